Context: an optimization exercise on an open-source flow, tuned for small area. The choices shown serve that exercise and are no tape-out recipe. At most, simulation tests tie the RTL to the original design; equivalence was not proved. The runs stand in the order in which they began. Some may have run side by side, so a run need not build on the results above it, and the first need not be the original design. The series may have gaps, and a smaller design here may also do less where the tests do not look. Only the layout flow was run in runs 3, 4 and 9; the RTL was not checked for function there. Power is estimated from default activity; no workload was simulated.

**design/flow/run.sh**
```bash
#!/bin/bash
# synth_recipe.tcl (not shown) runs the flow's synth.tcl, then flattens the netlist and writes it again
# the make line also repeats each setting of config.mk as NAME=value (left out here)
make -C /OpenROAD-flow-scripts/flow DESIGN_CONFIG=/design/flow/config.mk WORK_HOME=/design/flow/orfs CLKGATE_MAP_FILE= SYNTH_SCRIPT=/design/flow/synth_recipe.tcl finish
```
**design/flow/config.mk**
```make
export PLATFORM = sky130hd
export DESIGN_NAME = uart_string_loopback
export DESIGN_NICKNAME = uart_string_loopback
export VERILOG_FILES = /design/flow/design.v
export SDC_FILE = /design/flow/constraint.sdc
export NUM_CORES = 4
export LEC_CHECK = 0
export CAP_MARGIN = 20
export CORE_MARGIN = 2
export CORE_UTILIZATION = 40
export SLEW_MARGIN = 20
```
**design/flow/constraint.sdc**
```tcl
create_clock -name core_clock -period 20.0 [get_ports {clk}]
set_input_delay 4.0000 -clock core_clock [delete_from_list [all_inputs] [get_ports {clk}]]
set_output_delay 4.0000 -clock core_clock [all_outputs]
set_load 0.01 [all_outputs]
```
**design/flow/design.v**
```verilog
module uart_rx (
    input clk,                
    input rst_n,              
    input rx,                 
    output reg [7:0] data_out,  
    output reg valid           
);
    parameter BAUD_DIV = 434;   
    parameter TICK_DIV = 27;  
    localparam STATE_IDLE  = 2'd0, STATE_START = 2'd1, STATE_DATA  = 2'd2, STATE_STOP  = 2'd3;
    reg [1:0] state;
    reg [12:0] clk_counter;
    reg [3:0] tick_counter;
    reg [3:0] bit_index;
    reg [7:0] rx_shift;
    reg rx_sync1, rx_sync2;  
    always @(posedge clk or negedge rst_n) begin
        if (!rst_n) begin
            rx_sync1 <= 1'b1;
            rx_sync2 <= 1'b1;
        end else begin
            rx_sync1 <= rx;
            rx_sync2 <= rx_sync1;
        end
    end
    always @(posedge clk or negedge rst_n) begin
        if (!rst_n) begin
            state       <= STATE_IDLE;
            clk_counter <= 13'd0;
            tick_counter <= 4'd0;
            bit_index   <= 4'd0;
            rx_shift    <= 8'd0;
            data_out    <= 8'd0;
            valid       <= 1'b0;
        end else begin
            case (state)
                STATE_IDLE: begin
                    valid       <= 0;
                    clk_counter <= 13'd0;
                    tick_counter <= 4'd0;
                    bit_index   <= 4'd0;
                    if (rx_sync2 == 1'b0) begin
                        state <= STATE_START;
                    end
                end
                STATE_START: begin
                    if (clk_counter < TICK_DIV - 1'b1) begin
                        clk_counter <= clk_counter + 13'd1;
                    end else begin
                        clk_counter <= 13'd0;
                        tick_counter <= tick_counter + 4'd1;
                        if (tick_counter == 4'd8) begin
                            if (rx_sync2 == 1'b0) begin
                                state <= STATE_DATA;
                            end else begin
                                state <= STATE_IDLE;
                            end
                        end
                    end
                end
                STATE_DATA: begin
                    if (clk_counter < TICK_DIV - 1'b1) begin
                        clk_counter <= clk_counter + 13'd1;
                    end else begin
                        clk_counter <= 13'd0;
                        tick_counter <= tick_counter + 4'd1;
                        if (tick_counter == 4'd8) begin
                            rx_shift[bit_index] <= rx_sync2;
                            if (bit_index < 4'd7) begin
                                bit_index <= bit_index + 4'd1;
                            end else begin
                                bit_index <= 4'd0;
                                state <= STATE_STOP;
                            end
                        end
                    end
                end
                STATE_STOP: begin
                    if (clk_counter < TICK_DIV - 1'b1) begin
                        clk_counter <= clk_counter + 13'd1;
                    end else begin
                        clk_counter <= 13'd0;
                        tick_counter <= tick_counter + 4'd1;
                        if (tick_counter == 4'd8) begin
                            if (rx_sync2 == 1'b1) begin
                                data_out <= rx_shift;
                                valid <= 1'b1;
                            end
                            state <= STATE_IDLE;
                        end
                    end
                end
                default: state <= STATE_IDLE;
            endcase
        end
    end
endmodule
module uart_tx (
    input clk,
    input rst_n,
    input trigger,
    input [7:0] data_in,
    output reg tx,
    output reg busy
);
    parameter BAUD_DIV = 434;   
    parameter TICK_DIV = 27;  
    localparam STATE_IDLE  = 2'd0, STATE_START = 2'd1, STATE_DATA  = 2'd2, STATE_STOP  = 2'd3;
    reg [1:0] state;
    reg [12:0] clk_counter;
    reg [3:0] tick_counter;
    reg [3:0] bit_index;
    reg [7:0] tx_shift;
    always @(posedge clk or negedge rst_n) begin
        if (!rst_n) begin
            state        <= STATE_IDLE;
            tx           <= 1'b1;
            clk_counter  <= 13'd0;
            tick_counter <= 4'd0;
            bit_index    <= 4'd0;
            busy         <= 1'b0;
            tx_shift     <= 8'd0;
        end else begin
            case (state)
                STATE_IDLE: begin
                    tx           <= 1'b1;
                    clk_counter  <= 13'd0;
                    tick_counter <= 4'd0;
                    bit_index    <= 4'd0;
                    busy         <= 1'b0;
                    if (trigger) begin
                        busy      <= 1'b1;
                        tx_shift  <= data_in;
                        state     <= STATE_START;
                    end
                end
                STATE_START: begin
                    tx <= 1'b0;
                    if (clk_counter < TICK_DIV - 1'b1) begin
                        clk_counter <= clk_counter + 1'b1;
                    end else begin
                        clk_counter <= 13'd0;
                        if (tick_counter < 4'd15) begin
                            tick_counter <= tick_counter + 1'b1;
                        end else begin
                            tick_counter <= 4'd0;
                            state <= STATE_DATA;
                        end
                    end
                end
                STATE_DATA: begin
                    tx <= tx_shift[0];
                    if (clk_counter < TICK_DIV - 1'b1) begin
                        clk_counter <= clk_counter + 1'b1;
                    end else begin
                        clk_counter <= 13'd0;
                        if (tick_counter < 4'd15) begin
                            tick_counter <= tick_counter + 1'b1;
                        end else begin
                            tick_counter <= 4'd0;
                            tx_shift <= {1'b0, tx_shift[7:1]};
                            if (bit_index < 4'd7) begin
                                bit_index <= bit_index + 1'b1;
                            end else begin
                                bit_index <= 4'd0;
                                state <= STATE_STOP;
                            end
                        end
                    end
                end
                STATE_STOP: begin
                    tx <= 1'b1;
                    if (clk_counter < TICK_DIV - 1'b1) begin
                        clk_counter <= clk_counter + 1'b1;
                    end else begin
                        clk_counter <= 13'd0;
                        if (tick_counter < 4'd15) begin
                            tick_counter <= tick_counter + 1'b1;
                        end else begin
                            tick_counter <= 4'd0;
                            state <= STATE_IDLE;
                        end
                    end
                end
                default: state <= STATE_IDLE;
            endcase
        end
    end
endmodule
module uart_string_loopback (
    input  wire clk,
    input  wire rst_n,
    input  wire rx,
    output wire tx
);
parameter BUFFER_SIZE = 32;  
parameter DATA_WIDTH = 8;      
reg [DATA_WIDTH-1:0] buffer [0:BUFFER_SIZE-1];  
reg [$clog2(BUFFER_SIZE)-1:0] write_ptr;        
reg [$clog2(BUFFER_SIZE)-1:0] read_ptr;         
wire [DATA_WIDTH-1:0] rx_data;                  
wire rx_valid;                                  
reg [DATA_WIDTH-1:0] tx_data;                   
reg trigger;                                    
wire tx_busy;                                   
reg full, empty;                                
wire buffer_full  = (write_ptr == read_ptr - 1) || (write_ptr == (BUFFER_SIZE-1) && read_ptr == 0);
wire buffer_empty = (write_ptr == read_ptr);
uart_rx uart_rx_inst (
    .clk(clk),
    .rst_n(rst_n),
    .rx(rx),
    .data_out(rx_data),
    .valid(rx_valid)
);
uart_tx uart_tx_inst (
    .clk(clk),
    .rst_n(rst_n),
    .trigger(trigger),
    .data_in(tx_data),
    .tx(tx),
    .busy(tx_busy)
);
always @(posedge clk or negedge rst_n) begin
    if (!rst_n) begin
        write_ptr <= 1'b0;
        read_ptr  <= 1'b0;
        trigger   <= 1'b0;
    end else begin
        if (rx_valid && !buffer_full) begin
            buffer[write_ptr] <= rx_data;
            write_ptr <= (write_ptr == BUFFER_SIZE-1) ? 0 : write_ptr + 1'b1;
        end
        if (!tx_busy && !buffer_empty && !trigger) begin
            tx_data <= buffer[read_ptr];
            trigger <= 1'b1;
            read_ptr <= (read_ptr == BUFFER_SIZE-1) ? 0 : read_ptr + 1'b1;
        end 
		  else begin
            trigger <= 1'b0;
        end
    end
end
endmodule
```
==> results.json, run 1 <==
{
  "status": "complete, no violations",
  "setup_violations": 0,
  "dieArea_sq_um": 38300,
  "synthesis.area_sq_um": 14700,
  "synth_flop_cell": "edfxtp_1",
  "num_rows": 70,
  "via_per_inst": 6.08,
  "gp_congestion": 1.04,
  "ys_types": 80,
  "r2r_setup_slack_ns": 15.95,
  "cp_max_fo": 34,
  "design.core.area_sq_um": 36300,
  "grt_usage_pct": 21.6,
  "wl_mm": 41.0,
  "r2r_end": "buffer[4][2]$_DFFE_PP_",
  "synth-edff-count": 264,
  "final_core_util_pct": 45.3,
  "clk_root_buffer_cell": "clkbuf_16",
  "grt_busiest_layer": "met2",
  "leakage_nw": 6.06,
  "cts_resized": 0,
  "start_util_pct": 40.4,
  "clock-sinks": 350,
  "synth-seq-cells": 350,
  "vias": 9444,
  "drt_pass1_iterations": 8,
  "startpoint": "rst_n",
  "startpoint_type": "primary input",
  "groute.layer.met3.usage_pct": 5.66,
  "htree_levels": 2,
  "period_needed_ns": 6.07,
  "nets": 1087,
  "antenna_found_initial": 2,
  "routedWlPerCell_um": 26.4,
  "ant_nets": 0,
  "cap_violations": 0,
  "hold_viol_final": 0,
  "layout_common_cells": "edfxtp_1, dfrtp_1, nand2_1",
  "grt_pass1_vias": 8862,
  "grt_pass1_wl_mm": 60.1,
  "cts-buffers-inserted": 37,
  "rsz0062_at_grt": "no",
  "slew_headroom_pct": 23.0,
  "cts_tree": "done",
  "cts_buffer_depth": 3,
  "die_width_um": 196,
  "overflow": 0,
  "crit_path_end_kind": "flip-flop",
  "period_share_pct": 30.3,
  "grt_max_degree": 59,
  "clock_latency_ns": 0.54,
  "skew_ns": 0.0288,
  "fmax_mhz": 165,
  "cts_hold_repair.buffers": 0,
  "worst_slew_pin_slew_ns": 1.15,
  "drv_slew": 0,
  "path_clk_slew_ns": 0.06,
  "met1_usage_pct": 29.6,
  "hold_class": "flip-flop to flip-flop",
  "portBuffers": 3,
  "power.total_w": 0.00208,
  "dpl.hpwl_mm": 26.6,
  "post-cts-setup-buffers": 0,
  "ys.warnings.count": 4,
  "cp.required_ns": 20.13,
  "syn_to_final_growth_pct": 12.3,
  "drt-initial-drc-count": 1391,
  "final_common_cell": "edfxtp_1",
  "path_class": "primary input to flip-flop",
  "io_pins": 4,
  "grt_use_met2_pct": 32.5,
  "avgSynthCellArea_sq_um": 14.1,
  "async_flop_share_pct": 24.6,
  "critPathCapture": "buffer[4][2]$_DFFE_PP_",
  "die_height_um": 196,
  "drive_gt1_share_pct": 13.6,
  "route.detailed.drc": 0,
  "critPathArrivalTime_ns": 6.20,
  "tns_ns": 0,
  "synthCells": 1044,
  "n_fill_cell": 3124,
  "rr_startpoint": "read_ptr[4]$_DFFE_PN0P_",
  "ys_seq_area_share_pct": 68.7,
  "vdd_ir_drop_max_uv": 66.7,
  "power_density_nw_per_um2": 126,
  "rr_worst_depth": 7
}
## routing by layer
metal,wire (um),share of wire (%)
met5,0,0
met4,1830,4.5
met3,4710,11
met2,18300,45
met1,16200,39
## through the flow
step | std cells | hold slack (ns) | area, sq um | worst slack, ns
global placement | 1483 | 0.349 | 15200 | 13.57
global route | 1551 | 0.364 | 16500 | 13.86
detailed placement | 1483 | 0.349 | 15200 | 13.50
floorplan | 1059 | 0.345 | 14700 | 14.63
CTS | 1550 | 0.358 | 16400 | 14.04
finish | 1553 | 0.356 | 16500 | 13.93
## area by class of cell
| type | count | area (sq um) | area share, % |
|---|---|---|---|
| Sequential cell | 350 | 10100 | 61.2 |
| Multi-Input combinational cell | 619 | 4340 | 26.3 |
| Clock buffer | 46 | 1020 | 6.16 |
| Tap cell | 468 | 586 | 3.55 |
| Clock inverter | 21 | 196 | 1.19 |
| Timing Repair Buffer | 19 | 145 | 0.881 |
| Inverter | 28 | 105 | 0.638 |
| Antenna cell | 2 | 5.00 | 0.0304 |
## kinds of logic (layout without fill, tap and decap cells)
kind of cell	Yosys count	in the layout	share of synthesized area, %
muxes	53	53	4.23
xor gates and xnor gates	20	20	1.19
adders and majority gates	29	29	2.47
buffers and inverters	90	114	2.68
other	1	18	0.0255
AOI/OAI and AO/OA	223	223	11.0
and+or+nand+nor	278	278	9.74
DFF	350	350	68.7
## registers in the layout, summed over array words and instances (netlist names), 2 cells and up, named ones only
register / flops
buffer: 256
uart_rx_inst.clk_counter: 13
uart_tx_inst.clk_counter: 13
tx_data: 8
uart_rx_inst.data_out: 8
uart_rx_inst.rx_shift: 8
uart_tx_inst.tx_shift: 8
read_ptr: 5
write_ptr: 5
uart_rx_inst.bit_index: 4
uart_rx_inst.tick_counter: 4
uart_tx_inst.bit_index: 4
uart_tx_inst.tick_counter: 4
uart_tx_inst.state: 2
## worst max-delay path, cell delays in order
cell,delay (ns)
buf_4,0.40
inv_1,0.21
nor2_1,0.34
nand2_1,0.28
nor3_1,0.93
## how the worst min path moves through the flow
stage,from,to,slack (ns),depth (start not counted)
2_1_floorplan,uart_rx_inst.rx_sync1$_DFF_PN1_,uart_rx_inst.rx_sync2$_DFF_PN1_,0.35,0
3_3_place_gp,uart_rx_inst.rx_sync1$_DFF_PN1_,uart_rx_inst.rx_sync2$_DFF_PN1_,0.35,0
3_5_place_dp,uart_rx_inst.rx_sync1$_DFF_PN1_,uart_rx_inst.rx_sync2$_DFF_PN1_,0.35,0
4_1_cts,uart_rx_inst.rx_sync1$_DFF_PN1_,uart_rx_inst.rx_sync2$_DFF_PN1_,0.36,0
5_1_grt,uart_rx_inst.rx_sync1$_DFF_PN1_,uart_rx_inst.rx_sync2$_DFF_PN1_,0.36,0
6_report,uart_rx_inst.rx_sync1$_DFF_PN1_,uart_rx_inst.rx_sync2$_DFF_PN1_,0.36,0
## Yosys cell counts, drive strengths merged (7+ instances only)
cell type / number / area [sq um]
clkbuf: 32 / 120
nand2: 64 / 240
inv: 28 / 105
a21oi: 13 / 65.1
a22oi: 45 / 338
xor2: 12 / 105
mux2: 32 / 360
o21ai: 53 / 265
xnor2: 8 / 70.1
nor2: 34 / 133
nand3: 44 / 220
buf: 30 / 169
o22ai: 12 / 75.1
ha: 29 / 363
a32oi: 15 / 131
dfrtp: 83 / 2080
edfxtp: 264 / 7930
nand4: 12 / 75.1
a31oi: 7 / 43.8
nand2b: 10 / 62.6
nor3: 53 / 265
nor2b: 12 / 75.1
mux2i: 17 / 170
a222oi: 8 / 80.1
## report_power, final
group          internal (W)  leakage, nW  switching (W)
clock network      0.000402        0.584       0.000281
registers          0.000830         3.91      0.0000426
logic              0.000167         1.57       0.000358
total               0.00140         6.06       0.000682
==> inputs of run 2 (changes only) <==
==> design/flow/design.v (replaced) <==
module uart_rx (
    input clk,
    input rst_n,
    input rx,
    output reg bit_out,      
    output reg [2:0] bit_idx,  
    output wire bit_ok,      
    output reg valid         
);
    localparam STATE_IDLE  = 2'd0, STATE_START = 2'd1, STATE_DATA  = 2'd2, STATE_STOP  = 2'd3;
    reg [1:0] state;
    reg [4:0] clk_counter;
    reg [3:0] tick_counter;
    reg rx_sync1, rx_sync2;
    always @(posedge clk or negedge rst_n) begin
        if (!rst_n) begin
            rx_sync1 <= 1'b1;
            rx_sync2 <= 1'b1;
        end else begin
            rx_sync1 <= rx;
            rx_sync2 <= rx_sync1;
        end
    end
    wire sample = (clk_counter == 5'd26) && (tick_counter == 4'd8);
    assign bit_ok = (state == STATE_STOP) || (state == STATE_DATA && bit_idx != 3'd7);
    always @(posedge clk or negedge rst_n) begin
        if (!rst_n) begin
            state <= STATE_IDLE;
            valid <= 1'b0;
        end else begin
            case (state)
                STATE_IDLE: begin
                    valid <= 1'b0;
                    if (!rx_sync2) state <= STATE_START;
                end
                STATE_START: if (sample) state <= rx_sync2 ? STATE_IDLE : STATE_DATA;
                STATE_DATA:  if (sample && bit_idx == 3'd6) state <= STATE_STOP;
                STATE_STOP: if (sample) begin
                    valid <= rx_sync2;
                    state <= STATE_IDLE;
                end
            endcase
        end
    end
    always @(posedge clk) begin
        if (state == STATE_IDLE) begin
            clk_counter  <= 5'd0;
            tick_counter <= 4'd0;
            bit_idx      <= 3'd7;
        end else begin
            if (clk_counter == 5'd26) begin
                clk_counter  <= 5'd0;
                tick_counter <= tick_counter + 4'd1;
            end else begin
                clk_counter <= clk_counter + 5'd1;
            end
            if (sample && state == STATE_DATA) begin
                bit_out <= rx_sync2;
                bit_idx <= bit_idx + 3'd1;
            end
        end
    end
endmodule
module uart_tx (
    input clk,
    input rst_n,
    input trigger,
    input bit_in,
    input bit_load,
    output reg [2:0] bit_idx,
    output reg tx,
    output wire busy
);
    localparam STATE_IDLE  = 2'd0, STATE_START = 2'd1, STATE_DATA  = 2'd2, STATE_STOP  = 2'd3;
    reg [1:0] state;
    reg [4:0] clk_counter;
    reg [3:0] tick_counter;
    reg next_bit;
    wire bit_end = (clk_counter == 5'd26) && (tick_counter == 4'd15);
    wire bit_begin = (clk_counter == 5'd0) && (tick_counter == 4'd0);
    assign busy = (state != STATE_IDLE);
    always @(posedge clk or negedge rst_n) begin
        if (!rst_n) begin
            state <= STATE_IDLE;
            tx    <= 1'b1;
        end else begin
            case (state)
                STATE_IDLE: begin
                    tx <= 1'b1;
                    if (trigger) state <= STATE_START;
                end
                STATE_START: begin
                    tx <= 1'b0;
                    if (bit_end) state <= STATE_DATA;
                end
                STATE_DATA: begin
                    if (bit_begin) tx <= next_bit;
                    if (bit_end && bit_idx == 3'd0) state <= STATE_STOP;
                end
                STATE_STOP: begin
                    tx <= 1'b1;
                    if (bit_idx == 3'd2) state <= STATE_IDLE;
                end
            endcase
        end
    end
    always @(posedge clk) begin
        if (bit_load) next_bit <= bit_in;
        if (state == STATE_IDLE) begin
            clk_counter  <= 5'd0;
            tick_counter <= 4'd0;
            bit_idx      <= 3'd0;
        end else if (clk_counter == 5'd26) begin
            clk_counter  <= 5'd0;
            tick_counter <= tick_counter + 4'd1;
            if (tick_counter == 4'd15) bit_idx <= bit_idx + 3'd1;
        end else begin
            clk_counter <= clk_counter + 5'd1;
        end
    end
endmodule
module uart_string_loopback (
    input  wire clk,
    input  wire rst_n,
    input  wire rx,
    output wire tx
);
reg [255:0] ring;
reg [7:0] addr;
reg [4:0] write_ptr;
reg [4:0] read_ptr;
reg trigger;
wire rx_bit, rx_bit_ok, rx_valid;
wire [2:0] rx_idx, tx_idx;
wire tx_busy;
wire buffer_full  = (write_ptr + 5'd1 == read_ptr);
wire buffer_empty = (write_ptr == read_ptr);
wire write_en = rx_bit_ok && (addr == {write_ptr, rx_idx});
wire read_en  = (addr == {read_ptr, tx_idx});
uart_rx uart_rx_inst (
    .clk(clk),
    .rst_n(rst_n),
    .rx(rx),
    .bit_out(rx_bit),
    .bit_idx(rx_idx),
    .bit_ok(rx_bit_ok),
    .valid(rx_valid)
);
uart_tx uart_tx_inst (
    .clk(clk),
    .rst_n(rst_n),
    .trigger(trigger),
    .bit_in(ring[7]),
    .bit_load(read_en),
    .bit_idx(tx_idx),
    .tx(tx),
    .busy(tx_busy)
);
always @(posedge clk)
    ring <= {ring[254:0], write_en ? rx_bit : ring[255]};
always @(posedge clk or negedge rst_n) begin
    if (!rst_n) begin
        addr      <= 8'd0;
        write_ptr <= 5'd0;
        read_ptr  <= 5'd0;
        trigger   <= 1'b0;
    end else begin
        addr <= addr + 8'd1;
        if (rx_valid && !buffer_full)
            write_ptr <= write_ptr + 5'd1;
        if (!tx_busy && !buffer_empty && !trigger) begin
            trigger  <= 1'b1;
            read_ptr <= read_ptr + 5'd1;
        end else begin
            trigger <= 1'b0;
        end
    end
end
endmodule
==> run 2 against run 1 <==
  * Die area is 45% lower
  * Wire length is 76% lower
  * First-iteration DRC count fell by 91%
  * Global-route usage fell by 12 points
  * Final area down 44%
  * Via count fell by 63%
  * Utilization is 2.4 points higher
  * Fmax is 8.6% higher
  * Register-to-register slack improved by 1.9 ns
==> results.json, run 2 <==
{
  "gp_congestion": 0.700,
  "synthCells": 529,
  "worst_slew_pin_slew_ns": 0.532,
  "hold_depth": 0,
  "cp.buffers_inverters": 1,
  "layout_common_cells": "dfxtp_1, nor2_1, clkbuf_16",
  "die_height_um": 145,
  "worstPathCellList": "clkdlybuf4s50_1",
  "grt_pass1_vias": 3620,
  "drv_slew": 0,
  "r2r_setup_slack_ns": 17.83,
  "yosysTopAreaCell": "dfxtp_1",
  "skew_ns": 0.0115,
  "synth-seq-cells": 309,
  "antenna_found_initial": 0,
  "synth.area.top_cells": "dfxtp_1, dfrtp_1, ha_1",
  "placed_area_sq_um": 8250,
  "dieArea_sq_um": 21000,
  "reg_top3": "ring: 256 flops, addr: 8 flops",
  "routedWlPerCell_um": 11.8,
  "crit_path_end_kind": "output port",
  "clock-sinks": 309,
  "drt-initial-drc-count": 124,
  "cp.required_ns": 16.00,
  "cap_violations": 0,
  "yosys-top-cells-count": "dfxtp_1, nor2_1, xnor2_1",
  "r2r_end": "read_ptr[1]$_DFFE_PN0P_",
  "grt_max_degree": 28,
  "pre_cts_slack_ns": 14.96,
  "ys_types": 53,
  "slew_headroom_pct": 63.6,
  "synth_fa_ha_area_share_pct": 3.78,
  "hold_class": "flip-flop to flip-flop",
  "portBuffers": 3,
  "grt_pass1_wl_mm": 17.7,
  "drt_pass1_iterations": 4,
  "start_util_pct": 40.8,
  "yosysMostFrequentCell": "dfxtp_1",
  "io_pins": 4,
  "ys.warnings.count": 3,
  "synth.top_cell.area_share_pct": 70.6,
  "synth-edff-count": 2,
  "final_common_cell": "dfxtp_1",
  "cts_tree": "done",
  "rr_startpoint": "uart_tx_inst.state[0]$_DFFE_PN0P_",
  "status": "complete, no violations",
  "path_clk_slew_ns": 0.07,
  "period_needed_ns": 5.59,
  "ant_nets": 0,
  "critPathTopFamily": "flip-flops",
  "grt_usage_pct": 9.96,
  "timing.final.ws_setup_ns": 14.41,
  "hold_viol_final": 0,
  "cts_hold_repair.buffers": 0,
  "crit_slowest_cell": "dfstp_2",
  "rsz0062_at_grt": "no",
  "htree_levels": 1,
  "synth_flop_cell": "dfxtp_1",
  "synth_xor_area_share_pct": 5.40,
  "n_fill_cell": 1658,
  "synth_top_family_by_area": "simple AND/OR/NAND/NOR gates",
  "min_to": "ring[29]$_DFF_P_",
  "num_rows": 51,
  "path_class": "flip-flop to output port",
  "period_share_pct": 27.9,
  "syn_to_final_growth_pct": 17.0,
  "die_width_um": 145,
  "largest_register_ffs": 256,
  "cts-buffers-inserted": 27,
  "route.detailed.drc": 0,
  "holdWs_ns": 0.321,
  "rr_worst_depth": 5,
  "async_flop_share_pct": 8.74,
  "fin_area_sq_um": 9300,
  "synthMuxAreaShare_pct": 0.929,
  "cp_max_fo": 2,
  "wl_mm": 9.85,
  "drive_gt1_share_pct": 11.7,
  "synth_compound_area_share_pct": 2.99,
  "post-cts-setup-buffers": 0,
  "nets": 579,
  "tns_ns": 0,
  "vias": 3481,
  "synth_simple_gate_area_share_pct": 5.42,
  "clk_root_buffer_cell": "clkbuf_16",
  "setup_violations": 0,
  "cts_resized": 0,
  "fmax_mhz": 179,
  "critPathMaxStageDelay_ns": 0.53,
  "cts_buffer_depth": 3,
  "critPathArrivalTime_ns": 1.59,
  "avgSynthCellArea_sq_um": 15.0,
  "design.core.area_sq_um": 19500,
  "diodes": 0,
  "synthesis.area_sq_um": 7940,
  "dpl.hpwl_mm": 5.61,
  "ys_seq_area_share_pct": 79.9,
  "startpoint_type": "flip-flop",
  "overflow": 0,
  "clock_latency_ns": 0.53,
  "top_register": "ring",
  "via_per_inst": 4.15,
  "hold_path.startpoint": "ring[28]$_DFF_P_"
}
[run 2: cell types whose count changed in the layout (fill, tap and decap cells not counted), moves of 18 or more]
cell	change
a22oi_1	-45
edfxtp_1	-262
xnor2_1	+18
dfrtp_1	-51
nand2_1	-50
nor3_1	-39
dfxtp_1	+280
mux2_2	-28
nand3_1	-33
o21ai_0	-47
[run 2: cell type report]
| class | count | area, sq um | area share [%] |
|---|---|---|---|
| clock buffers | 34 | 763 | 8.21 |
| clock inverters | 16 | 280 | 3.01 |
| inverters | 18 | 67.6 | 0.727 |
| multi-input cells | 192 | 1470 | 15.8 |
| flip-flops and latches | 309 | 6340 | 68.3 |
| well taps | 265 | 332 | 3.57 |
| repair buffers | 4 | 37.5 | 0.404 |
[run 2: how the worst max path moves through the flow]
stage,start,to,slack [ns],depth (start not counted)
after floorplan,uart_tx_inst.tx$_DFFE_PN1P_,tx,15.47,0
after global placement,uart_tx_inst.tx$_DFFE_PN1P_,tx,14.97,1
after detailed placement,uart_tx_inst.tx$_DFFE_PN1P_,tx,14.96,1
after CTS,uart_tx_inst.tx$_DFFE_PN1P_,tx,14.37,1
after global routing,uart_tx_inst.tx$_DFFE_PN1P_,tx,14.35,1
final,uart_tx_inst.tx$_DFFE_PN1P_,tx,14.41,1
[run 2: metrics by stage]
step | util (%) | std cells
floorplan | - | 529
global placement | 42.4 | 788
detailed placement | 42.4 | 788
CTS | 47.8 | 838
global route | 47.8 | 838
finish | 47.8 | 838
[run 2: per-layer routing]
layer | up-vias | part of all wire [%] | wire, um | track usage (%)
met3 | 20 | 4.3 | 422 | 2.64
met1 | 1656 | 50 | 4970 | 13.9
met5 | - | 0 | 0 | 0
met2 | 43 | 43 | 4210 | 14.6
met4 | 0 | 2.5 | 248 | 4.26
li1 | 1762 | - | - | -
[run 2: logic make-up (layout without fill, tap and decap cells)]
logic type	Yosys count	count (layout)
compound gates	31	31
xor+xnor	49	49
fa+ha+maj	24	24
buf+inv	28	72
flops	309	309
mux	6	6
simple gates	82	82
Power of run 2 is not shown: the default activity estimate is doubtful for this run.
==> inputs of run 3 (changes only) <==
--- a/design/flow/design.v
+++ b/design/flow/design.v
@@ -4,6 +4,6 @@
     input rx,
-    output reg bit_out,      
+    output reg bit_out,        
     output reg [2:0] bit_idx,  
-    output wire bit_ok,      
-    output reg valid         
+    output wire bit_ok,        
+    output wire valid          
 );
@@ -11,5 +11,7 @@
     reg [1:0] state;
-    reg [4:0] clk_counter;
+    reg cnt_lsb;            
+    reg [3:0] cnt_hi;       
     reg [3:0] tick_counter;
     reg rx_sync1, rx_sync2;
+    wire [4:0] clk_counter = {cnt_hi, cnt_lsb};
     always @(posedge clk or negedge rst_n) begin
@@ -23,21 +25,23 @@
     end
-    wire sample = (clk_counter == 5'd26) && (tick_counter == 4'd8);
+    wire tick_end = (clk_counter == 5'd26);
+    wire sample = tick_end && (tick_counter == 4'd8);
     assign bit_ok = (state == STATE_STOP) || (state == STATE_DATA && bit_idx != 3'd7);
+    assign valid = (state == STATE_IDLE) && cnt_lsb;
     always @(posedge clk or negedge rst_n) begin
         if (!rst_n) begin
-            state <= STATE_IDLE;
-            valid <= 1'b0;
+            state   <= STATE_IDLE;
+            cnt_lsb <= 1'b0;
         end else begin
             case (state)
-                STATE_IDLE: begin
-                    valid <= 1'b0;
-                    if (!rx_sync2) state <= STATE_START;
-                end
+                STATE_IDLE:  if (!rx_sync2) state <= STATE_START;
                 STATE_START: if (sample) state <= rx_sync2 ? STATE_IDLE : STATE_DATA;
                 STATE_DATA:  if (sample && bit_idx == 3'd6) state <= STATE_STOP;
-                STATE_STOP: if (sample) begin
-                    valid <= rx_sync2;
-                    state <= STATE_IDLE;
-                end
+                STATE_STOP:  if (sample) state <= STATE_IDLE;
             endcase
+            if (state == STATE_IDLE)
+                cnt_lsb <= 1'b0;
+            else if (tick_end)
+                cnt_lsb <= (state == STATE_STOP) && sample && rx_sync2;
+            else
+                cnt_lsb <= ~cnt_lsb;
         end
@@ -46,3 +50,3 @@
         if (state == STATE_IDLE) begin
-            clk_counter  <= 5'd0;
+            cnt_hi       <= 4'd0;
             tick_counter <= 4'd0;
@@ -50,7 +54,7 @@
         end else begin
-            if (clk_counter == 5'd26) begin
-                clk_counter  <= 5'd0;
+            if (tick_end) begin
+                cnt_hi       <= 4'd0;
                 tick_counter <= tick_counter + 4'd1;
             end else begin
-                clk_counter <= clk_counter + 5'd1;
+                cnt_hi <= cnt_hi + {3'd0, cnt_lsb};
             end
@@ -66,3 +70,3 @@
     input rst_n,
-    input trigger,
+    input trigger,           
     input bit_in,
@@ -92,3 +96,3 @@
                 STATE_START: begin
-                    tx <= 1'b0;
+                    tx <= (clk_counter == 5'd31);
                     if (bit_end) state <= STATE_DATA;
@@ -109,3 +113,3 @@
         if (state == STATE_IDLE) begin
-            clk_counter  <= 5'd0;
+            clk_counter  <= 5'd31;
             tick_counter <= 4'd0;
@@ -131,3 +135,2 @@
 reg [4:0] read_ptr;
-reg trigger;
 wire rx_bit, rx_bit_ok, rx_valid;
@@ -137,2 +140,3 @@
 wire buffer_empty = (write_ptr == read_ptr);
+wire trigger      = !tx_busy && !buffer_empty;
 wire write_en = rx_bit_ok && (addr == {write_ptr, rx_idx});
@@ -165,3 +169,2 @@
         read_ptr  <= 5'd0;
-        trigger   <= 1'b0;
     end else begin
@@ -170,8 +173,4 @@
             write_ptr <= write_ptr + 5'd1;
-        if (!tx_busy && !buffer_empty && !trigger) begin
-            trigger  <= 1'b1;
+        if (trigger)
             read_ptr <= read_ptr + 5'd1;
-        end else begin
-            trigger <= 1'b0;
-        end
     end
--- a/design/flow/config.mk
+++ b/design/flow/config.mk
@@ -9,3 +9,6 @@
 export CORE_MARGIN = 2
-export CORE_UTILIZATION = 40
+export CORE_UTILIZATION = 60
+export CTS_BUF_LIST = sky130_fd_sc_hd__clkbuf_4
+export CTS_CLUSTER_DIAMETER = 50
+export CTS_CLUSTER_SIZE = 10
 export SLEW_MARGIN = 20
==> run 3 against run 2 <==
  * Critical endpoint unchanged
  * Non-clock buffer count stayed put
  * Clock skew is 0.020 ns higher
  * Sequential cell count is 2 lower
  * Sequential share of layout area is 6.7 points higher
  * Die area is 33% lower
  * Highest routed layer unchanged
  * Largest cell class unchanged
  * Final cell count is 14% lower
==> results.json, run 3 <==
{
  "final_common_cell": "dfxtp_1",
  "cts_buffer_depth": 3,
  "grt_max_degree": 27,
  "rr_worst_depth": 7,
  "routedWlPerCell_um": 12.7,
  "portBuffers": 3,
  "grt_pass1_vias": 3411,
  "grt_pass1_wl_mm": 16.4,
  "drive_gt1_share_pct": 11.2,
  "fmax_mhz": 176,
  "overflow": 0,
  "async_flop_share_pct": 8.47,
  "yosysMostFrequentCell": "dfxtp_1",
  "top_register": "ring",
  "cts_hold_repair.buffers": 0,
  "yosysTopAreaCell": "dfxtp_1",
  "critPathCapture": "tx",
  "antenna_found_initial": 0,
  "hold_class": "flip-flop to flip-flop",
  "cp_max_fo": 2,
  "startpoint_type": "flip-flop",
  "gp_congestion": 0.752,
  "via_per_inst": 4.65,
  "yosys-top-cells-count": "dfxtp_1, xnor2_1, ha_1",
  "clock_latency_ns": 0.61,
  "grt_usage_pct": 14.6,
  "period_needed_ns": 5.67,
  "path_clk_slew_ns": 0.11,
  "cts-buffers-inserted": 37,
  "slew_headroom_pct": 61.7,
  "rr_startpoint": "uart_tx_inst.clk_counter[0]$_SDFF_PP1_",
  "start_util_pct": 61.7,
  "crit_slowest_cell": "dfstp_2",
  "die_height_um": 118,
  "syn_to_final_growth_pct": 7.14,
  "ys.warnings.count": 3,
  "design.core.area_sq_um": 12700,
  "drt-initial-drc-count": 125,
  "cp.buffers_inverters": 1,
  "synth-seq-cells": 307,
  "reg_top3": "ring: 256 flops, addr: 8 flops",
  "drv_slew": 0,
  "clk_root_buffer_cell": "clkbuf_4",
  "synth_flop_cell": "dfxtp_1",
  "cap_violations": 0,
  "num_rows": 41,
  "synthCells": 511,
  "clock-sinks": 307,
  "htree_levels": 2,
  "path_class": "flip-flop to output port",
  "layout_common_cells": "dfxtp_1, clkbuf_4, xnor2_1",
  "hold_viol_final": 0,
  "critPathTopFamily": "flip-flops",
  "r2r_end": "uart_tx_inst.state[1]$_DFFE_PN0P_",
  "startpoint": "uart_tx_inst.tx$_DFFE_PN1P_",
  "drt_pass1_iterations": 4,
  "dpl.hpwl_mm": 5.36,
  "route.detailed.drc": 0,
  "setup_violations": 0,
  "worstPathCellList": "clkdlybuf4s50_1",
  "wl_mm": 9.22,
  "post-cts-setup-buffers": 0,
  "rsz0062_at_grt": "no",
  "synth.area.top_cells": "dfxtp_1, dfrtp_1, ha_1",
  "ys_seq_area_share_pct": 80.3,
  "critPathArrivalTime_ns": 1.67,
  "ys_types": 43,
  "critPathMaxStageDelay_ns": 0.54,
  "dieArea_sq_um": 14000,
  "tns_ns": 0,
  "ant_nets": 0,
  "nets": 572,
  "cts_resized": 0,
  "cts_tree": "done",
  "r2r_setup_slack_ns": 17.93,
  "synth.top_cell.area_share_pct": 71.2,
  "skew_ns": 0.0317,
  "synth-edff-count": 2,
  "die_width_um": 118,
  "cp.depth": 1,
  "largest_register_ffs": 256,
  "status": "complete, no violations",
  "avgSynthCellArea_sq_um": 15.4,
  "vias": 3365,
  "period_share_pct": 28.4,
  "io_pins": 4,
  "cp.required_ns": 16.00,
  "worst_slew_pin_slew_ns": 0.568,
  "synthesis.area_sq_um": 7850,
  "diodes": 0,
  "crit_path_end_kind": "output port"
}
## run 3: cell types whose count changed in the layout (fill, tap and decap cells not counted), moves of 3 or more
cell	delta
nand3_1	-3
clkbuf_4	+45
a21oi_1	-3
clkbuf_16	-28
nor2_1	-12
clkinv_2	-5
bufinv_16	-7
clkbuf_8	-4
nand2_1	+4
a21o_1	+4
## run 3: cell families after synthesis
logic type	Yosys count	synth area share, %
adder cells (fa/ha/maj)	25	3.98
flip-flops	307	80.3
buffers and inverters	26	1.35
AND/OR/NAND/NOR	71	5.16
AO/OA/AOI/OAI	23	2.18
multiplexers	9	1.31
XOR/XNOR	50	5.75
## run 3: final cells by class
cell class,count,area (sq um)
repair buffers,4,37.5
flip-flops and latches,307,6300
clock inverters,2,16.3
clock buffers,45,338
multi-input cells,178,1440
inverters,16,60.1
fillers,972,4310
well taps,172,215
## run 3: worst min-delay path by stage
stage,slack [ns],start,cells after the start,to
after global placement,0.31,ring[36]$_DFF_P_,0,ring[37]$_DFF_P_
final,0.31,ring[232]$_DFF_P_,0,ring[233]$_DFF_P_
after CTS,0.32,ring[232]$_DFF_P_,0,ring[233]$_DFF_P_
after detailed placement,0.31,ring[175]$_DFF_P_,0,ring[176]$_DFF_P_
after floorplan,0.31,ring[99]$_DFF_P_,0,ring[100]$_DFF_P_
after global routing,0.32,ring[176]$_DFF_P_,0,ring[177]$_DFF_P_
## run 3: routing by layer
metal	GRT usage [%]	vias to the layer above	part of all wire (%)
met5	0	-	0
li1	-	1719	-
met4	6.18	0	2.7
met1	20.9	1574	52
met3	5.26	20	4.4
met2	20.0	52	41
## run 3: through the flow
step | std cells | util (%) | setup WS, ns | hold WS, ns | instance area, sq um
2_1_floorplan | 511 | - | 15.47 | 0.310 | 7850
3_3_place_gp | 677 | 63.3 | 14.97 | 0.312 | 8060
3_5_place_dp | 677 | 63.3 | 14.97 | 0.312 | 8060
4_1_cts | 724 | 66.1 | 14.28 | 0.318 | 8410
5_1_grt | 724 | 66.1 | 14.24 | 0.321 | 8410
6_report | 724 | 66.1 | 14.33 | 0.312 | 8410
Power of run 3 is not shown: the default activity estimate is doubtful for this run.
==> inputs of run 4 (changes only) <==
--- a/design/flow/config.mk
+++ b/design/flow/config.mk
@@ -10,5 +10,5 @@
 export CORE_UTILIZATION = 60
-export CTS_BUF_LIST = sky130_fd_sc_hd__clkbuf_4
+export CTS_BUF_LIST = sky130_fd_sc_hd__clkbuf_8
 export CTS_CLUSTER_DIAMETER = 50
-export CTS_CLUSTER_SIZE = 10
+export CTS_CLUSTER_SIZE = 16
 export SLEW_MARGIN = 20
==> run 4 against run 3 <==
  * Global-route usage shrank 0.39 points
  * Sequential cell count is the same
  * Clock-buffer cell count shrank 20
  * Fmax grew 1.5%
  * Via count shrank 2.5%
  * Still clean
  * Non-clock buffer count is the same
  * Worst setup slack gained 0.085 ns
  * Critical path type unchanged
==> results.json, run 4 <==
{
  "worstPathCellList": "clkdlybuf4s50_1",
  "placed_area_sq_um": 8060,
  "crit_path_end_kind": "output port",
  "vias": 3282,
  "grt_pass1_wl_mm": 16.3,
  "path_clk_slew_ns": 0.09,
  "dp_cells": 677,
  "drt-initial-drc-count": 140,
  "portBuffers": 3,
  "cts_tree": "done",
  "grt_pass1_vias": 3300,
  "crit_slowest_cell": "dfstp_2",
  "critPathTopFamily": "flip-flops",
  "seq_area_sq_um": 6300,
  "grt_max_degree": 27,
  "critPathMaxStageDelay_ns": 0.54,
  "route.detailed.drc": 0,
  "synth.top_cell.area_share_pct": 71.2,
  "layout_common_cells": "dfxtp_1, xnor2_1, ha_1, clkbuf_8, dfrtp_1",
  "cp_max_fo": 2,
  "yosysMostFrequentCell": "dfxtp_1",
  "hold_path.startpoint": "ring[81]$_DFF_P_",
  "io_pins": 4,
  "cp.required_ns": 16.00,
  "synth.area.top_cells": "dfxtp_1, dfrtp_1, ha_1",
  "skew_ns": 0.0198,
  "ys_seq_area_share_pct": 80.3,
  "layout.cells.non_filler": 713,
  "fmax_mhz": 179,
  "design.core.area_sq_um": 12700,
  "gp_congestion": 0.752,
  "die_width_um": 118,
  "cts-buffers-inserted": 25,
  "async_flop_share_pct": 8.47,
  "dpl.hpwl_mm": 5.36,
  "diodes": 0,
  "critPathArrivalTime_ns": 1.59,
  "rr_startpoint": "uart_tx_inst.clk_counter[0]$_SDFF_PP1_",
  "synth-seq-cells": 307,
  "hold_depth": 0,
  "reg_top3": "ring: 256 flops, addr: 8 flops",
  "htree_levels": 1,
  "yosysTopAreaCell": "dfxtp_1",
  "drv_slew": 0,
  "grt_usage_pct": 14.2,
  "ys.warnings.count": 3,
  "r2r_setup_slack_ns": 17.93,
  "r2r_end": "uart_tx_inst.state[1]$_DFFE_PN0P_",
  "num_rows": 41,
  "cap_violations": 0,
  "drive_gt1_share_pct": 8.32,
  "hold_class": "flip-flop to flip-flop",
  "synthesis.area_sq_um": 7850,
  "avgSynthCellArea_sq_um": 15.4,
  "synth_flop_cell": "dfxtp_1",
  "tns_ns": 0,
  "routedWlPerCell_um": 12.9,
  "fin_area_sq_um": 8480,
  "hold_viol_final": 0,
  "cp.buffers_inverters": 1,
  "startpoint_type": "flip-flop",
  "top_register": "ring",
  "rr_worst_depth": 7,
  "start_util_pct": 61.7,
  "largest_register_ffs": 256,
  "syn_to_final_growth_pct": 8.07,
  "rsz0062_at_grt": "no",
  "n_fill_cell": 969,
  "period_needed_ns": 5.59,
  "via_per_inst": 4.60,
  "wl_mm": 9.18,
  "overflow": 0,
  "cts_resized": 0,
  "clock_latency_ns": 0.53,
  "drt_pass1_iterations": 4,
  "final_common_cell": "dfxtp_1",
  "setup_violations": 0,
  "nets": 560,
  "cts_buffer_depth": 3,
  "synth-edff-count": 2,
  "ys_types": 43,
  "cts_hold_repair.buffers": 0,
  "period_share_pct": 27.9,
  "dieArea_sq_um": 14000,
  "min_to": "ring[82]$_DFF_P_",
  "status": "complete, no violations",
  "synthCells": 511,
  "multiInputGateArea_sq_um": 1440,
  "antenna_found_initial": 0,
  "post-cts-setup-buffers": 0,
  "clock-sinks": 307,
  "path_class": "flip-flop to output port",
  "clk_root_buffer_cell": "clkbuf_8",
  "die_height_um": 118,
  "yosys-top-cells-count": "dfxtp_1, xnor2_1, ha_1",
  "worst_slew_pin_slew_ns": 0.592,
  "slew_headroom_pct": 60.1,
  "ant_nets": 0
}
[run 4: cell counts after synthesis]
No cell type changed its count.
[run 4: layer usage]
metal / share of wire [%] / routed length [um] / up-vias / track usage, %
li1: - / - / 1675 / -
met3: 3.2 / 294 / 25 / 3.33
met5: 0 / 0 / - / 0
met4: 3.1 / 282 / 0 / 5.51
met1: 53 / 4880 / 1541 / 21.7
met2: 41 / 3720 / 41 / 19.5
[run 4: stage by stage]
step	hold slack, ns	utilization [%]	setup slack [ns]
floorplan	0.310	-	15.47
finish	0.308	66.7	14.41
global placement	0.312	63.3	14.97
global route	0.313	66.7	14.35
detailed placement	0.312	63.3	14.97
CTS	0.310	66.7	14.38
[run 4: cell families after synthesis]
group | synth area share, %
buffers and inverters | 1.35
and+or+nand+nor | 5.16
AOI/OAI and AO/OA | 2.18
muxes | 1.31
xor gates and xnor gates | 5.75
DFF | 80.3
adders and majority gates | 3.98
[run 4: how the worst max path moves through the flow]
stage,startpoint,end,slack [ns],cells after the start
6_report,uart_tx_inst.tx$_DFFE_PN1P_,tx,14.41,1
5_1_grt,uart_tx_inst.tx$_DFFE_PN1P_,tx,14.35,1
4_1_cts,uart_tx_inst.tx$_DFFE_PN1P_,tx,14.38,1
3_5_place_dp,uart_tx_inst.tx$_DFFE_PN1P_,tx,14.97,1
3_3_place_gp,uart_tx_inst.tx$_DFFE_PN1P_,tx,14.97,1
2_1_floorplan,uart_tx_inst.tx$_DFFE_PN1P_,tx,15.47,0
[run 4: cell type report]
| class | count | area share, % |
|---|---|---|
| clock buffer | 25 | 4.06 |
| clock inverter | 11 | 0.973 |
| inverter | 16 | 0.708 |
| multi-input combinational | 178 | 17.0 |
| sequential | 307 | 74.3 |
| tap | 172 | 2.54 |
| timing repair buffer | 4 | 0.442 |
Power of run 4 is not shown: the default activity estimate is doubtful for this run.
==> inputs of run 5 (changes only) <==
--- a/design/flow/design.v
+++ b/design/flow/design.v
@@ -7,11 +7,10 @@
     output wire bit_ok,        
-    output wire valid          
+    output reg valid           
 );
     localparam STATE_IDLE  = 2'd0, STATE_START = 2'd1, STATE_DATA  = 2'd2, STATE_STOP  = 2'd3;
+    localparam [8:0] LFSR_END  = 9'h1ee;
+    localparam [8:0] LFSR_IDLE = 9'h11c;     
     reg [1:0] state;
-    reg cnt_lsb;            
-    reg [3:0] cnt_hi;       
-    reg [3:0] tick_counter;
+    reg [8:0] lfsr;
     reg rx_sync1, rx_sync2;
-    wire [4:0] clk_counter = {cnt_hi, cnt_lsb};
     always @(posedge clk or negedge rst_n) begin
@@ -25,11 +24,10 @@
     end
-    wire tick_end = (clk_counter == 5'd26);
-    wire sample = tick_end && (tick_counter == 4'd8);
+    wire sample = (lfsr == LFSR_END);
     assign bit_ok = (state == STATE_STOP) || (state == STATE_DATA && bit_idx != 3'd7);
-    assign valid = (state == STATE_IDLE) && cnt_lsb;
     always @(posedge clk or negedge rst_n) begin
         if (!rst_n) begin
-            state   <= STATE_IDLE;
-            cnt_lsb <= 1'b0;
+            state <= STATE_IDLE;
+            valid <= 1'b0;
         end else begin
+            valid <= 1'b0;
             case (state)
@@ -38,10 +36,7 @@
                 STATE_DATA:  if (sample && bit_idx == 3'd6) state <= STATE_STOP;
-                STATE_STOP:  if (sample) state <= STATE_IDLE;
+                STATE_STOP:  if (sample) begin
+                    valid <= rx_sync2;
+                    state <= STATE_IDLE;
+                end
             endcase
-            if (state == STATE_IDLE)
-                cnt_lsb <= 1'b0;
-            else if (tick_end)
-                cnt_lsb <= (state == STATE_STOP) && sample && rx_sync2;
-            else
-                cnt_lsb <= ~cnt_lsb;
         end
@@ -50,12 +45,6 @@
         if (state == STATE_IDLE) begin
-            cnt_hi       <= 4'd0;
-            tick_counter <= 4'd0;
-            bit_idx      <= 3'd7;
+            lfsr    <= LFSR_IDLE;
+            bit_idx <= 3'd7;
         end else begin
-            if (tick_end) begin
-                cnt_hi       <= 4'd0;
-                tick_counter <= tick_counter + 4'd1;
-            end else begin
-                cnt_hi <= cnt_hi + {3'd0, cnt_lsb};
-            end
+            lfsr <= {lfsr[7:0], lfsr[8] ^ lfsr[4] ^ sample};
             if (sample && state == STATE_DATA) begin
@@ -78,8 +67,8 @@
     localparam STATE_IDLE  = 2'd0, STATE_START = 2'd1, STATE_DATA  = 2'd2, STATE_STOP  = 2'd3;
+    localparam [8:0] LFSR_END  = 9'h1ee;
+    localparam [8:0] LFSR_IDLE = 9'h1f7;     
     reg [1:0] state;
-    reg [4:0] clk_counter;
-    reg [3:0] tick_counter;
+    reg [8:0] lfsr;
     reg next_bit;
-    wire bit_end = (clk_counter == 5'd26) && (tick_counter == 4'd15);
-    wire bit_begin = (clk_counter == 5'd0) && (tick_counter == 4'd0);
+    wire hit = (lfsr == LFSR_END);
     assign busy = (state != STATE_IDLE);
@@ -95,13 +84,13 @@
                 end
-                STATE_START: begin
-                    tx <= (clk_counter == 5'd31);
-                    if (bit_end) state <= STATE_DATA;
+                STATE_START: if (hit) begin
+                    tx    <= 1'b0;
+                    state <= STATE_DATA;
                 end
-                STATE_DATA: begin
-                    if (bit_begin) tx <= next_bit;
-                    if (bit_end && bit_idx == 3'd0) state <= STATE_STOP;
+                STATE_DATA: if (hit) begin
+                    tx <= next_bit;
+                    if (bit_idx == 3'd7) state <= STATE_STOP;
                 end
-                STATE_STOP: begin
+                STATE_STOP: if (hit) begin
                     tx <= 1'b1;
-                    if (bit_idx == 3'd2) state <= STATE_IDLE;
+                    if (bit_idx == 3'd1) state <= STATE_IDLE;
                 end
@@ -113,11 +102,7 @@
         if (state == STATE_IDLE) begin
-            clk_counter  <= 5'd31;
-            tick_counter <= 4'd0;
-            bit_idx      <= 3'd0;
-        end else if (clk_counter == 5'd26) begin
-            clk_counter  <= 5'd0;
-            tick_counter <= tick_counter + 4'd1;
-            if (tick_counter == 4'd15) bit_idx <= bit_idx + 3'd1;
+            lfsr    <= LFSR_IDLE;
+            bit_idx <= 3'd7;
         end else begin
-            clk_counter <= clk_counter + 5'd1;
+            lfsr <= {lfsr[7:0], lfsr[8] ^ lfsr[4] ^ hit};
+            if (hit) bit_idx <= bit_idx + 3'd1;
         end
==> design/flow/flow/run.sh (new file) <==
#!/bin/bash
# The standard layout, with clock tree synthesis told not to add dummy loads
export CTS_ARGS="-sink_clustering_enable -repair_clock_nets -buf_list sky130_fd_sc_hd__clkbuf_4 -sink_clustering_size 10 -sink_clustering_max_diameter 50 -dont_use_dummy_load"
bash standard.sh > standard.log 2>&1
==> design/flow/standard.sh (new file) <==
#!/bin/bash
# synth_recipe.tcl (not shown) runs the flow's synth.tcl, then flattens the netlist and writes it again
# the make line also repeats each setting of config.mk as NAME=value (left out here)
make -C /OpenROAD-flow-scripts/flow DESIGN_CONFIG=/design/flow/config.mk WORK_HOME=/design/flow/orfs CLKGATE_MAP_FILE= SYNTH_SCRIPT=/design/flow/synth_recipe.tcl "${@:-finish}"
--- a/design/flow/config.mk
+++ b/design/flow/config.mk
@@ -10,5 +10,5 @@
 export CORE_UTILIZATION = 60
-export CTS_BUF_LIST = sky130_fd_sc_hd__clkbuf_8
+export CTS_BUF_LIST = sky130_fd_sc_hd__clkbuf_4
 export CTS_CLUSTER_DIAMETER = 50
-export CTS_CLUSTER_SIZE = 16
+export CTS_CLUSTER_SIZE = 10
 export SLEW_MARGIN = 20
removed: design/flow/run.sh
==> run 5 against run 4 <==
  * Sequential share of layout area rose by 3.8 points
  * Still clean
  * Worst setup slack worse by 0.036 ns
  * Clock-buffer cell count grew 12
  * Utilization is 2.0 points lower
  * Final area is 4.5% lower
  * Critical path type unchanged
  * Fmax is 0.64% lower
==> results.json, run 5 <==
{
  "r2r_setup_slack_ns": 17.95,
  "hold_viol_final": 0,
  "crit_slowest_cell": "dfstp_2",
  "crit_path_end_kind": "output port",
  "worstPathCellList": "clkdlybuf4s50_1",
  "cts_buffer_depth": 3,
  "drv_slew": 0,
  "dpl.hpwl_mm": 4.83,
  "grt_pass1_wl_mm": 14.9,
  "drt-initial-drc-count": 111,
  "ys_types": 47,
  "drt_pass1_iterations": 4,
  "grt_max_degree": 27,
  "grt_usage_pct": 14.2,
  "antenna_found_initial": 0,
  "start_util_pct": 60.9,
  "cts_resized": 0,
  "critPathTopFamily": "flip-flops",
  "dieArea_sq_um": 13600,
  "setup_violations": 0,
  "synth-seq-cells": 308,
  "fmax_mhz": 178,
  "startpoint": "uart_tx_inst.tx$_DFFE_PN1P_",
  "synth.top_cell.area_share_pct": 73.5,
  "yosysMostFrequentCell": "dfxtp_1",
  "final_common_cell": "dfxtp_1",
  "yosys-top-cells-count": "dfxtp_1, dfrtp_1, xnor2_1",
  "cts_hold_repair.buffers": 0,
  "n_fill_cell": 965,
  "layout_common_cells": "dfxtp_1, clkbuf_4, dfrtp_1",
  "cts-buffers-inserted": 37,
  "clock-sinks": 308,
  "yosysTopAreaCell": "dfxtp_1",
  "critPathArrivalTime_ns": 1.62,
  "tns_ns": 0,
  "path_class": "flip-flop to output port",
  "reg_top3": "ring: 256 flops, uart_rx_inst.lfsr: 9 flops, uart_tx_inst.lfsr: 9 flops",
  "overflow": 0,
  "cp.buffers_inverters": 1,
  "drive_gt1_share_pct": 11.5,
  "cp.required_ns": 16.00,
  "diodes": 0,
  "worst_slew_pin_slew_ns": 0.538,
  "ys_seq_area_share_pct": 82.9,
  "htree_levels": 2,
  "routedWlPerCell_um": 12.5,
  "async_flop_share_pct": 8.44,
  "die_height_um": 117,
  "wl_mm": 8.65,
  "synth-edff-count": 2,
  "die_width_um": 117,
  "clock_latency_ns": 0.59,
  "portBuffers": 3,
  "synthCells": 491,
  "gp_congestion": 0.790,
  "nets": 540,
  "ant_nets": 0,
  "synthesis.area_sq_um": 7630,
  "rr_startpoint": "write_ptr[0]$_DFFE_PN0P_",
  "hold_class": "flip-flop to flip-flop",
  "largest_register_ffs": 256,
  "io_pins": 4,
  "status": "complete, no violations",
  "synth_flop_cell": "dfxtp_1",
  "path_clk_slew_ns": 0.10,
  "synth.area.top_cells": "dfxtp_1, dfrtp_1, xnor2_1",
  "cap_violations": 0,
  "post-cts-setup-buffers": 0,
  "skew_ns": 0.0415,
  "route.detailed.drc": 0,
  "syn_to_final_growth_pct": 6.20,
  "period_share_pct": 28.1,
  "rsz0062_at_grt": "no",
  "hold_path.startpoint": "ring[89]$_DFF_P_",
  "startpoint_type": "flip-flop",
  "top_register": "ring",
  "num_rows": 41,
  "period_needed_ns": 5.62,
  "cp_max_fo": 2,
  "via_per_inst": 4.66,
  "ys.warnings.count": 3,
  "critPathMaxStageDelay_ns": 0.54,
  "clk_root_buffer_cell": "clkbuf_4",
  "avgSynthCellArea_sq_um": 15.5,
  "slew_headroom_pct": 64.1,
  "cts_tree": "done",
  "vias": 3237,
  "grt_pass1_vias": 3129,
  "design.core.area_sq_um": 12500
}
## run 5: cell count changes in the layout (fill, tap and decap cells not counted), sizes merged, moves of 4 or more
cell    before  now
a211o        0    4
nand2       18   13
clkbuf      25   37
xor2        21   16
inv         24   11
nand4        9    5
nor2b        0    7
xnor2       28   21
a21o         5    1
nand4b       2    6
or2          0   13
ha          25   13
## run 5: kinds of logic (layout without fill, tap and decap cells)
logic type	count (synthesis)	in the layout	share of synthesized area (%)
AOI/OAI and AO/OA	26	26	2.36
xor gates and xnor gates	37	37	4.45
adders and majority gates	13	13	2.13
buffers and inverters	21	52	1.30
DFF	308	308	82.9
muxes	7	7	1.07
and+or+nand+nor	79	79	5.84
## run 5: cell type report
| class | count | area [sq um] | share of cell area (%) |
|---|---|---|---|
| well taps | 172 | 215 | 2.66 |
| repair buffers | 4 | 37.5 | 0.463 |
| flip-flops and latches | 308 | 6320 | 78.0 |
| multi-input cells | 162 | 1210 | 14.9 |
| inverters | 11 | 41.3 | 0.510 |
| clock buffers | 37 | 278 | 3.43 |
## run 5: through the flow
stage	utilization [%]	cell area (sq um)	hold WS, ns	cells	worst slack [ns]
2_1_floorplan	-	7630	0.310	491	15.47
3_3_place_gp	62.5	7820	0.312	657	14.97
3_5_place_dp	62.5	7820	0.312	657	14.97
4_1_cts	64.7	8100	0.299	694	14.32
5_1_grt	64.7	8100	0.296	694	14.29
6_report	64.7	8100	0.295	694	14.38
## run 5: path summary, 6_finish.rpt
path,endpoint,depth (start not counted)
max reg2reg,write_ptr[1]$_DFFE_PN0P_,6
min,ring[90]$_DFF_P_,0
max in group asynchronous,uart_rx_inst.rx_sync1$_DFF_PN1_,2
min in group asynchronous,addr[4]$_DFF_PN0_,2
min reg2reg,ring[90]$_DFF_P_,0
max,tx,1
## run 5: per-layer routing
layer / wire length, um / GRT usage [%] / vias up / share of wire (%)
met1: 4660 / 20.8 / 1527 / 54
met5: 0 / 0 / - / 0
li1: - / - / 1646 / -
met3: 344 / 4.62 / 19 / 4.0
met2: 3390 / 18.4 / 45 / 39
met4: 255 / 8.24 / 0 / 2.9
Power of run 5 is not shown: the default activity estimate is doubtful for this run.
==> inputs of run 6 (changes only) <==
==> design/flow/run.sh (new file) <==
#!/bin/bash
# synth_recipe.tcl (not shown) runs the flow's synth.tcl, then flattens the netlist and writes it again
# the make line also repeats each setting of config.mk as NAME=value (left out here)
make -C /OpenROAD-flow-scripts/flow DESIGN_CONFIG=/design/flow/config.mk WORK_HOME=/design/flow/orfs CLKGATE_MAP_FILE= SYNTH_SCRIPT=/design/flow/synth_recipe.tcl finish
removed: design/flow/flow/run.sh
removed: design/flow/standard.sh
==> run 6 against run 5 <==
  * Still clean on timing, DRC and antenna
  * Synthesized area did not move
  * Clock-buffer cell count is 4 higher
  * Global-route usage grew 0.11 points
  * First-iteration DRC count shrank 5.4%
  * Via count up 0.59%
  * Critical path depth stayed put
  * Final cell count increased by 1.3%
  * Register-to-register slack is essentially flat
  * Clock skew is 0.020 ns lower
  * Sequential share of layout area shrank 0.80 points
  * Critical endpoint unchanged
  * Highest routed layer unchanged
==> results.json, run 6 <==
{
  "status": "complete, no violations",
  "diodes": 0,
  "overflow": 0,
  "cts_tree": "done",
  "top_register": "ring",
  "reg_top3": "ring: 256 flops, uart_rx_inst.lfsr: 9 flops, uart_tx_inst.lfsr: 9 flops",
  "cts_buffer_depth": 3,
  "grt_max_degree": 27,
  "rsz0062_at_grt": "no",
  "hold_path.startpoint": "ring[235]$_DFF_P_",
  "r2r_setup_slack_ns": 17.94,
  "worstPathCellList": "clkdlybuf4s50_1",
  "drv_slew": 0,
  "post-cts-setup-buffers": 0,
  "tns_ns": 0,
  "synth.top_cell.area_share_pct": 73.5,
  "setup_violations": 0,
  "crit_path_end_kind": "output port",
  "start_util_pct": 60.9,
  "layout.cells.non_filler": 703,
  "crit_slowest_cell": "dfstp_2",
  "num_rows": 41,
  "ys_seq_area_share_pct": 82.9,
  "cts_hold_repair.buffers": 0,
  "grt_use_met2_pct": 18.5,
  "nets": 540,
  "critPathMaxStageDelay_ns": 0.54,
  "ys_types": 47,
  "cp.buffers_inverters": 1,
  "vias": 3256,
  "critPathTopFamily": "flip-flops",
  "yosysTopAreaCell": "dfxtp_1",
  "syn_to_final_growth_pct": 7.30,
  "die_width_um": 117,
  "cts-buffers-inserted": 37,
  "dp_cells": 657,
  "clock-sinks": 308,
  "drt-initial-drc-count": 105,
  "cap_violations": 0,
  "min_to": "ring[236]$_DFF_P_",
  "dpl.hpwl_mm": 4.83,
  "n_fill_cell": 955,
  "ys.warnings.count": 3,
  "grt_pass1_vias": 3172,
  "synth_flop_cell": "dfxtp_1",
  "gp_congestion": 0.790,
  "final_common_cell": "dfxtp_1",
  "cp.required_ns": 16.00,
  "slew_headroom_pct": 65.0,
  "path_class": "flip-flop to output port",
  "hold_class": "flip-flop to flip-flop",
  "antenna_found_initial": 0,
  "skew_ns": 0.0210,
  "synth.area.top_cells": "dfxtp_1, dfrtp_1, xnor2_1",
  "rr_worst_depth": 5,
  "critPathArrivalTime_ns": 1.67,
  "grt_pass1_wl_mm": 15.0,
  "avgSynthCellArea_sq_um": 15.5,
  "grt_busiest_layer": "met1",
  "cts_resized": 0,
  "ant_nets": 0,
  "pre_cts_slack_ns": 14.97,
  "clock_latency_ns": 0.61,
  "grt_usage_pct": 14.3,
  "synth-edff-count": 2,
  "route.detailed.drc": 0,
  "path_clk_slew_ns": 0.11,
  "synth-seq-cells": 308,
  "io_pins": 4,
  "cp_max_fo": 2,
  "yosys-top-cells-count": "dfxtp_1, dfrtp_1, xnor2_1",
  "startpoint_type": "flip-flop",
  "yosysMostFrequentCell": "dfxtp_1",
  "layout_common_cells": "dfxtp_1, clkbuf_4, dfrtp_1",
  "synthesis.area_sq_um": 7630,
  "dieArea_sq_um": 13600,
  "largest_register_ffs": 256,
  "synthCells": 491,
  "hold_viol_final": 0,
  "fmax_mhz": 176,
  "clk_root_buffer_cell": "clkbuf_4",
  "groute.layer.met3.usage_pct": 4.62,
  "routedWlPerCell_um": 12.3,
  "hold_depth": 0,
  "design.core.area_sq_um": 12500,
  "timing.final.ws_setup_ns": 14.33,
  "wl_mm": 8.67,
  "rr_startpoint": "write_ptr[2]$_DFFE_PN0P_",
  "period_share_pct": 28.3,
  "portBuffers": 3,
  "async_flop_share_pct": 8.44,
  "drive_gt1_share_pct": 12.8,
  "htree_levels": 2,
  "drt_pass1_iterations": 4,
  "period_needed_ns": 5.67,
  "via_per_inst": 4.63,
  "die_height_um": 117,
  "r2r_end": "uart_tx_inst.state[1]$_DFFE_PN0P_",
  "worst_slew_pin_slew_ns": 0.521,
  "met1_usage_pct": 20.8
}
-- run 6: cell count changes in the layout (fill, tap and decap cells not counted) --
cell / previous run / this run
bufinv_16: 0 / 1
clkbuf_4: 37 / 41
clkinv_1: 0 / 1
clkinv_4: 0 / 1
clkinvlp_4: 0 / 1
inv_2: 0 / 1
-- run 6: worst max path at each step --
stage                                start  endpoint  cells after the start
2_1_floorplan  uart_tx_inst.tx$_DFFE_PN1P_        tx                      0
3_3_place_gp   uart_tx_inst.tx$_DFFE_PN1P_        tx                      1
3_5_place_dp   uart_tx_inst.tx$_DFFE_PN1P_        tx                      1
4_1_cts        uart_tx_inst.tx$_DFFE_PN1P_        tx                      1
5_1_grt        uart_tx_inst.tx$_DFFE_PN1P_        tx                      1
6_report       uart_tx_inst.tx$_DFFE_PN1P_        tx                      1
-- run 6: layout make-up --
type                    instances  area (sq um)  area share [%]
multi-input cells             162          1210            14.8
clock inverters                 5          53.8           0.657
repair buffers                  4          37.5           0.459
well taps                     172           215            2.63
flip-flops and latches        308          6320            77.2
clock buffers                  41           308            3.76
inverters                      11          41.3           0.505
-- run 6: metrics by stage --
stage,hold slack [ns],area (sq um),utilization [%]
finish,0.318,8180,65.4
global route,0.328,8180,65.4
CTS,0.325,8180,65.4
detailed placement,0.312,7820,62.5
global placement,0.312,7820,62.5
floorplan,0.310,7630,-
-- run 6: logic make-up after synthesis --
family	synth area share [%]
buf+inv	1.30
simple gates	5.84
flops	82.9
xor+xnor	4.45
compound gates	2.36
fa+ha+maj	2.13
mux	1.07
-- run 6: metal layers --
layer | wire length, um | part of all wire, %
met4 | 324 | 3.7
met1 | 4690 | 54
met3 | 302 | 3.5
met5 | 0 | 0
met2 | 3360 | 39
Power of run 6 is not shown: the default activity estimate is doubtful for this run.
==> inputs of run 7 (changes only) <==
==> design/flow/flow/run.sh (new file) <==
#!/bin/bash
# The standard layout; clock tree without dummy loads, port buffers of the
# smallest buffer, and downsizing of gates off the critical paths
export CTS_ARGS="-sink_clustering_enable -repair_clock_nets -buf_list sky130_fd_sc_hd__clkbuf_4 -sink_clustering_size 10 -sink_clustering_max_diameter 50 -dont_use_dummy_load"
export BUFFER_PORTS_ARGS="-buffer_cell sky130_fd_sc_hd__buf_1"
export RECOVER_POWER=100
bash standard.sh > standard.log 2>&1
==> design/flow/standard.sh (new file) <==
#!/bin/bash
# synth_recipe.tcl (not shown) runs the flow's synth.tcl, then flattens the netlist and writes it again
# the make line also repeats each setting of config.mk as NAME=value (left out here)
make -C /OpenROAD-flow-scripts/flow DESIGN_CONFIG=/design/flow/config.mk WORK_HOME=/design/flow/orfs CLKGATE_MAP_FILE= SYNTH_SCRIPT=/design/flow/synth_recipe.tcl "${@:-finish}"
--- a/design/flow/config.mk
+++ b/design/flow/config.mk
@@ -9,3 +9,3 @@
 export CORE_MARGIN = 2
-export CORE_UTILIZATION = 60
+export CORE_UTILIZATION = 70
 export CTS_BUF_LIST = sky130_fd_sc_hd__clkbuf_4
removed: design/flow/run.sh
==> run 7 against run 6 <==
  * Register-to-register slack lost 0.16 ns
  * Fmax up 8.6%
  * Synthesized cell count did not move
  * Via count fell by 1.9%
  * Sequential share of layout area rose by 1.6 points
  * Critical path type unchanged
  * Largest cell class unchanged
==> results.json, run 7 <==
{
  "async_flop_share_pct": 8.44,
  "antenna_found_initial": 1,
  "portBuffers": 3,
  "dp_cells": 625,
  "hold_viol_final": 0,
  "drv_slew": 0,
  "largest_register_ffs": 256,
  "synthCells": 491,
  "tns_ns": 0,
  "clk_root_buffer_cell": "clkbuf_4",
  "synth-edff-count": 2,
  "status": "complete, no violations",
  "grt_usage_pct": 17.5,
  "synth.area.top_cells": "dfxtp_1, dfrtp_1, xnor2_1",
  "n_fill_cell": 664,
  "die_width_um": 108,
  "slew_headroom_pct": 8.24,
  "avgSynthCellArea_sq_um": 15.5,
  "startpoint_type": "flip-flop",
  "dpl.hpwl_mm": 5.61,
  "die_height_um": 108,
  "fmax_mhz": 192,
  "hold_class": "flip-flop to flip-flop",
  "yosysTopAreaCell": "dfxtp_1",
  "pre_cts_slack_ns": 15.35,
  "grt_pass1_vias": 3298,
  "crit_slowest_cell": "dfstp_2",
  "ant_nets": 0,
  "cp.buffers_inverters": 1,
  "io_pins": 4,
  "gp_congestion": 0.729,
  "htree_levels": 2,
  "route.detailed.drc": 0,
  "routedWlPerCell_um": 14.2,
  "drive_gt1_share_pct": 10.4,
  "crit_path_end_kind": "output port",
  "wl_mm": 9.43,
  "critPathMaxStageDelay_ns": 0.54,
  "ys_types": 47,
  "via_per_inst": 4.82,
  "syn_to_final_growth_pct": 5.13,
  "layout.cells.non_filler": 662,
  "clock_latency_ns": 0.56,
  "cts_resized": 0,
  "nets": 539,
  "overflow": 0,
  "vias": 3193,
  "design.core.area_sq_um": 10700,
  "grt_pass1_wl_mm": 16.0,
  "drt-initial-drc-count": 135,
  "synth.top_cell.area_share_pct": 73.5,
  "path_class": "flip-flop to output port",
  "setup_violations": 0,
  "critPathTopFamily": "flip-flops",
  "ys.warnings.count": 3,
  "grt_max_degree": 27,
  "start_util_pct": 71.0,
  "holdWs_ns": 0.310,
  "path_clk_slew_ns": 0.11,
  "layout_common_cells": "dfxtp_1, clkbuf_4, dfrtp_1",
  "cts_tree": "done",
  "worstPathCellList": "buf_1",
  "clock-sinks": 308,
  "top_register": "ring",
  "synthesis.area_sq_um": 7630,
  "dieArea_sq_um": 11700,
  "synth-seq-cells": 308,
  "final_common_cell": "dfxtp_1",
  "critPathArrivalTime_ns": 1.22,
  "period_share_pct": 26.1,
  "post-cts-setup-buffers": 0,
  "cap_violations": 0,
  "cp_max_fo": 2,
  "timing.final.ws_setup_ns": 14.78,
  "synth_flop_cell": "dfxtp_1",
  "cts_hold_repair.buffers": 0,
  "ys_seq_area_share_pct": 82.9,
  "yosys-top-cells-count": "dfxtp_1, dfrtp_1, xnor2_1",
  "rsz0062_at_grt": "no",
  "yosysMostFrequentCell": "dfxtp_1",
  "num_rows": 38,
  "cts_buffer_depth": 3,
  "period_needed_ns": 5.22,
  "worst_slew_pin_slew_ns": 1.38,
  "cp.required_ns": 16.00,
  "cts-buffers-inserted": 36,
  "drt_pass1_iterations": 4,
  "reg_top3": "ring: 256 flops, uart_rx_inst.lfsr: 9 flops, uart_tx_inst.lfsr: 9 flops",
  "skew_ns": 0.0352
}
[run 7: per-stage QoR]
stage | cell area, sq um | utilization [%]
2_1_floorplan | 7630 | -
3_3_place_gp | 7760 | 72.3
3_5_place_dp | 7760 | 72.3
4_1_cts | 8030 | 74.8
5_1_grt | 8020 | 74.6
6_report | 8020 | 74.6
[run 7: cells by family (layout without fill, tap and decap cells)]
group	Yosys count	after routing	share of synthesized area, %
flip-flops	308	308	82.9
AND/OR/NAND/NOR	79	79	5.84
XOR/XNOR	37	37	4.45
AO/OA/AOI/OAI	26	26	2.36
buffers and inverters	21	51	1.30
adder cells (fa/ha/maj)	13	13	2.13
multiplexers	7	7	1.07
other	0	1	0
[run 7: worst paths after layout]
| check | depth (start not counted) | to | startpoint | slack (ns) |
|---|---|---|---|---|
| setup / recovery | 1 | tx | uart_tx_inst.tx$_DFFE_PN1P_ | 14.78 |
| hold / removal | 0 | ring[65]$_DFF_P_ | ring[64]$_DFF_P_ | 0.31 |
| setup reg to reg | 6 | write_ptr[1]$_DFFE_PN0P_ | write_ptr[0]$_DFFE_PN0P_ | 17.78 |
| hold reg to reg | 0 | ring[65]$_DFF_P_ | ring[64]$_DFF_P_ | 0.31 |
| max in group asynchronous | 2 | addr[0]$_DFF_PN0_ | rst_n | 15.34 |
| min in group asynchronous | 2 | addr[7]$_DFF_PN0_ | rst_n | 3.84 |
[run 7: final cells by class]
cell class / instances / area (sq um) / share of cell area [%]
Inverter: 11 / 41.3 / 0.515
Tap cell: 140 / 175 / 2.18
Sequential cell: 308 / 6320 / 78.8
Timing Repair Buffer: 4 / 15.0 / 0.187
Antenna cell: 1 / 2.50 / 0.0312
Multi-Input combinational cell: 162 / 1190 / 14.9
Clock buffer: 36 / 270 / 3.37
[run 7: routing by layer]
metal,share of wire (%),vias to the layer above,track usage (%)
met1,50,1487,25.4
li1,-,1643,-
met5,0,-,0
met4,2.0,0,7.33
met3,3.4,18,4.22
met2,44,45,25.7
Power of run 7 is not shown: the default activity estimate is doubtful for this run.
==> inputs of run 8 (changes only) <==
==> design/flow/flow/run.sh (replaced) <==
#!/bin/bash
# The standard layout; clock tree without dummy loads, port buffers of the
# smallest buffer, and downsizing of gates off the critical paths
export CTS_ARGS="-sink_clustering_enable -repair_clock_nets -buf_list sky130_fd_sc_hd__clkbuf_8 -sink_clustering_size 18 -sink_clustering_max_diameter 60 -dont_use_dummy_load"
export BUFFER_PORTS_ARGS="-buffer_cell sky130_fd_sc_hd__buf_1"
export RECOVER_POWER=100
bash standard.sh > standard.log 2>&1
==> run 8 against run 7 <==
  * Utilization up 0.15 points
  * Final area is 0.20% higher
  * Critical path depth did not move
  * Critical path type unchanged
  * Critical endpoint unchanged
==> results.json, run 8 <==
{
  "status": "complete, no violations",
  "ys_seq_area_share_pct": 82.9,
  "avgSynthCellArea_sq_um": 15.5,
  "drt_pass1_iterations": 4,
  "skew_ns": 0.0428,
  "cts_resized": 0,
  "n_fill_cell": 659,
  "diodes": 0,
  "critPathTopFamily": "flip-flops",
  "clock_latency_ns": 0.51,
  "critPathArrivalTime_ns": 1.16,
  "yosys-top-cells-count": "dfxtp_1, dfrtp_1, xnor2_1",
  "cp_max_fo": 2,
  "worst_slew_pin_slew_ns": 1.39,
  "startpoint_type": "flip-flop",
  "path_clk_slew_ns": 0.09,
  "cts_tree": "done",
  "fmax_mhz": 194,
  "rsz0062_at_grt": "no",
  "io_pins": 4,
  "slew_headroom_pct": 7.35,
  "critPathMaxStageDelay_ns": 0.54,
  "cap_violations": 0,
  "portBuffers": 3,
  "clk_root_buffer_cell": "clkbuf_8",
  "path_class": "flip-flop to output port",
  "grt_pass1_vias": 3171,
  "ant_nets": 0,
  "wl_mm": 9.35,
  "hold_class": "flip-flop to flip-flop",
  "reg_top3": "ring: 256 flops, uart_rx_inst.lfsr: 9 flops, uart_tx_inst.lfsr: 9 flops",
  "drive_gt1_share_pct": 7.71,
  "tns_ns": 0,
  "grt_pass1_wl_mm": 15.6,
  "design.core.area_sq_um": 10700,
  "crit_slowest_cell": "dfstp_2",
  "yosysTopAreaCell": "dfxtp_1",
  "route.detailed.drc": 0,
  "post-cts-setup-buffers": 0,
  "cts_hold_repair.buffers": 0,
  "setup_violations": 0,
  "layout_common_cells": "dfxtp_1, dfrtp_1, xnor2_1, clkbuf_8",
  "period_needed_ns": 5.16,
  "die_height_um": 108,
  "yosysMostFrequentCell": "dfxtp_1",
  "hold_viol_final": 0,
  "synth.area.top_cells": "dfxtp_1, dfrtp_1, xnor2_1",
  "clock-sinks": 308,
  "synth-seq-cells": 308,
  "crit_path_end_kind": "output port",
  "start_util_pct": 71.0,
  "dpl.hpwl_mm": 5.61,
  "cp.required_ns": 16.00,
  "cp.buffers_inverters": 1,
  "worstPathCellList": "buf_1",
  "synth.top_cell.area_share_pct": 73.5,
  "drv_slew": 0,
  "synth_flop_cell": "dfxtp_1",
  "largest_register_ffs": 256,
  "synthCells": 491,
  "top_register": "ring",
  "overflow": 0,
  "ys_types": 47,
  "final_common_cell": "dfxtp_1",
  "dieArea_sq_um": 11700,
  "synth-edff-count": 2,
  "antenna_found_initial": 0,
  "grt_max_degree": 27,
  "cts-buffers-inserted": 21,
  "ys.warnings.count": 3,
  "async_flop_share_pct": 8.44,
  "die_width_um": 108,
  "grt_usage_pct": 17.0,
  "syn_to_final_growth_pct": 5.35,
  "drt-initial-drc-count": 144,
  "htree_levels": 1,
  "via_per_inst": 4.85,
  "vias": 3133,
  "cts_buffer_depth": 3,
  "nets": 524,
  "period_share_pct": 25.8,
  "routedWlPerCell_um": 14.5,
  "synthesis.area_sq_um": 7630,
  "gp_congestion": 0.729,
  "num_rows": 38
}
run 8: cell counts after synthesis:
Identical to the previous run, type by type.
run 8: kinds of logic (layout without fill, tap and decap cells):
logic type	after synthesis	in the layout	synth area share, %
mux	7	7	1.07
xor+xnor	37	37	4.45
fa+ha+maj	13	13	2.13
flops	308	308	82.9
compound gates	26	26	2.36
simple gates	79	79	5.84
buf+inv	21	36	1.30
run 8: final cells by class:
| type | instances | area, sq um | share of cell area [%] |
|---|---|---|---|
| clock buffer | 21 | 289 | 3.60 |
| inverter | 11 | 41.3 | 0.514 |
| multi-input combinational | 162 | 1190 | 14.9 |
| sequential | 308 | 6320 | 78.7 |
| tap | 140 | 175 | 2.18 |
| timing repair buffer | 4 | 15.0 | 0.187 |
run 8: final timing paths:
| path | slack (ns) | depth (start not counted) | endpoint | from |
|---|---|---|---|---|
| setup / recovery | 14.84 | 1 | tx | uart_tx_inst.tx$_DFFE_PN1P_ |
| hold / removal | 0.31 | 0 | ring[144]$_DFF_P_ | ring[143]$_DFF_P_ |
| setup reg to reg | 17.75 | 6 | write_ptr[1]$_DFFE_PN0P_ | write_ptr[0]$_DFFE_PN0P_ |
| hold reg to reg | 0.31 | 0 | ring[144]$_DFF_P_ | ring[143]$_DFF_P_ |
| max in group asynchronous | 15.27 | 2 | write_ptr[3]$_DFFE_PN0P_ | rst_n |
| min in group asynchronous | 3.87 | 2 | addr[0]$_DFF_PN0_ | rst_n |
run 8: routing by layer:
metal,global-route usage (%),wire length [um],vias up
li1,-,-,1595
met1,25.0,4680,1483
met2,26.0,4150,34
met3,3.01,271,21
met4,5.49,251,0
met5,0,0,-
run 8: metrics by stage:
| step | util [%] | cells | cell area [sq um] | setup WS (ns) | hold WS [ns] |
|---|---|---|---|---|---|
| 2_1_floorplan | - | 491 | 7630 | 15.47 | 0.310 |
| 3_3_place_gp | 72.3 | 625 | 7760 | 15.35 | 0.313 |
| 3_5_place_dp | 72.3 | 625 | 7760 | 15.35 | 0.312 |
| 4_1_cts | 74.9 | 646 | 8050 | 14.81 | 0.311 |
| 5_1_grt | 74.8 | 646 | 8040 | 14.77 | 0.322 |
| 6_report | 74.8 | 646 | 8040 | 14.84 | 0.311 |
Power of run 8 is not shown: the default activity estimate is doubtful for this run.
==> inputs of run 9 (changes only) <==
==> design/flow/design.v (replaced) <==
module uart_rx (
    input clk,
    input rst_n,
    input rx,
    output reg bit_out,        
    output wire [2:0] bit_idx,
    output wire bit_ok,        
    output reg valid           
);
    localparam [3:0] PHASE_IDLE = 4'b0000, PHASE_START = 4'b0110;
    localparam [8:0] LFSR_END  = 9'h1ee;
    localparam [8:0] LFSR_IDLE = 9'h11c;     
    reg [3:0] phase;
    reg [8:0] lfsr;
    reg rx_sync1, rx_sync2;
    always @(posedge clk or negedge rst_n) begin
        if (!rst_n) begin
            rx_sync1 <= 1'b1;
            rx_sync2 <= 1'b1;
        end else begin
            rx_sync1 <= rx;
            rx_sync2 <= rx_sync1;
        end
    end
    wire sample = (lfsr == LFSR_END);
    wire idle   = (phase == PHASE_IDLE);
    assign bit_ok  = phase[3];
    assign bit_idx = phase[2:0];
    always @(posedge clk or negedge rst_n) begin
        if (!rst_n) begin
            phase <= PHASE_IDLE;
            valid <= 1'b0;
        end else begin
            valid <= sample && (phase == 4'b1111) && rx_sync2;
            if (idle) begin
                if (!rx_sync2) phase <= PHASE_START;
            end else if (sample) begin
                if (phase == PHASE_START && rx_sync2)
                    phase <= PHASE_IDLE;
                else
                    phase <= phase + 4'd1;
            end
        end
    end
    always @(posedge clk) begin
        if (sample) bit_out <= rx_sync2;
        if (idle)
            lfsr <= LFSR_IDLE;
        else
            lfsr <= {lfsr[7:0], lfsr[8] ^ lfsr[4] ^ sample};
    end
endmodule
module uart_tx (
    input clk,
    input rst_n,
    input trigger,           
    input bit_in,
    input bit_load,
    output wire [2:0] bit_idx,
    output reg tx,
    output wire busy
);
    localparam [3:0] PHASE_IDLE = 4'b0010, PHASE_START = 4'b0111;
    localparam [8:0] LFSR_END  = 9'h1ee;
    localparam [8:0] LFSR_IDLE = 9'h1f7;     
    reg [3:0] phase;
    reg [8:0] lfsr;
    reg next_bit;
    wire hit  = (lfsr == LFSR_END);
    wire idle = (phase == PHASE_IDLE);
    assign busy    = !idle;
    assign bit_idx = phase[2:0];
    always @(posedge clk or negedge rst_n) begin
        if (!rst_n) begin
            phase <= PHASE_IDLE;
            tx    <= 1'b1;
        end else begin
            if (idle) begin
                if (trigger) phase <= PHASE_START;
            end else if (hit) begin
                phase <= phase + 4'd1;
                tx <= phase[3] ? next_bit : !phase[2];
            end
        end
    end
    always @(posedge clk) begin
        if (bit_load) next_bit <= bit_in;
        if (idle)
            lfsr <= LFSR_IDLE;
        else
            lfsr <= {lfsr[7:0], lfsr[8] ^ lfsr[4] ^ hit};
    end
endmodule
module uart_string_loopback (
    input  wire clk,
    input  wire rst_n,
    input  wire rx,
    output wire tx
);
reg [255:0] ring;
reg [7:0] addr;
reg [4:0] write_ptr;
reg [4:0] read_ptr;
wire rx_bit, rx_bit_ok, rx_valid;
wire [2:0] rx_idx, tx_idx;
wire tx_busy;
wire at_w = (addr[7:3] == write_ptr);
wire at_r = (addr[7:3] == read_ptr);
reg  at_w_d;
reg buffer_nonempty;
reg buffer_full;
wire push    = rx_valid && !buffer_full;
wire trigger = !tx_busy && buffer_nonempty;
wire write_en = rx_bit_ok && at_w && (addr[2:0] == rx_idx);
wire read_en  = at_r && (addr[2:0] == tx_idx);
uart_rx uart_rx_inst (
    .clk(clk),
    .rst_n(rst_n),
    .rx(rx),
    .bit_out(rx_bit),
    .bit_idx(rx_idx),
    .bit_ok(rx_bit_ok),
    .valid(rx_valid)
);
uart_tx uart_tx_inst (
    .clk(clk),
    .rst_n(rst_n),
    .trigger(trigger),
    .bit_in(ring[7]),
    .bit_load(read_en),
    .bit_idx(tx_idx),
    .tx(tx),
    .busy(tx_busy)
);
always @(posedge clk)
    at_w_d <= at_w;
always @(posedge clk)
    ring <= {ring[254:0], write_en ? rx_bit : ring[255]};
always @(posedge clk or negedge rst_n) begin
    if (!rst_n) begin
        addr         <= 8'd0;
        write_ptr    <= 5'd0;
        read_ptr     <= 5'd0;
        buffer_nonempty <= 1'b0;
        buffer_full     <= 1'b0;
    end else begin
        addr <= addr + 8'd1;
        if (push) begin
            write_ptr       <= write_ptr + 5'd1;
            buffer_nonempty <= 1'b1;
        end else if (at_w) begin
            buffer_nonempty <= !at_r;
        end
        if (trigger) begin
            read_ptr    <= read_ptr + 5'd1;
            buffer_full <= 1'b0;
        end else if (at_w_d && !at_w) begin
            buffer_full <= at_r;
        end
    end
end
endmodule
==> design/flow/flow/run.sh (replaced) <==
#!/bin/bash
# The standard layout; clock tree without dummy loads, port buffers of the
# smallest buffer, and downsizing of gates off the critical paths
export CTS_ARGS="-sink_clustering_enable -repair_clock_nets -buf_list sky130_fd_sc_hd__clkbuf_4 -sink_clustering_size 10 -sink_clustering_max_diameter 50 -dont_use_dummy_load"
export BUFFER_PORTS_ARGS="-buffer_cell sky130_fd_sc_hd__buf_1"
export RECOVER_POWER=100
bash standard.sh > standard.log 2>&1
==> run 9 against run 8 <==
  * Now fails the layout checks on capacitance limit, slew limit
  * First-iteration DRC count is 2.1% lower
  * Worst setup slack got worse by 0.055 ns
  * Die area shrank 2.2%
  * Clock skew is 0.012 ns higher
  * Utilization increased by 1.3 points
==> results.json, run 9 <==
{
  "critPathTopFamily": "flip-flops",
  "synthCells": 470,
  "die_height_um": 107,
  "crit_slowest_cell": "dfstp_2",
  "groute.layer.met3.usage_pct": 4.26,
  "yosys-top-cells-count": "dfxtp_1, dfrtp_1, xnor2_1",
  "die_width_um": 107,
  "routedWlPerCell_um": 13.8,
  "critPathMaxStageDelay_ns": 0.54,
  "drt_pass1_iterations": 4,
  "cp.required_ns": 16.00,
  "grt_max_degree": 33,
  "synth-seq-cells": 309,
  "crit_path_end_kind": "output port",
  "overflow": 0,
  "grt_pass1_vias": 3235,
  "synth_flop_cell": "dfxtp_1",
  "synth.area.top_cells": "dfxtp_1, dfrtp_1, xnor2_1",
  "rsz0062_at_grt": "no",
  "hold_path.startpoint": "ring[164]$_DFF_P_",
  "status": "complete, but fails checks",
  "cts-buffers-inserted": 37,
  "holdWs_ns": 0.258,
  "final_common_cell": "dfxtp_1",
  "antenna_found_initial": 0,
  "startpoint_type": "flip-flop",
  "r2r_setup_slack_ns": 17.41,
  "dieArea_sq_um": 11500,
  "hold_viol_final": 0,
  "post-cts-setup-buffers": 0,
  "wl_mm": 8.78,
  "ys_seq_area_share_pct": 85.5,
  "pre_cts_slack_ns": 15.34,
  "clock-sinks": 309,
  "ys_types": 40,
  "nets": 514,
  "drt-initial-drc-count": 141,
  "num_rows": 37,
  "worstPathCellList": "buf_1",
  "yosysTopAreaCell": "dfxtp_1",
  "grt_usage_pct": 16.9,
  "clock_latency_ns": 0.58,
  "period_share_pct": 26.1,
  "design.core.area_sq_um": 10300,
  "cp.buffers_inverters": 1,
  "yosysMostFrequentCell": "dfxtp_1",
  "diodes": 0,
  "synth_simple_gate_area_share_pct": 6.65,
  "period_needed_ns": 5.22,
  "n_fill_cell": 592,
  "largest_register_ffs": 256,
  "fmax_mhz": 192,
  "r2r_end": "uart_tx_inst.phase[2]$_DFFE_PN0P_",
  "vias": 3125,
  "ys.warnings.count": 3,
  "synthMuxAreaShare_pct": 0.705,
  "gp_congestion": 0.745,
  "violations": "capacitance limit, slew limit",
  "cp_max_fo": 2,
  "synth_top_family_by_area": "simple AND/OR/NAND/NOR gates",
  "worst_slew_pin_slew_ns": 1.66,
  "path_class": "flip-flop to output port",
  "layout_common_cells": "dfxtp_1, clkbuf_4, dfrtp_1",
  "met1_usage_pct": 23.7,
  "cts_buffer_depth": 3,
  "cap_violations": 1,
  "critPathArrivalTime_ns": 1.22,
  "synth_fa_ha_area_share_pct": 1.34,
  "start_util_pct": 72.2,
  "path_clk_slew_ns": 0.10,
  "cts_resized": 0,
  "tns_ns": 0,
  "slew_headroom_pct": -11.0,
  "skew_ns": 0.0552,
  "rr_startpoint": "uart_tx_inst.phase[1]$_DFFE_PN1P_",
  "synth-edff-count": 2,
  "ant_nets": 0,
  "portBuffers": 3,
  "avgSynthCellArea_sq_um": 15.9,
  "via_per_inst": 4.91,
  "htree_levels": 2,
  "startpoint": "uart_tx_inst.tx$_DFFE_PN1P_",
  "setup_violations": 0,
  "dpl.hpwl_mm": 5.08,
  "synthesis.area_sq_um": 7460,
  "final_core_util_pct": 76.0,
  "syn_to_final_growth_pct": 5.29,
  "io_pins": 4,
  "grt_use_met2_pct": 25.3,
  "async_flop_share_pct": 10.4,
  "synth.top_cell.area_share_pct": 73.8,
  "rr_worst_depth": 5,
  "clk_root_buffer_cell": "clkbuf_4",
  "reg_top3": "ring: 256 flops, uart_rx_inst.lfsr: 9 flops, uart_tx_inst.lfsr: 9 flops",
  "hold_depth": 0,
  "route.detailed.drc": 0,
  "drive_gt1_share_pct": 10.8,
  "cts_hold_repair.buffers": 0,
  "synth_compound_area_share_pct": 1.24,
  "cts_tree": "done",
  "timing.final.ws_setup_ns": 14.78,
  "top_register": "ring",
  "hold_class": "flip-flop to flip-flop",
  "drv_slew": 33,
  "grt_busiest_layer": "met2",
  "synth_xor_area_share_pct": 3.52,
  "grt_pass1_wl_mm": 15.2,
  "min_to": "ring[165]$_DFF_P_"
}
==> run 9: cell types whose count changed in the layout (fill, tap and decap cells not counted), sizes merged, moves of 5 or more <==
cell	change
nor2	-6
clkbuf	+16
ha	-5
dfxtp	-5
xor2	-8
dfrtp	+5
==> run 9: worst register-to-register path, stage by stage (launching register included) <==
cell and delay (ns):
dfstp_1 0.64, ha_1 0.18, nor3b_1 0.95, and4b_1 0.39, and3_1 0.21, o21ai_0 0.14
==> run 9: layout make-up <==
class	instances	area, sq um	share of cell area [%]
repair buffers	3	11.3	0.143
multi-input cells	143	986	12.6
clock buffers	37	278	3.54
well taps	136	170	2.17
flip-flops and latches	309	6370	81.2
inverters	9	33.8	0.430
==> run 9: metal layers <==
layer / routed length, um / part of all wire (%)
met1: 4350 / 50
met2: 3900 / 44
met3: 348 / 4.0
met4: 185 / 2.1
met5: 0 / 0
==> run 9: per-stage QoR <==
stage / area (sq um) / instances
final: 7850 / 637
after floorplan: 7460 / 470
after CTS: 7870 / 637
after global placement: 7590 / 600
after detailed placement: 7590 / 600
after global routing: 7850 / 637
==> run 9: how the worst max path moves through the flow <==
stage	end	slack, ns	cells after the start
floorplan	tx	15.47	0
global placement	tx	15.35	1
detailed placement	tx	15.34	1
CTS	tx	14.74	1
global route	tx	14.71	1
finish	tx	14.78	1
==> run 9: kinds of logic (layout without fill, tap and decap cells) <==
group                      Yosys count  count (layout)
buffers and inverters               18              49
muxes                                5               5
AOI/OAI and AO/OA                   16              16
xor gates and xnor gates            30              30
DFF                                309             309
adders and majority gates            8               8
and+or+nand+nor                     84              84
Power of run 9 is not shown: the default activity estimate is doubtful for this run.
==> inputs of run 10 (changes only) <==
--- a/design/flow/design.v
+++ b/design/flow/design.v
@@ -7,5 +7,5 @@
     output wire bit_ok,        
-    output reg valid           
+    output wire valid          
 );
-    localparam [3:0] PHASE_IDLE = 4'b0000, PHASE_START = 4'b0110;
+    localparam [3:0] PHASE_IDLE = 4'b0001, PHASE_VALID = 4'b0000, PHASE_START = 4'b0110;
     localparam [8:0] LFSR_END  = 9'h1ee;
@@ -25,5 +25,6 @@
     wire sample = (lfsr == LFSR_END);
-    wire idle   = (phase == PHASE_IDLE);
+    wire idle   = (phase[3:1] == 3'b000);    
     assign bit_ok  = phase[3];
     assign bit_idx = phase[2:0];
+    assign valid   = (phase == PHASE_VALID);
     always @(posedge clk or negedge rst_n) begin
@@ -31,9 +32,7 @@
             phase <= PHASE_IDLE;
-            valid <= 1'b0;
         end else begin
-            valid <= sample && (phase == 4'b1111) && rx_sync2;
             if (idle) begin
-                if (!rx_sync2) phase <= PHASE_START;
+                phase <= rx_sync2 ? PHASE_IDLE : PHASE_START;
             end else if (sample) begin
-                if (phase == PHASE_START && rx_sync2)
+                if ((phase == PHASE_START || phase == 4'b1111) && (rx_sync2 ^ phase[3]))
                     phase <= PHASE_IDLE;
==> run 10 against run 9 <==
  * Still fails the layout checks on capacitance limit, slew limit
  * Non-clock buffer count is 1 higher
  * Hold slack better by 0.061 ns
  * Via count is 4.3% lower
  * Final cell count is 1.3% lower
  * Synthesized area is 0.76% lower
  * Critical path type unchanged
  * Sequential share of layout area is 0.099 points higher
  * Sequential cell count is 1 lower
==> results.json, run 10 <==
{
  "status": "complete, but fails checks",
  "violations": "capacitance limit, slew limit",
  "synth_fa_ha_area_share_pct": 1.35,
  "grt_pass1_wl_mm": 14.6,
  "path_class": "flip-flop to output port",
  "synthCells": 461,
  "largest_register_ffs": 256,
  "drv_slew": 32,
  "ys.warnings.count": 3,
  "cts_hold_repair.buffers": 0,
  "htree_levels": 2,
  "avgSynthCellArea_sq_um": 16.1,
  "nets": 506,
  "cts_resized": 0,
  "yosysTopAreaCell": "dfxtp_1",
  "synth_top_family_by_area": "simple AND/OR/NAND/NOR gates",
  "top_register": "ring",
  "cts_tree": "done",
  "antenna_found_initial": 0,
  "cts-buffers-inserted": 36,
  "rr_startpoint": "uart_tx_inst.phase[1]$_DFFE_PN1P_",
  "ant_nets": 0,
  "synth.top_cell.area_share_pct": 74.4,
  "fin_area_sq_um": 7810,
  "drive_gt1_share_pct": 9.33,
  "synth-seq-cells": 308,
  "crit_slowest_cell": "dfstp_2",
  "grt_max_degree": 32,
  "critPathMaxStageDelay_ns": 0.54,
  "gp_congestion": 0.726,
  "rsz0062_at_grt": "no",
  "diodes": 0,
  "critPathArrivalTime_ns": 1.24,
  "async_flop_share_pct": 10.1,
  "cp.buffers_inverters": 1,
  "path_clk_slew_ns": 0.10,
  "routedWlPerCell_um": 13.4,
  "cts_buffer_depth": 3,
  "final_core_util_pct": 76.0,
  "reg_top3": "ring: 256 flops, uart_rx_inst.lfsr: 9 flops, uart_tx_inst.lfsr: 9 flops",
  "r2r_end": "uart_tx_inst.tx$_DFFE_PN1P_",
  "placed_area_sq_um": 7560,
  "ys_seq_area_share_pct": 85.8,
  "slew_headroom_pct": -9.34,
  "grt_usage_pct": 16.2,
  "setup_violations": 0,
  "overflow": 0,
  "cp_max_fo": 2,
  "rr_worst_depth": 5,
  "vias": 2991,
  "start_util_pct": 72.0,
  "portBuffers": 3,
  "drt_pass1_iterations": 4,
  "synth_compound_area_share_pct": 1.78,
  "startpoint": "uart_tx_inst.tx$_DFFE_PN1P_",
  "period_share_pct": 26.2,
  "pre_cts_slack_ns": 15.35,
  "synthMuxAreaShare_pct": 0.998,
  "yosysMostFrequentCell": "dfxtp_1",
  "syn_to_final_growth_pct": 5.56,
  "synth_xor_area_share_pct": 3.67,
  "post-cts-setup-buffers": 0,
  "n_fill_cell": 614,
  "dieArea_sq_um": 11400,
  "r2r_setup_slack_ns": 17.59,
  "critPathTopFamily": "flip-flops",
  "dpl.hpwl_mm": 4.92,
  "design.core.area_sq_um": 10300,
  "tns_ns": 0,
  "layout_common_cells": "dfxtp_1, clkbuf_4, dfrtp_1",
  "fmax_mhz": 191,
  "period_needed_ns": 5.24,
  "die_width_um": 107,
  "yosys-top-cells-count": "dfxtp_1, dfrtp_1, xnor2_1",
  "drt-initial-drc-count": 107,
  "clock-sinks": 308,
  "synth-edff-count": 2,
  "timing.final.ws_setup_ns": 14.76,
  "cp.depth": 1,
  "clk_root_buffer_cell": "clkbuf_4",
  "grt_pass1_vias": 3169,
  "crit_path_end_kind": "output port",
  "die_height_um": 107,
  "num_rows": 37,
  "startpoint_type": "flip-flop",
  "hold_class": "flip-flop to flip-flop",
  "cp.required_ns": 16.00,
  "wl_mm": 8.46,
  "route.detailed.drc": 0,
  "synth_flop_cell": "dfxtp_1",
  "hold_viol_final": 0,
  "worst_slew_pin_slew_ns": 1.64,
  "critPathCapture": "tx",
  "io_pins": 4,
  "ys_types": 42,
  "skew_ns": 0.0377,
  "synthesis.area_sq_um": 7400,
  "worstPathCellList": "buf_1",
  "final_common_cell": "dfxtp_1",
  "clock_latency_ns": 0.56,
  "synth.area.top_cells": "dfxtp_1, dfrtp_1, xnor2_1",
  "via_per_inst": 4.76,
  "synth_simple_gate_area_share_pct": 5.58,
  "cap_violations": 1
}
[run 10: changes by cell type in the layout (fill, tap and decap cells not counted), sizes merged, moves of 4 or more]
cell and delta:
and2 +4, o31ai +4, nand2b +4, or2 -5, a21oi -4, nand3 -4, nor2b -7
[run 10: worst min-delay path by stage]
| stage | start | end | slack [ns] | cells past startpoint |
|---|---|---|---|---|
| floorplan | ring[99]$_DFF_P_ | ring[100]$_DFF_P_ | 0.31 | 0 |
| global placement | ring[177]$_DFF_P_ | ring[178]$_DFF_P_ | 0.31 | 0 |
| detailed placement | ring[13]$_DFF_P_ | ring[14]$_DFF_P_ | 0.31 | 0 |
| CTS | ring[121]$_DFF_P_ | ring[122]$_DFF_P_ | 0.31 | 0 |
| global route | ring[2]$_DFF_P_ | ring[3]$_DFF_P_ | 0.32 | 0 |
| finish | ring[121]$_DFF_P_ | ring[122]$_DFF_P_ | 0.32 | 0 |
[run 10: stage by stage]
stage	hold WS, ns	instances
2_1_floorplan	0.310	461
5_1_grt	0.318	629
3_3_place_gp	0.312	593
4_1_cts	0.314	629
6_report	0.319	629
3_5_place_dp	0.312	593
[run 10: layout make-up]
cell class                 instances  area [sq um]  area share [%]
inverter                           8          30.0           0.384
multi-input combinational        137           978            12.5
sequential                       308          6350            81.3
timing repair buffer               4          15.0           0.192
tap                              136           170            2.18
clock buffer                      36           270            3.46
[run 10: cell families after synthesis]
group,Yosys count
AO/OA/AOI/OAI,19
XOR/XNOR,31
adder cells (fa/ha/maj),8
buffers and inverters,16
flip-flops,308
multiplexers,7
AND/OR/NAND/NOR,72
[run 10: routing by layer]
metal  global-route usage [%]  part of all wire (%)
met1                     24.6                    53
met2                     22.7                    42
met3                     4.74                   3.3
met4                     5.29                   1.3
met5                        0                     0
Power of run 10 is not shown: the default activity estimate is doubtful for this run.
==> inputs of run 11 (changes only) <==
==> design/flow/flow/run.sh (replaced) <==
#!/bin/bash
# The standard layout; clock tree without dummy loads, port buffers of the
# smallest buffer, and downsizing of gates off the critical paths
export CTS_ARGS="-sink_clustering_enable -repair_clock_nets -buf_list sky130_fd_sc_hd__clkbuf_4 -sink_clustering_size 12 -sink_clustering_max_diameter 40 -dont_use_dummy_load"
export BUFFER_PORTS_ARGS="-buffer_cell sky130_fd_sc_hd__buf_1"
export RECOVER_POWER=100
bash standard.sh > standard.log 2>&1
--- a/design/flow/config.mk
+++ b/design/flow/config.mk
@@ -9,6 +9,3 @@
 export CORE_MARGIN = 2
-export CORE_UTILIZATION = 70
-export CTS_BUF_LIST = sky130_fd_sc_hd__clkbuf_4
-export CTS_CLUSTER_DIAMETER = 50
-export CTS_CLUSTER_SIZE = 10
+export CORE_UTILIZATION = 75
 export SLEW_MARGIN = 20
==> run 11 against run 10 <==
  * The layout still fails its checks (capacitance limit, slew limit)
  * Sequential cell count did not move
  * Clock-buffer cell count down 5
  * Via count grew 1.6%
  * Synthesized area unchanged
  * Synthesized cell count unchanged
  * Clock skew rose by 0.024 ns
  * Non-clock buffer count did not move
  * Hold slack worse by 0.049 ns
  * Wire length up 5.3%
  * Critical path depth unchanged
  * Final area is 0.50% lower
  * Worst setup slack worse by 0.085 ns
  * Critical endpoint unchanged
==> results.json, run 11 <==
{
  "htree_levels": 1,
  "critPathArrivalTime_ns": 1.33,
  "critPathMaxStageDelay_ns": 0.54,
  "yosys-top-cells-count": "dfxtp_1, dfrtp_1, xnor2_1",
  "die_width_um": 103,
  "synth_flop_cell": "dfxtp_1",
  "synth_xor_area_share_pct": 3.67,
  "cp.required_ns": 16.00,
  "min_to": "ring[37]$_DFF_P_",
  "synthMuxAreaShare_pct": 0.998,
  "rr_worst_depth": 5,
  "gp_congestion": 0.761,
  "worstPathCellList": "buf_1",
  "syn_to_final_growth_pct": 5.04,
  "grt_max_degree": 32,
  "cts-buffers-inserted": 31,
  "design.core.area_sq_um": 9680,
  "num_rows": 36,
  "dpl.hpwl_mm": 5.31,
  "setup_violations": 0,
  "startpoint_type": "flip-flop",
  "timing.final.ws_setup_ns": 14.67,
  "layout_common_cells": "dfxtp_1, clkbuf_4, dfrtp_1",
  "synth_compound_area_share_pct": 1.78,
  "placed_area_sq_um": 7550,
  "critPathTopFamily": "flip-flops",
  "r2r_end": "uart_tx_inst.tx$_DFFE_PN1P_",
  "grt_pass1_vias": 2997,
  "ys.warnings.count": 3,
  "route.detailed.drc": 0,
  "overflow": 0,
  "start_util_pct": 76.4,
  "antenna_found_initial": 1,
  "final_core_util_pct": 80.3,
  "period_share_pct": 26.6,
  "post-cts-setup-buffers": 0,
  "reg_top3": "ring: 256 flops, uart_rx_inst.lfsr: 9 flops, uart_tx_inst.lfsr: 9 flops",
  "drv_slew": 32,
  "ys_types": 42,
  "hold_viol_final": 0,
  "slew_headroom_pct": -7.65,
  "yosysTopAreaCell": "dfxtp_1",
  "die_height_um": 103,
  "wl_mm": 8.91,
  "rsz0062_at_grt": "no",
  "cts_tree": "done",
  "clock-sinks": 308,
  "grt_usage_pct": 17.7,
  "skew_ns": 0.0613,
  "drt-initial-drc-count": 110,
  "cap_violations": 1,
  "drive_gt1_share_pct": 8.20,
  "dieArea_sq_um": 10700,
  "synthesis.area_sq_um": 7400,
  "violations": "capacitance limit, slew limit",
  "clock_latency_ns": 0.62,
  "synthCells": 461,
  "tns_ns": 0,
  "cp.buffers_inverters": 1,
  "portBuffers": 3,
  "status": "complete, but fails checks",
  "top_register": "ring",
  "avgSynthCellArea_sq_um": 16.1,
  "hold_depth": 0,
  "r2r_setup_slack_ns": 17.37,
  "yosysMostFrequentCell": "dfxtp_1",
  "hold_path.startpoint": "ring[36]$_DFF_P_",
  "ant_nets": 0,
  "vias": 3038,
  "largest_register_ffs": 256,
  "cts_resized": 0,
  "path_clk_slew_ns": 0.11,
  "crit_slowest_cell": "dfstp_1",
  "cp_max_fo": 2,
  "fin_area_sq_um": 7770,
  "period_needed_ns": 5.33,
  "cts_buffer_depth": 3,
  "worst_slew_pin_slew_ns": 1.61,
  "via_per_inst": 4.88,
  "synth_simple_gate_area_share_pct": 5.58,
  "ys_seq_area_share_pct": 85.8,
  "hold_class": "flip-flop to flip-flop",
  "async_flop_share_pct": 10.1,
  "nets": 501,
  "synth.top_cell.area_share_pct": 74.4,
  "clk_root_buffer_cell": "clkbuf_4",
  "io_pins": 4,
  "rr_startpoint": "uart_tx_inst.phase[1]$_DFFE_PN1P_",
  "final_common_cell": "dfxtp_1",
  "routedWlPerCell_um": 14.3,
  "path_class": "flip-flop to output port",
  "synth-edff-count": 2,
  "cts_hold_repair.buffers": 0,
  "drt_pass1_iterations": 4,
  "grt_pass1_wl_mm": 14.3,
  "pre_cts_slack_ns": 15.33,
  "fmax_mhz": 188,
  "crit_path_end_kind": "output port",
  "synth_top_family_by_area": "simple AND/OR/NAND/NOR gates",
  "synth_fa_ha_area_share_pct": 1.35,
  "synth-seq-cells": 308,
  "synth.area.top_cells": "dfxtp_1, dfrtp_1, xnor2_1"
}
==> run 11: cell counts after synthesis <==
No cell type changed its count.
==> run 11: area by class of cell <==
| cell class | count | area, sq um |
|---|---|---|
| tap | 133 | 166 |
| clock buffer | 31 | 233 |
| inverter | 8 | 30.0 |
| timing repair buffer | 4 | 15.0 |
| multi-input combinational | 137 | 978 |
| sequential | 308 | 6350 |
| antenna | 1 | 2.50 |
| fill | 504 | 1910 |
==> run 11: cells by family after synthesis <==
logic type      Yosys count
buf+inv                  16
mux                       7
xor+xnor                 31
flops                   308
simple gates             72
compound gates           19
fa+ha+maj                 8
==> run 11: layer usage <==
metal  global-route usage (%)  up-vias  part of all wire (%)
met3                     3.97       19                   4.1
met2                     26.1       65                    44
met5                        0        -                     0
met4                     7.69        0                   2.4
met1                     25.6     1421                    50
li1                         -     1533                     -
==> run 11: worst max path at each step <==
stage | startpoint | end | slack, ns | depth (start not counted)
floorplan | uart_tx_inst.tx$_DFFE_PN1P_ | tx | 15.47 | 0
CTS | uart_tx_inst.tx$_DFFE_PN1P_ | tx | 14.60 | 1
global route | uart_tx_inst.tx$_DFFE_PN1P_ | tx | 14.56 | 1
detailed placement | uart_tx_inst.tx$_DFFE_PN1P_ | tx | 15.33 | 1
finish | uart_tx_inst.tx$_DFFE_PN1P_ | tx | 14.67 | 1
global placement | uart_tx_inst.tx$_DFFE_PN1P_ | tx | 15.35 | 1
==> run 11: metrics by stage <==
stage	instances	hold WS, ns
after floorplan	461	0.310
after CTS	621	0.275
after global placement	590	0.312
after global routing	622	0.279
after detailed placement	590	0.312
final	622	0.270
Power of run 11 is not shown: the default activity estimate is doubtful for this run.
==> inputs of run 12 (changes only) <==
==> design/flow/flow/run.sh (replaced) <==
#!/bin/bash
# The standard layout, with three changes:
# - after the standard synthesis, its combinational gates are re-mapped for
#   area (flow/resynth.ys); the flip-flops stay exactly as synthesised;
# - clock tree synthesis adds no dummy loads and uses clkbuf_4;
# - port buffers are buf_2.
set -euo pipefail
export CTS_ARGS="-sink_clustering_enable -repair_clock_nets -buf_list sky130_fd_sc_hd__clkbuf_4 -sink_clustering_size 10 -sink_clustering_max_diameter 50 -dont_use_dummy_load"
export BUFFER_PORTS_ARGS="-buffer_cell sky130_fd_sc_hd__buf_2"
R=orfs/results/$FLOW_PLATFORM/uart_string_loopback/base
LIB=$FLOW_HOME/platforms/sky130hd/lib/sky130_fd_sc_hd__tt_025C_1v80.lib

bash standard.sh synth > standard_synth.log 2>&1
cp $R/1_2_yosys.v standard_synth_netlist.v
sed -e "s#LIB_FILE#$LIB#g" -e "s#NETLIST_IN#standard_synth_netlist.v#" \
    -e "s#NETLIST_OUT#$R/1_2_yosys.v#" -e "s#TOP_NAME#$FLOW_TOP#" flow/resynth.ys > resynth.ys
yosys -c resynth.ys > resynth.log 2>&1 || yosys -s resynth.ys > resynth.log 2>&1
rm -f $R/1_synth.odb $R/1_synth.sdc
bash standard.sh synth > standard_synth_odb.log 2>&1
bash standard.sh > standard.log 2>&1
==> design/flow/flow/area.abc (new file) <==
strash; dch -f; amap; strash; dch -f; amap
==> design/flow/flow/resynth.ys (new file) <==
# Re-map the combinational logic of the standard synthesis for area.
# Every flip-flop instance is kept as it is (a black box here), with its name
# and cell type; only the gates between them are rebuilt.
read_liberty -ignore_miss_func LIB_FILE
blackbox =sky130_fd_sc_hd__df* =sky130_fd_sc_hd__edf* =sky130_fd_sc_hd__sdf* =sky130_fd_sc_hd__sedf* =sky130_fd_sc_hd__dl*
read_verilog NETLIST_IN
hierarchy -top TOP_NAME
stat -liberty LIB_FILE
flatten
opt -purge
abc -liberty LIB_FILE -dont_use *lpflow* -dont_use *probe* -script flow/area.abc
opt_clean -purge
hilomap -singleton -hicell sky130_fd_sc_hd__conb_1 HI -locell sky130_fd_sc_hd__conb_1 LO
insbuf -buf sky130_fd_sc_hd__buf_4 A X
splitnets
opt_clean -purge
stat -liberty LIB_FILE
write_verilog -noattr -noexpr -nohex -nodec NETLIST_OUT
--- a/design/flow/config.mk
+++ b/design/flow/config.mk
@@ -9,3 +9,3 @@
 export CORE_MARGIN = 2
-export CORE_UTILIZATION = 75
+export CORE_UTILIZATION = 70
 export SLEW_MARGIN = 20
==> run 12 against run 11 <==
  * Synthesized area is 3.4% lower
  * Clock-buffer cell count is 5 higher
  * Wire length is 6.2% lower
  * Hold slack better by 0.045 ns
  * Register-to-register slack hardly changed
  * Final cell count is 2.7% higher
  * Sequential cell count stayed put
  * Now clean on timing, DRC and antenna
==> results.json, run 12 <==
{
  "clk_root_buffer_cell": "clkbuf_4",
  "diodes": 0,
  "design.core.area_sq_um": 9860,
  "final_common_cell": "dfxtp_1",
  "period_share_pct": 25.9,
  "grt_max_degree": 32,
  "cts_buffer_depth": 3,
  "min_to": "ring[31]$_DFF_P_",
  "grt_usage_pct": 16.5,
  "skew_ns": 0.0393,
  "synthesis.area_sq_um": 7150,
  "cts_resized": 0,
  "post-cts-setup-buffers": 0,
  "dpl.hpwl_mm": 4.58,
  "drive_gt1_share_pct": 9.09,
  "gp_congestion": 0.742,
  "die_width_um": 105,
  "path_clk_slew_ns": 0.11,
  "vias": 3122,
  "synthCells": 467,
  "crit_path_end_kind": "output port",
  "nets": 511,
  "grt_pass1_vias": 3166,
  "drt_pass1_iterations": 4,
  "dieArea_sq_um": 11000,
  "clock_latency_ns": 0.56,
  "critPathMaxStageDelay_ns": 0.54,
  "layout_common_cells": "dfxtp_1, clkinv_1, clkbuf_4",
  "num_rows": 36,
  "route.detailed.drc": 0,
  "rr_worst_depth": 9,
  "routedWlPerCell_um": 13.1,
  "startpoint_type": "flip-flop",
  "io_pins": 4,
  "hold_path.startpoint": "ring[30]$_DFF_P_",
  "cts-buffers-inserted": 36,
  "hold_class": "flip-flop to flip-flop",
  "portBuffers": 3,
  "reg_top3": "ring: 256 flops, uart_rx_inst.lfsr: 9 flops, uart_tx_inst.lfsr: 9 flops",
  "crit_slowest_cell": "dfstp_2",
  "cap_violations": 0,
  "path_class": "flip-flop to output port",
  "rr_startpoint": "uart_rx_inst.phase[1]$_DFFE_PN0P_",
  "cp.buffers_inverters": 1,
  "drt-initial-drc-count": 93,
  "avgSynthCellArea_sq_um": 15.3,
  "cp.required_ns": 16.00,
  "hold_depth": 0,
  "cts_hold_repair.buffers": 0,
  "grt_pass1_wl_mm": 14.6,
  "die_height_um": 105,
  "status": "complete, no violations",
  "drv_slew": 0,
  "wl_mm": 8.36,
  "critPathArrivalTime_ns": 1.19,
  "r2r_setup_slack_ns": 17.38,
  "syn_to_final_growth_pct": 6.48,
  "ant_nets": 0,
  "htree_levels": 2,
  "rsz0062_at_grt": "no",
  "start_util_pct": 72.5,
  "cts_tree": "done",
  "antenna_found_initial": 0,
  "largest_register_ffs": 256,
  "worstPathCellList": "buf_2",
  "period_needed_ns": 5.19,
  "clock-sinks": 308,
  "tns_ns": 0,
  "overflow": 0,
  "r2r_end": "write_ptr[4]$_DFFE_PN0P_",
  "via_per_inst": 4.89,
  "fmax_mhz": 193,
  "multiInputGateArea_sq_um": 673,
  "hold_viol_final": 0,
  "slew_headroom_pct": 47.9,
  "seq_area_sq_um": 6350,
  "cp_max_fo": 2,
  "setup_violations": 0,
  "ys.warnings.count": 3,
  "top_register": "ring",
  "n_fill_cell": 585,
  "critPathTopFamily": "flip-flops",
  "worst_slew_pin_slew_ns": 0.775
}
==> run 12: metal layers <==
metal	up-vias	routed length (um)	track usage (%)
li1	1592	-	-
met3	13	326	4.74
met2	57	3580	24.1
met1	1460	4330	23.7
met5	-	0	0
met4	0	123	6.00
==> run 12: area by class of cell <==
type,instances,share of cell area (%)
clock buffer,36,3.55
inverter,37,1.82
timing repair buffer,3,0.197
tap,133,2.19
sequential,308,83.4
multi-input combinational,122,8.84
==> run 12: stage by stage <==
step	hold WS, ns	worst slack, ns	instances	util [%]	cell area, sq um
after floorplan	0.310	15.47	467	-	7150
after global placement	0.310	15.38	603	74.3	7330
after detailed placement	0.312	15.38	603	74.4	7340
after CTS	0.295	14.77	639	77.1	7610
after global routing	0.298	14.74	639	77.2	7610
final	0.314	14.81	639	77.2	7610
==> run 12: worst max path at each step <==
stage,startpoint,endpoint,slack [ns],depth (start not counted)
after floorplan,uart_tx_inst.tx$_DFFE_PN1P_,tx,15.47,0
after global placement,uart_tx_inst.tx$_DFFE_PN1P_,tx,15.38,1
after detailed placement,uart_tx_inst.tx$_DFFE_PN1P_,tx,15.38,1
after CTS,uart_tx_inst.tx$_DFFE_PN1P_,tx,14.77,1
after global routing,uart_tx_inst.tx$_DFFE_PN1P_,tx,14.74,1
final,uart_tx_inst.tx$_DFFE_PN1P_,tx,14.81,1
Power of run 12 is not shown: the default activity estimate is doubtful for this run.
==> inputs of run 13 (changes only) <==
--- a/design/flow/flow/run.sh
+++ b/design/flow/flow/run.sh
@@ -16,3 +16,3 @@
     -e "s#NETLIST_OUT#$R/1_2_yosys.v#" -e "s#TOP_NAME#$FLOW_TOP#" flow/resynth.ys > resynth.ys
-yosys -c resynth.ys > resynth.log 2>&1 || yosys -s resynth.ys > resynth.log 2>&1
+yosys -s resynth.ys > resynth.log 2>&1
 rm -f $R/1_synth.odb $R/1_synth.sdc
==> run 13 against run 12 <==
  * Largest cell class unchanged
  * Critical path type unchanged
  * Sequential cell count is the same
  * Die area unchanged
  * Still clean
  * Clock skew is the same
  * Global-route usage unchanged
==> results.json, run 13 <==
{
  "top_register": "ring",
  "final_common_cell": "dfxtp_1",
  "groute.layer.met3.usage_pct": 4.74,
  "clock-sinks": 308,
  "fin_area_sq_um": 7610,
  "crit_path_end_kind": "output port",
  "synthesis.area_sq_um": 7150,
  "route.detailed.drc": 0,
  "cts_buffer_depth": 3,
  "io_pins": 4,
  "n_fill_cell": 585,
  "reg_top3": "ring: 256 flops, uart_rx_inst.lfsr: 9 flops, uart_tx_inst.lfsr: 9 flops",
  "met1_usage_pct": 23.7,
  "path_class": "flip-flop to output port",
  "fmax_mhz": 193,
  "startpoint_type": "flip-flop",
  "setup_violations": 0,
  "critPathArrivalTime_ns": 1.19,
  "status": "complete, no violations",
  "routedWlPerCell_um": 13.1,
  "cp_max_fo": 2,
  "pre_cts_slack_ns": 15.38,
  "hold_class": "flip-flop to flip-flop",
  "design.core.area_sq_um": 9860,
  "nets": 511,
  "cts-buffers-inserted": 36,
  "clock_latency_ns": 0.56,
  "ys.warnings.count": 3,
  "synthCells": 467,
  "multiInputGateArea_sq_um": 673,
  "drt-initial-drc-count": 93,
  "cts_hold_repair.buffers": 0,
  "period_needed_ns": 5.19,
  "seq_area_sq_um": 6350,
  "skew_ns": 0.0393,
  "grt_pass1_vias": 3166,
  "crit_slowest_cell": "dfstp_2",
  "cp.required_ns": 16.00,
  "slew_headroom_pct": 47.9,
  "hold_viol_final": 0,
  "grt_use_met2_pct": 24.1,
  "worst_slew_pin_slew_ns": 0.775,
  "worstPathCellList": "buf_2",
  "diodes": 0,
  "critPathMaxStageDelay_ns": 0.54,
  "cts_resized": 0,
  "cap_violations": 0,
  "placed_area_sq_um": 7340,
  "gp_congestion": 0.742,
  "drive_gt1_share_pct": 9.09,
  "grt_busiest_layer": "met2",
  "drv_slew": 0,
  "portBuffers": 3,
  "tns_ns": 0,
  "period_share_pct": 25.9,
  "largest_register_ffs": 256,
  "wl_mm": 8.36,
  "holdWs_ns": 0.314,
  "dpl.hpwl_mm": 4.58,
  "clk_root_buffer_cell": "clkbuf_4",
  "die_width_um": 105,
  "grt_pass1_wl_mm": 14.6,
  "ant_nets": 0,
  "rsz0062_at_grt": "no",
  "layout_common_cells": "dfxtp_1, clkinv_1, clkbuf_4",
  "start_util_pct": 72.5,
  "dieArea_sq_um": 11000,
  "post-cts-setup-buffers": 0,
  "path_clk_slew_ns": 0.11,
  "num_rows": 36,
  "die_height_um": 105,
  "overflow": 0,
  "syn_to_final_growth_pct": 6.48,
  "timing.final.ws_setup_ns": 14.81,
  "htree_levels": 2,
  "cp.buffers_inverters": 1,
  "grt_max_degree": 32,
  "critPathTopFamily": "flip-flops",
  "cts_tree": "done",
  "avgSynthCellArea_sq_um": 15.3,
  "via_per_inst": 4.89,
  "grt_usage_pct": 16.5,
  "vias": 3122,
  "drt_pass1_iterations": 4,
  "antenna_found_initial": 0
}
-- run 13: worst paths after layout --
check / to / startpoint / depth (start not counted) / slack (ns)
worst max-delay path: tx / uart_tx_inst.tx$_DFFE_PN1P_ / 1 / 14.81
worst min-delay path: ring[31]$_DFF_P_ / ring[30]$_DFF_P_ / 0 / 0.31
worst max register to register: write_ptr[4]$_DFFE_PN0P_ / uart_rx_inst.phase[1]$_DFFE_PN0P_ / 9 / 17.38
worst min register to register: ring[31]$_DFF_P_ / ring[30]$_DFF_P_ / 0 / 0.31
max in group asynchronous: uart_rx_inst.phase[2]$_DFFE_PN0P_ / rst_n / 1 / 16.07
min in group asynchronous: uart_tx_inst.phase[3]$_DFFE_PN0P_ / rst_n / 1 / 3.50
-- run 13: cell type report --
type,instances,area share [%]
Sequential cell,308,83.4
Multi-Input combinational cell,122,8.84
Clock buffer,36,3.55
Tap cell,133,2.19
Inverter,37,1.82
Timing Repair Buffer,3,0.197
-- run 13: per-stage QoR --
step	std cells	utilization, %
4_1_cts	639	77.1
5_1_grt	639	77.2
6_report	639	77.2
3_3_place_gp	603	74.3
2_1_floorplan	467	-
3_5_place_dp	603	74.4
-- run 13: metal layers --
layer	routed length, um	up-vias	part of all wire, %
li1	-	1592	-
met5	0	-	0
met3	326	13	3.9
met4	123	0	1.5
met1	4330	1460	52
met2	3580	57	43
Power of run 13 is not shown: the default activity estimate is doubtful for this run.
==> inputs of run 14 (changes only) <==
--- a/design/flow/design.v
+++ b/design/flow/design.v
@@ -99,5 +99,5 @@
 reg [255:0] ring;
-reg [7:0] addr;
-reg [4:0] write_ptr;
-reg [4:0] read_ptr;
+reg [2:0] bit_pos;
+reg [4:0] write_rel;     
+reg [4:0] read_rel;      
 wire rx_bit, rx_bit_ok, rx_valid;
@@ -105,5 +105,6 @@
 wire tx_busy;
-wire at_w = (addr[7:3] == write_ptr);
-wire at_r = (addr[7:3] == read_ptr);
-reg  at_w_d;
+wire slot_end = (bit_pos == 3'd7);
+wire at_w = (write_rel == 5'd0);
+wire at_r = (read_rel == 5'd0);
+wire after_w = (write_rel == 5'd31);
 reg buffer_nonempty;
@@ -112,4 +113,4 @@
 wire trigger = !tx_busy && buffer_nonempty;
-wire write_en = rx_bit_ok && at_w && (addr[2:0] == rx_idx);
-wire read_en  = at_r && (addr[2:0] == tx_idx);
+wire write_en = rx_bit_ok && at_w && (bit_pos == rx_idx);
+wire read_en  = at_r && (bit_pos == tx_idx);
 uart_rx uart_rx_inst (
@@ -134,4 +135,2 @@
 always @(posedge clk)
-    at_w_d <= at_w;
-always @(posedge clk)
     ring <= {ring[254:0], write_en ? rx_bit : ring[255]};
@@ -139,5 +138,5 @@
     if (!rst_n) begin
-        addr         <= 8'd0;
-        write_ptr    <= 5'd0;
-        read_ptr     <= 5'd0;
+        bit_pos         <= 3'd0;
+        write_rel       <= 5'd0;
+        read_rel        <= 5'd0;
         buffer_nonempty <= 1'b0;
@@ -145,15 +144,19 @@
     end else begin
-        addr <= addr + 8'd1;
-        if (push) begin
-            write_ptr       <= write_ptr + 5'd1;
+        bit_pos <= bit_pos + 3'd1;
+        if (push && !slot_end)
+            write_rel <= write_rel + 5'd1;
+        else if (!push && slot_end)
+            write_rel <= write_rel - 5'd1;
+        if (trigger && !slot_end)
+            read_rel <= read_rel + 5'd1;
+        else if (!trigger && slot_end)
+            read_rel <= read_rel - 5'd1;
+        if (push)
             buffer_nonempty <= 1'b1;
-        end else if (at_w) begin
+        else if (at_w)
             buffer_nonempty <= !at_r;
-        end
-        if (trigger) begin
-            read_ptr    <= read_ptr + 5'd1;
+        if (trigger)
             buffer_full <= 1'b0;
-        end else if (at_w_d && !at_w) begin
+        else if (after_w)
             buffer_full <= at_r;
-        end
     end
==> run 14 against run 13 <==
  * Still clean
  * First-iteration DRC count up 49%
  * Wire length down 0.36%
  * Fmax down 0.44%
  * Highest routed layer unchanged
==> results.json, run 14 <==
{
  "overflow": 0,
  "setup_violations": 0,
  "reg_top3": "ring: 256 flops, uart_rx_inst.lfsr: 9 flops, uart_tx_inst.lfsr: 9 flops",
  "final_common_cell": "dfxtp_1",
  "clock-sinks": 302,
  "dieArea_sq_um": 10900,
  "clk_root_buffer_cell": "clkbuf_4",
  "gp_congestion": 0.745,
  "path_clk_slew_ns": 0.10,
  "nets": 513,
  "cts-buffers-inserted": 36,
  "ys.warnings.count": 3,
  "hold_viol_final": 0,
  "diodes": 0,
  "clock_latency_ns": 0.53,
  "cts_hold_repair.buffers": 0,
  "syn_to_final_growth_pct": 6.49,
  "htree_levels": 2,
  "routedWlPerCell_um": 13.0,
  "start_util_pct": 72.2,
  "grt_max_degree": 27,
  "die_width_um": 104,
  "worst_slew_pin_slew_ns": 0.823,
  "portBuffers": 3,
  "avgSynthCellArea_sq_um": 15.0,
  "worstPathCellList": "buf_2",
  "antenna_found_initial": 0,
  "slew_headroom_pct": 45.0,
  "vias": 3086,
  "dpl.hpwl_mm": 4.80,
  "rr_worst_depth": 13,
  "drive_gt1_share_pct": 8.86,
  "drt-initial-drc-count": 139,
  "drv_slew": 0,
  "synthesis.area_sq_um": 7050,
  "grt_pass1_wl_mm": 14.4,
  "cap_violations": 0,
  "path_class": "flip-flop to output port",
  "drt_pass1_iterations": 4,
  "hold_depth": 0,
  "die_height_um": 104,
  "top_register": "ring",
  "cp.required_ns": 16.00,
  "layout_common_cells": "dfxtp_1, clkinv_1, clkbuf_4",
  "post-cts-setup-buffers": 0,
  "largest_register_ffs": 256,
  "crit_slowest_cell": "dfstp_2",
  "design.core.area_sq_um": 9770,
  "synthCells": 469,
  "cp_max_fo": 2,
  "io_pins": 4,
  "grt_pass1_vias": 3141,
  "hold_path.startpoint": "ring[125]$_DFF_P_",
  "cts_buffer_depth": 3,
  "min_to": "ring[126]$_DFF_P_",
  "critPathMaxStageDelay_ns": 0.54,
  "num_rows": 36,
  "holdWs_ns": 0.285,
  "cp.buffers_inverters": 1,
  "r2r_end": "read_rel[4]$_DFFE_PN0P_",
  "route.detailed.drc": 0,
  "critPathArrivalTime_ns": 1.21,
  "via_per_inst": 4.81,
  "cts_tree": "done",
  "wl_mm": 8.33,
  "crit_path_end_kind": "output port",
  "fmax_mhz": 192,
  "period_needed_ns": 5.21,
  "critPathTopFamily": "flip-flops",
  "r2r_setup_slack_ns": 16.62,
  "startpoint_type": "flip-flop",
  "tns_ns": 0,
  "period_share_pct": 26.0,
  "grt_usage_pct": 16.4,
  "rsz0062_at_grt": "no",
  "skew_ns": 0.0363,
  "hold_class": "flip-flop to flip-flop",
  "cts_resized": 0,
  "rr_startpoint": "uart_tx_inst.phase[1]$_DFFE_PN1P_",
  "ant_nets": 0,
  "status": "complete, no violations"
}
[run 14: layout make-up]
type	instances	area (sq um)
timing repair buffer	3	15.0
multi-input combinational	131	722
fill	577	2260
tap	133	166
clock buffer	36	270
inverter	36	135
sequential	302	6200
[run 14: per-layer routing]
metal | up-vias | global-route usage (%) | routed length (um)
met1 | 1425 | 23.8 | 4210
met3 | 14 | 4.45 | 372
met4 | 0 | 6.85 | 137
met5 | - | 0 | 0
met2 | 57 | 23.7 | 3610
li1 | 1590 | - | -
[run 14: how the worst max path moves through the flow]
| stage | slack (ns) | endpoint | start | cells after the start |
|---|---|---|---|---|
| floorplan | 15.47 | tx | uart_tx_inst.tx$_DFFE_PN1P_ | 0 |
| global placement | 15.37 | tx | uart_tx_inst.tx$_DFFE_PN1P_ | 1 |
| detailed placement | 15.36 | tx | uart_tx_inst.tx$_DFFE_PN1P_ | 1 |
| CTS | 14.75 | tx | uart_tx_inst.tx$_DFFE_PN1P_ | 1 |
| global route | 14.74 | tx | uart_tx_inst.tx$_DFFE_PN1P_ | 1 |
| finish | 14.79 | tx | uart_tx_inst.tx$_DFFE_PN1P_ | 1 |
[run 14: per-stage QoR]
stage               cells  instance area, sq um  util [%]  setup WS [ns]
floorplan             469                  7050         -          15.47
global placement      605                  7230      74.0          15.37
detailed placement    605                  7230      74.0          15.36
CTS                   641                  7500      76.8          14.75
global route          641                  7510      76.8          14.74
finish                641                  7510      76.8          14.79
Power of run 14 is not shown: the default activity estimate is doubtful for this run.
==> inputs of run 15 (changes only) <==
--- a/design/flow/flow/run.sh
+++ b/design/flow/flow/run.sh
@@ -7,3 +7,3 @@
 set -euo pipefail
-export CTS_ARGS="-sink_clustering_enable -repair_clock_nets -buf_list sky130_fd_sc_hd__clkbuf_4 -sink_clustering_size 10 -sink_clustering_max_diameter 50 -dont_use_dummy_load"
+export CTS_ARGS="-sink_clustering_enable -repair_clock_nets -buf_list sky130_fd_sc_hd__clkbuf_8 -sink_clustering_size 20 -sink_clustering_max_diameter 45 -dont_use_dummy_load"
 export BUFFER_PORTS_ARGS="-buffer_cell sky130_fd_sc_hd__buf_2"
--- a/design/flow/config.mk
+++ b/design/flow/config.mk
@@ -9,3 +9,4 @@
 export CORE_MARGIN = 2
-export CORE_UTILIZATION = 70
+export CORE_UTILIZATION = 85
+export PLACE_DENSITY = 0.9
 export SLEW_MARGIN = 20
==> run 15 against run 14 <==
  * The run now fails in detailed placement
  * Synthesized cell count did not move
  * Synthesized area did not move
==> results.json, run 15 <==
{
  "error": "Error: detail_place.tcl, 38 bad optional access",
  "die_height_um": 95.1,
  "synthesis.area_sq_um": 7050,
  "stop_stage": "detailed placement",
  "synthCells": 469,
  "avgSynthCellArea_sq_um": 15.0,
  "status": "did not finish",
  "num_rows": 33,
  "ys.warnings.count": 3,
  "portBuffers": 3,
  "gp_congestion": 0.825,
  "die_width_um": 95.1,
  "io_pins": 4,
  "start_util_pct": 86.7
}
## run 15: how the worst min path moves through the flow
stage                        start                end  slack [ns]  cells after the start
floorplan         ring[99]$_DFF_P_  ring[100]$_DFF_P_        0.31                      0
global placement   ring[4]$_DFF_P_    ring[5]$_DFF_P_        0.31                      0
## run 15: through the flow
| stage | setup WS (ns) | power [W] | hold WS, ns | std cells | cell area [sq um] |
|---|---|---|---|---|---|
| 2_1_floorplan | 15.47 | 0.000617 | 0.310 | 469 | 7050 |
| 3_3_place_gp | 15.37 | 0.000618 | 0.312 | 577 | 7200 |
## run 15: power by group through the flow
stage | logic (W) | registers (W) | clock network (W)
global placement | 0.00000132 | 0.000617 | 0
floorplan | 0.000000161 | 0.000617 | 0
==> inputs of run 16 (changes only) <==
--- a/design/flow/flow/run.sh
+++ b/design/flow/flow/run.sh
@@ -7,3 +7,3 @@
 set -euo pipefail
-export CTS_ARGS="-sink_clustering_enable -repair_clock_nets -buf_list sky130_fd_sc_hd__clkbuf_8 -sink_clustering_size 20 -sink_clustering_max_diameter 45 -dont_use_dummy_load"
+export CTS_ARGS="-sink_clustering_enable -repair_clock_nets -buf_list sky130_fd_sc_hd__clkbuf_4 -sink_clustering_size 12 -sink_clustering_max_diameter 40 -dont_use_dummy_load"
 export BUFFER_PORTS_ARGS="-buffer_cell sky130_fd_sc_hd__buf_2"
==> run 16 against run 15 <==
  * The flow again stops in detailed placement
  * Synthesized area unchanged
  * Synthesized cell count unchanged
==> results.json, run 16 <==
{
  "stop_stage": "detailed placement",
  "synthesis.area_sq_um": 7050,
  "portBuffers": 3,
  "status": "did not finish",
  "die_height_um": 95.1,
  "start_util_pct": 86.7,
  "synthCells": 469,
  "avgSynthCellArea_sq_um": 15.0,
  "io_pins": 4,
  "error": "Error: detail_place.tcl, 38 bad optional access",
  "gp_congestion": 0.825,
  "ys.warnings.count": 3,
  "die_width_um": 95.1,
  "num_rows": 33
}
[run 16: power groups by stage]
| stage | logic [W] | registers [W] | clock network [W] |
|---|---|---|---|
| 2_1_floorplan | 0.000000161 | 0.000617 | 0 |
| 3_3_place_gp | 0.00000132 | 0.000617 | 0 |
[run 16: worst min-delay path by stage]
stage                      from           endpoint  slack [ns]
2_1_floorplan  ring[99]$_DFF_P_  ring[100]$_DFF_P_        0.31
3_3_place_gp    ring[4]$_DFF_P_    ring[5]$_DFF_P_        0.31
[run 16: through the flow]
| stage | hold WS, ns | setup slack, ns | cell area (sq um) |
|---|---|---|---|
| 3_3_place_gp | 0.312 | 15.37 | 7200 |
| 2_1_floorplan | 0.310 | 15.47 | 7050 |
==> inputs of run 17 (changes only) <==
--- a/design/flow/config.mk
+++ b/design/flow/config.mk
@@ -9,4 +9,3 @@
 export CORE_MARGIN = 2
-export CORE_UTILIZATION = 85
-export PLACE_DENSITY = 0.9
+export CORE_UTILIZATION = 70
 export SLEW_MARGIN = 20
==> run 17 against run 16 <==
  * Now clean on timing, DRC and antenna
  * Synthesized area stayed put
  * Synthesized cell count is the same
==> results.json, run 17 <==
{
  "clock-sinks": 302,
  "clk_root_buffer_cell": "clkbuf_4",
  "overflow": 0,
  "wl_mm": 8.18,
  "num_rows": 36,
  "avgSynthCellArea_sq_um": 15.0,
  "tns_ns": 0,
  "cts_buffer_depth": 3,
  "drt_pass1_iterations": 5,
  "critPathArrivalTime_ns": 1.23,
  "reg_top3": "ring: 256 flops, uart_rx_inst.lfsr: 9 flops, uart_tx_inst.lfsr: 9 flops",
  "hold_viol_final": 0,
  "status": "complete, no violations",
  "period_share_pct": 26.1,
  "portBuffers": 3,
  "placed_area_sq_um": 7230,
  "worst_slew_pin_slew_ns": 0.807,
  "grt_usage_pct": 15.9,
  "synthCells": 469,
  "diodes": 0,
  "gp_congestion": 0.745,
  "nets": 507,
  "rsz0062_at_grt": "no",
  "cp.required_ns": 16.00,
  "syn_to_final_growth_pct": 5.85,
  "worstPathCellList": "buf_2",
  "fin_area_sq_um": 7470,
  "dieArea_sq_um": 10900,
  "top_register": "ring",
  "startpoint_type": "flip-flop",
  "grt_max_degree": 27,
  "period_needed_ns": 5.23,
  "die_height_um": 104,
  "cts-buffers-inserted": 30,
  "cp.buffers_inverters": 1,
  "cap_violations": 0,
  "route.detailed.drc": 0,
  "cts_resized": 0,
  "path_class": "flip-flop to output port",
  "drt-initial-drc-count": 125,
  "critPathTopFamily": "flip-flops",
  "final_common_cell": "dfxtp_1",
  "slew_headroom_pct": 45.7,
  "hold_class": "flip-flop to flip-flop",
  "die_width_um": 104,
  "grt_pass1_wl_mm": 14.2,
  "path_clk_slew_ns": 0.10,
  "n_fill_cell": 586,
  "setup_violations": 0,
  "crit_path_end_kind": "output port",
  "cts_tree": "done",
  "io_pins": 4,
  "ant_nets": 0,
  "skew_ns": 0.0633,
  "dpl.hpwl_mm": 4.80,
  "clock_latency_ns": 0.63,
  "design.core.area_sq_um": 9770,
  "antenna_found_initial": 0,
  "largest_register_ffs": 256,
  "cp_max_fo": 2,
  "ys.warnings.count": 3,
  "drv_slew": 0,
  "synthesis.area_sq_um": 7050,
  "vias": 3129,
  "start_util_pct": 72.2,
  "fmax_mhz": 191,
  "layout_common_cells": "dfxtp_1, clkinv_1, nor2_1",
  "via_per_inst": 4.93,
  "crit_slowest_cell": "dfstp_2",
  "critPathMaxStageDelay_ns": 0.54,
  "post-cts-setup-buffers": 0,
  "routedWlPerCell_um": 12.9,
  "final_core_util_pct": 76.4,
  "grt_pass1_vias": 3068,
  "cts_hold_repair.buffers": 0,
  "drive_gt1_share_pct": 7.77,
  "htree_levels": 1
}
## run 17: metrics by stage
stage / setup slack [ns] / hold slack (ns) / cells
6_report: 14.77 / 0.277 / 635
5_1_grt: 14.70 / 0.277 / 635
4_1_cts: 14.72 / 0.275 / 635
3_5_place_dp: 15.36 / 0.312 / 605
3_3_place_gp: 15.37 / 0.313 / 605
2_1_floorplan: 15.47 / 0.310 / 469
## run 17: cell type report
type                    count  area [sq um]  area share [%]
flip-flops and latches    302          6200            83.1
clock buffers              30           225            3.02
well taps                 133           166            2.23
inverters                  36           135            1.81
multi-input cells         131           722            9.67
repair buffers              3          15.0           0.201
## run 17: routing by layer
metal	part of all wire, %	wire (um)	track usage, %
met3	3.7	304	3.51
met2	43	3540	23.4
met1	50	4110	23.7
met5	0	0	0
met4	2.8	232	5.50
## run 17: worst reg2reg max path, stage by stage (launching register included)
cell      delay [ns]
dfstp_2         0.56
clkinv_1        0.09
nor4_2          0.68
nand2_1         0.27
nor2_1          0.42
clkinv_1        0.17
o22ai_1         0.25
nor2b_1         0.10
nor2_1          0.14
clkinv_1        0.13
nor3_1          0.21
a31oi_1         0.08
nand2_1         0.09
o21ai_0         0.07
## run 17: path summary, 6_finish.rpt
kind,start,endpoint,slack [ns],cells after the start
hold / removal,ring[133]$_DFF_P_,ring[134]$_DFF_P_,0.28,0
max in group asynchronous,rst_n,uart_tx_inst.phase[2]$_DFFE_PN0P_,16.19,1
min in group asynchronous,rst_n,uart_rx_inst.phase[2]$_DFFE_PN0P_,3.35,1
hold reg to reg,ring[133]$_DFF_P_,ring[134]$_DFF_P_,0.28,0
setup / recovery,uart_tx_inst.tx$_DFFE_PN1P_,tx,14.77,1
setup reg to reg,uart_tx_inst.phase[1]$_DFFE_PN1P_,read_rel[4]$_DFFE_PN0P_,16.61,13
Power of run 17 is not shown: the default activity estimate is doubtful for this run.
==> inputs of run 18 (changes only) <==
--- a/design/flow/flow/run.sh
+++ b/design/flow/flow/run.sh
@@ -7,3 +7,3 @@
 set -euo pipefail
-export CTS_ARGS="-sink_clustering_enable -repair_clock_nets -buf_list sky130_fd_sc_hd__clkbuf_4 -sink_clustering_size 12 -sink_clustering_max_diameter 40 -dont_use_dummy_load"
+export CTS_ARGS="-sink_clustering_enable -repair_clock_nets -buf_list sky130_fd_sc_hd__clkbuf_8 -sink_clustering_size 20 -sink_clustering_max_diameter 45 -dont_use_dummy_load"
 export BUFFER_PORTS_ARGS="-buffer_cell sky130_fd_sc_hd__buf_2"
==> run 18 against run 17 <==
  * Still clean
  * Clock skew grew 0.012 ns
  * Critical path depth is the same
  * Final area grew 0.67%
  * Hold slack gained 0.022 ns
  * Final cell count shrank 1.6%
  * Non-clock buffer count is the same
  * Synthesized area is the same
  * Synthesized cell count is the same
  * Worst setup slack gained 0.095 ns
  * Die area is the same
  * Wire length grew 2.4%
  * Global-route usage grew 0.20 points
==> results.json, run 18 <==
{
  "avgSynthCellArea_sq_um": 15.0,
  "slew_headroom_pct": 46.4,
  "crit_path_end_kind": "output port",
  "via_per_inst": 4.83,
  "design.core.area_sq_um": 9770,
  "tns_ns": 0,
  "portBuffers": 3,
  "rr_startpoint": "uart_tx_inst.phase[1]$_DFFE_PN1P_",
  "synthCells": 469,
  "critPathMaxStageDelay_ns": 0.54,
  "worstPathCellList": "buf_2",
  "cp_max_fo": 2,
  "fmax_mhz": 195,
  "setup_violations": 0,
  "status": "complete, no violations",
  "drive_gt1_share_pct": 5.89,
  "final_common_cell": "dfxtp_1",
  "htree_levels": 1,
  "cts_buffer_depth": 3,
  "drt-initial-drc-count": 134,
  "die_height_um": 104,
  "num_rows": 36,
  "cp.required_ns": 16.00,
  "top_register": "ring",
  "ys.warnings.count": 3,
  "gp_congestion": 0.745,
  "hold_path.startpoint": "ring[166]$_DFF_P_",
  "period_needed_ns": 5.13,
  "start_util_pct": 72.2,
  "r2r_setup_slack_ns": 16.60,
  "dpl.hpwl_mm": 4.80,
  "synthesis.area_sq_um": 7050,
  "critPathArrivalTime_ns": 1.13,
  "clock-sinks": 302,
  "cp.buffers_inverters": 1,
  "worst_slew_pin_slew_ns": 0.802,
  "diodes": 0,
  "clk_root_buffer_cell": "clkbuf_8",
  "largest_register_ffs": 256,
  "cap_violations": 0,
  "hold_depth": 0,
  "grt_max_degree": 27,
  "drt_pass1_iterations": 4,
  "r2r_end": "read_rel[4]$_DFFE_PN0P_",
  "critPathTopFamily": "flip-flops",
  "grt_pass1_vias": 3000,
  "layout_common_cells": "dfxtp_1, clkinv_1, nor2_1",
  "clock_latency_ns": 0.52,
  "startpoint_type": "flip-flop",
  "rsz0062_at_grt": "no",
  "overflow": 0,
  "rr_worst_depth": 13,
  "dieArea_sq_um": 10900,
  "hold_class": "flip-flop to flip-flop",
  "post-cts-setup-buffers": 0,
  "syn_to_final_growth_pct": 6.56,
  "vias": 3020,
  "grt_usage_pct": 16.1,
  "ant_nets": 0,
  "crit_slowest_cell": "dfstp_2",
  "period_share_pct": 25.7,
  "antenna_found_initial": 0,
  "routedWlPerCell_um": 13.4,
  "wl_mm": 8.38,
  "drv_slew": 0,
  "nets": 497,
  "cts-buffers-inserted": 20,
  "io_pins": 4,
  "cts_tree": "done",
  "path_class": "flip-flop to output port",
  "cts_resized": 0,
  "min_to": "ring[167]$_DFF_P_",
  "path_clk_slew_ns": 0.11,
  "route.detailed.drc": 0,
  "reg_top3": "ring: 256 flops, uart_rx_inst.lfsr: 9 flops, uart_tx_inst.lfsr: 9 flops",
  "hold_viol_final": 0,
  "grt_pass1_wl_mm": 14.2,
  "skew_ns": 0.0754,
  "die_width_um": 104,
  "cts_hold_repair.buffers": 0
}
## run 18: worst max-delay path by stage
stage / cells past startpoint / slack (ns) / endpoint / startpoint
2_1_floorplan: 0 / 15.47 / tx / uart_tx_inst.tx$_DFFE_PN1P_
3_3_place_gp: 1 / 15.37 / tx / uart_tx_inst.tx$_DFFE_PN1P_
3_5_place_dp: 1 / 15.36 / tx / uart_tx_inst.tx$_DFFE_PN1P_
4_1_cts: 1 / 14.84 / tx / uart_tx_inst.tx$_DFFE_PN1P_
5_1_grt: 1 / 14.84 / tx / uart_tx_inst.tx$_DFFE_PN1P_
6_report: 1 / 14.87 / tx / uart_tx_inst.tx$_DFFE_PN1P_
## run 18: routing by layer
metal | global-route usage, % | share of wire, % | up-vias
met5 | 0 | 0 | -
met4 | 5.50 | 1.8 | 0
met3 | 3.57 | 3.9 | 14
met2 | 23.5 | 42 | 45
met1 | 24.3 | 52 | 1408
li1 | - | - | 1553
## run 18: area by class of cell
type | count | area (sq um)
fillers | 565 | 2260
flip-flops and latches | 302 | 6200
well taps | 133 | 166
inverters | 36 | 135
repair buffers | 3 | 15.0
clock buffers | 20 | 275
multi-input cells | 131 | 722
## run 18: stage by stage
stage          std cells  hold slack (ns)  area (sq um)  utilization, %  setup slack (ns)
3_5_place_dp         605            0.312          7230            74.0             15.36
2_1_floorplan        469            0.310          7050               -             15.47
6_report             625            0.299          7520            76.9             14.87
3_3_place_gp         605            0.313          7230            74.0             15.37
5_1_grt              625            0.287          7520            76.9             14.84
4_1_cts              625            0.293          7510            76.8             14.84
Power of run 18 is not shown: the default activity estimate is doubtful for this run.
==> inputs of run 19 (changes only) <==
--- a/design/flow/design.v
+++ b/design/flow/design.v
@@ -10,4 +10,5 @@
     localparam [3:0] PHASE_IDLE = 4'b0001, PHASE_VALID = 4'b0000, PHASE_START = 4'b0110;
-    localparam [8:0] LFSR_END  = 9'h1ee;
-    localparam [8:0] LFSR_IDLE = 9'h11c;     
+    localparam [8:0] LFSR_END  = 9'h0ee;
+    localparam [8:0] LFSR_MASK = 9'h17f;     
+    localparam [8:0] LFSR_IDLE = 9'h031;     
     reg [3:0] phase;
@@ -24,3 +25,3 @@
     end
-    wire sample = (lfsr == LFSR_END);
+    wire sample = ((lfsr & LFSR_MASK) == (LFSR_END & LFSR_MASK));
     wire idle   = (phase[3:1] == 3'b000);    
@@ -48,3 +49,3 @@
         else
-            lfsr <= {lfsr[7:0], lfsr[8] ^ lfsr[4] ^ sample};
+            lfsr <= {lfsr[7], lfsr[6], lfsr[5], lfsr[4], lfsr[3], lfsr[2], lfsr[1], lfsr[0] ^ sample, lfsr[8] ^ lfsr[3]};
     end
@@ -62,4 +63,5 @@
     localparam [3:0] PHASE_IDLE = 4'b0010, PHASE_START = 4'b0111;
-    localparam [8:0] LFSR_END  = 9'h1ee;
-    localparam [8:0] LFSR_IDLE = 9'h1f7;     
+    localparam [8:0] LFSR_END  = 9'h0ee;
+    localparam [8:0] LFSR_MASK = 9'h17f;     
+    localparam [8:0] LFSR_IDLE = 9'h077;     
     reg [3:0] phase;
@@ -67,3 +69,3 @@
     reg next_bit;
-    wire hit  = (lfsr == LFSR_END);
+    wire hit  = ((lfsr & LFSR_MASK) == (LFSR_END & LFSR_MASK));
     wire idle = (phase == PHASE_IDLE);
@@ -89,3 +91,3 @@
         else
-            lfsr <= {lfsr[7:0], lfsr[8] ^ lfsr[4] ^ hit};
+            lfsr <= {lfsr[7], lfsr[6], lfsr[5], lfsr[4], lfsr[3], lfsr[2], lfsr[1], lfsr[0] ^ hit, lfsr[8] ^ lfsr[3]};
     end
--- a/design/flow/flow/run.sh
+++ b/design/flow/flow/run.sh
@@ -7,3 +7,3 @@
 set -euo pipefail
-export CTS_ARGS="-sink_clustering_enable -repair_clock_nets -buf_list sky130_fd_sc_hd__clkbuf_8 -sink_clustering_size 20 -sink_clustering_max_diameter 45 -dont_use_dummy_load"
+export CTS_ARGS="-sink_clustering_enable -repair_clock_nets -buf_list sky130_fd_sc_hd__clkbuf_4 -sink_clustering_size 12 -sink_clustering_max_diameter 40 -dont_use_dummy_load"
 export BUFFER_PORTS_ARGS="-buffer_cell sky130_fd_sc_hd__buf_2"
==> run 19 against run 18 <==
  * Die area down 0.70%
  * Final cell count grew 1.3%
  * Hold slack improved by 0.019 ns
  * Worst setup slack worse by 0.10 ns
  * Critical endpoint unchanged
==> results.json, run 19 <==
{
  "worstPathCellList": "buf_2",
  "grt_pass1_wl_mm": 13.5,
  "r2r_end": "read_rel[4]$_DFFE_PN0P_",
  "wl_met2_mm": 3.25,
  "hold_path.startpoint": "ring[14]$_DFF_P_",
  "clock_latency_ns": 0.59,
  "reg_top3": "ring: 256 flops, uart_rx_inst.lfsr: 9 flops, uart_tx_inst.lfsr: 9 flops",
  "period_needed_ns": 5.24,
  "via_per_inst": 4.67,
  "clk_root_buffer_cell": "clkbuf_4",
  "cts_resized": 0,
  "avgSynthCellArea_sq_um": 15.0,
  "num_rows": 36,
  "cp_max_fo": 2,
  "drt-initial-drc-count": 86,
  "routedWlPerCell_um": 12.3,
  "largest_register_ffs": 256,
  "die_width_um": 104,
  "gp_congestion": 0.865,
  "nets": 505,
  "r2r_setup_slack_ns": 17.64,
  "synthesis.area_sq_um": 7000,
  "rsz0062_at_grt": "no",
  "cp.required_ns": 16.00,
  "slew_headroom_pct": 36.3,
  "design.core.area_sq_um": 9730,
  "final_core_util_pct": 76.1,
  "wl_met3_um": 223,
  "cap_violations": 0,
  "cts_buffer_depth": 3,
  "layout_common_cells": "dfxtp_1, nor2_1, clkinv_1, clkbuf_4",
  "tns_ns": 0,
  "cp.depth": 1,
  "vias": 2958,
  "route.detailed.drc": 0,
  "critPathMaxStageDelay_ns": 0.54,
  "setup_violations": 0,
  "status": "complete, no violations",
  "skew_ns": 0.0348,
  "die_height_um": 104,
  "top_register": "ring",
  "antenna_found_initial": 0,
  "io_pins": 4,
  "post-cts-setup-buffers": 0,
  "path_class": "flip-flop to output port",
  "critPathArrivalTime_ns": 1.24,
  "top_layer": "met4",
  "rr_startpoint": "uart_tx_inst.phase[2]$_DFFE_PN0P_",
  "wl_mm": 7.76,
  "drive_gt1_share_pct": 7.40,
  "cts_hold_repair.buffers": 0,
  "critPathCapture": "tx",
  "dieArea_sq_um": 10800,
  "cts-buffers-inserted": 29,
  "synthCells": 468,
  "cts_tree": "done",
  "path_clk_slew_ns": 0.11,
  "startpoint_type": "flip-flop",
  "crit_path_end_kind": "output port",
  "drt_pass1_iterations": 4,
  "grt_pass1_vias": 3004,
  "ys.warnings.count": 3,
  "startpoint": "uart_tx_inst.tx$_DFFE_PN1P_",
  "drv_slew": 0,
  "fmax_mhz": 191,
  "dpl.hpwl_mm": 4.40,
  "portBuffers": 3,
  "cp.buffers_inverters": 1,
  "wl_met1_mm": 4.18,
  "syn_to_final_growth_pct": 5.70,
  "htree_levels": 1,
  "grt_usage_pct": 15.2,
  "hold_viol_final": 0,
  "critPathTopFamily": "flip-flops",
  "diodes": 0,
  "ant_nets": 0,
  "holdWs_ns": 0.318,
  "worst_slew_pin_slew_ns": 0.947,
  "clock-sinks": 302,
  "overflow": 0,
  "period_share_pct": 26.2,
  "rr_worst_depth": 12,
  "start_util_pct": 72.0,
  "dp_cells": 604,
  "grt_max_degree": 27,
  "layout.cells.non_filler": 633,
  "hold_class": "flip-flop to flip-flop",
  "crit_slowest_cell": "dfstp_2",
  "final_common_cell": "dfxtp_1"
}
## run 19: worst min path at each step
stage	cells past startpoint	slack, ns	endpoint
6_report	0	0.32	ring[15]$_DFF_P_
5_1_grt	0	0.30	ring[134]$_DFF_P_
4_1_cts	0	0.30	ring[137]$_DFF_P_
3_5_place_dp	0	0.31	ring[194]$_DFF_P_
3_3_place_gp	0	0.31	ring[18]$_DFF_P_
2_1_floorplan	0	0.31	ring[100]$_DFF_P_
## run 19: layout make-up
cell class	count	area [sq um]
fill	600	2330
multi-input combinational	137	691
timing repair buffer	3	15.0
sequential	302	6200
clock buffer	29	218
inverter	29	109
tap	133	166
## run 19: metal layers
metal | vias to the layer above | track usage [%]
met3 | 7 | 3.63
met2 | 31 | 21.7
met4 | 0 | 5.50
met1 | 1359 | 22.9
li1 | 1561 | -
met5 | - | 0
## run 19: stage by stage
| step | cell area, sq um | setup slack (ns) |
|---|---|---|
| CTS | 7400 | 14.71 |
| global route | 7400 | 14.68 |
| finish | 7400 | 14.76 |
| floorplan | 7000 | 15.47 |
| global placement | 7180 | 15.38 |
| detailed placement | 7180 | 15.38 |
Power of run 19 is not shown: the default activity estimate is doubtful for this run.
==> inputs of run 20 (changes only) <==
--- a/design/flow/flow/run.sh
+++ b/design/flow/flow/run.sh
@@ -7,3 +7,3 @@
 set -euo pipefail
-export CTS_ARGS="-sink_clustering_enable -repair_clock_nets -buf_list sky130_fd_sc_hd__clkbuf_4 -sink_clustering_size 12 -sink_clustering_max_diameter 40 -dont_use_dummy_load"
+export CTS_ARGS="-sink_clustering_enable -repair_clock_nets -buf_list sky130_fd_sc_hd__clkbuf_4 -sink_clustering_size 12 -sink_clustering_max_diameter 30 -dont_use_dummy_load"
 export BUFFER_PORTS_ARGS="-buffer_cell sky130_fd_sc_hd__buf_2"
==> run 20 against run 19 <==
  * Highest routed layer unchanged
  * Still clean on timing, DRC and antenna
  * Via count up 1.1%
  * Sequential share of layout area down 0.59 points
  * Clock-buffer cell count up 7
  * First-iteration DRC count up 27%
  * Non-clock buffer count unchanged
==> results.json, run 20 <==
{
  "fin_area_sq_um": 7450,
  "startpoint_type": "flip-flop",
  "wl_mm": 7.83,
  "wl_met2_mm": 3.14,
  "wl_met3_um": 316,
  "io_pins": 4,
  "worst_slew_pin_slew_ns": 0.946,
  "setup_violations": 0,
  "clock-sinks": 302,
  "clock_latency_ns": 0.55,
  "ys.warnings.count": 3,
  "layout_common_cells": "dfxtp_1, nor2_1, clkbuf_4",
  "grt_pass1_wl_mm": 13.9,
  "hold_viol_final": 0,
  "grt_usage_pct": 15.7,
  "clk_root_buffer_cell": "clkbuf_4",
  "worstPathCellList": "buf_2",
  "crit_path_end_kind": "output port",
  "largest_register_ffs": 256,
  "vias": 2990,
  "die_height_um": 104,
  "synthCells": 468,
  "hold_path.startpoint": "ring[179]$_DFF_P_",
  "grt_pass1_vias": 3078,
  "antenna_found_initial": 0,
  "die_width_um": 104,
  "routedWlPerCell_um": 12.2,
  "final_common_cell": "dfxtp_1",
  "via_per_inst": 4.67,
  "portBuffers": 3,
  "critPathArrivalTime_ns": 1.18,
  "avgSynthCellArea_sq_um": 15.0,
  "fmax_mhz": 193,
  "cp_max_fo": 2,
  "cts_resized": 0,
  "period_share_pct": 25.9,
  "dieArea_sq_um": 10800,
  "rr_startpoint": "uart_tx_inst.phase[2]$_DFFE_PN0P_",
  "cap_violations": 0,
  "route.detailed.drc": 0,
  "reg_top3": "ring: 256 flops, uart_rx_inst.lfsr: 9 flops, uart_tx_inst.lfsr: 9 flops",
  "min_to": "ring[180]$_DFF_P_",
  "ant_nets": 0,
  "htree_levels": 2,
  "r2r_setup_slack_ns": 17.64,
  "status": "complete, no violations",
  "placed_area_sq_um": 7180,
  "post-cts-setup-buffers": 0,
  "hold_depth": 0,
  "top_register": "ring",
  "nets": 512,
  "cts-buffers-inserted": 36,
  "rsz0062_at_grt": "no",
  "cp.required_ns": 16.00,
  "cts_tree": "done",
  "skew_ns": 0.0522,
  "cp.buffers_inverters": 1,
  "critPathTopFamily": "flip-flops",
  "synthesis.area_sq_um": 7000,
  "cts_buffer_depth": 3,
  "path_clk_slew_ns": 0.11,
  "overflow": 0,
  "top_layer": "met4",
  "hold_class": "flip-flop to flip-flop",
  "slew_headroom_pct": 36.3,
  "r2r_end": "read_rel[4]$_DFFE_PN0P_",
  "start_util_pct": 72.0,
  "holdWs_ns": 0.294,
  "critPathMaxStageDelay_ns": 0.53,
  "diodes": 0,
  "drt_pass1_iterations": 4,
  "num_rows": 36,
  "grt_max_degree": 27,
  "syn_to_final_growth_pct": 6.45,
  "design.core.area_sq_um": 9730,
  "path_class": "flip-flop to output port",
  "wl_met1_mm": 4.21,
  "tns_ns": 0,
  "rr_worst_depth": 12,
  "drive_gt1_share_pct": 8.68,
  "gp_congestion": 0.865,
  "drt-initial-drc-count": 109,
  "dpl.hpwl_mm": 4.40,
  "cts_hold_repair.buffers": 0,
  "crit_slowest_cell": "dfstp_2",
  "drv_slew": 0,
  "period_needed_ns": 5.18
}
==> run 20: metal layers <==
metal | vias to the layer above | global-route usage, %
li1 | 1578 | -
met4 | 0 | 7.14
met1 | 1357 | 23.6
met5 | - | 0
met3 | 16 | 4.76
met2 | 39 | 21.1
==> run 20: final cells by class <==
cell class              count  area (sq um)
inverters                  29           109
clock buffers              36           270
fillers                   596          2280
repair buffers              3          15.0
multi-input cells         137           691
well taps                 133           166
flip-flops and latches    302          6200
==> run 20: how the worst max path moves through the flow <==
stage / startpoint / to / cells past startpoint
6_report: uart_tx_inst.tx$_DFFE_PN1P_ / tx / 1
5_1_grt: uart_tx_inst.tx$_DFFE_PN1P_ / tx / 1
4_1_cts: uart_tx_inst.tx$_DFFE_PN1P_ / tx / 1
3_5_place_dp: uart_tx_inst.tx$_DFFE_PN1P_ / tx / 1
3_3_place_gp: uart_tx_inst.tx$_DFFE_PN1P_ / tx / 1
2_1_floorplan: uart_tx_inst.tx$_DFFE_PN1P_ / tx / 0
==> run 20: metrics by stage <==
| step | utilization, % | setup WS (ns) | instances |
|---|---|---|---|
| floorplan | - | 15.47 | 468 |
| global placement | 73.8 | 15.38 | 604 |
| detailed placement | 73.8 | 15.38 | 604 |
| CTS | 76.6 | 14.80 | 640 |
| global route | 76.6 | 14.78 | 640 |
| finish | 76.6 | 14.82 | 640 |
Power of run 20 is not shown: the default activity estimate is doubtful for this run.
==> inputs of run 21 (changes only) <==
==> design/flow/flow/run.sh (replaced) <==
#!/bin/bash
# The standard layout, with three changes:
# - after the standard synthesis, its combinational gates are re-mapped for
#   area (flow/resynth.ys, with each ABC script flow/area*.abc, keeping the
#   smallest result); the flip-flops stay exactly as synthesised;
# - clock tree synthesis adds no dummy loads and uses clkbuf_4;
# - port buffers are buf_2.
set -euo pipefail
export CTS_ARGS="-sink_clustering_enable -repair_clock_nets -buf_list sky130_fd_sc_hd__clkbuf_4 -sink_clustering_size 12 -sink_clustering_max_diameter 40 -dont_use_dummy_load"
export BUFFER_PORTS_ARGS="-buffer_cell sky130_fd_sc_hd__buf_2"
R=orfs/results/$FLOW_PLATFORM/uart_string_loopback/base
LIB=$FLOW_HOME/platforms/sky130hd/lib/sky130_fd_sc_hd__tt_025C_1v80.lib

bash standard.sh synth > standard_synth.log 2>&1
cp $R/1_2_yosys.v standard_synth_netlist.v

best=""; best_area=""
for s in flow/area*.abc; do
  n=$(basename $s .abc)
  sed -e "s#LIB_FILE#$LIB#g" -e "s#NETLIST_IN#standard_synth_netlist.v#" \
      -e "s#NETLIST_OUT#resynth_$n.v#" -e "s#TOP_NAME#$FLOW_TOP#" \
      -e "s#ABC_SCRIPT#$s#" flow/resynth.ys > resynth_$n.ys
  if timeout 300 yosys -s resynth_$n.ys > resynth_$n.log 2>&1; then
    a=$(grep "Chip area for module" resynth_$n.log | tail -1 | awk '{print $NF}')
    echo "$n $a" >> resynth_areas.log
    if [ -z "$best" ] || awk -v a="$a" -v b="$best_area" 'BEGIN{exit !(a < b)}'; then
      best=$n; best_area=$a
    fi
  fi
done
echo "picked $best $best_area" >> resynth_areas.log
cp resynth_$best.v $R/1_2_yosys.v
rm -f $R/1_synth.odb $R/1_synth.sdc
bash standard.sh synth > standard_synth_odb.log 2>&1
bash standard.sh > standard.log 2>&1
==> design/flow/flow/area1.abc (new file) <==
strash; dch -f; amap; strash; dch -f; amap
==> design/flow/flow/area2.abc (new file) <==
strash; &get -n; &deepsyn -T 10; &put; dch -f; amap; strash; dch -f; amap
==> design/flow/flow/area3.abc (new file) <==
strash; dch -f; amap; strash; dch -f; amap; strash; dch -f; amap; strash; dch -f; amap
--- a/design/flow/flow/resynth.ys
+++ b/design/flow/flow/resynth.ys
@@ -10,3 +10,3 @@
 opt -purge
-abc -liberty LIB_FILE -dont_use *lpflow* -dont_use *probe* -script flow/area.abc
+abc -liberty LIB_FILE -dont_use *lpflow* -dont_use *probe* -script ABC_SCRIPT
 opt_clean -purge
removed: design/flow/flow/area.abc
==> run 21 against run 20 <==
  * Critical endpoint unchanged
  * Wire length is 1.5% lower
  * Fmax decreased by 0.60%
  * Worst setup slack worse by 0.031 ns
  * Via count fell by 4.1%
==> results.json, run 21 <==
{
  "status": "complete, no violations",
  "dieArea_sq_um": 10700,
  "synthesis.area_sq_um": 6950,
  "period_needed_ns": 5.22,
  "routedWlPerCell_um": 12.4,
  "cp.buffers_inverters": 1,
  "wl_met3_um": 327,
  "portBuffers": 3,
  "r2r_setup_slack_ns": 17.11,
  "gp_congestion": 0.795,
  "start_util_pct": 71.8,
  "slew_headroom_pct": 37.1,
  "reg_top3": "ring: 256 flops, uart_rx_inst.lfsr: 9 flops, uart_tx_inst.lfsr: 9 flops",
  "vias": 2868,
  "cts_tree": "done",
  "synthCells": 457,
  "layout_common_cells": "dfxtp_1, nor2_1, clkbuf_4",
  "die_width_um": 104,
  "cts_hold_repair.buffers": 0,
  "critPathMaxStageDelay_ns": 0.54,
  "tns_ns": 0,
  "grt_usage_pct": 15.6,
  "cts_resized": 0,
  "top_register": "ring",
  "path_clk_slew_ns": 0.12,
  "via_per_inst": 4.61,
  "cts_buffer_depth": 3,
  "syn_to_final_growth_pct": 5.74,
  "fmax_mhz": 192,
  "skew_ns": 0.0631,
  "critPathTopFamily": "flip-flops",
  "setup_violations": 0,
  "cp_max_fo": 2,
  "clock_latency_ns": 0.62,
  "num_rows": 36,
  "path_class": "flip-flop to output port",
  "ys.warnings.count": 3,
  "wl_met2_mm": 3.07,
  "clock-sinks": 302,
  "grt_pass1_wl_mm": 13.8,
  "overflow": 0,
  "post-cts-setup-buffers": 0,
  "crit_path_end_kind": "output port",
  "design.core.area_sq_um": 9680,
  "diodes": 0,
  "clk_root_buffer_cell": "clkbuf_4",
  "worstPathCellList": "buf_2",
  "drv_slew": 0,
  "cts-buffers-inserted": 29,
  "cp.depth": 1,
  "route.detailed.drc": 0,
  "drt_pass1_iterations": 4,
  "wl_mm": 7.71,
  "largest_register_ffs": 256,
  "cap_violations": 0,
  "rr_startpoint": "uart_rx_inst.phase[2]$_DFFE_PN0P_",
  "nets": 494,
  "grt_max_degree": 27,
  "critPathArrivalTime_ns": 1.22,
  "worst_slew_pin_slew_ns": 0.936,
  "rsz0062_at_grt": "no",
  "avgSynthCellArea_sq_um": 15.2,
  "crit_slowest_cell": "dfstp_2",
  "rr_worst_depth": 8,
  "htree_levels": 1,
  "final_common_cell": "dfxtp_1",
  "antenna_found_initial": 0,
  "hold_viol_final": 0,
  "hold_class": "flip-flop to flip-flop",
  "die_height_um": 104,
  "period_share_pct": 26.1,
  "startpoint": "uart_tx_inst.tx$_DFFE_PN1P_",
  "critPathCapture": "tx",
  "grt_pass1_vias": 2942,
  "cp.required_ns": 16.00,
  "drive_gt1_share_pct": 7.57,
  "dpl.hpwl_mm": 4.36,
  "r2r_end": "write_rel[3]$_DFFE_PN0P_",
  "drt-initial-drc-count": 56,
  "wl_met1_mm": 4.12,
  "n_fill_cell": 575,
  "ant_nets": 0,
  "top_layer": "met4",
  "startpoint_type": "flip-flop",
  "io_pins": 4
}
==> run 21: area by class of cell <==
| class | count | area [sq um] | area share [%] |
|---|---|---|---|
| flip-flops and latches | 302 | 6200 | 84.4 |
| well taps | 133 | 166 | 2.26 |
| inverters | 28 | 105 | 1.43 |
| clock buffers | 29 | 218 | 2.96 |
| multi-input cells | 127 | 643 | 8.75 |
| repair buffers | 3 | 15.0 | 0.204 |
==> run 21: through the flow <==
step                      hold WS [ns]  instance area (sq um)  utilization, %  cells  setup slack, ns
after global placement           0.311                   7130            73.6    593            15.38
final                            0.285                   7350            75.9    622            14.78
after floorplan                  0.310                   6950               -    457            15.47
after global routing             0.276                   7350            75.9    622            14.70
after CTS                        0.282                   7350            75.9    622            14.73
after detailed placement         0.312                   7130            73.6    593            15.37
==> run 21: worst min path at each step <==
stage | startpoint | endpoint | slack, ns | depth (start not counted)
2_1_floorplan | ring[99]$_DFF_P_ | ring[100]$_DFF_P_ | 0.31 | 0
3_3_place_gp | ring[2]$_DFF_P_ | ring[3]$_DFF_P_ | 0.31 | 0
3_5_place_dp | ring[148]$_DFF_P_ | ring[149]$_DFF_P_ | 0.31 | 0
4_1_cts | ring[148]$_DFF_P_ | ring[149]$_DFF_P_ | 0.28 | 0
5_1_grt | ring[142]$_DFF_P_ | ring[143]$_DFF_P_ | 0.28 | 0
6_report | ring[192]$_DFF_P_ | ring[193]$_DFF_P_ | 0.29 | 0
==> run 21: metal layers <==
metal	up-vias	GRT usage (%)
li1	1526	-
met1	1279	24.3
met2	43	21.6
met3	20	3.59
met4	0	6.08
met5	-	0
Power of run 21 is not shown: the default activity estimate is doubtful for this run.
==> inputs of run 22 (changes only) <==
--- a/design/flow/flow/run.sh
+++ b/design/flow/flow/run.sh
@@ -8,3 +8,3 @@
 set -euo pipefail
-export CTS_ARGS="-sink_clustering_enable -repair_clock_nets -buf_list sky130_fd_sc_hd__clkbuf_4 -sink_clustering_size 12 -sink_clustering_max_diameter 40 -dont_use_dummy_load"
+export CTS_ARGS="-sink_clustering_enable -repair_clock_nets -buf_list sky130_fd_sc_hd__clkbuf_4 -sink_clustering_size 12 -sink_clustering_max_diameter 40 -dont_use_dummy_load -sink_clustering_levels 1"
 export BUFFER_PORTS_ARGS="-buffer_cell sky130_fd_sc_hd__buf_2"
==> run 22 against run 21 <==
  * First-iteration DRC count stayed put
  * Fmax stayed put
  * Synthesized cell count stayed put
  * Sequential cell count stayed put
  * Final cell count stayed put
  * Clock-buffer cell count stayed put
  * Die area stayed put
  * Final area stayed put
  * Synthesized area stayed put
  * Hold slack stayed put
  * Worst setup slack stayed put
  * Critical path depth stayed put
  * Critical path type unchanged
==> results.json, run 22 <==
{
  "status": "complete, no violations",
  "grt_usage_pct": 15.6,
  "worst_slew_pin_slew_ns": 0.936,
  "top_register": "ring",
  "num_rows": 36,
  "critPathTopFamily": "flip-flops",
  "design.core.area_sq_um": 9680,
  "drt_pass1_iterations": 4,
  "cap_violations": 0,
  "grt_max_degree": 27,
  "drt-initial-drc-count": 56,
  "grt_pass1_vias": 2942,
  "ant_nets": 0,
  "nets": 494,
  "period_needed_ns": 5.22,
  "clock_latency_ns": 0.62,
  "vias": 2868,
  "fmax_mhz": 192,
  "wl_mm": 7.71,
  "layout_common_cells": "dfxtp_1, nor2_1, clkbuf_4",
  "cts-buffers-inserted": 29,
  "path_class": "flip-flop to output port",
  "crit_slowest_cell": "dfstp_2",
  "final_core_util_pct": 75.9,
  "rsz0062_at_grt": "no",
  "cts_resized": 0,
  "setup_violations": 0,
  "n_fill_cell": 575,
  "route.detailed.drc": 0,
  "period_share_pct": 26.1,
  "routedWlPerCell_um": 12.4,
  "portBuffers": 3,
  "pre_cts_slack_ns": 15.37,
  "drive_gt1_share_pct": 7.57,
  "start_util_pct": 71.8,
  "dieArea_sq_um": 10700,
  "hold_viol_final": 0,
  "gp_congestion": 0.795,
  "via_per_inst": 4.61,
  "dpl.hpwl_mm": 4.36,
  "slew_headroom_pct": 37.1,
  "critPathArrivalTime_ns": 1.22,
  "clk_root_buffer_cell": "clkbuf_4",
  "cp_max_fo": 2,
  "antenna_found_initial": 0,
  "crit_path_end_kind": "output port",
  "hold_class": "flip-flop to flip-flop",
  "ys.warnings.count": 3,
  "io_pins": 4,
  "cts_tree": "done",
  "overflow": 0,
  "cp.buffers_inverters": 1,
  "seq_area_sq_um": 6200,
  "drv_slew": 0,
  "multiInputGateArea_sq_um": 643,
  "htree_levels": 1,
  "cp.required_ns": 16.00,
  "path_clk_slew_ns": 0.12,
  "timing.final.ws_setup_ns": 14.78,
  "die_height_um": 104,
  "avgSynthCellArea_sq_um": 15.2,
  "diodes": 0,
  "tns_ns": 0,
  "cts_hold_repair.buffers": 0,
  "worstPathCellList": "buf_2",
  "critPathMaxStageDelay_ns": 0.54,
  "final_common_cell": "dfxtp_1",
  "startpoint_type": "flip-flop",
  "die_width_um": 104,
  "cts_buffer_depth": 3,
  "synthesis.area_sq_um": 6950,
  "post-cts-setup-buffers": 0,
  "largest_register_ffs": 256,
  "synthCells": 457,
  "skew_ns": 0.0631,
  "clock-sinks": 302,
  "reg_top3": "ring: 256 flops, uart_rx_inst.lfsr: 9 flops, uart_tx_inst.lfsr: 9 flops",
  "grt_pass1_wl_mm": 13.8,
  "syn_to_final_growth_pct": 5.74,
  "holdWs_ns": 0.285
}
[run 22: path summary, 6_finish.rpt]
path                                                     endpoint  slack [ns]                               from  depth (start not counted)
min in group asynchronous       uart_rx_inst.phase[3]$_DFFE_PN0P_        3.36                              rst_n                          1
max in group asynchronous             uart_tx_inst.tx$_DFFE_PN1P_       16.20                              rst_n                          1
worst max-delay path                                           tx       14.78        uart_tx_inst.tx$_DFFE_PN1P_                          1
worst max register to register           write_rel[3]$_DFFE_PN0P_       17.11  uart_rx_inst.phase[2]$_DFFE_PN0P_                          8
worst min-delay path                            ring[193]$_DFF_P_        0.29                  ring[192]$_DFF_P_                          0
worst min register to register                  ring[193]$_DFF_P_        0.29                  ring[192]$_DFF_P_                          0
[run 22: through the flow]
| step | instances | area, sq um |
|---|---|---|
| floorplan | 457 | 6950 |
| global placement | 593 | 7130 |
| detailed placement | 593 | 7130 |
| CTS | 622 | 7350 |
| global route | 622 | 7350 |
| finish | 622 | 7350 |
[run 22: per-layer routing]
metal | global-route usage (%) | up-vias | wire length (um)
met1 | 24.3 | 1279 | 4120
li1 | - | 1526 | -
met3 | 3.59 | 20 | 327
met2 | 21.6 | 43 | 3070
met4 | 6.08 | 0 | 193
met5 | 0 | - | 0
[run 22: layout make-up]
type,instances,area share (%)
Inverter,28,1.43
Tap cell,133,2.26
Multi-Input combinational cell,127,8.75
Timing Repair Buffer,3,0.204
Sequential cell,302,84.4
Clock buffer,29,2.96
Power of run 22 is not shown: the default activity estimate is doubtful for this run.
==> inputs of run 23 (changes only) <==
--- a/design/flow/flow/run.sh
+++ b/design/flow/flow/run.sh
@@ -8,3 +8,3 @@
 set -euo pipefail
-export CTS_ARGS="-sink_clustering_enable -repair_clock_nets -buf_list sky130_fd_sc_hd__clkbuf_4 -sink_clustering_size 12 -sink_clustering_max_diameter 40 -dont_use_dummy_load -sink_clustering_levels 1"
+export CTS_ARGS="-sink_clustering_enable -repair_clock_nets -buf_list {sky130_fd_sc_hd__clkbuf_2 sky130_fd_sc_hd__clkbuf_4} -sink_clustering_size 12 -sink_clustering_max_diameter 40 -dont_use_dummy_load"
 export BUFFER_PORTS_ARGS="-buffer_cell sky130_fd_sc_hd__buf_2"
==> run 23 against run 22 <==
  * Clock-buffer cell count unchanged
  * Largest cell class unchanged
  * Non-clock buffer count unchanged
  * Synthesized area did not move
  * Final cell count unchanged
  * Clock skew unchanged
  * Utilization stayed put
  * Critical path depth did not move
  * Worst setup slack unchanged
  * Global-route usage is the same
  * Critical endpoint unchanged
  * Final area unchanged
  * Still clean on timing, DRC and antenna
==> results.json, run 23 <==
{
  "status": "complete, no violations",
  "cp.buffers_inverters": 1,
  "skew_ns": 0.0631,
  "io_pins": 4,
  "critPathArrivalTime_ns": 1.22,
  "dpl.hpwl_mm": 4.36,
  "antenna_found_initial": 0,
  "cts_tree": "done",
  "avgSynthCellArea_sq_um": 15.2,
  "synthesis.area_sq_um": 6950,
  "drive_gt1_share_pct": 7.57,
  "cap_violations": 0,
  "synthCells": 457,
  "cp.required_ns": 16.00,
  "slew_headroom_pct": 37.1,
  "layout_common_cells": "dfxtp_1, nor2_1, clkbuf_4",
  "clock_latency_ns": 0.62,
  "drt-initial-drc-count": 56,
  "diodes": 0,
  "startpoint_type": "flip-flop",
  "die_height_um": 104,
  "vias": 2868,
  "htree_levels": 1,
  "cts_resized": 0,
  "route.detailed.drc": 0,
  "cp_max_fo": 2,
  "rsz0062_at_grt": "no",
  "critPathMaxStageDelay_ns": 0.54,
  "final_common_cell": "dfxtp_1",
  "crit_path_end_kind": "output port",
  "setup_violations": 0,
  "cts_buffer_depth": 3,
  "reg_top3": "ring: 256 flops, uart_rx_inst.lfsr: 9 flops, uart_tx_inst.lfsr: 9 flops",
  "dieArea_sq_um": 10700,
  "hold_viol_final": 0,
  "portBuffers": 3,
  "start_util_pct": 71.8,
  "tns_ns": 0,
  "grt_max_degree": 27,
  "critPathTopFamily": "flip-flops",
  "clk_root_buffer_cell": "clkbuf_4",
  "worstPathCellList": "buf_2",
  "drv_slew": 0,
  "drt_pass1_iterations": 4,
  "die_width_um": 104,
  "grt_usage_pct": 15.6,
  "top_register": "ring",
  "path_clk_slew_ns": 0.12,
  "period_needed_ns": 5.22,
  "ys.warnings.count": 3,
  "largest_register_ffs": 256,
  "hold_class": "flip-flop to flip-flop",
  "grt_pass1_vias": 2942,
  "worst_slew_pin_slew_ns": 0.936,
  "syn_to_final_growth_pct": 5.74,
  "post-cts-setup-buffers": 0,
  "via_per_inst": 4.61,
  "cts-buffers-inserted": 29,
  "crit_slowest_cell": "dfstp_2",
  "nets": 494,
  "clock-sinks": 302,
  "gp_congestion": 0.795,
  "cts_hold_repair.buffers": 0,
  "ant_nets": 0,
  "num_rows": 36,
  "fmax_mhz": 192,
  "holdWs_ns": 0.285,
  "wl_mm": 7.71,
  "path_class": "flip-flop to output port",
  "period_share_pct": 26.1,
  "overflow": 0,
  "routedWlPerCell_um": 12.4,
  "grt_pass1_wl_mm": 13.8,
  "design.core.area_sq_um": 9680
}
==> run 23: cell type report <==
type | instances | area, sq um
Sequential cell | 302 | 6200
Fill cell | 575 | 2330
Multi-Input combinational cell | 127 | 643
Clock buffer | 29 | 218
Tap cell | 133 | 166
Inverter | 28 | 105
Timing Repair Buffer | 3 | 15.0
==> run 23: worst register-to-register path, cell delays in order (launching register included) <==
cell and delay, ns:
dfrtp_1 0.46, nor3_1 0.74, clkinv_1 0.35, nor3_1 0.31, nand2_1 0.12, o22ai_1 0.32, a21boi_0 0.29, nor2_1 0.07
a21oi_1 0.11
==> run 23: metrics by stage <==
stage	std cells	setup WS (ns)	cell area [sq um]	util [%]
floorplan	457	15.47	6950	-
global placement	593	15.38	7130	73.6
detailed placement	593	15.37	7130	73.6
CTS	622	14.73	7350	75.9
global route	622	14.70	7350	75.9
finish	622	14.78	7350	75.9
==> run 23: routing by layer <==
metal / up-vias / wire [um] / global-route usage, %
met5: - / 0 / 0
met4: 0 / 193 / 6.08
met3: 20 / 327 / 3.59
met2: 43 / 3070 / 21.6
met1: 1279 / 4120 / 24.3
li1: 1526 / - / -
==> run 23: final timing paths <==
check | start | endpoint | slack (ns) | cells after the start
hold reg to reg | ring[192]$_DFF_P_ | ring[193]$_DFF_P_ | 0.29 | 0
setup reg to reg | uart_rx_inst.phase[2]$_DFFE_PN0P_ | write_rel[3]$_DFFE_PN0P_ | 17.11 | 8
min in group asynchronous | rst_n | uart_rx_inst.phase[3]$_DFFE_PN0P_ | 3.36 | 1
max in group asynchronous | rst_n | uart_tx_inst.tx$_DFFE_PN1P_ | 16.20 | 1
setup / recovery | uart_tx_inst.tx$_DFFE_PN1P_ | tx | 14.78 | 1
hold / removal | ring[192]$_DFF_P_ | ring[193]$_DFF_P_ | 0.29 | 0
Power of run 23 is not shown: the default activity estimate is doubtful for this run.
==> inputs of run 24 (changes only) <==
--- a/design/flow/flow/run.sh
+++ b/design/flow/flow/run.sh
@@ -8,3 +8,3 @@
 set -euo pipefail
-export CTS_ARGS="-sink_clustering_enable -repair_clock_nets -buf_list {sky130_fd_sc_hd__clkbuf_2 sky130_fd_sc_hd__clkbuf_4} -sink_clustering_size 12 -sink_clustering_max_diameter 40 -dont_use_dummy_load"
+export CTS_ARGS="-sink_clustering_enable -repair_clock_nets -buf_list sky130_fd_sc_hd__clkbuf_4 -sink_clustering_size 13 -sink_clustering_max_diameter 40 -dont_use_dummy_load"
 export BUFFER_PORTS_ARGS="-buffer_cell sky130_fd_sc_hd__buf_2"
--- a/design/flow/config.mk
+++ b/design/flow/config.mk
@@ -9,3 +9,3 @@
 export CORE_MARGIN = 2
-export CORE_UTILIZATION = 70
+export CORE_UTILIZATION = 78
 export SLEW_MARGIN = 20
==> run 24 against run 23 <==
  * Synthesized cell count unchanged
  * The flow now stops in clock tree synthesis
  * Synthesized area unchanged
==> results.json, run 24 <==
{
  "gp_congestion": 0.750,
  "avgSynthCellArea_sq_um": 15.2,
  "cts-buffers-inserted": 27,
  "die_height_um": 98.4,
  "num_rows": 34,
  "error": "[ERROR DPL-0033] detailed placement checks failed during check placement.",
  "cts_buffer_depth": 3,
  "start_util_pct": 80.1,
  "die_width_um": 98.4,
  "post-cts-setup-buffers": 0,
  "dpl.hpwl_mm": 6.21,
  "stop_stage": "clock tree synthesis",
  "portBuffers": 3,
  "pre_cts_slack_ns": 15.38,
  "status": "did not finish",
  "clk_root_buffer_cell": "clkbuf_4",
  "ys.warnings.count": 3,
  "synthesis.area_sq_um": 6950,
  "io_pins": 4,
  "cts_resized": 0,
  "cts_hold_repair.buffers": 0,
  "placed_area_sq_um": 7100,
  "synthCells": 457,
  "htree_levels": 1
}
## run 24: per-stage QoR
stage,power (W),cells
3_5_place_dp,0.000618,568
3_3_place_gp,0.000618,568
2_1_floorplan,0.000617,457
## run 24: how the worst max path moves through the flow
stage          slack (ns)  end  depth (start not counted)
3_5_place_dp        15.38   tx                          1
3_3_place_gp        15.38   tx                          1
2_1_floorplan       15.47   tx                          0
## run 24: power groups by stage
stage	logic, W	registers [W]	clock network (W)
after detailed placement	0.00000126	0.000617	0
after floorplan	0.0000000618	0.000617	0
after global placement	0.00000124	0.000617	0
==> inputs of run 25 (changes only) <==
--- a/design/flow/design.v
+++ b/design/flow/design.v
@@ -103,3 +103,3 @@
 reg [4:0] write_rel;     
-reg [4:0] read_rel;      
+reg [4:0] count;         
 wire rx_bit, rx_bit_ok, rx_valid;
@@ -109,8 +109,7 @@
 wire at_w = (write_rel == 5'd0);
-wire at_r = (read_rel == 5'd0);
-wire after_w = (write_rel == 5'd31);
-reg buffer_nonempty;
-reg buffer_full;
+wire at_r = (write_rel == count);
+wire buffer_full  = (count == 5'd31);
+wire buffer_empty = (count == 5'd0);
 wire push    = rx_valid && !buffer_full;
-wire trigger = !tx_busy && buffer_nonempty;
+wire trigger = !tx_busy && !buffer_empty;
 wire write_en = rx_bit_ok && at_w && (bit_pos == rx_idx);
@@ -140,7 +139,5 @@
     if (!rst_n) begin
-        bit_pos         <= 3'd0;
-        write_rel       <= 5'd0;
-        read_rel        <= 5'd0;
-        buffer_nonempty <= 1'b0;
-        buffer_full     <= 1'b0;
+        bit_pos   <= 3'd0;
+        write_rel <= 5'd0;
+        count     <= 5'd0;
     end else begin
@@ -151,14 +148,6 @@
             write_rel <= write_rel - 5'd1;
-        if (trigger && !slot_end)
-            read_rel <= read_rel + 5'd1;
-        else if (!trigger && slot_end)
-            read_rel <= read_rel - 5'd1;
-        if (push)
-            buffer_nonempty <= 1'b1;
-        else if (at_w)
-            buffer_nonempty <= !at_r;
-        if (trigger)
-            buffer_full <= 1'b0;
-        else if (after_w)
-            buffer_full <= at_r;
+        if (push && !trigger)
+            count <= count + 5'd1;
+        else if (!push && trigger)
+            count <= count - 5'd1;
     end
--- a/design/flow/flow/run.sh
+++ b/design/flow/flow/run.sh
@@ -8,3 +8,3 @@
 set -euo pipefail
-export CTS_ARGS="-sink_clustering_enable -repair_clock_nets -buf_list sky130_fd_sc_hd__clkbuf_4 -sink_clustering_size 13 -sink_clustering_max_diameter 40 -dont_use_dummy_load"
+export CTS_ARGS="-sink_clustering_enable -repair_clock_nets -buf_list sky130_fd_sc_hd__clkbuf_4 -sink_clustering_size 12 -sink_clustering_max_diameter 40 -dont_use_dummy_load"
 export BUFFER_PORTS_ARGS="-buffer_cell sky130_fd_sc_hd__buf_2"
--- a/design/flow/config.mk
+++ b/design/flow/config.mk
@@ -9,3 +9,3 @@
 export CORE_MARGIN = 2
-export CORE_UTILIZATION = 78
+export CORE_UTILIZATION = 70
 export SLEW_MARGIN = 20
==> run 25 against run 24 <==
  * The run now finishes clean
  * Synthesized area fell by 0.50%
  * Synthesized cell count rose by 0.66%
==> results.json, run 25 <==
{
  "ys.warnings.count": 3,
  "largest_register_ffs": 256,
  "startpoint_type": "flip-flop",
  "grt_usage_pct": 16.6,
  "period_share_pct": 26.3,
  "clock_latency_ns": 0.61,
  "antenna_found_initial": 0,
  "top_register": "ring",
  "drive_gt1_share_pct": 7.52,
  "ant_nets": 0,
  "fmax_mhz": 190,
  "avgSynthCellArea_sq_um": 15.0,
  "cts_buffer_depth": 3,
  "dpl.hpwl_mm": 4.77,
  "grt_pass1_vias": 2947,
  "hold_class": "flip-flop to flip-flop",
  "gp_congestion": 0.859,
  "worst_slew_pin_slew_ns": 0.920,
  "vias": 2982,
  "cp.buffers_inverters": 1,
  "die_width_um": 103,
  "design.core.area_sq_um": 9680,
  "cp.depth": 1,
  "hold_depth": 0,
  "multiInputGateArea_sq_um": 632,
  "path_class": "flip-flop to output port",
  "crit_slowest_cell": "dfstp_2",
  "cap_violations": 0,
  "die_height_um": 103,
  "start_util_pct": 71.4,
  "worstPathCellList": "buf_2",
  "diodes": 0,
  "grt_pass1_wl_mm": 13.7,
  "routedWlPerCell_um": 12.8,
  "rsz0062_at_grt": "no",
  "crit_path_end_kind": "output port",
  "skew_ns": 0.0670,
  "syn_to_final_growth_pct": 5.77,
  "critPathTopFamily": "flip-flops",
  "nets": 497,
  "rr_worst_depth": 8,
  "slew_headroom_pct": 38.2,
  "n_fill_cell": 604,
  "r2r_setup_slack_ns": 17.16,
  "tns_ns": 0,
  "period_needed_ns": 5.25,
  "io_pins": 4,
  "setup_violations": 0,
  "dieArea_sq_um": 10700,
  "synthesis.area_sq_um": 6920,
  "via_per_inst": 4.77,
  "reg_top3": "ring: 256 flops, uart_rx_inst.lfsr: 9 flops, uart_tx_inst.lfsr: 9 flops",
  "drv_slew": 0,
  "htree_levels": 1,
  "cp.required_ns": 16.00,
  "cp_max_fo": 2,
  "route.detailed.drc": 0,
  "synthCells": 460,
  "critPathArrivalTime_ns": 1.25,
  "layout_common_cells": "dfxtp_1, clkinv_1, nor2_1",
  "cts-buffers-inserted": 29,
  "final_common_cell": "dfxtp_1",
  "path_clk_slew_ns": 0.12,
  "cts_tree": "done",
  "post-cts-setup-buffers": 0,
  "num_rows": 36,
  "status": "complete, no violations",
  "drt_pass1_iterations": 4,
  "clock-sinks": 300,
  "overflow": 0,
  "cts_hold_repair.buffers": 0,
  "hold_viol_final": 0,
  "grt_max_degree": 25,
  "seq_area_sq_um": 6150,
  "cts_resized": 0,
  "clk_root_buffer_cell": "clkbuf_4",
  "drt-initial-drc-count": 89,
  "critPathMaxStageDelay_ns": 0.55,
  "wl_mm": 8.01,
  "portBuffers": 3
}
-- run 25: stage by stage --
| stage | hold WS, ns | std cells | setup WS [ns] | area (sq um) | util, % |
|---|---|---|---|---|---|
| floorplan | 0.310 | 460 | 15.47 | 6920 | - |
| global placement | 0.312 | 596 | 15.37 | 7100 | 73.3 |
| detailed placement | 0.312 | 596 | 15.37 | 7100 | 73.3 |
| CTS | 0.272 | 625 | 14.70 | 7310 | 75.5 |
| global route | 0.290 | 625 | 14.64 | 7310 | 75.5 |
| finish | 0.280 | 625 | 14.75 | 7310 | 75.5 |
-- run 25: area by class of cell --
type	instances	share of cell area [%]
clock buffers	29	2.98
inverters	35	1.80
multi-input cells	125	8.64
flip-flops and latches	300	84.1
well taps	133	2.28
repair buffers	3	0.205
-- run 25: metal layers --
layer,vias to the layer above,global-route usage [%],part of all wire (%)
met1,1390,24.5,52
met3,9,4.17,3.5
met2,41,24.3,43
met4,0,5.67,1.3
li1,1542,-,-
met5,-,0,0
-- run 25: worst paths after layout --
check	startpoint	endpoint
worst max-delay path	uart_tx_inst.tx$_DFFE_PN1P_	tx
worst min-delay path	ring[221]$_DFF_P_	ring[222]$_DFF_P_
worst max register to register	uart_rx_inst.phase[3]$_DFFE_PN0P_	count[3]$_DFFE_PN0P_
worst min register to register	ring[221]$_DFF_P_	ring[222]$_DFF_P_
max in group asynchronous	rst_n	uart_tx_inst.phase[1]$_DFFE_PN1P_
min in group asynchronous	rst_n	count[4]$_DFFE_PN0P_
Power of run 25 is not shown: the default activity estimate is doubtful for this run.

==> afterwards: timing with drivers on the ports <==
The results above use ideal ports. As a check the final layouts listed here were re-extracted and re-timed, cells and wires unchanged.
Step 1 (the two cells are an assumption about what drives the block):
set clk [get_ports {clk}]
set_driving_cell -lib_cell sky130_fd_sc_hd__clkbuf_16 $clk
set_driving_cell -lib_cell sky130_fd_sc_hd__buf_2 [delete_from_list [all_inputs] $clk]
Step 2 times the ports against the registers' clock, not the clock port: input delays grow and output delays shrink by t, the midpoint of the rising clock arrivals with the driver on.
Three values: no drivers, after step 1, after step 2; two values: the first two.
| run | t (ns) | slack for setup (ns) | worst setup path after step 2 | clock arrival spread, ns | worst register clock-pin slew, ns |
|---|---|---|---|---|---|
| run 1 | 0.575 | 13.934 / 13.960 / 13.386 | input to register | 0.029 / 0.029 | 0.06 / 0.06 |
| run 2 | 0.567 | 14.413 / 14.374 / 14.941 | register to output | 0.015 / 0.014 | 0.07 / 0.07 |
| run 3 | 0.629 | 14.328 / 14.295 / 14.924 | register to output | 0.032 / 0.032 | 0.11 / 0.11 |
| run 4 | 0.562 | 14.413 / 14.375 / 14.937 | register to output | 0.022 / 0.022 | 0.10 / 0.10 |
| run 5 | 0.610 | 14.378 / 14.345 / 14.955 | register to output | 0.062 / 0.062 | 0.10 / 0.10 |
| run 6 | 0.632 | 14.332 / 14.299 / 14.931 | register to output | 0.028 / 0.028 | 0.11 / 0.11 |
| run 7 | 0.580 | 14.780 / 14.744 / 14.773 | input, reset recovery | 0.047 / 0.047 | 0.11 / 0.11 |
| run 8 | 0.523 | 14.839 / 14.806 / 14.754 | input, reset recovery | 0.044 / 0.044 | 0.10 / 0.10 |
| run 9 | 0.582 | 14.784 / 14.755 / 14.573 | input, reset recovery | 0.062 / 0.061 | 0.10 / 0.10 |
| run 10 | 0.563 | 14.757 / 14.729 / 14.530 | input, reset recovery | 0.044 / 0.044 | 0.10 / 0.10 |
| run 11 | 0.626 | 14.672 / 14.636 / 14.561 | input, reset recovery | 0.067 / 0.068 | 0.11 / 0.11 |
| run 12 | 0.573 | 14.814 / 14.784 / 15.356 | register to output | 0.044 / 0.045 | 0.11 / 0.11 |
| run 13 | 0.573 | 14.814 / 14.784 / 15.356 | register to output | 0.044 / 0.045 | 0.11 / 0.11 |
| run 14 | 0.551 | 14.792 / 14.761 / 15.313 | register to output | 0.051 / 0.051 | 0.11 / 0.11 |
| run 17 | 0.621 | 14.771 / 14.743 / 15.363 | register to output | 0.067 / 0.067 | 0.12 / 0.12 |
| run 18 | 0.515 | 14.866 / 14.828 / 15.343 | register to output | 0.076 / 0.076 | 0.11 / 0.11 |
| run 19 | 0.602 | 14.762 / 14.731 / 15.333 | register to output | 0.038 / 0.038 | 0.12 / 0.12 |
| run 20 | 0.561 | 14.815 / 14.784 / 15.345 | register to output | 0.068 / 0.068 | 0.11 / 0.11 |
| run 21 | 0.621 | 14.784 / 14.752 / 15.373 | register to output | 0.070 / 0.070 | 0.12 / 0.12 |
| run 22 | 0.621 | 14.784 / 14.752 / 15.373 | register to output | 0.070 / 0.070 | 0.12 / 0.12 |
| run 23 | 0.621 | 14.784 / 14.752 / 15.373 | register to output | 0.070 / 0.070 | 0.12 / 0.12 |
| run 25 | 0.611 | 14.750 / 14.719 / 15.331 | register to output | 0.073 / 0.073 | 0.12 / 0.12 |
The setup slack of run 1, which loses most, moves by +0.026 ns with the drivers and by -0.548 ns with both steps. Setup slack includes reset recovery checks.
